This is an optimization exercise on Yosys and OpenROAD, whose aim is small area, not a production implementation.
RTL that was checked went through simulation tests only; none was proved equivalent to the original.
Runs are listed by start time; runs that overlapped did not see each other's results, and the first one shown may already differ from the original design.
The series may have gaps, and a smaller design here may also do less where the tests do not look.
Only the layout flow was run in runs 4, 9, 11 and 12; the RTL was not checked for function there.
No activity file was given, so power comes from the tool's default toggle rates.

File: design.v
module APB_Master(
	input PCLK,                
	input PRESETn,             
	input TRANSFER,            
	input [31:0] PRDATA,       
	input PREADY,              
	input [31:0] address,      
	input [31:0] write_data,   
    input write_en,            
	output reg PSELx,          
	output reg PENABLE,        
	output reg PWRITE,		   
	output reg [31:0] PADDR,   
	output reg [31:0] PWDATA,  
	output reg [31:0] read_data
	);
	localparam IDLE = 0;
	localparam SETUP = 1;
	localparam ACCESS = 2;
	reg [1:0] state , next_state;
    always @(posedge PCLK or negedge PRESETn) begin
        if (!PRESETn) begin
            state <= IDLE;   
        end else begin
            state <= next_state;   
        end
    end
    always @(*) begin
        case (state)
            IDLE: begin
                if (TRANSFER) begin
                    next_state = SETUP;   
                end else begin
                    next_state = IDLE;    
                end
            end
            SETUP: begin
                next_state = ACCESS;   
            end
            ACCESS: begin
                if (PREADY) begin
                    next_state = IDLE;   
                end else begin
                    next_state = ACCESS;  
                end
            end
            default: next_state = IDLE;   
        endcase
    end
    always @(posedge PCLK or negedge PRESETn) begin
        if (!PRESETn) begin
            PADDR <= 32'b0;
            PSELx <= 1'b0;
            PENABLE <= 1'b0;
            PWRITE <= 1'b0;
            PWDATA <= 32'b0;
            read_data <= 32'b0;
        end else begin
            case (state)
                IDLE: begin
                    PSELx <= 1'b0;
                    PENABLE <= 1'b0;
                end
                SETUP: begin
                    PADDR <= address;      
                    PWRITE <= write_en;    
                    PSELx <= 1'b1;         
                    PWDATA <= write_data;  
                    PENABLE <= 1'b0;       
                end
                ACCESS: begin
                    PENABLE <= 1'b1;   
                    if (!PWRITE && PREADY) begin
                        read_data <= PRDATA;  
                    end
                end
            endcase
        end
    end
endmodule
module APB_Slave (
    input PCLK,
    input PRESETn,
    input PSELx,
    input PENABLE,
    input PWRITE,
    input [31:0] PADDR,
    input [31:0] PWDATA,
    output reg PREADY,
    output reg [31:0] PRDATA
);
    reg [31:0] memory [0:7];
    always @(posedge PCLK or negedge PRESETn) begin
        if (!PRESETn) begin
            PRDATA <= 32'b0;
            PREADY <= 1'b0;
        end
        else begin
            if (PSELx && PENABLE) begin
                if (PWRITE) begin
                    memory[PADDR[2:0]] <= PWDATA;
                    PREADY <= 1'b1;
                end
                else begin
                    PRDATA <= memory[PADDR[2:0]];
                    PREADY <= 1'b1;
                end
            end 
            else begin
                PREADY <= 1'b0;
            end
        end
    end
endmodule
module APB_WRAPPER(
    input PCLK,             
    input PRESETn,          
    input TRANSFER,         
    input [31:0] address,   
    input [31:0] write_data,  
    input write_en,         
    output [31:0] read_data  
);
    wire PSELx;
    wire PENABLE;
    wire PWRITE;
    wire [31:0] PADDR;
    wire [31:0] PWDATA;
    wire [31:0] PRDATA;
    wire PREADY;
    APB_Master MASTER (
        .PCLK(PCLK),
        .PRESETn(PRESETn),
        .PREADY(PREADY),      
        .PRDATA(PRDATA),     
        .TRANSFER(TRANSFER),
        .address(address),
        .write_data(write_data),
        .write_en(write_en),
        .PADDR(PADDR),
        .PSELx(PSELx),
        .PENABLE(PENABLE),
        .PWRITE(PWRITE),
        .PWDATA(PWDATA),
        .read_data(read_data)
    );
    APB_Slave SLAVE (
        .PCLK(PCLK),
        .PRESETn(PRESETn),
        .PSELx(PSELx),
        .PENABLE(PENABLE),
        .PREADY(PREADY),
        .PWRITE(PWRITE),
        .PADDR(PADDR),
        .PWDATA(PWDATA),
        .PRDATA(PRDATA)
    );
endmodule
File: run.sh
#!/bin/bash
# synth_recipe.tcl (not shown) runs the flow's synth.tcl, then flattens the netlist and writes it again
# the make line also repeats each setting of config.mk as NAME=value (left out here)
make -C /OpenROAD-flow-scripts/flow DESIGN_CONFIG=/design/flow/config.mk WORK_HOME=/design/flow/orfs CLKGATE_MAP_FILE= SYNTH_SCRIPT=/design/flow/synth_recipe.tcl finish
File: config.mk
export PLATFORM = sky130hd
export DESIGN_NAME = APB_WRAPPER
export DESIGN_NICKNAME = APB_WRAPPER
export VERILOG_FILES = /design/flow/design.v
export SDC_FILE = /design/flow/constraint.sdc
export NUM_CORES = 4
export LEC_CHECK = 0
export CAP_MARGIN = 20
export CORE_MARGIN = 2
export CORE_UTILIZATION = 40
export PLACE_DENSITY = 0.6
export SLEW_MARGIN = 20
File: constraint.sdc
create_clock -name core_clock -period 5.0 [get_ports {PCLK}]
set_input_delay 1.0000 -clock core_clock [delete_from_list [all_inputs] [get_ports {PCLK}]]
set_output_delay 1.0000 -clock core_clock [all_outputs]
set_load 0.01 [all_outputs]
==> run_results.csv, run 1 <==
group,metric,value,unit
sta,post-route-min-period,2.98,ns
sta,tightest_slew,0.963,ns
worst_setup_path,cp_slowest_stage_delay,0.92,ns
worst_setup_path,critical_path_required,5.17,ns
sta,maxSlewViolCount,0,
synthesis,synth_seq_cells,361,
floorplan,num_io_pins,100,
worst_setup_path,critical_path.max_fanout,45,
synthesis,synth.cell_area,0.0138,mm2
floorplan,die_w,189,um
synthesis,syn_inst,809,
final_layout,post-route-util,0.487,
sta,hold_ws,0.458,ns
synthesis,synth_top_area_frac,0.559,
sta,rsz0062_at_grt,"no",
placed_design,place_congestion,0.695,
flow_run,cap_violations,0,
worst_setup_path,end_kind,"register",
synthesis,syn-mean-instance-area,17.0,um2
clock_tree,root_buffer,"clkbuf_16",
final_layout,nets,964,
clock_tree,cts_tree,"yes",
power_and_ir_drop,power_density,597,mW/mm2
grt,antenna_found_initial,0,
placed_design,dpl.hpwl,15.7,mm
floorplan,rows,67,
worst_setup_path,worst-setup-path-type,"register to register",
final_layout,nFillCells,2863,
grt,grt_pass1_wl,42.7,mm
final_layout,multi_input_area,0.00308,mm2
synthesis,synth.most_common_cell,"edfxtp_1",
route,wire_per_inst,20.4,um
floorplan,initial_core_util,0.408,
grt,grt_max_degree,69,
floorplan,die-area,0.0359,mm2
synthesis,synthFlopType,"edfxtp_1",
route,totalWireLength,28.0,mm
route,drc,0,
power_and_ir_drop,peakVddDrop,0.277,mV
sta,setup_viol,0,
clock_tree,cts_resized,0,
sta,hold_viol_final,0,
worst_setup_path,cp.arrival,3.14,ns
clock_tree,hold_buffers,0,
sta,relSlewSlack,0.358,
synthesis,yosysTopAreaCell,"edfxtp_1",
final_layout,drive_above_1_share,0.208,
synthesis,yosysSeqAreaShare,0.750,
min_path,hold_path.class,"register to register",
sta,fin_skew,0.0151,ns
final_layout,area_delta_synth_final,19.2,%
placed_design,io_buffers,70,
route,via_per_inst,5.12,
clock_tree,post_cts_buffers,0,
outcome,status,"timing/DRC/antenna clean",
floorplan,die_h,189,um
clock_tree,clock-sinks,361,
synthesis,synth_edf_count,256,
grt,grt_pass1_vias,7090,
worst_setup_path,cpMaxStageDelayCell,"or3_2",
clock_tree,h-tree-depth,2,
clock_tree,insertion_delay,0.52,ns
sta,max_freq,336,MHz
worst_setup_path,start_kind,"register",
sta,fin_setup_tns,0,ns
route,ant_nets,0,
floorplan,core,0.0337,mm2
route,dr.pass1.iters,4,
grt,globalRouteOverflowTotal,0,
placed_design,pre_cts_ws,1.95,ns
synthesis,netlist_top_cells_count,"edfxtp_1, dfrtp_1, mux2i_1",
synthesis,netlist_top_cells_area,"edfxtp_1, dfrtp_1, mux2i_1",
synthesis,synth_fp_nets,877,
final_layout,diodes,0,
grt,track_usage,0.158,
synthesis,ys_types,37,
clock_tree,cts_buffers,38,
route,drt_iter0_markers,515,
sta,fin_ws,2.02,ns
sta,min_period_over_period,0.596,
clock_tree,clockBufferDepth,3,
power_and_ir_drop,p_leak,6.08,nW
synthesis,ys_warn_count,3,
final_layout,ff_latch_area,0.0103,mm2
route,dr_total_vias,7040,
clock_tree,clk_pin_slew,0.06,ns
synthesis,async_reset_ff_frac,0.291,
worst_setup_path,cp_cell_sequence,"or3_2 > nor2_4 > buf_4",
layout make-up:
class | instances | share of cell area
sequential | 361 | 0.629
multi-input combinational | 366 | 0.188
clock inverter | 17 | 0.0172
tap | 448 | 0.0342
clock buffer | 53 | 0.0690
timing repair buffer | 95 | 0.0548
inverter | 34 | 0.00778
layer usage:
layer	track usage	up-vias	share of wire
li1	-	3284	-
met1	0.218	3521	0.43
met2	0.257	192	0.48
met3	0.0289	43	0.071
met4	0.0495	0	0.021
met5	0	-	0
worst max-delay path: cells and delay by family, from the launching register on:
| kind | cells | cell delay, ns |
|---|---|---|
| AND/OR/NAND/NOR | 2 | 1.40 |
| flip-flops | 1 | 0.75 |
| buffers and inverters | 1 | 0.45 |
sequential cells by signal (all words and copies together), names as in the netlist:
register / cells
SLAVE.PREADY: 1
MASTER.PADDR: 3
MASTER.PWRITE: 1
MASTER.PWDATA: 32
MASTER.PSELx: 1
MASTER.read_data: 32
SLAVE.PRDATA: 32
SLAVE.memory: 256
MASTER.state: 2
MASTER.PENABLE: 1
logic make-up (layout without fill, tap and decap cells):
family / count (synthesis) / in the layout / synth area share
DFF: 361 / 361 / 0.750
muxes: 155 / 155 / 0.119
AOI/OAI and AO/OA: 141 / 141 / 0.0756
buffers and inverters: 82 / 199 / 0.0314
and+or+nand+nor: 70 / 70 / 0.0246
where the power goes:
group	switching, mW	total, mW	internal, mW
Combinational	1.18	2.21	1.03
Clock	1.14	3.09	1.95
Sequential	0.551	4.49	3.94
Total	2.87	9.79	6.92
worst paths after layout:
path | slack (ns) | to | depth (start not counted) | from
max | 2.02 | SLAVE.memory[0][5]$_DFFE_PP_ | 3 | MASTER.PADDR[2]$_DFFE_PN0P_
min | 0.46 | MASTER.state[1]$_DFF_PN0_ | 1 | SLAVE.PREADY$_DFF_PN0_
max reg2reg | 2.02 | SLAVE.memory[0][5]$_DFFE_PP_ | 3 | MASTER.PADDR[2]$_DFFE_PN0P_
min reg2reg | 0.46 | MASTER.state[1]$_DFF_PN0_ | 1 | SLAVE.PREADY$_DFF_PN0_
max in group asynchronous | 3.11 | MASTER.PADDR[2]$_DFFE_PN0P_ | 3 | PRESETn
min in group asynchronous | 0.77 | SLAVE.PRDATA[17]$_DFFE_PN0P_ | 2 | PRESETn
through the flow:
step / total power, mW / instances / cell area (um2)
final: 9.79 / 1374 / 16400
after global routing: 10.3 / 1374 / 16400
after CTS: 9.90 / 1374 / 16400
after detailed placement: 6.79 / 1304 / 15000
after global placement: 6.74 / 1304 / 15000
after floorplan: 5.95 / 809 / 13800
cells in the final DEF, fill, tap and decap left out, types with 4 or more instances in the layout:
cell type,n
edfxtp_1,256
dfrtp_1,102
mux2i_1,88
clkdlybuf4s50_1,69
mux2_2,67
o22ai_1,63
clkbuf_16,41
inv_1,34
nand2_1,31
o21ai_1,25
buf_4,25
a221oi_2,19
a221oi_1,9
bufinv_16,7
nand2b_1,6
o21ai_0,6
nor2b_1,6
a31oi_1,6
clkbuf_1,6
clkbuf_8,6
nand3_1,4
a21oi_1,4
nor2_1,4
a21o_1,4
==> inputs of run 2 (changes only) <==
==> design.v (replaced) <==
module APB_WRAPPER(
    input PCLK,
    input PRESETn,
    input TRANSFER,
    input [31:0] address,
    input [31:0] write_data,
    input write_en,
    output reg [31:0] read_data
);
    localparam IDLE  = 3'b000;
    localparam SETUP = 3'b001;
    localparam W1    = 3'b010;
    localparam W2    = 3'b011;
    localparam W3    = 3'b100;
    localparam R1    = 3'b101;
    localparam R2    = 3'b110;
    localparam R3    = 3'b111;
    reg [2:0] state;
    reg [2:0] next_state;
    reg [2:0] raddr;
    reg [31:0] memory [0:7];
    always @(*) begin
        case (state)
            IDLE:    next_state = TRANSFER ? SETUP : IDLE;
            SETUP:   next_state = write_en ? W1 : R1;
            W1:      next_state = W2;
            W2:      next_state = W3;
            R1:      next_state = R2;
            R2:      next_state = R3;
            default: next_state = IDLE;
        endcase
    end
    always @(posedge PCLK or negedge PRESETn) begin
        if (!PRESETn)
            state <= IDLE;
        else
            state <= next_state;
    end
    always @(posedge PCLK) begin
        if (state == SETUP)
            raddr <= address[2:0];
    end
    always @(posedge PCLK) begin
        if (state == SETUP && write_en)
            memory[address[2:0]] <= write_data;
    end
    wire load = (state == R3);
    reg [7:0] rsel;
    always @(posedge PCLK) begin
        rsel <= (state == R2) ? (8'b1 << raddr) : 8'b0;
    end
    wire [31:0] rd_next = ({32{rsel[0]}} & memory[0]) | ({32{rsel[1]}} & memory[1])
                        | ({32{rsel[2]}} & memory[2]) | ({32{rsel[3]}} & memory[3])
                        | ({32{rsel[4]}} & memory[4]) | ({32{rsel[5]}} & memory[5])
                        | ({32{rsel[6]}} & memory[6]) | ({32{rsel[7]}} & memory[7])
                        | ({32{~load}} & read_data);
    always @(posedge PCLK or negedge PRESETn) begin
        if (!PRESETn)
            read_data <= 32'b0;
        else
            read_data <= rd_next;
    end
endmodule
--- a/config.mk
+++ b/config.mk
@@ -7,6 +7,6 @@
 export LEC_CHECK = 0
 export CAP_MARGIN = 20
 export CORE_MARGIN = 2
-export CORE_UTILIZATION = 40
-export PLACE_DENSITY = 0.6
+export CORE_UTILIZATION = 60
+export PLACE_DENSITY = 0.7
 export SLEW_MARGIN = 20
==> run 2 against run 1 <==
Combinational power fell by 68%. Critical path depth rose by 2. Wire length fell by 20%. Clock-buffer cell count fell by 6. Area after synthesis fell by 22%. Register-to-register slack improved by 0.57 ns. Worst hold slack improved by 0.013 ns. Critical path type is now input port to register. Critical endpoint is now memory[4][18]$_DFFE_PP_. Highest routed layer unchanged.
==> run_results.csv, run 2 <==
group,metric,value,unit
outcome,status,"timing/DRC/antenna clean",
synthesis,synthFlopType,"edfxtp_1",
worst_setup_path,crit_cells,5,
power_and_ir_drop,p_seq_frac,0.533,
clock_tree,hold_buffers,0,
worst_setup_path,cp_slowest_stage_delay,0.70,ns
floorplan,die_h,138,um
synthesis,synth_seq_cells,302,
clock_tree,root_buffer,"clkbuf_16",
sta,max_freq,351,MHz
worst_setup_path,ff2ff_setup_slack,2.59,ns
placed_design,placed_area,0.0117,mm2
sta,hold_viol_final,0,
clock_tree,clockBufferDepth,3,
power_and_ir_drop,switching_power,1.33,mW
worst_setup_path,start_kind,"input port",
worst_setup_path,critPathBufInv,2,
floorplan,initial_core_util,0.617,
clock_tree,cts_tree,"yes",
synthesis,synth_fp_nets,631,
final_layout,fin_cells,895,
clock_tree,clock-sinks,302,
sta,fin_setup_tns,0,ns
min_path,min_from,"memory[4][5]$_DFFE_PP_",
synthesis,async_reset_ff_frac,0.116,
route,totalWireLength,22.3,mm
sta,maxSlewViolCount,0,
sta,setup_viol,0,
synthesis,synth.cell_area,0.0107,mm2
synthesis,yosysSeqAreaShare,0.823,
placed_design,dp.cells,840,
synthesis,syn-mean-instance-area,19.0,um2
final_layout,final_common_cell,"edfxtp_1",
clock_tree,h-tree-depth,1,
worst_setup_path,r2r-end,"memory[4][18]$_DFFE_PP_",
worst_setup_path,cp.arrival,3.07,ns
min_path,hold_path.class,"register to register",
floorplan,core,0.0174,mm2
final_layout,area_delta_synth_final,17.7,%
worst_setup_path,worst-setup-path-type,"input port to register",
synthesis,syn_inst,563,
route,drt_iter0_markers,391,
placed_design,io_buffers,70,
worst_setup_path,end_kind,"register",
synthesis,synth.most_common_cell,"edfxtp_1",
power_and_ir_drop,power_density,460,mW/mm2
sta,rsz0062_at_grt,"no",
power_and_ir_drop,power_frac_clock,0.346,
placed_design,dpl.hpwl,11.4,mm
power_and_ir_drop,power.share.switching,0.230,
final_layout,drive_above_1_share,0.148,
worst_setup_path,cp_cell_sequence,"clkdlybuf4s50_1 > and4bb_2 > nand2b_1 > nor2_4 > buf_4",
synthesis,yosysTopAreaCell,"edfxtp_1",
synthesis,netlist_top_cells_count,"edfxtp_1, a22oi_1, nand2_1",
final_layout,final_cell_mix,"edfxtp_1, clkdlybuf4s50_1, a22oi_1",
floorplan,num_io_pins,100,
route,ant_nets,0,
route,dr_total_vias,5677,
sta,min_period_over_period,0.570,
route,via_per_inst,6.34,
route,wire_per_inst,25.0,um
synthesis,synth_top_area_frac,0.726,
grt,track_usage,0.247,
min_path,min_delay_path_depth,2,
grt,globalRouteOverflowTotal,0,
synthesis,ys_warn_count,1,
clock_tree,cts_buffers,29,
power_and_ir_drop,peakVddDrop,0.361,mV
worst_setup_path,cpMaxStageDelayCell,"nor2_4",
placed_design,place_congestion,0.699,
sta,tightest_slew,1.14,ns
floorplan,rows,48,
power_and_ir_drop,combPwrFrac,0.120,
floorplan,die-area,0.0189,mm2
floorplan,die_w,138,um
worst_setup_path,rr_worst_depth,4,
flow_run,cap_violations,0,
sta,relSlewSlack,0.243,
clock_tree,post_cts_buffers,0,
final_layout,finalInstanceArea,0.0126,mm2
grt,grt_pass1_vias,5778,
clock_tree,clk_pin_slew,0.06,ns
synthesis,ys_types,23,
grt,antenna_found_initial,0,
final_layout,diodes,0,
route,dr.pass1.iters,5,
synthesis,netlist_top_cells_area,"edfxtp_1, dfrtp_1, a22oi_1",
worst_setup_path,path_delay_family,"simple AND/OR/NAND/NOR gates",
sta,post-route-min-period,2.85,ns
clock_tree,insertion_delay,0.54,ns
worst_setup_path,critical_path_required,5.22,ns
worst_setup_path,critical_path.max_fanout,21,
min_path,hold_path_end,"read_data[5]$_DFF_PN0_",
sta,fin_skew,0.0142,ns
clock_tree,cts_resized,0,
synthesis,synth_edf_count,259,
grt,grt_max_degree,36,
worst_setup_path,reg2reg_from,"state[1]$_DFF_PN0_",
final_layout,largest_reg_flops,256,
route,drc,0,
power_and_ir_drop,p_leak,4.14,nW
power_and_ir_drop,p_int,4.47,mW
grt,grt_pass1_wl,33.9,mm
final_layout,nets,715,
## run 2: worst min-delay path, cell delays in order (launching register included)
cell	delay (ns)
edfxtp_1	0.32
a22oi_1	0.06
nand4_1	0.06
## run 2: routing by layer
metal  routed length [um]  track usage  up-vias
met4                  236       0.0510        0
met3                 1540       0.0313       22
met5                    0            0        -
met2                11000        0.412      220
li1                     -            -     2505
met1                 9550        0.359     2930
## run 2: layout make-up
cell class,count,area (um2)
fill,1030,4760
tap,225,282
clock buffer,47,853
inverter,1,3.75
clock inverter,7,36.3
multi-input combinational,232,1810
sequential,302,8820
timing repair buffer,81,793
## run 2: how the worst max path moves through the flow
| stage | endpoint | start |
|---|---|---|
| floorplan | memory[0][0]$_DFFE_PP_ | write_en |
| global route | memory[4][18]$_DFFE_PP_ | write_en |
| detailed placement | memory[4][26]$_DFFE_PP_ | write_en |
| global placement | memory[4][28]$_DFFE_PP_ | write_en |
| CTS | memory[4][18]$_DFFE_PP_ | write_en |
| finish | memory[4][18]$_DFFE_PP_ | write_en |
## run 2: cell families (layout without fill, tap and decap cells)
family,after synthesis,after routing,share of synthesized area
simple gates,99,99,0.0472
compound gates,133,133,0.117
flops,302,302,0.823
buf+inv,29,136,0.0129
## run 2: power by group through the flow
stage	clock network [mW]	logic [mW]	registers, mW
5_1_grt	2.13	0.762	3.11
4_1_cts	2.03	0.697	3.09
2_1_floorplan	0	0.277	3.14
3_3_place_gp	0	0.675	3.13
6_report	2.01	0.698	3.09
3_5_place_dp	0	0.694	3.14
## run 2: metrics by stage
step	worst slack, ns	total power [mW]	utilization	hold WS [ns]
detailed placement	1.60	3.83	0.673	0.462
finish	2.15	5.80	0.726	0.472
CTS	2.15	5.82	0.725	0.472
global placement	1.63	3.81	0.673	0.452
global route	2.04	6.00	0.726	0.496
floorplan	1.01	3.42	-	0.447
==> inputs of run 3 (changes only) <==
==> flow/run.sh (new file) <==
#!/bin/bash
# Own layout flow: the standard flow with smaller port buffers and a
# clock tree without dummy loads. Logs go to ./flow_make.log and ORFS's logs.
set -euo pipefail
export BUFFER_PORTS_ARGS="-buffer_cell sky130_fd_sc_hd__buf_1"
export CTS_ARGS="-sink_clustering_enable -repair_clock_nets -dont_use_dummy_load -buf_list {sky130_fd_sc_hd__clkbuf_4 sky130_fd_sc_hd__clkbuf_8} -sink_clustering_size 20 -sink_clustering_max_diameter 50"
bash standard.sh finish > flow_make.log 2>&1
==> standard.sh (new file) <==
#!/bin/bash
# synth_recipe.tcl (not shown) runs the flow's synth.tcl, then flattens the netlist and writes it again
# the make line also repeats each setting of config.mk as NAME=value (left out here)
make -C /OpenROAD-flow-scripts/flow DESIGN_CONFIG=/design/flow/config.mk WORK_HOME=/design/flow/orfs CLKGATE_MAP_FILE= SYNTH_SCRIPT=/design/flow/synth_recipe.tcl "${@:-finish}"
removed: run.sh
==> run 3 against run 2 <==
Area after synthesis unchanged. Sequential power barely moved. Cell count decreased by 2.7%. Clock power shrank 43%. Synthesized cell count is the same. Register-to-register slack got worse by 0.15 ns. Maximum frequency rose by 9.5%. Via count fell by 1.6%. Wire length shrank 0.64%.
==> run_results.csv, run 3 <==
group,metric,value,unit
grt,antenna_found_initial,0,
clock_tree,clk_pin_slew,0.10,ns
floorplan,die_w,138,um
route,drc,0,
floorplan,initial_core_util,0.617,
synthesis,ys_warn_count,1,
synthesis,syn_inst,563,
power_and_ir_drop,total_power,4.77,mW
synthesis,synth_seq_cells,302,
power_and_ir_drop,p_leak,3.72,nW
outcome,status,"timing/DRC/antenna clean",
route,dr_total_vias,5585,
clock_tree,hold_buffers,0,
final_layout,nets,716,
synthesis,netlist_top_cells_count,"edfxtp_1, a22oi_1, nand2_1",
placed_design,io_buffers,70,
min_path,hold_path.class,"register to register",
sta,fin_setup_tns,0,ns
grt,grt_pass1_wl,33.0,mm
synthesis,synthSimpleGateAreaFrac,0.0472,
synthesis,synth.most_common_cell,"edfxtp_1",
synthesis,netlist_top_cells_area,"edfxtp_1, dfrtp_1, a22oi_1",
clock_tree,insertion_delay,0.55,ns
final_layout,largest_reg_flops,256,
sta,rsz0062_at_grt,"no",
worst_setup_path,endpoint,"memory[7][9]$_DFFE_PP_",
clock_tree,cts_buffers,26,
grt,grt_pass1_vias,5729,
sta,hold_viol_final,0,
synthesis,synth_top_family_by_area,"compound AO/OA/AOI/OAI gates",
sta,setup_viol,0,
clock_tree,root_buffer,"clkbuf_8",
sta,min_period_over_period,0.521,
floorplan,rows,48,
synthesis,syn-mean-instance-area,19.0,um2
worst_setup_path,critical_path_required,5.22,ns
route,via_per_inst,6.41,
worst_setup_path,r2r-end,"memory[7][9]$_DFFE_PP_",
synthesis,synth_top_area_frac,0.726,
power_and_ir_drop,peakVddDrop,0.304,mV
sta,post-route-min-period,2.60,ns
placed_design,place_congestion,0.702,
worst_setup_path,reg2reg_from,"state[1]$_DFF_PN0_",
final_layout,diodes,0,
clock_tree,cts_resized,0,
grt,track_usage,0.243,
sta,max_freq,384,MHz
synthesis,synth_mux_area_frac,0,
grt,grt_max_degree,36,
route,wire_per_inst,25.5,um
final_layout,drive_above_1_share,0.135,
sta,fin_ws,2.40,ns
worst_setup_path,worst-setup-path-type,"input port to register",
placed_design,placed_area,0.0113,mm2
flow_run,cap_violations,0,
worst_setup_path,start_kind,"input port",
placed_design,pre_cts_ws,1.84,ns
synthesis,async_reset_ff_frac,0.116,
worst_setup_path,rr_worst_depth,4,
route,totalWireLength,22.2,mm
worst_setup_path,end_kind,"register",
synthesis,synth_compound_area_frac,0.117,
power_and_ir_drop,power_density,409,mW/mm2
floorplan,die_h,138,um
final_layout,finalInstanceArea,0.0117,mm2
sta,fin_skew,0.0506,ns
route,dr.pass1.iters,5,
clock_tree,cts_tree,"yes",
sta,relSlewSlack,0.241,
worst_setup_path,cp.arrival,2.82,ns
clock_tree,post_cts_buffers,0,
clock_tree,h-tree-depth,1,
final_layout,area_delta_synth_final,9.03,%
synthesis,yosysTopAreaCell,"edfxtp_1",
floorplan,num_io_pins,100,
synthesis,ys_types,23,
sta,tightest_slew,1.14,ns
synthesis,synth_xor_area_frac,0,
synthesis,synth.cell_area,0.0107,mm2
worst_setup_path,crit_start,"write_en",
synthesis,yosysSeqAreaShare,0.823,
synthesis,synthFlopType,"edfxtp_1",
route,drt_iter0_markers,507,
synthesis,synth_edf_count,259,
final_layout,final_cell_mix,"edfxtp_1, buf_1, a22oi_1",
worst_setup_path,critical_path.max_fanout,23,
clock_tree,clock-sinks,302,
route,ant_nets,0,
grt,globalRouteOverflowTotal,0,
synthesis,synth_fp_nets,631,
synthesis,synth_fa_ha_area_frac,0,
sta,maxSlewViolCount,0,
floorplan,die-area,0.0189,mm2
clock_tree,clockBufferDepth,3,
floorplan,core,0.0174,mm2
final_layout,final_common_cell,"edfxtp_1",
worst_setup_path,ff2ff_setup_slack,2.44,ns
placed_design,dpl.hpwl,11.8,mm
-- run 3: worst min path at each step --
| stage | startpoint | endpoint | depth (start not counted) |
|---|---|---|---|
| 2_1_floorplan | memory[6][0]$_DFFE_PP_ | read_data[0]$_DFF_PN0_ | 2 |
| 3_3_place_gp | memory[6][14]$_DFFE_PP_ | read_data[14]$_DFF_PN0_ | 2 |
| 3_5_place_dp | memory[5][2]$_DFFE_PP_ | read_data[2]$_DFF_PN0_ | 2 |
| 4_1_cts | memory[4][15]$_DFFE_PP_ | read_data[15]$_DFF_PN0_ | 2 |
| 5_1_grt | memory[7][18]$_DFFE_PP_ | read_data[18]$_DFF_PN0_ | 2 |
| 6_report | memory[4][15]$_DFFE_PP_ | read_data[15]$_DFF_PN0_ | 2 |
-- run 3: cell type report --
class                   instances  area (um2)
multi-input cells             232        1810
fillers                      1162        5680
flip-flops and latches        302        8820
well taps                     225         282
repair buffers                 85         402
inverters                       1        3.75
clock buffers                  26         358
-- run 3: critical path, cell delays in order --
cell and delay [ns]:
buf_1 0.15, and4bb_2 0.27, nand2_1 0.21, nor2_4 0.81, buf_4 0.35
-- run 3: where the power goes --
group	total (mW)	internal (mW)	switching, mW
clock network	1.15	0.463	0.690
logic	0.541	0.202	0.338
registers	3.08	2.94	0.141
total	4.77	3.60	1.17
-- run 3: per-stage QoR --
step,cells,utilization,hold WS [ns]
5_1_grt,871,0.673,0.490
3_5_place_dp,843,0.650,0.462
2_1_floorplan,563,-,0.447
3_3_place_gp,843,0.650,0.449
6_report,871,0.673,0.455
4_1_cts,869,0.670,0.463
-- run 3: logic make-up after synthesis --
logic type | Yosys count
compound gates | 133
simple gates | 99
flops | 302
buf+inv | 29
-- run 3: layer usage --
layer | vias to the layer above | track usage | wire length [um]
met3 | 30 | 0.0430 | 1760
met4 | 0 | 0.0641 | 316
li1 | 2481 | - | -
met5 | - | 0 | 0
met2 | 222 | 0.375 | 10600
met1 | 2852 | 0.366 | 9520
==> inputs of run 4 (changes only) <==
--- a/design.v
+++ b/design.v
@@ -1,3 +1,22 @@
+module APB_aoi222 (
+    input  a1, a2, b1, b2, c1, c2,
+    output y
+);
+    assign y = ~((a1 & a2) | (b1 & b2) | (c1 & c2));
+endmodule
+module APB_rdbit (
+    input  [7:0] sel,
+    input  [7:0] word,
+    input        hold,
+    input        q,
+    output       d
+);
+    wire y0, y1, y2;
+    APB_aoi222 g0 (.a1(sel[0]), .a2(word[0]), .b1(sel[1]), .b2(word[1]), .c1(sel[2]), .c2(word[2]), .y(y0));
+    APB_aoi222 g1 (.a1(sel[3]), .a2(word[3]), .b1(sel[4]), .b2(word[4]), .c1(sel[5]), .c2(word[5]), .y(y1));
+    APB_aoi222 g2 (.a1(sel[6]), .a2(word[6]), .b1(sel[7]), .b2(word[7]), .c1(hold),   .c2(q),       .y(y2));
+    assign d = ~(y0 & y1 & y2);
+endmodule
 module APB_WRAPPER(
     input PCLK,
     input PRESETn,
@@ -45,15 +64,26 @@
             memory[address[2:0]] <= write_data;
     end
     wire load = (state == R3);
-    reg [7:0] rsel;
-    always @(posedge PCLK) begin
-        rsel <= (state == R2) ? (8'b1 << raddr) : 8'b0;
-    end
-    wire [31:0] rd_next = ({32{rsel[0]}} & memory[0]) | ({32{rsel[1]}} & memory[1])
-                        | ({32{rsel[2]}} & memory[2]) | ({32{rsel[3]}} & memory[3])
-                        | ({32{rsel[4]}} & memory[4]) | ({32{rsel[5]}} & memory[5])
-                        | ({32{rsel[6]}} & memory[6]) | ({32{rsel[7]}} & memory[7])
-                        | ({32{~load}} & read_data);
+    wire [7:0] rsel;
+    genvar g;
+    generate
+        for (g = 0; g < 8; g = g + 1) begin : dec
+            assign rsel[g] = load & (raddr == g);
+        end
+    endgenerate
+    wire [31:0] rd_next;
+    generate
+        for (g = 0; g < 32; g = g + 1) begin : rd
+            APB_rdbit bit_mux (
+                .sel(rsel),
+                .word({memory[7][g], memory[6][g], memory[5][g], memory[4][g],
+                       memory[3][g], memory[2][g], memory[1][g], memory[0][g]}),
+                .hold(~load),
+                .q(read_data[g]),
+                .d(rd_next[g])
+            );
+        end
+    endgenerate
     always @(posedge PCLK or negedge PRESETn) begin
         if (!PRESETn)
             read_data <= 32'b0;
--- a/config.mk
+++ b/config.mk
@@ -10,3 +10,5 @@
 export CORE_UTILIZATION = 60
 export PLACE_DENSITY = 0.7
 export SLEW_MARGIN = 20
+export SYNTH_HIERARCHICAL = 1
+export SYNTH_MINIMUM_KEEP_SIZE = 0
==> run 4 against run 3 <==
Worst hold slack improved by 0.021 ns. Clock power fell by 7%. Sequential power fell by 4%. Maximum frequency fell by 0.75%. Clock skew rose by 0.026 ns. Setup slack got worse by 0.020 ns. Flip-flop and latch count fell by 8. Combinational power rose by 1%. First-iteration DRC count rose by 82%. Register-to-register slack improved by 0.07 ns.
==> run_results.csv, run 4 <==
group,metric,value,unit
sta,post-route-min-period,2.62,ns
synthesis,synth_seq_cells,294,
synthesis,synth_fa_ha_area_frac,0,
route,drt_iter0_markers,924,
outcome,status,"timing/DRC/antenna clean",
route,totalWireLength,21.3,mm
final_layout,fin_cells,794,
synthesis,yosysTopAreaCell,"edfxtp_1",
sta,tightest_slew,1.07,ns
synthesis,synth_mux_area_frac,0.00100,
power_and_ir_drop,p_leak,3.50,nW
worst_setup_path,reg2reg_from,"state[1]$_DFF_PN0_",
power_and_ir_drop,power_density,414,mW/mm2
worst_setup_path,r2r-end,"memory[7][19]$_DFFE_PP_",
clock_tree,post_cts_buffers,0,
worst_setup_path,rr_worst_depth,4,
worst_setup_path,worst-setup-path-type,"input port to register",
clock_tree,h-tree-depth,1,
worst_setup_path,critical_path_required,5.24,ns
synthesis,synthFlopType,"edfxtp_1",
worst_setup_path,cp_slowest_stage_delay,0.91,ns
synthesis,synth.most_common_cell,"edfxtp_1",
placed_design,io_buffers,70,
final_layout,diodes,0,
min_path,hold_path.class,"register to register",
clock_tree,cts_tree,"yes",
power_and_ir_drop,peakVddDrop,0.287,mV
synthesis,synthSimpleGateAreaFrac,0.0358,
synthesis,netlist_top_cells_area,"edfxtp_1, a222oi_1, dfrtp_1",
route,dr_total_vias,5458,
route,via_per_inst,6.87,
route,dr.pass1.iters,6,
clock_tree,cts_resized,0,
min_path,hold_path_end,"read_data[16]$_DFF_PN0_",
synthesis,synth_top_family_by_area,"compound AO/OA/AOI/OAI gates",
clock_tree,root_buffer,"clkbuf_8",
min_path,min_from,"memory[1][16]$_DFFE_PP_",
grt,grt_pass1_wl,32.1,mm
clock_tree,clockBufferDepth,3,
grt,grt_pass1_vias,5596,
floorplan,core,0.0165,mm2
final_layout,nFillCells,1110,
sta,setup_viol,0,
synthesis,synth_edf_count,259,
worst_setup_path,cp.arrival,2.86,ns
clock_tree,clock-sinks,294,
floorplan,die_w,133,um
final_layout,drive_above_1_share,0.108,
worst_setup_path,start_kind,"input port",
route,drc,0,
floorplan,die-area,0.0177,mm2
sta,fin_setup_tns,0,ns
synthesis,ys_warn_count,7,
final_layout,nets,644,
grt,track_usage,0.246,
sta,maxSlewViolCount,0,
placed_design,dpl.hpwl,10.7,mm
synthesis,syn-mean-instance-area,21.6,um2
route,wire_per_inst,26.9,um
synthesis,syn_inst,463,
sta,rsz0062_at_grt,"no",
clock_tree,clk_pin_slew,0.08,ns
worst_setup_path,cp_cell_sequence,"buf_1 > and4bb_2 > nand2_1 > nor2_4 > buf_4",
sta,max_freq,381,MHz
placed_design,dp.cells,771,
min_path,min_delay_path_depth,2,
sta,hold_viol_final,0,
synthesis,synth_top_area_frac,0.777,
floorplan,num_io_pins,100,
final_layout,area_delta_synth_final,10.8,%
synthesis,synth_compound_area_frac,0.0980,
placed_design,place_congestion,0.702,
final_layout,finalInstanceArea,0.0111,mm2
clock_tree,hold_buffers,0,
grt,antenna_found_initial,0,
worst_setup_path,cpMaxStageDelayCell,"nor2_4",
placed_design,placed_area,0.0108,mm2
clock_tree,insertion_delay,0.55,ns
sta,relSlewSlack,0.282,
flow_run,cap_violations,0,
final_layout,largest_reg_flops,256,
grt,globalRouteOverflowTotal,0,
synthesis,synth_fp_nets,531,
sta,fin_skew,0.0767,ns
grt,grt_max_degree,36,
route,ant_nets,0,
worst_setup_path,ff2ff_setup_slack,2.51,ns
synthesis,synth_xor_area_frac,0,
floorplan,die_h,133,um
floorplan,initial_core_util,0.608,
floorplan,rows,47,
sta,min_period_over_period,0.525,
synthesis,yosysSeqAreaShare,0.865,
synthesis,synth.cell_area,0.0100,mm2
synthesis,ys_types,18,
synthesis,netlist_top_cells_count,"edfxtp_1, a222oi_1, dfrtp_1",
final_layout,final_common_cell,"edfxtp_1",
clock_tree,cts_buffers,23,
final_layout,final_cell_mix,"edfxtp_1, a222oi_1, buf_1",
worst_setup_path,critical_path.max_fanout,26,
final_layout,post-route-util,0.673,
worst_setup_path,end_kind,"register",
synthesis,async_reset_ff_frac,0.119,
## run 4: cell count changes after synthesis, sizes merged, moves of 32 or more
| cell | change |
|---|---|
| a22o | -32 |
| nand4 | -32 |
| nand3 | +32 |
| nand2 | -34 |
| a22oi | -64 |
| a221oi | -32 |
| a222oi | +96 |
## run 4: kinds of logic (layout without fill, tap and decap cells)
logic type	after synthesis	count (layout)
AOI/OAI and AO/OA	100	100
buffers and inverters	1	112
muxes	1	1
and+or+nand+nor	67	67
DFF	294	294
## run 4: area by class of cell
type	count	area [um2]	share of cell area
clock buffer	23	317	0.0286
multi-input combinational	168	1430	0.129
sequential	294	8650	0.781
tap	220	275	0.0248
timing repair buffer	89	407	0.0367
## run 4: metrics by stage
step | setup WS (ns) | hold slack [ns] | power (mW)
floorplan | 1.87 | 0.447 | 3.32
global placement | 1.87 | 0.455 | 3.54
detailed placement | 1.82 | 0.458 | 3.57
CTS | 2.38 | 0.473 | 4.62
global route | 2.28 | 0.489 | 4.77
finish | 2.38 | 0.476 | 4.59
## run 4: how the worst max path moves through the flow
stage	start	endpoint
floorplan	write_en	memory[7][0]$_DFFE_PP_
global placement	write_en	memory[7][16]$_DFFE_PP_
detailed placement	write_en	memory[7][16]$_DFFE_PP_
CTS	write_en	memory[7][19]$_DFFE_PP_
global route	write_en	memory[7][19]$_DFFE_PP_
finish	write_en	memory[7][19]$_DFFE_PP_
## run 4: modules after synthesis, one instance, submodules excluded
| module | cells | copies in the design |
|---|---|---|
| APB_rdbit | 1 | 32 |
| APB_WRAPPER | 335 | 1 |
| APB_aoi222 | 1 | 96 |
## run 4: layer usage
layer	track usage	wire, um	up-vias
met5	0	0	-
met4	0.0768	435	0
met3	0.0441	2130	40
met2	0.408	10600	301
met1	0.343	8190	2799
li1	-	-	2318
## run 4: critical path, delay by kind of cell
family        cells  cell delay (ns)
simple gates      3             1.41
buf+inv           2             0.44
## run 4: power breakdown
part / switching (mW) / internal, mW / total (mW)
sequential: 0.114 / 2.86 / 2.97
clock: 0.658 / 0.412 / 1.07
combinational: 0.333 / 0.215 / 0.548
==> inputs of run 5 (changes only) <==
--- a/design.v
+++ b/design.v
@@ -16,6 +16,12 @@
     APB_aoi222 g1 (.a1(sel[3]), .a2(word[3]), .b1(sel[4]), .b2(word[4]), .c1(sel[5]), .c2(word[5]), .y(y1));
     APB_aoi222 g2 (.a1(sel[6]), .a2(word[6]), .b1(sel[7]), .b2(word[7]), .c1(hold),   .c2(q),       .y(y2));
     assign d = ~(y0 & y1 & y2);
+endmodule
+module APB_mux2 (
+    input  s, a, b,
+    output y
+);
+    assign y = s ? a : b;
 endmodule
 module APB_WRAPPER(
     input PCLK,
@@ -36,8 +42,6 @@
     localparam R3    = 3'b111;
     reg [2:0] state;
     reg [2:0] next_state;
-    reg [2:0] raddr;
-    reg [31:0] memory [0:7];
     always @(*) begin
         case (state)
             IDLE:    next_state = TRANSFER ? SETUP : IDLE;
@@ -55,20 +59,48 @@
         else
             state <= next_state;
     end
+    reg [2:0]  taddr;
+    reg        pend;
+    reg [31:0] wdata;
     always @(posedge PCLK) begin
-        if (state == SETUP)
-            raddr <= address[2:0];
+        if (state == SETUP) begin
+            taddr <= address[2:0];
+            pend  <= write_en;
+            wdata <= write_data;
+        end
     end
+    reg [1:0] rot;
+    always @(posedge PCLK)
+        rot <= rot + 2'd1;
+    reg [31:0] ring0 [0:3];
+    reg [31:0] ring1 [0:3];
+    wire at_slot0 = pend & (taddr[1:0] == rot);
+    wire wr0 = at_slot0 & ~taddr[2];
+    wire wr1 = at_slot0 &  taddr[2];
+    wire [31:0] in0, in1;
+    genvar g;
+    generate
+        for (g = 0; g < 32; g = g + 1) begin : wr
+            APB_mux2 m0 (.s(wr0), .a(wdata[g]), .b(ring0[0][g]), .y(in0[g]));
+            APB_mux2 m1 (.s(wr1), .a(wdata[g]), .b(ring1[0][g]), .y(in1[g]));
+        end
+    endgenerate
     always @(posedge PCLK) begin
-        if (state == SETUP && write_en)
-            memory[address[2:0]] <= write_data;
+        ring0[0] <= ring0[1];
+        ring0[1] <= ring0[2];
+        ring0[2] <= ring0[3];
+        ring0[3] <= in0;
+        ring1[0] <= ring1[1];
+        ring1[1] <= ring1[2];
+        ring1[2] <= ring1[3];
+        ring1[3] <= in1;
     end
     wire load = (state == R3);
+    wire [1:0] rslot = taddr[1:0] - rot;
     wire [7:0] rsel;
-    genvar g;
     generate
         for (g = 0; g < 8; g = g + 1) begin : dec
-            assign rsel[g] = load & (raddr == g);
+            assign rsel[g] = load & ({taddr[2], rslot} == g);
         end
     endgenerate
     wire [31:0] rd_next;
@@ -76,8 +108,8 @@
         for (g = 0; g < 32; g = g + 1) begin : rd
             APB_rdbit bit_mux (
                 .sel(rsel),
-                .word({memory[7][g], memory[6][g], memory[5][g], memory[4][g],
-                       memory[3][g], memory[2][g], memory[1][g], memory[0][g]}),
+                .word({ring1[3][g], ring1[2][g], ring1[1][g], ring1[0][g],
+                       ring0[3][g], ring0[2][g], ring0[1][g], ring0[0][g]}),
                 .hold(~load),
                 .q(read_data[g]),
                 .d(rd_next[g])
==> flow/run.sh (replaced) <==
#!/bin/bash
# Own layout flow: the standard flow with every synthesised cell first
# set to its smallest size, smaller port buffers, and a clock tree without
# dummy loads. make's output goes to ./flow_make.log, each step's to ORFS's logs.
set -euo pipefail
here=$(pwd)
export PRE_FLOORPLAN_TCL="$here/flow/downsize.tcl"
export BUFFER_PORTS_ARGS="-buffer_cell sky130_fd_sc_hd__buf_1"
export CTS_ARGS="-sink_clustering_enable -repair_clock_nets -dont_use_dummy_load -buf_list {sky130_fd_sc_hd__clkbuf_4 sky130_fd_sc_hd__clkbuf_8} -sink_clustering_size 20 -sink_clustering_max_diameter 50"
bash standard.sh finish > flow_make.log 2>&1
==> flow/downsize.tcl (new file) <==
# Before floorplan: set every cell to the smallest-area drive strength of its
# own family (same function and pins). Later repair steps size cells up and
# buffer nets again wherever slew, capacitance or timing needs it.
set db [ord::get_db]
set block [[$db getChip] getBlock]
set best [dict create]
foreach lib [$db getLibs] {
  foreach m [$lib getMasters] {
    set name [$m getName]
    if {[string match "*lpflow*" $name] || [string match "*probe*" $name]} { continue }
    if {![regexp {^(sky130_fd_sc_hd__[a-z0-9]+)_([0-9]+)$} $name -> fam n]} { continue }
    set lc [get_lib_cells $name]
    if {$lc eq "" || [get_property $lc dont_use]} { continue }
    set area [expr {[$m getWidth] * [$m getHeight]}]
    if {![dict exists $best $fam] || $area < [lindex [dict get $best $fam] 1]} {
      dict set best $fam [list $m $area]
    }
  }
}
set n_swapped 0
foreach inst [$block getInsts] {
  set name [[$inst getMaster] getName]
  if {![regexp {^(sky130_fd_sc_hd__[a-z0-9]+)_([0-9]+)$} $name -> fam n]} { continue }
  if {![dict exists $best $fam]} { continue }
  set m [lindex [dict get $best $fam] 0]
  if {[$m getName] ne $name} {
    $inst swapMaster $m
    incr n_swapped
  }
}
puts "downsize.tcl: swapped $n_swapped cells to their smallest size"
==> run 5 against run 4 <==
Flip-flop and latch count rose by 35. Worst hold slack got worse by 0.21 ns. Clock skew rose by 0.0013 ns. Maximum frequency fell by 6.5%. Global-route usage fell by 0.30 points. Sequential power rose by 56%. Clock power rose by 13%. Utilization rose by 0.34 points. Clock-buffer cell count rose by 3. Largest cell class unchanged.
==> run_results.csv, run 5 <==
group,metric,value,unit
sta,rsz0062_at_grt,"no",
floorplan,die_h,128,um
sta,setup_viol,0,
floorplan,num_io_pins,100,
power_and_ir_drop,power_density,657,mW/mm2
final_layout,post-route-util,0.677,
outcome,status,"timing/DRC/antenna clean",
placed_design,io_buffers,70,
clock_tree,hold_buffers,0,
final_layout,drive_above_1_share,0.0752,
synthesis,syn_inst,557,
sta,tightest_slew,1.14,ns
final_layout,nets,736,
min_path,hold_path_end,"ring1[2][3]$_DFF_P_",
grt,globalRouteOverflowTotal,0,
worst_setup_path,critical_path_required,5.41,ns
min_path,min_delay_path_depth,0,
route,ant_nets,0,
sta,maxSlewViolCount,0,
sta,relSlewSlack,0.237,
clock_tree,insertion_delay,0.56,ns
sta,max_freq,357,MHz
clock_tree,root_buffer,"clkbuf_8",
floorplan,core,0.0150,mm2
route,dr_total_vias,5377,
worst_setup_path,cp.arrival,3.21,ns
floorplan,die_w,128,um
sta,min_period_over_period,0.561,
worst_setup_path,ff2ff_setup_slack,2.20,ns
power_and_ir_drop,peakVddDrop,0.345,mV
power_and_ir_drop,p_leak,4.00,nW
route,totalWireLength,19.5,mm
min_path,hold_path.class,"register to register",
min_path,min_from,"ring1[3][3]$_DFF_P_",
sta,hold_ws,0.268,ns
worst_setup_path,critical_path.max_fanout,17,
floorplan,die-area,0.0163,mm2
final_layout,nFillCells,1058,
sta,post-route-min-period,2.80,ns
floorplan,rows,45,
route,via_per_inst,6.30,
final_layout,final_common_cell,"dfxtp_1",
flow_run,cap_violations,0,
clock_tree,post_cts_buffers,0,
synthesis,synth_fp_nets,626,
grt,track_usage,0.243,
final_layout,ff_latch_area,0.00712,mm2
final_layout,final_cell_mix,"dfxtp_1, a222oi_1, buf_1",
sta,hold_viol_final,0,
worst_setup_path,end_kind,"register",
grt,grt_pass1_wl,30.8,mm
route,wire_per_inst,22.9,um
worst_setup_path,rr_worst_depth,7,
final_layout,diodes,0,
clock_tree,cts_resized,0,
worst_setup_path,reg2reg_from,"taddr[0]$_DFFE_PN_",
clock_tree,clockBufferDepth,3,
sta,fin_setup_tns,0,ns
route,dr.pass1.iters,6,
clock_tree,clk_pin_slew,0.11,ns
synthesis,ys_warn_count,11,
route,drt_iter0_markers,692,
worst_setup_path,start_kind,"register",
grt,antenna_found_initial,0,
route,drc,0,
placed_design,place_congestion,0.765,
floorplan,initial_core_util,0.609,
clock_tree,clock-sinks,329,
worst_setup_path,r2r-end,"read_data[31]$_DFF_PN0_",
clock_tree,cts_tree,"yes",
worst_setup_path,worst-setup-path-type,"register to register",
grt,grt_max_degree,36,
sta,fin_skew,0.0779,ns
clock_tree,h-tree-depth,1,
clock_tree,cts_buffers,26,
placed_design,dpl.hpwl,10.8,mm
grt,grt_pass1_vias,5777,
final_layout,multi_input_area,0.00208,mm2
-- run 5: power breakdown --
part           switching [mW]  total (mW)  internal, mW  leakage (nW)
Clock                   0.740        1.21         0.465         0.187
Sequential              0.646        4.63          3.98          2.95
Combinational           0.458       0.850         0.392         0.858
Total                    1.84        6.68          4.84          4.00
-- run 5: critical path, cell delays in order, from the launching register on --
cell and delay (ns):
edfxtp_1 0.32, inv_1 0.04, ha_1 0.37, or3_1 0.46, nor2_2 0.76, buf_4 0.45
a222oi_1 0.16, nand3_1 0.15
-- run 5: layout make-up --
cell class                 count  area share
clock buffer                  26      0.0352
inverter                       5     0.00185
tap                          188      0.0231
sequential                   329       0.700
timing repair buffer          82      0.0348
multi-input combinational    223       0.205
-- run 5: worst max path at each step --
stage | endpoint | from
finish | read_data[31]$_DFF_PN0_ | taddr[0]$_DFFE_PN_
global route | read_data[31]$_DFF_PN0_ | taddr[0]$_DFFE_PN_
CTS | read_data[31]$_DFF_PN0_ | taddr[0]$_DFFE_PN_
detailed placement | read_data[31]$_DFF_PN0_ | taddr[0]$_DFFE_PN_
global placement | read_data[0]$_DFF_PN0_ | taddr[0]$_DFFE_PN_
floorplan | read_data[0]$_DFF_PN0_ | state[2]$_DFF_PN0_
-- run 5: per-layer routing --
metal  wire, um  GRT usage  up-vias
li1           -          -     2440
met1       8540      0.346     2667
met2       9080      0.386      233
met3       1590     0.0377       37
met4        340     0.0847        0
met5          0          0        -
-- run 5: stage by stage --
step,setup WS (ns),power [mW],instance area (um2),instances
2_1_floorplan,1.19,5.01,9160,557
3_3_place_gp,2.33,5.40,9810,827
6_report,2.20,6.68,10200,853
5_1_grt,2.05,7.03,10200,853
4_1_cts,2.19,6.72,10200,853
3_5_place_dp,2.22,5.51,9810,827
==> inputs of run 6 (changes only) <==
==> flow/run.sh (replaced) <==
#!/bin/bash
# Own layout flow: the standard flow with every synthesised cell first
# set to its smallest size, smaller port buffers, and a clock tree without
# dummy loads. make's output goes to ./flow_make.log, each step's to ORFS's logs.
set -euo pipefail
here=$(pwd)
export PRE_FLOORPLAN_TCL="$here/flow/downsize.tcl"
export BUFFER_PORTS_ARGS="-buffer_cell sky130_fd_sc_hd__buf_1"
export CTS_ARGS="-sink_clustering_enable -repair_clock_nets -dont_use_dummy_load -buf_list {sky130_fd_sc_hd__clkbuf_8 sky130_fd_sc_hd__clkbuf_16} -sink_clustering_size 30 -sink_clustering_max_diameter 40"
bash standard.sh finish > flow_make.log 2>&1
==> run 6 against run 5 <==
Still clean. Clock skew down 0.040 ns. Die area unchanged. Sequential share of layout area shrank 3.4 points. Largest cell class unchanged.
==> run_results.csv, run 6 <==
group,metric,value,unit
sta,relSlewSlack,0.210,
grt,grt_pass1_vias,5812,
outcome,status,"timing/DRC/antenna clean",
synthesis,ys_warn_count,11,
synthesis,synth_fp_nets,626,
route,ant_nets,0,
min_path,min_delay_path_depth,0,
sta,post-route-min-period,2.85,ns
flow_run,cap_violations,0,
final_layout,diodes,0,
sta,max_freq,351,MHz
clock_tree,clock-sinks,329,
power_and_ir_drop,power_density,710,mW/mm2
power_and_ir_drop,p_leak,4.24,nW
synthesis,syn_inst,557,
route,totalWireLength,19.9,mm
worst_setup_path,start_kind,"register",
clock_tree,cts_tree,"yes",
floorplan,die_h,128,um
grt,use_met3,0.0419,
floorplan,initial_core_util,0.609,
min_path,hold_path.class,"register to register",
worst_setup_path,cp_slowest_stage_delay,0.82,ns
clock_tree,post_cts_buffers,0,
clock_tree,h-tree-depth,2,
sta,hold_ws,0.324,ns
sta,tightest_slew,1.18,ns
sta,fin_setup_tns,0,ns
placed_design,place_congestion,0.765,
power_and_ir_drop,peakVddDrop,0.341,mV
placed_design,dpl.hpwl,10.8,mm
grt,grt_max_degree,36,
worst_setup_path,rr_worst_depth,7,
route,drt_iter0_markers,744,
sta,rsz0062_at_grt,"no",
grt,grtUsageMet1,0.348,
min_path,hold_path_end,"ring0[1][15]$_DFF_P_",
worst_setup_path,critical_path.max_fanout,17,
clock_tree,hold_buffers,0,
worst_setup_path,cp.arrival,3.26,ns
clock_tree,root_buffer,"clkbuf_16",
floorplan,rows,45,
final_layout,nFillCells,987,
grt,grt_pass1_wl,31.1,mm
final_layout,ff_latch_area,0.00712,mm2
grt,grt.busiest_layer,"met2",
worst_setup_path,ff2ff_setup_slack,2.15,ns
grt,globalRouteMet2Util,0.391,
worst_setup_path,cp_cell_sequence,"inv_1 > ha_1 > or3_1 > nor2_2 > buf_4 > a222oi_1 > nand3_1",
floorplan,core,0.0150,mm2
clock_tree,cts_resized,0,
sta,fin_skew,0.0375,ns
sta,hold_viol_final,0,
route,drc,0,
grt,track_usage,0.249,
grt,antenna_found_initial,0,
final_layout,final_cell_mix,"dfxtp_1, a222oi_1, buf_1",
placed_design,io_buffers,70,
route,dr.pass1.iters,7,
sta,setup_viol,0,
worst_setup_path,end_kind,"register",
floorplan,num_io_pins,100,
sta,maxSlewViolCount,0,
final_layout,multi_input_area,0.00208,mm2
final_layout,drive_above_1_share,0.0875,
final_layout,final_common_cell,"dfxtp_1",
power_and_ir_drop,total_power,7.59,mW
worst_setup_path,cpMaxStageDelayCell,"nor2_2",
final_layout,nets,745,
sta,min_period_over_period,0.570,
floorplan,die-area,0.0163,mm2
clock_tree,clk_pin_slew,0.08,ns
route,wire_per_inst,23.1,um
route,via_per_inst,6.40,
route,dr_total_vias,5513,
worst_setup_path,reg2reg_from,"taddr[0]$_DFFE_PN_",
clock_tree,insertion_delay,0.51,ns
worst_setup_path,critical_path_required,5.40,ns
worst_setup_path,r2r-end,"read_data[31]$_DFF_PN0_",
grt,globalRouteOverflowTotal,0,
clock_tree,cts_buffers,35,
clock_tree,clockBufferDepth,3,
min_path,min_from,"ring0[2][15]$_DFF_P_",
floorplan,die_w,128,um
worst_setup_path,worst-setup-path-type,"register to register",
run 6: area by class of cell:
class	count	share of cell area
clock buffers	35	0.0819
inverters	5	0.00176
multi-input cells	223	0.195
flip-flops and latches	329	0.666
well taps	188	0.0220
repair buffers	82	0.0331
run 6: how the worst max path moves through the flow:
| stage | from | to | slack, ns | depth (start not counted) |
|---|---|---|---|---|
| floorplan | state[2]$_DFF_PN0_ | read_data[0]$_DFF_PN0_ | 1.19 | 5 |
| global placement | taddr[0]$_DFFE_PN_ | read_data[0]$_DFF_PN0_ | 2.33 | 7 |
| detailed placement | taddr[0]$_DFFE_PN_ | read_data[31]$_DFF_PN0_ | 2.22 | 7 |
| CTS | taddr[0]$_DFFE_PN_ | read_data[31]$_DFF_PN0_ | 2.20 | 7 |
| global route | taddr[0]$_DFFE_PN_ | read_data[31]$_DFF_PN0_ | 2.06 | 7 |
| finish | taddr[0]$_DFFE_PN_ | read_data[31]$_DFF_PN0_ | 2.15 | 7 |
run 6: where the power goes:
part / leakage (nW) / switching (mW) / internal [mW] / total (mW)
Sequential: 2.95 / 0.652 / 3.99 / 4.64
Clock: 0.431 / 0.871 / 1.23 / 2.10
Combinational: 0.858 / 0.459 / 0.392 / 0.851
Total: 4.24 / 1.98 / 5.61 / 7.59
run 6: worst max-delay path: cells and delay by family, from the launching register on:
kind            cells  cell delay (ns)
simple gates        3             1.44
buf+inv             2             0.48
fa+ha+maj           1             0.37
flops               1             0.31
compound gates      1             0.16
run 6: per-stage QoR:
stage,util,setup WS (ns),area (um2),instances
final,0.711,2.15,10700,862
after global routing,0.711,2.06,10700,862
after CTS,0.711,2.20,10700,862
after detailed placement,0.653,2.22,9810,827
after global placement,0.653,2.33,9810,827
after floorplan,-,1.19,9160,557
run 6: per-layer routing:
| metal | up-vias | wire length [um] |
|---|---|---|
| li1 | 2466 | - |
| met1 | 2776 | 8650 |
| met2 | 235 | 9380 |
| met3 | 36 | 1470 |
| met4 | 0 | 410 |
| met5 | - | 0 |
==> inputs of run 7 (changes only) <==
==> flow/run.sh (replaced) <==
#!/bin/bash
# Own layout flow: the standard flow with every synthesised cell first
# set to its smallest size, smaller port buffers, and a clock tree without
# dummy loads. make's output goes to ./flow_make.log, each step's to ORFS's logs.
set -euo pipefail
here=$(pwd)
export PRE_FLOORPLAN_TCL="$here/flow/downsize.tcl"
export BUFFER_PORTS_ARGS="-buffer_cell sky130_fd_sc_hd__buf_1"
export CTS_ARGS="-sink_clustering_enable -repair_clock_nets -dont_use_dummy_load -buf_list {sky130_fd_sc_hd__clkbuf_4 sky130_fd_sc_hd__clkbuf_8} -sink_clustering_size 20 -sink_clustering_max_diameter 50"
bash standard.sh finish > flow_make.log 2>&1
--- a/config.mk
+++ b/config.mk
@@ -7,8 +7,8 @@
 export LEC_CHECK = 0
 export CAP_MARGIN = 20
 export CORE_MARGIN = 2
-export CORE_UTILIZATION = 60
-export PLACE_DENSITY = 0.7
+export CORE_UTILIZATION = 70
+export PLACE_DENSITY = 0.85
 export SLEW_MARGIN = 20
 export SYNTH_HIERARCHICAL = 1
 export SYNTH_MINIMUM_KEEP_SIZE = 0
==> run 7 against run 6 <==
Still clean on timing, DRC and antenna. Sequential share of layout area increased by 3.9 points. Power decreased by 12%. Sequential power increased by 1%. Clock power decreased by 47%. Clock-buffer cell count decreased by 14. Wire length increased by 0.98%. First-iteration DRC count increased by 24%. Register-to-register slack got worse by 0.37 ns.
==> run_results.csv, run 7 <==
group,metric,value,unit
clock_tree,root_buffer,"clkbuf_8",
synthesis,syn_inst,557,
power_and_ir_drop,power.share.switching,0.287,
grt,grt_max_degree,37,
route,ant_nets,0,
route,drt_iter0_markers,923,
floorplan,rows,41,
sta,relSlewSlack,0.315,
power_and_ir_drop,power_frac_clock,0.167,
route,drc,0,
worst_setup_path,cp.arrival,3.68,ns
min_path,hold_path.class,"register to register",
clock_tree,hold_buffers,0,
sta,min_period_over_period,0.644,
sta,fin_setup_tns,0,ns
placed_design,dp.cells,813,
placed_design,io_buffers,70,
route,wire_per_inst,24.1,um
placed_design,dpl.hpwl,11.3,mm
grt,grt_pass1_vias,6024,
floorplan,num_io_pins,100,
sta,rsz0062_at_grt,"no",
worst_setup_path,end_kind,"register",
clock_tree,post_cts_buffers,0,
placed_design,placed_area,0.00980,mm2
final_layout,nets,733,
route,wl_met2,9.86,mm
synthesis,synth_fp_nets,626,
grt,track_usage,0.289,
worst_setup_path,start_kind,"register",
sta,hold_viol_final,0,
route,dr.pass1.iters,6,
final_layout,drive_above_1_share,0.0710,
placed_design,place_congestion,0.768,
floorplan,die_w,118,um
worst_setup_path,critical_path.max_fanout,25,
flow_run,cap_violations,0,
power_and_ir_drop,power_density,660,mW/mm2
sta,setup_viol,0,
clock_tree,clockBufferDepth,3,
worst_setup_path,critical_path_required,5.46,ns
power_and_ir_drop,switching_power,1.91,mW
grt,grt_pass1_wl,32.0,mm
route,met3WireLength,1.73,mm
final_layout,finalInstanceArea,0.0101,mm2
sta,max_freq,311,MHz
sta,maxSlewViolCount,0,
route,via_per_inst,6.68,
grt,globalRouteOverflowTotal,0,
floorplan,die_h,118,um
clock_tree,clock-sinks,329,
power_and_ir_drop,peakVddDrop,0.448,mV
worst_setup_path,worst-setup-path-type,"register to register",
route,routed.top_layer,"met4",
floorplan,die-area,0.0140,mm2
grt,antenna_found_initial,0,
synthesis,ys_warn_count,11,
outcome,status,"timing/DRC/antenna clean",
power_and_ir_drop,p_seq_frac,0.704,
route,routedLengthMet1,7.97,mm
clock_tree,clk_pin_slew,0.11,ns
clock_tree,cts_resized,0,
power_and_ir_drop,p_int,4.75,mW
floorplan,core,0.0127,mm2
clock_tree,cts_tree,"yes",
route,dr_total_vias,5573,
sta,tightest_slew,1.02,ns
sta,fin_skew,0.0337,ns
final_layout,final_common_cell,"dfxtp_1",
floorplan,initial_core_util,0.720,
final_layout,fin_cells,834,
clock_tree,insertion_delay,0.53,ns
power_and_ir_drop,combPwrFrac,0.129,
sta,post-route-min-period,3.22,ns
clock_tree,cts_buffers,21,
route,totalWireLength,20.1,mm
final_layout,nFillCells,778,
worst_setup_path,crit_start,"state[2]$_DFF_PN0_",
final_layout,diodes,0,
final_layout,final_cell_mix,"dfxtp_1, a222oi_1, buf_1",
worst_setup_path,reg2reg_from,"state[2]$_DFF_PN0_",
min_path,min_from,"ring0[3][18]$_DFF_P_",
clock_tree,h-tree-depth,1,
power_and_ir_drop,p_leak,3.98,nW
==> run 7: per-stage QoR <==
stage                     total power [mW]   util  hold WS [ns]  setup slack [ns]
after detailed placement              5.53  0.770         0.336              1.87
after floorplan                       5.01      -         0.330              1.19
final                                 6.67  0.794         0.323              1.78
after global placement                5.38  0.770         0.331              1.93
after global routing                  6.97  0.794         0.336              1.64
after CTS                             6.65  0.793         0.328              1.78
==> run 7: area by class of cell <==
class	instances	area [um2]	area share
clock buffer	21	289	0.0286
tap	172	215	0.0213
timing repair buffer	84	369	0.0366
inverter	5	18.8	0.00186
multi-input combinational	223	2080	0.206
sequential	329	7120	0.705
==> run 7: critical path, cell delays in order, from the launching register on <==
cell      delay, ns
dfrtp_1        0.45
and3_1         0.24
inv_1          0.38
buf_4          0.39
nor4_2         0.86
buf_4          0.50
a222oi_1       0.21
nand3_1        0.12
==> run 7: layer usage <==
layer / up-vias / track usage
met4: 0 / 0.108
met1: 2767 / 0.380
met2: 318 / 0.484
met5: - / 0
li1: 2428 / -
met3: 60 / 0.0487
==> run 7: power by group through the flow <==
stage,clock (mW),sequential [mW],combinational [mW]
6_report,1.11,4.69,0.860
5_1_grt,1.22,4.81,0.941
4_1_cts,1.12,4.67,0.863
3_5_place_dp,0,4.68,0.847
3_3_place_gp,0,4.57,0.810
2_1_floorplan,0,4.51,0.504
==> run 7: worst paths after layout <==
path,end,slack [ns],cells after the start
max,read_data[10]$_DFF_PN0_,1.78,7
min in group asynchronous,read_data[17]$_DFF_PN0_,0.55,2
min reg2reg,ring0[2][18]$_DFF_P_,0.32,0
max in group asynchronous,state[1]$_DFF_PN0_,4.02,2
max reg2reg,read_data[10]$_DFF_PN0_,1.78,7
min,ring0[2][18]$_DFF_P_,0.32,0
==> inputs of run 8 (changes only) <==
==> flow/run.sh (replaced) <==
#!/bin/bash
# Own layout flow: the standard flow with every synthesised cell first
# set to its smallest size, smaller port buffers, and a clock tree without
# dummy loads. make's output goes to ./flow_make.log, each step's to ORFS's logs.
set -euo pipefail
here=$(pwd)
export PRE_FLOORPLAN_TCL="$here/flow/downsize.tcl"
export BUFFER_PORTS_ARGS="-buffer_cell sky130_fd_sc_hd__buf_1"
export CTS_ARGS="-sink_clustering_enable -repair_clock_nets -dont_use_dummy_load -buf_list {sky130_fd_sc_hd__clkbuf_4 sky130_fd_sc_hd__clkbuf_8} -sink_clustering_size 24 -sink_clustering_max_diameter 35"
bash standard.sh finish > flow_make.log 2>&1
--- a/config.mk
+++ b/config.mk
@@ -7,8 +7,8 @@
 export LEC_CHECK = 0
 export CAP_MARGIN = 20
 export CORE_MARGIN = 2
-export CORE_UTILIZATION = 70
-export PLACE_DENSITY = 0.85
+export CORE_UTILIZATION = 60
+export PLACE_DENSITY = 0.7
 export SLEW_MARGIN = 20
 export SYNTH_HIERARCHICAL = 1
 export SYNTH_MINIMUM_KEEP_SIZE = 0
==> run 8 against run 7 <==
Still clean on timing, DRC and antenna. Global-route usage is 4.1 points lower. Worst hold slack worse by 0.013 ns. Maximum frequency up 13%. Highest routed layer unchanged. Combinational power is 1% lower. Clock-buffer cell count rose by 16. Synthesized cell count stayed put.
==> run_results.csv, run 8 <==
group,metric,value,unit
power_and_ir_drop,power_density,672,mW/mm2
placed_design,placed_area,0.00981,mm2
worst_setup_path,cp_slowest_stage_delay,0.81,ns
final_layout,fin_cells,864,
final_layout,finalInstanceArea,0.0103,mm2
floorplan,initial_core_util,0.609,
min_path,hold_path.class,"register to register",
clock_tree,post_cts_buffers,0,
grt,grt_pass1_wl,30.9,mm
sta,hold_ws,0.310,ns
sta,fin_ws,2.16,ns
sta,hold_viol_final,0,
route,ant_nets,0,
worst_setup_path,path_delay_family,"simple AND/OR/NAND/NOR gates",
final_layout,final_common_cell,"dfxtp_1",
synthesis,ys_warn_count,11,
route,dr.pass1.iters,6,
final_layout,post-route-util,0.687,
worst_setup_path,cp.arrival,3.27,ns
clock_tree,cts_tree,"yes",
final_layout,nets,747,
grt,antenna_found_initial,0,
power_and_ir_drop,peakVddDrop,0.348,mV
floorplan,num_io_pins,100,
sta,maxSlewViolCount,0,
placed_design,io_buffers,70,
grt,globalRouteOverflowTotal,0,
synthesis,synth_fp_nets,626,
route,dr_total_vias,5471,
floorplan,die-area,0.0163,mm2
worst_setup_path,reg2reg_from,"taddr[0]$_DFFE_PN_",
placed_design,place_congestion,0.765,
worst_setup_path,critical_path.max_fanout,17,
power_and_ir_drop,p_leak,4.08,nW
clock_tree,h-tree-depth,2,
floorplan,die_h,128,um
worst_setup_path,start_kind,"register",
clock_tree,clock-sinks,329,
route,totalWireLength,19.8,mm
sta,rsz0062_at_grt,"no",
final_layout,final_cell_mix,"dfxtp_1, a222oi_1, buf_1",
placed_design,pre_cts_ws,2.22,ns
sta,relSlewSlack,0.247,
min_path,min_from,"ring1[3][3]$_DFF_P_",
clock_tree,clk_pin_slew,0.08,ns
clock_tree,hold_buffers,0,
sta,tightest_slew,1.13,ns
worst_setup_path,cpMaxStageDelayCell,"nor2_2",
floorplan,core,0.0150,mm2
placed_design,dpl.hpwl,10.8,mm
sta,max_freq,352,MHz
grt,grt_max_degree,36,
min_path,min_delay_path_depth,0,
power_and_ir_drop,total_power,6.93,mW
clock_tree,cts_buffers,37,
sta,setup_viol,0,
grt,grt_pass1_vias,5824,
final_layout,nFillCells,1059,
clock_tree,cts_resized,0,
route,drc,0,
final_layout,drive_above_1_share,0.0902,
route,wire_per_inst,23.0,um
floorplan,rows,45,
worst_setup_path,end_kind,"register",
worst_setup_path,critPathBufInv,2,
min_path,hold_path_end,"ring1[2][3]$_DFF_P_",
clock_tree,root_buffer,"clkbuf_8",
route,drt_iter0_markers,715,
worst_setup_path,cp_cell_sequence,"inv_1 > ha_1 > or3_1 > nor2_2 > buf_4 > a222oi_1 > nand3_1",
worst_setup_path,critical_path_required,5.42,ns
final_layout,diodes,0,
worst_setup_path,crit_cells,7,
outcome,status,"timing/DRC/antenna clean",
synthesis,syn_inst,557,
worst_setup_path,ff2ff_setup_slack,2.16,ns
worst_setup_path,r2r-end,"read_data[31]$_DFF_PN0_",
flow_run,cap_violations,0,
grt,track_usage,0.248,
route,via_per_inst,6.33,
sta,post-route-min-period,2.84,ns
sta,min_period_over_period,0.569,
clock_tree,insertion_delay,0.53,ns
placed_design,dp.cells,827,
floorplan,die_w,128,um
sta,fin_setup_tns,0,ns
worst_setup_path,rr_worst_depth,7,
clock_tree,clockBufferDepth,3,
sta,fin_skew,0.0523,ns
worst_setup_path,worst-setup-path-type,"register to register",
[run 8: cell types whose count changed in the layout (fill, tap and decap cells not counted), sizes merged]
cell and delta:
clkbuf +16, buf -2
[run 8: power by group]
part / total [mW] / switching (mW) / leakage (nW) / internal, mW
Combinational: 0.848 / 0.456 / 0.858 / 0.392
Clock: 1.45 / 0.792 / 0.266 / 0.659
Sequential: 4.63 / 0.648 / 2.95 / 3.99
Total: 6.93 / 1.90 / 4.08 / 5.04
[run 8: final cells by class]
| cell class | count | area, um2 | share of cell area |
|---|---|---|---|
| timing repair buffer | 82 | 354 | 0.0343 |
| multi-input combinational | 223 | 2080 | 0.202 |
| tap | 188 | 235 | 0.0228 |
| inverter | 5 | 18.8 | 0.00182 |
| clock buffer | 37 | 509 | 0.0493 |
| sequential | 329 | 7120 | 0.690 |
[run 8: worst max path at each step]
| stage | slack (ns) | end | start |
|---|---|---|---|
| after floorplan | 1.19 | read_data[0]$_DFF_PN0_ | state[2]$_DFF_PN0_ |
| after detailed placement | 2.22 | read_data[31]$_DFF_PN0_ | taddr[0]$_DFFE_PN_ |
| after global routing | 2.05 | read_data[31]$_DFF_PN0_ | state[2]$_DFF_PN0_ |
| after global placement | 2.33 | read_data[0]$_DFF_PN0_ | taddr[0]$_DFFE_PN_ |
| final | 2.16 | read_data[31]$_DFF_PN0_ | taddr[0]$_DFFE_PN_ |
| after CTS | 2.20 | read_data[31]$_DFF_PN0_ | taddr[0]$_DFFE_PN_ |
[run 8: metal layers]
layer | global-route usage | vias to the layer above | wire, um
met3 | 0.0536 | 44 | 1630
li1 | - | 2459 | -
met4 | 0.0886 | 0 | 421
met2 | 0.387 | 250 | 9010
met1 | 0.346 | 2718 | 8770
met5 | 0 | - | 0
==> inputs of run 9 (changes only) <==
--- a/design.v
+++ b/design.v
@@ -17,11 +17,11 @@
     APB_aoi222 g2 (.a1(sel[6]), .a2(word[6]), .b1(sel[7]), .b2(word[7]), .c1(hold),   .c2(q),       .y(y2));
     assign d = ~(y0 & y1 & y2);
 endmodule
-module APB_mux2 (
-    input  s, a, b,
+module APB_ao22 (
+    input  a1, a2, b1, b2,
     output y
 );
-    assign y = s ? a : b;
+    assign y = (a1 & a2) | (b1 & b2);
 endmodule
 module APB_WRAPPER(
     input PCLK,
@@ -59,16 +59,22 @@
         else
             state <= next_state;
     end
-    reg [2:0]  taddr;
-    reg        pend;
-    reg [31:0] wdata;
-    always @(posedge PCLK) begin
-        if (state == SETUP) begin
-            taddr <= address[2:0];
-            pend  <= write_en;
-            wdata <= write_data;
+    wire cap  = (state == SETUP);
+    wire capn = ~cap;
+    reg  [2:0]  taddr;
+    reg         pend;
+    reg  [31:0] wdata;
+    wire [35:0] cap_d;
+    wire [35:0] cap_in  = {write_en, address[2:0], write_data};
+    wire [35:0] cap_old = {pend, taddr, wdata};
+    genvar g;
+    generate
+        for (g = 0; g < 36; g = g + 1) begin : capm
+            APB_ao22 m (.a1(cap), .a2(cap_in[g]), .b1(capn), .b2(cap_old[g]), .y(cap_d[g]));
         end
-    end
+    endgenerate
+    always @(posedge PCLK)
+        {pend, taddr, wdata} <= cap_d;
     reg [1:0] rot;
     always @(posedge PCLK)
         rot <= rot + 2'd1;
@@ -77,12 +83,13 @@
     wire at_slot0 = pend & (taddr[1:0] == rot);
     wire wr0 = at_slot0 & ~taddr[2];
     wire wr1 = at_slot0 &  taddr[2];
+    wire wr0n = ~wr0;
+    wire wr1n = ~wr1;
     wire [31:0] in0, in1;
-    genvar g;
     generate
         for (g = 0; g < 32; g = g + 1) begin : wr
-            APB_mux2 m0 (.s(wr0), .a(wdata[g]), .b(ring0[0][g]), .y(in0[g]));
-            APB_mux2 m1 (.s(wr1), .a(wdata[g]), .b(ring1[0][g]), .y(in1[g]));
+            APB_ao22 m0 (.a1(wr0), .a2(wdata[g]), .b1(wr0n), .b2(ring0[0][g]), .y(in0[g]));
+            APB_ao22 m1 (.a1(wr1), .a2(wdata[g]), .b1(wr1n), .b2(ring1[0][g]), .y(in1[g]));
         end
     endgenerate
     always @(posedge PCLK) begin
==> flow/run.sh (replaced) <==
#!/bin/bash
# Own layout flow: the standard flow with every synthesised cell first
# set to its smallest size, smaller port buffers, and a clock tree without
# dummy loads. make's output goes to ./flow_make.log, each step's to ORFS's logs.
set -euo pipefail
here=$(pwd)
export PRE_FLOORPLAN_TCL="$here/flow/downsize.tcl"
export BUFFER_PORTS_ARGS="-buffer_cell sky130_fd_sc_hd__buf_1"
export CTS_ARGS="-sink_clustering_enable -repair_clock_nets -dont_use_dummy_load -buf_list {sky130_fd_sc_hd__clkbuf_4 sky130_fd_sc_hd__clkbuf_8} -sink_clustering_size 20 -sink_clustering_max_diameter 50"
bash standard.sh finish > flow_make.log 2>&1
--- a/config.mk
+++ b/config.mk
@@ -7,8 +7,8 @@
 export LEC_CHECK = 0
 export CAP_MARGIN = 20
 export CORE_MARGIN = 2
-export CORE_UTILIZATION = 60
-export PLACE_DENSITY = 0.7
+export CORE_UTILIZATION = 70
+export PLACE_DENSITY = 0.85
 export SLEW_MARGIN = 20
 export SYNTH_HIERARCHICAL = 1
 export SYNTH_MINIMUM_KEEP_SIZE = 0
==> run 9 against run 8 <==
Still clean on timing, DRC and antenna. Setup slack better by 0.34 ns. Non-clock buffer count up 3. Power down 8.3%. Worst hold slack about the same. Die area down 16%. Critical path type unchanged. Largest cell class unchanged.
==> run_results.csv, run 9 <==
group,metric,value,unit
clock_tree,post_cts_buffers,0,
sta,tightest_slew,0.900,ns
synthesis,synth.cell_area,0.00898,mm2
worst_setup_path,worst-setup-path-type,"register to register",
route,drt_iter0_markers,1072,
grt,grt_pass1_vias,6389,
synthesis,synth_fp_nets,665,
synthesis,netlist_top_cells_area,"dfxtp_1, a222oi_1, a22o_1",
clock_tree,cts_buffers,21,
grt,globalRouteOverflowTotal,0,
route,routedLengthMet1,8.28,mm
worst_setup_path,start_kind,"register",
clock_tree,clock-sinks,329,
final_layout,multi_input_area,0.00224,mm2
synthesis,synth_top_area_frac,0.655,
clock_tree,clk_pin_slew,0.11,ns
min_path,min_delay_path_depth,0,
sta,relSlewSlack,0.398,
synthesis,synth_seq_cells,329,
worst_setup_path,rr_worst_depth,6,
final_layout,drive_above_1_share,0.0685,
clock_tree,root_buffer,"clkbuf_8",
route,met3WireLength,2.36,mm
outcome,status,"timing/DRC/antenna clean",
sta,maxSlewViolCount,0,
route,routed.top_layer,"met4",
clock_tree,cts_tree,"yes",
power_and_ir_drop,p_leak,4.03,nW
synthesis,syn_inst,596,
clock_tree,h-tree-depth,1,
route,ant_nets,0,
final_layout,final_cell_mix,"dfxtp_1, a22o_1, a222oi_1",
final_layout,area_delta_synth_final,10.3,%
clock_tree,hold_buffers,0,
final_layout,nets,772,
synthesis,ys_area,0.00899,mm2
placed_design,placed_area,0.00961,mm2
floorplan,core,0.0126,mm2
final_layout,finalInstanceArea,0.00990,mm2
synthesis,synth_top_family_by_area,"compound AO/OA/AOI/OAI gates",
clock_tree,clockBufferDepth,3,
route,dr_total_vias,6146,
worst_setup_path,end_kind,"register",
sta,rsz0062_at_grt,"no",
floorplan,die_h,117,um
grt,antenna_found_initial,0,
floorplan,initial_core_util,0.714,
synthesis,synth.most_common_cell,"dfxtp_1",
sta,fin_setup_tns,0,ns
route,wire_per_inst,24.7,um
synthesis,synth_edf_count,0,
floorplan,num_io_pins,100,
sta,setup_viol,0,
route,totalWireLength,21.6,mm
route,wl_met2,10.5,mm
clock_tree,insertion_delay,0.53,ns
synthesis,yosysSeqAreaShare,0.752,
floorplan,rows,41,
synthesis,yosysTopAreaCell,"dfxtp_1",
flow_run,cap_violations,0,
synthesis,synthSimpleGateAreaFrac,0.0317,
sta,max_freq,399,MHz
placed_design,dpl.hpwl,12.0,mm
worst_setup_path,critical_path_required,5.40,ns
synthesis,synthFlopType,"dfxtp_1",
sta,fin_skew,0.0366,ns
synthesis,synth_compound_area_frac,0.208,
sta,hold_ws,0.310,ns
synthesis,syn-mean-instance-area,15.1,um2
route,via_per_inst,7.04,
worst_setup_path,critical_path.max_fanout,21,
sta,post-route-min-period,2.50,ns
placed_design,io_buffers,70,
synthesis,async_reset_ff_frac,0.106,
sta,min_period_over_period,0.501,
placed_design,place_congestion,0.776,
sta,hold_viol_final,0,
power_and_ir_drop,power_density,642,mW/mm2
final_layout,nFillCells,758,
synthesis,synth_fa_ha_area_frac,0.00139,
min_path,hold_path.class,"register to register",
route,dr.pass1.iters,7,
worst_setup_path,cp.arrival,2.91,ns
synthesis,ys_warn_count,11,
grt,grt_pass1_wl,33.7,mm
route,drc,0,
floorplan,die-area,0.0137,mm2
synthesis,netlist_top_cells_count,"dfxtp_1, a22o_1, a222oi_1",
final_layout,ff_latch_area,0.00676,mm2
power_and_ir_drop,total_power,6.36,mW
synthesis,ys_types,25,
power_and_ir_drop,peakVddDrop,0.592,mV
final_layout,final_common_cell,"dfxtp_1",
final_layout,post-route-util,0.788,
grt,track_usage,0.322,
synthesis,synth_xor_area_frac,0.00473,
clock_tree,cts_resized,0,
floorplan,die_w,117,um
synthesis,synth_mux_area_frac,0,
grt,grt_max_degree,37,
final_layout,diodes,0,
## run 9: worst max-delay path, stage by stage, from the launching register on
cell and delay (ns):
dfxtp_1 0.35, xnor2_1 0.31, xor2_1 0.44, nor2_2 0.29
buf_4 0.32, a222oi_1 0.49, nand3_1 0.16
## run 9: power by group
part	leakage, nW	internal, mW	switching [mW]
Clock	0.151	0.381	0.730
Sequential	2.91	3.57	0.592
Combinational	0.969	0.500	0.588
## run 9: worst paths after layout
kind,from,endpoint,slack [ns]
min reg2reg,ring1[2][20]$_DFF_P_,ring1[1][20]$_DFF_P_,0.31
max reg2reg,rot[1]$_DFF_P_,read_data[16]$_DFF_PN0_,2.50
max,rot[1]$_DFF_P_,read_data[16]$_DFF_PN0_,2.50
max in group asynchronous,PRESETn,read_data[1]$_DFF_PN0_,4.02
min in group asynchronous,PRESETn,read_data[23]$_DFF_PN0_,0.54
min,ring1[2][20]$_DFF_P_,ring1[1][20]$_DFF_P_,0.31
## run 9: layout make-up
cell class | instances | area share
flip-flops and latches | 329 | 0.683
multi-input cells | 261 | 0.226
repair buffers | 85 | 0.0380
clock buffers | 21 | 0.0292
well taps | 172 | 0.0217
inverters | 5 | 0.00190
## run 9: cell families (layout without fill, tap and decap cells)
| group | count (synthesis) | count (layout) |
|---|---|---|
| adders and majority gates | 1 | 1 |
| xor gates and xnor gates | 4 | 4 |
| buffers and inverters | 6 | 111 |
| AOI/OAI and AO/OA | 201 | 201 |
| DFF | 329 | 329 |
| and+or+nand+nor | 55 | 55 |
## run 9: Yosys stat by module (local to each module, per instance)
module / flops+latches / copies in the design / cells inside / cell area [um2]
APB_ao22: 0 / 100 / 1 / 8.76
APB_aoi222: 0 / 96 / 1 / 10.0
APB_rdbit: 0 / 32 / 1 / 5.00
APB_WRAPPER: 329 / 1 / 368 / 6990
## run 9: per-stage QoR
| stage | setup WS [ns] | std cells |
|---|---|---|
| CTS | 2.52 | 873 |
| global route | 2.42 | 873 |
| finish | 2.50 | 873 |
| detailed placement | 2.61 | 852 |
| floorplan | 1.16 | 596 |
| global placement | 2.73 | 852 |
## run 9: metal layers
metal / vias to the layer above / GRT usage
li1: 2653 / -
met1: 3013 / 0.438
met2: 429 / 0.525
met3: 51 / 0.0597
met4: 0 / 0.116
met5: - / 0
==> inputs of run 10 (changes only) <==
--- a/design.v
+++ b/design.v
@@ -17,11 +17,11 @@
     APB_aoi222 g2 (.a1(sel[6]), .a2(word[6]), .b1(sel[7]), .b2(word[7]), .c1(hold),   .c2(q),       .y(y2));
     assign d = ~(y0 & y1 & y2);
 endmodule
-module APB_ao22 (
-    input  a1, a2, b1, b2,
+module APB_mux2 (
+    input  s, a, b,
     output y
 );
-    assign y = (a1 & a2) | (b1 & b2);
+    assign y = s ? a : b;
 endmodule
 module APB_WRAPPER(
     input PCLK,
@@ -59,22 +59,16 @@
         else
             state <= next_state;
     end
-    wire cap  = (state == SETUP);
-    wire capn = ~cap;
-    reg  [2:0]  taddr;
-    reg         pend;
-    reg  [31:0] wdata;
-    wire [35:0] cap_d;
-    wire [35:0] cap_in  = {write_en, address[2:0], write_data};
-    wire [35:0] cap_old = {pend, taddr, wdata};
-    genvar g;
-    generate
-        for (g = 0; g < 36; g = g + 1) begin : capm
-            APB_ao22 m (.a1(cap), .a2(cap_in[g]), .b1(capn), .b2(cap_old[g]), .y(cap_d[g]));
+    reg [2:0]  taddr;
+    reg        pend;
+    reg [31:0] wdata;
+    always @(posedge PCLK) begin
+        if (state == SETUP) begin
+            taddr <= address[2:0];
+            pend  <= write_en;
+            wdata <= write_data;
         end
-    endgenerate
-    always @(posedge PCLK)
-        {pend, taddr, wdata} <= cap_d;
+    end
     reg [1:0] rot;
     always @(posedge PCLK)
         rot <= rot + 2'd1;
@@ -83,13 +77,12 @@
     wire at_slot0 = pend & (taddr[1:0] == rot);
     wire wr0 = at_slot0 & ~taddr[2];
     wire wr1 = at_slot0 &  taddr[2];
-    wire wr0n = ~wr0;
-    wire wr1n = ~wr1;
     wire [31:0] in0, in1;
+    genvar g;
     generate
         for (g = 0; g < 32; g = g + 1) begin : wr
-            APB_ao22 m0 (.a1(wr0), .a2(wdata[g]), .b1(wr0n), .b2(ring0[0][g]), .y(in0[g]));
-            APB_ao22 m1 (.a1(wr1), .a2(wdata[g]), .b1(wr1n), .b2(ring1[0][g]), .y(in1[g]));
+            APB_mux2 m0 (.s(wr0), .a(wdata[g]), .b(ring0[0][g]), .y(in0[g]));
+            APB_mux2 m1 (.s(wr1), .a(wdata[g]), .b(ring1[0][g]), .y(in1[g]));
         end
     endgenerate
     always @(posedge PCLK) begin
==> flow/run.sh (replaced) <==
#!/bin/bash
# Own layout flow: the standard flow with every synthesised cell first
# set to its smallest size, smaller port buffers, and a clock tree without
# dummy loads. make's output goes to ./flow_make.log, each step's to ORFS's logs.
set -euo pipefail
here=$(pwd)
export PRE_FLOORPLAN_TCL="$here/flow/downsize.tcl"
export BUFFER_PORTS_ARGS="-buffer_cell sky130_fd_sc_hd__buf_1"
export CTS_ARGS="-sink_clustering_enable -repair_clock_nets -dont_use_dummy_load -buf_list {sky130_fd_sc_hd__clkbuf_4} -sink_clustering_size 10 -sink_clustering_max_diameter 30"
bash standard.sh finish > flow_make.log 2>&1
==> run 10 against run 9 <==
Cell count is 1.7% lower. Critical path type unchanged. Combinational power down 22%. Final area grew 2.5%. Flip-flop and latch count did not move. Global-route usage shrank 3.6 points. Power is 5.5% higher. Utilization increased by 1.0 points. First-iteration DRC count fell by 16%. Still clean on timing, DRC and antenna. Critical endpoint is now read_data[9]$_DFF_PN0_. Non-clock buffer count decreased by 1.
==> run_results.csv, run 10 <==
group,metric,value,unit
clock_tree,h-tree-depth,2,
sta,fin_skew,0.0542,ns
clock_tree,post_cts_buffers,0,
grt,antenna_found_initial,0,
route,totalWireLength,19.6,mm
floorplan,die-area,0.0140,mm2
worst_setup_path,start_kind,"register",
sta,hold_viol_final,0,
final_layout,diodes,0,
final_layout,nFillCells,769,
clock_tree,cts_tree,"yes",
placed_design,dp.cells,813,
clock_tree,root_buffer,"clkbuf_4",
sta,tightest_slew,1.04,ns
final_layout,nets,757,
sta,maxSlewViolCount,0,
grt,globalRouteOverflowTotal,0,
route,wire_per_inst,22.9,um
power_and_ir_drop,power_density,661,mW/mm2
placed_design,io_buffers,70,
route,drt_iter0_markers,898,
final_layout,drive_above_1_share,0.103,
worst_setup_path,end_kind,"register",
floorplan,core,0.0127,mm2
grt,grt_max_degree,37,
sta,max_freq,305,MHz
grt,track_usage,0.286,
sta,fin_setup_tns,0,ns
clock_tree,insertion_delay,0.64,ns
sta,post-route-min-period,3.28,ns
final_layout,final_cell_mix,"dfxtp_1, a222oi_1, buf_1",
clock_tree,cts_buffers,45,
placed_design,dpl.hpwl,11.3,mm
clock_tree,clk_pin_slew,0.10,ns
worst_setup_path,worst-setup-path-type,"register to register",
worst_setup_path,cp.arrival,3.85,ns
final_layout,fin_cells,858,
route,ant_nets,0,
sta,setup_viol,0,
floorplan,die_w,118,um
route,dr.pass1.iters,6,
clock_tree,clock-sinks,329,
synthesis,syn_inst,557,
sta,relSlewSlack,0.298,
synthesis,ys_warn_count,11,
floorplan,die_h,118,um
flow_run,cap_violations,0,
min_path,hold_path.class,"register to register",
floorplan,initial_core_util,0.720,
final_layout,post-route-util,0.798,
route,drc,0,
grt,grt_pass1_wl,31.5,mm
floorplan,num_io_pins,100,
synthesis,synth_fp_nets,626,
grt,grt_pass1_vias,6109,
worst_setup_path,critical_path.max_fanout,25,
sta,min_period_over_period,0.655,
route,dr_total_vias,5648,
final_layout,final_common_cell,"dfxtp_1",
power_and_ir_drop,p_leak,4.03,nW
placed_design,place_congestion,0.768,
outcome,status,"timing/DRC/antenna clean",
route,via_per_inst,6.58,
floorplan,rows,41,
sta,rsz0062_at_grt,"no",
power_and_ir_drop,peakVddDrop,0.559,mV
clock_tree,cts_resized,0,
worst_setup_path,critical_path_required,5.58,ns
clock_tree,clockBufferDepth,3,
clock_tree,hold_buffers,0,
==> run 10: path summary, 6_finish.rpt <==
path	from	to	slack, ns	cells after the start
worst max-delay path	state[2]$_DFF_PN0_	read_data[9]$_DFF_PN0_	1.72	7
worst min-delay path	ring1[2][31]$_DFF_P_	ring1[1][31]$_DFF_P_	0.30	0
worst max register to register	state[2]$_DFF_PN0_	read_data[9]$_DFF_PN0_	1.72	7
worst min register to register	ring1[2][31]$_DFF_P_	ring1[1][31]$_DFF_P_	0.30	0
max in group asynchronous	PRESETn	read_data[31]$_DFF_PN0_	4.10	2
min in group asynchronous	PRESETn	read_data[17]$_DFF_PN0_	0.44	2
==> run 10: stage by stage <==
stage | total power, mW | area (um2) | setup slack [ns] | hold WS [ns]
global placement | 5.38 | 9800 | 1.93 | 0.331
global route | 7.03 | 10100 | 1.62 | 0.299
CTS | 6.70 | 10100 | 1.80 | 0.289
floorplan | 5.01 | 9160 | 1.19 | 0.330
finish | 6.71 | 10100 | 1.72 | 0.299
detailed placement | 5.53 | 9800 | 1.87 | 0.336
==> run 10: where the power goes <==
group	leakage (nW)	switching [mW]	internal (mW)
clock	0.207	0.771	0.415
combinational	0.872	0.459	0.393
sequential	2.95	0.688	3.98
==> run 10: routing by layer <==
layer  share of wire  up-vias  GRT usage
li1                -     2491          -
met1            0.41     2807      0.384
met2            0.49      307      0.470
met3           0.080       43     0.0497
met4           0.019        0      0.112
met5               0        -          0
==> run 10: layout make-up <==
cell class | instances | area (um2) | area share
clock buffers | 45 | 338 | 0.0333
flip-flops and latches | 329 | 7120 | 0.702
well taps | 172 | 215 | 0.0212
inverters | 5 | 18.8 | 0.00185
repair buffers | 84 | 369 | 0.0364
multi-input cells | 223 | 2080 | 0.205
==> run 10: critical path, cell delays in order, from the launching register on <==
cell,delay [ns]
dfrtp_1,0.44
and3_1,0.24
inv_1,0.38
buf_4,0.39
nor4_2,0.87
buf_4,0.52
a222oi_1,0.22
nand3_1,0.14
==> inputs of run 11 (changes only) <==
==> design.v (replaced) <==
module APB_ao22 (
    input  a1, a2, b1, b2,
    output y
);
    assign y = (a1 & a2) | (b1 & b2);
endmodule
module APB_aoi222 (
    input  a1, a2, b1, b2, c1, c2,
    output y
);
    assign y = ~((a1 & a2) | (b1 & b2) | (c1 & c2));
endmodule
module APB_ao2222 (
    input  a1, a2, b1, b2, c1, c2, d1, d2,
    output y
);
    wire abc_n, d_n;
    APB_aoi222 g (.a1(a1), .a2(a2), .b1(b1), .b2(b2), .c1(c1), .c2(c2), .y(abc_n));
    APB_nand2  n (.a(d1), .b(d2), .y(d_n));
    assign y = ~(abc_n & d_n);
endmodule
module APB_nand2 (
    input  a, b,
    output y
);
    assign y = ~(a & b);
endmodule
module APB_WRAPPER(
    input PCLK,
    input PRESETn,
    input TRANSFER,
    input [31:0] address,
    input [31:0] write_data,
    input write_en,
    output reg [31:0] read_data
);
    localparam IDLE  = 3'b000;
    localparam SETUP = 3'b001;
    localparam W1    = 3'b010;
    localparam W2    = 3'b011;
    localparam W3    = 3'b100;
    localparam R1    = 3'b101;
    localparam R2    = 3'b110;
    localparam R3    = 3'b111;
    reg [2:0] state;
    reg [2:0] next_state;
    always @(*) begin
        case (state)
            IDLE:    next_state = TRANSFER ? SETUP : IDLE;
            SETUP:   next_state = write_en ? W1 : R1;
            W1:      next_state = W2;
            W2:      next_state = W3;
            R1:      next_state = R2;
            R2:      next_state = R3;
            default: next_state = IDLE;
        endcase
    end
    always @(posedge PCLK or negedge PRESETn) begin
        if (!PRESETn)
            state <= IDLE;
        else
            state <= next_state;
    end
    genvar g;
    reg [1:0] rot;
    always @(posedge PCLK)
        rot <= rot + 2'd1;
    wire cap  = (state == SETUP);
    wire capn = ~cap;
    reg  [2:0] taddr;
    reg        pend;
    wire [3:0] cap_d;
    wire [3:0] cap_in  = {write_en, address[2:0]};
    wire [3:0] cap_old = {pend, taddr};
    generate
        for (g = 0; g < 4; g = g + 1) begin : capm
            APB_ao22 m (.a1(cap), .a2(cap_in[g]), .b1(capn), .b2(cap_old[g]), .y(cap_d[g]));
        end
    endgenerate
    always @(posedge PCLK)
        {pend, taddr} <= cap_d;
    reg [31:0] ring0 [0:3];
    reg [31:0] ring1 [0:3];
    reg [31:0] hbuf;
    wire at_slot0 = pend & (taddr[1:0] == rot);
    wire wr0  = at_slot0 & ~taddr[2];
    wire wr1  = at_slot0 &  taddr[2];
    wire wr0n = ~wr0;
    wire wr1n = ~wr1;
    wire [31:0] in0, in1;
    generate
        for (g = 0; g < 32; g = g + 1) begin : wr
            APB_ao22 m0 (.a1(wr0), .a2(hbuf[g]), .b1(wr0n), .b2(ring0[0][g]), .y(in0[g]));
            APB_ao22 m1 (.a1(wr1), .a2(hbuf[g]), .b1(wr1n), .b2(ring1[0][g]), .y(in1[g]));
        end
    endgenerate
    always @(posedge PCLK) begin
        ring0[0] <= ring0[1];
        ring0[1] <= ring0[2];
        ring0[2] <= ring0[3];
        ring0[3] <= in0;
        ring1[0] <= ring1[1];
        ring1[1] <= ring1[2];
        ring1[2] <= ring1[3];
        ring1[3] <= in1;
    end
    wire rd_e1  = cap & ~write_en & (address[1:0] == rot);
    wire rd_e23 = ((state == R1) | (state == R2)) & (taddr[1:0] == rot);
    wire h_wr = cap & write_en;
    wire h_r0 = (rd_e1 & ~address[2]) | (rd_e23 & ~taddr[2]);
    wire h_r1 = (rd_e1 &  address[2]) | (rd_e23 &  taddr[2]);
    wire h_hold = ~(h_wr | h_r0 | h_r1);
    wire [31:0] h_d;
    generate
        for (g = 0; g < 32; g = g + 1) begin : hm
            APB_ao2222 m (.a1(h_wr), .a2(write_data[g]), .b1(h_r0), .b2(ring0[0][g]),
                          .c1(h_r1), .c2(ring1[0][g]), .d1(h_hold), .d2(hbuf[g]), .y(h_d[g]));
        end
    endgenerate
    always @(posedge PCLK)
        hbuf <= h_d;
    wire load = (state == R3);
    wire at4  = load & (taddr[1:0] == rot);
    wire r_s0 = at4 & ~taddr[2];
    wire r_s1 = at4 &  taddr[2];
    wire r_h  = load & ~(taddr[1:0] == rot);
    wire r_q  = ~load;
    wire [31:0] rd_next;
    generate
        for (g = 0; g < 32; g = g + 1) begin : rm
            APB_ao2222 m (.a1(r_s0), .a2(ring0[0][g]), .b1(r_s1), .b2(ring1[0][g]),
                          .c1(r_h), .c2(hbuf[g]), .d1(r_q), .d2(read_data[g]), .y(rd_next[g]));
        end
    endgenerate
    always @(posedge PCLK or negedge PRESETn) begin
        if (!PRESETn)
            read_data <= 32'b0;
        else
            read_data <= rd_next;
    end
endmodule
--- a/flow/run.sh
+++ b/flow/run.sh
@@ -6,5 +6,5 @@
 here=$(pwd)
 export PRE_FLOORPLAN_TCL="$here/flow/downsize.tcl"
 export BUFFER_PORTS_ARGS="-buffer_cell sky130_fd_sc_hd__buf_1"
-export CTS_ARGS="-sink_clustering_enable -repair_clock_nets -dont_use_dummy_load -buf_list {sky130_fd_sc_hd__clkbuf_4} -sink_clustering_size 10 -sink_clustering_max_diameter 30"
+export CTS_ARGS="-sink_clustering_enable -repair_clock_nets -dont_use_dummy_load -buf_list {sky130_fd_sc_hd__clkbuf_4 sky130_fd_sc_hd__clkbuf_8} -sink_clustering_size 20 -sink_clustering_max_diameter 50"
 bash standard.sh finish > flow_make.log 2>&1
==> run 11 against run 10 <==
Wire length down 6.2%. Clock skew is 0.026 ns lower. Critical path type unchanged. Clock power down about 10%. Non-clock buffer count is 5 lower. Sequential share of layout area up 0.33 points. Via count fell by 1.8%. Synthesized cell count is 13% higher. Critical path depth fell by 1. Combinational power grew 27%.
==> run_results.csv, run 11 <==
group,metric,value,unit
sta,hold_viol_final,0,
worst_setup_path,critical_path.max_fanout,24,
power_and_ir_drop,total_power,6.23,mW
worst_setup_path,endpoint,"read_data[27]$_DFF_PN0_",
synthesis,synth_fa_ha_area_frac,0,
worst_setup_path,r2r-end,"read_data[27]$_DFF_PN0_",
worst_setup_path,crit_start,"state[2]$_DFF_PN0_",
synthesis,yosysSeqAreaShare,0.774,
synthesis,synthSimpleGateAreaFrac,0.0675,
floorplan,die_w,116,um
power_and_ir_drop,power_density,650,mW/mm2
grt,grt_pass1_vias,5714,
route,wire_per_inst,20.6,um
floorplan,rows,40,
power_and_ir_drop,p_leak,4.06,nW
grt,antenna_found_initial,0,
synthesis,netlist_top_cells_area,"dfxtp_1, dfrtp_1, a222oi_1",
worst_setup_path,critical_path_required,5.44,ns
route,totalWireLength,18.4,mm
sta,fin_skew,0.0277,ns
clock_tree,cts_buffers,20,
sta,hold_ws,0.309,ns
worst_setup_path,cp_cell_sequence,"nand3_2 > buf_4 > nor3_2 > buf_4 > a222oi_1 > nand2_1",
synthesis,netlist_top_cells_count,"dfxtp_1, nand2_1, a22o_1",
flow_run,cap_violations,0,
grt,grt_max_degree,36,
floorplan,initial_core_util,0.722,
route,via_per_inst,6.20,
clock_tree,insertion_delay,0.53,ns
clock_tree,post_cts_buffers,0,
worst_setup_path,path_common_cell,"buf_4",
worst_setup_path,end_kind,"register",
synthesis,async_reset_ff_frac,0.106,
final_layout,diodes,0,
sta,min_period_over_period,0.572,
min_path,min_from,"ring1[1][7]$_DFF_P_",
synthesis,ys_warn_count,11,
sta,fin_setup_tns,0,ns
synthesis,synth_top_area_frac,0.674,
floorplan,core,0.0121,mm2
route,dr.pass1.iters,8,
clock_tree,hold_buffers,0,
synthesis,syn_inst,627,
synthesis,synth_edf_count,0,
synthesis,syn-mean-instance-area,13.9,um2
clock_tree,h-tree-depth,1,
outcome,status,"timing/DRC/antenna clean",
placed_design,io_buffers,70,
worst_setup_path,start_kind,"register",
final_layout,nets,796,
synthesis,synth_mux_area_frac,0,
synthesis,synth_seq_cells,329,
placed_design,dpl.hpwl,10.0,mm
synthesis,synth_top_family_by_area,"compound AO/OA/AOI/OAI gates",
power_and_ir_drop,peakVddDrop,0.386,mV
sta,rsz0062_at_grt,"no",
synthesis,synth.most_common_cell,"dfxtp_1",
synthesis,ys_types,28,
synthesis,synth_xor_area_frac,0.00588,
clock_tree,cts_tree,"yes",
synthesis,synthFlopType,"dfxtp_1",
route,dr_total_vias,5545,
worst_setup_path,cp.arrival,3.30,ns
floorplan,num_io_pins,100,
worst_setup_path,cp_slowest_stage_delay,0.64,ns
sta,relSlewSlack,0.202,
clock_tree,root_buffer,"clkbuf_8",
final_layout,nFillCells,705,
final_layout,final_common_cell,"dfxtp_1",
worst_setup_path,rr_worst_depth,6,
synthesis,ys_area,0.00873,mm2
worst_setup_path,ff2ff_setup_slack,2.14,ns
final_layout,area_delta_synth_final,10.1,%
sta,maxSlewViolCount,0,
worst_setup_path,reg2reg_from,"state[2]$_DFF_PN0_",
worst_setup_path,worst-setup-path-type,"register to register",
clock_tree,clockBufferDepth,3,
route,ant_nets,0,
min_path,hold_path.class,"register to register",
grt,track_usage,0.279,
sta,max_freq,349,MHz
grt,globalRouteOverflowTotal,0,
sta,fin_ws,2.14,ns
worst_setup_path,cpMaxStageDelayCell,"nor3_2",
grt,grt_pass1_wl,28.8,mm
final_layout,drive_above_1_share,0.0510,
route,drt_iter0_markers,915,
placed_design,place_congestion,0.815,
synthesis,yosysTopAreaCell,"dfxtp_1",
final_layout,post-route-util,0.795,
floorplan,die_h,116,um
synthesis,synth.cell_area,0.00871,mm2
clock_tree,cts_resized,0,
sta,post-route-min-period,2.86,ns
placed_design,pre_cts_ws,2.08,ns
route,drc,0,
clock_tree,clock-sinks,329,
sta,setup_viol,0,
sta,tightest_slew,1.20,ns
synthesis,synth_compound_area_frac,0.150,
clock_tree,clk_pin_slew,0.11,ns
floorplan,die-area,0.0134,mm2
final_layout,final_cell_mix,"dfxtp_1, nand2_1, buf_1",
synthesis,synth_fp_nets,695,
-- run 11: layer usage --
layer,vias to the layer above,share of wire,wire [um],GRT usage
li1,2508,-,-,-
met1,2668,0.41,7590,0.383
met2,318,0.47,8600,0.444
met3,51,0.093,1700,0.0497
met4,0,0.028,520,0.116
met5,-,0,0,0
-- run 11: through the flow --
stage               std cells  area, um2
global placement          874       9310
global route              894       9590
floorplan                 627       8710
detailed placement        874       9310
finish                    894       9590
CTS                       894       9590
-- run 11: area by class of cell --
| type | count | area (um2) | area share |
|---|---|---|---|
| flip-flops and latches | 329 | 6760 | 0.705 |
| well taps | 168 | 210 | 0.0219 |
| repair buffers | 79 | 332 | 0.0346 |
| multi-input cells | 294 | 2000 | 0.208 |
| clock buffers | 20 | 275 | 0.0287 |
| inverters | 4 | 15.0 | 0.00157 |
-- run 11: logic make-up (layout without fill, tap and decap cells) --
logic type             count (synthesis)  after routing
flip-flops                           329            329
buffers and inverters                  4            103
XOR/XNOR                               5              5
AO/OA/AOI/OAI                        142            142
AND/OR/NAND/NOR                      147            147
-- run 11: how the worst min path moves through the flow --
stage,slack [ns],end,depth (start not counted)
after detailed placement,0.31,ring1[1][23]$_DFF_P_,0
final,0.31,ring1[0][7]$_DFF_P_,0
after floorplan,0.31,ring0[0][0]$_DFF_P_,0
after CTS,0.31,ring1[0][7]$_DFF_P_,0
after global routing,0.32,ring1[2][28]$_DFF_P_,0
after global placement,0.31,ring0[0][0]$_DFF_P_,0
-- run 11: where the power goes --
part | switching (mW) | internal (mW) | total, mW
combinational | 0.670 | 0.412 | 1.08
sequential | 0.488 | 3.59 | 4.07
clock | 0.709 | 0.364 | 1.07
total | 1.87 | 4.36 | 6.23
-- run 11: modules after synthesis, one instance, submodules excluded --
module,flip-flops and latches,cell area [um2]
APB_WRAPPER,329,7010
APB_ao2222,0,3.75
APB_ao22,0,8.76
APB_aoi222,0,10.0
APB_nand2,0,3.75
-- run 11: worst max-delay path: cells and delay by family (launching register included) --
family / cells / cell delay (ns)
buffers and inverters: 2 / 0.89
and+or+nand+nor: 3 / 1.23
DFF: 1 / 0.46
AOI/OAI and AO/OA: 1 / 0.21
==> inputs of run 12 (changes only) <==
--- a/config.mk
+++ b/config.mk
@@ -7,8 +7,8 @@
 export LEC_CHECK = 0
 export CAP_MARGIN = 20
 export CORE_MARGIN = 2
-export CORE_UTILIZATION = 70
-export PLACE_DENSITY = 0.85
+export CORE_UTILIZATION = 80
+export PLACE_DENSITY = 0.92
 export SLEW_MARGIN = 20
 export SYNTH_HIERARCHICAL = 1
 export SYNTH_MINIMUM_KEEP_SIZE = 0
==> run 12 against run 11 <==
Register-to-register slack worse by 0.27 ns. Clock-buffer cell count stayed put. Setup slack got worse by 0.27 ns. Die area decreased by 12%. Power is 3.1% higher. Utilization rose by 9.5 points. Non-clock buffer count grew 3. First-iteration DRC count grew 0.44%. Final area decreased by 0.31%. Largest cell class unchanged. Largest power group unchanged.
==> run_results.csv, run 12 <==
group,metric,value,unit
outcome,status,"timing/DRC/antenna clean",
power_and_ir_drop,peakVddDrop,0.529,mV
floorplan,die-area,0.0117,mm2
synthesis,synth_edf_count,0,
worst_setup_path,r2r-end,"read_data[26]$_DFF_PN0_",
synthesis,synth_fp_nets,695,
worst_setup_path,end_kind,"register",
sta,maxSlewViolCount,0,
route,drc,0,
synthesis,ys_types,28,
placed_design,place_congestion,0.769,
min_path,hold_path.class,"register to register",
clock_tree,cts_tree,"yes",
floorplan,rows,38,
final_layout,final_common_cell,"dfxtp_1",
clock_tree,clock-sinks,329,
route,totalWireLength,21.9,mm
final_layout,diodes,0,
worst_setup_path,rr_worst_depth,5,
clock_tree,cts_resized,0,
power_and_ir_drop,total_power,6.42,mW
final_layout,nets,799,
synthesis,synth_xor_area_frac,0.00588,
min_path,min_from,"ring0[3][13]$_DFF_P_",
min_path,min_delay_path_depth,0,
power_and_ir_drop,power_density,672,mW/mm2
synthesis,ys_warn_count,11,
synthesis,synth_compound_area_frac,0.150,
synthesis,async_reset_ff_frac,0.106,
route,wire_per_inst,25.2,um
grt,grt_pass1_vias,6044,
final_layout,nFillCells,428,
worst_setup_path,ff2ff_setup_slack,1.87,ns
synthesis,synth.most_common_cell,"dfxtp_1",
floorplan,core,0.0107,mm2
clock_tree,cts_buffers,20,
clock_tree,clk_pin_slew,0.12,ns
synthesis,synth_fa_ha_area_frac,0,
grt,grt_pass1_wl,32.7,mm
floorplan,initial_core_util,0.811,
placed_design,dpl.hpwl,11.9,mm
clock_tree,insertion_delay,0.54,ns
synthesis,synth_seq_cells,329,
flow_run,cap_violations,0,
grt,antenna_found_initial,0,
sta,fin_skew,0.0196,ns
synthesis,netlist_top_cells_area,"dfxtp_1, dfrtp_1, a222oi_1",
worst_setup_path,worst-setup-path-type,"register to register",
synthesis,synthFlopType,"dfxtp_1",
sta,setup_viol,0,
grt,track_usage,0.372,
sta,tightest_slew,1.04,ns
clock_tree,clockBufferDepth,3,
synthesis,synth_top_family_by_area,"compound AO/OA/AOI/OAI gates",
power_and_ir_drop,p_leak,4.08,nW
sta,post-route-min-period,3.13,ns
synthesis,synth_mux_area_frac,0,
clock_tree,h-tree-depth,1,
worst_setup_path,start_kind,"register",
clock_tree,root_buffer,"clkbuf_8",
route,drt_iter0_markers,919,
synthesis,synthSimpleGateAreaFrac,0.0675,
sta,hold_viol_final,0,
min_path,hold_path_end,"ring0[2][13]$_DFF_P_",
route,dr_total_vias,6055,
sta,relSlewSlack,0.306,
clock_tree,post_cts_buffers,0,
synthesis,yosysTopAreaCell,"dfxtp_1",
final_layout,area_delta_synth_final,9.75,%
route,dr.pass1.iters,7,
route,ant_nets,0,
synthesis,ys_area,0.00873,mm2
synthesis,syn-mean-instance-area,13.9,um2
worst_setup_path,critical_path.max_fanout,36,
floorplan,die_w,108,um
worst_setup_path,critical_path_required,5.47,ns
synthesis,synth.cell_area,0.00871,mm2
final_layout,final_cell_mix,"dfxtp_1, nand2_1, buf_1",
worst_setup_path,cp.arrival,3.61,ns
synthesis,syn_inst,627,
floorplan,die_h,108,um
sta,min_period_over_period,0.627,
grt,grt_max_degree,37,
sta,rsz0062_at_grt,"no",
sta,max_freq,319,MHz
synthesis,netlist_top_cells_count,"dfxtp_1, nand2_1, a22o_1",
floorplan,num_io_pins,100,
synthesis,synth_top_area_frac,0.674,
final_layout,drive_above_1_share,0.0549,
grt,globalRouteOverflowTotal,0,
worst_setup_path,reg2reg_from,"state[2]$_DFF_PN0_",
synthesis,yosysSeqAreaShare,0.774,
sta,fin_setup_tns,0,ns
clock_tree,hold_buffers,0,
route,via_per_inst,6.97,
placed_design,io_buffers,70,
## run 12: cell counts after synthesis
Identical to the previous run, type by type.
## run 12: kinds of logic (layout without fill, tap and decap cells)
family,after synthesis,after routing
compound gates,142,142
xor+xnor,5,5
buf+inv,4,106
flops,329,329
simple gates,147,147
## run 12: per-stage QoR
step / hold slack, ns / setup slack, ns / instances / utilization / area [um2]
finish: 0.319 / 1.87 / 869 / 0.890 / 9560
global route: 0.330 / 1.89 / 869 / 0.890 / 9560
CTS: 0.326 / 2.01 / 869 / 0.890 / 9560
detailed placement: 0.312 / 1.93 / 849 / 0.864 / 9280
global placement: 0.310 / 2.11 / 849 / 0.864 / 9280
floorplan: 0.310 / 1.56 / 627 / - / 8710
## run 12: critical path, cell delays in order, from the launching register on
cell and delay, ns:
dfrtp_1 0.49, nand3_2 0.83, nor2_2 1.04, buf_4 0.44, a222oi_1 0.15, nand2_1 0.12
## run 12: worst max path at each step
stage	start	endpoint	cells past startpoint
final	state[2]$_DFF_PN0_	read_data[26]$_DFF_PN0_	5
after global routing	state[2]$_DFF_PN0_	read_data[9]$_DFF_PN0_	5
after CTS	state[2]$_DFF_PN0_	read_data[27]$_DFF_PN0_	5
after detailed placement	address[1]	hbuf[15]$_DFF_P_	7
after global placement	address[0]	hbuf[12]$_DFF_P_	7
after floorplan	state[2]$_DFF_PN0_	read_data[0]$_DFF_PN0_	4
## run 12: report_power, final
part,switching [mW],total (mW),internal (mW)
Combinational,0.755,1.17,0.414
Sequential,0.562,4.15,3.59
Clock,0.739,1.10,0.364
## run 12: Yosys stat by module, one instance, submodules excluded
module	cell area, um2	flops+latches
APB_ao22	8.76	0
APB_aoi222	10.0	0
APB_nand2	3.75	0
APB_ao2222	3.75	0
APB_WRAPPER	7010	329
## run 12: cell type report
| type | instances | area, um2 | share of cell area |
|---|---|---|---|
| repair buffers | 82 | 354 | 0.0370 |
| clock buffers | 20 | 275 | 0.0288 |
| well taps | 140 | 175 | 0.0183 |
| inverters | 4 | 15.0 | 0.00157 |
| flip-flops and latches | 329 | 6760 | 0.707 |
| multi-input cells | 294 | 1980 | 0.207 |
## run 12: layer usage
metal  up-vias  share of wire  track usage
met5         -              0            0
met4         0          0.049        0.207
met3       111           0.10       0.0735
li1       2513              -            -
met1      2928           0.37        0.483
met2       503           0.48        0.593
==> inputs of run 13 (changes only) <==
--- a/design.v
+++ b/design.v
@@ -107,8 +107,8 @@
     wire rd_e1  = cap & ~write_en & (address[1:0] == rot);
     wire rd_e23 = ((state == R1) | (state == R2)) & (taddr[1:0] == rot);
     wire h_wr = cap & write_en;
-    wire h_r0 = (rd_e1 & ~address[2]) | (rd_e23 & ~taddr[2]);
-    wire h_r1 = (rd_e1 &  address[2]) | (rd_e23 &  taddr[2]);
+    wire h_r0 = (rd_e1 & ~address[2] & ~wr0) | (rd_e23 & ~taddr[2]);
+    wire h_r1 = (rd_e1 &  address[2] & ~wr1) | (rd_e23 &  taddr[2]);
     wire h_hold = ~(h_wr | h_r0 | h_r1);
     wire [31:0] h_d;
     generate
--- a/config.mk
+++ b/config.mk
@@ -7,8 +7,8 @@
 export LEC_CHECK = 0
 export CAP_MARGIN = 20
 export CORE_MARGIN = 2
-export CORE_UTILIZATION = 80
-export PLACE_DENSITY = 0.92
+export CORE_UTILIZATION = 70
+export PLACE_DENSITY = 0.85
 export SLEW_MARGIN = 20
 export SYNTH_HIERARCHICAL = 1
 export SYNTH_MINIMUM_KEEP_SIZE = 0
==> run 13 against run 12 <==
Clock power hardly changed. Sequential power is 2% lower. Setup slack better by 0.37 ns. Flip-flop and latch count stayed put. Sequential share of layout area is 0.58 points lower. Global-route usage is 8.2 points lower. Worst hold slack worse by 0.032 ns. Final area is 0.82% higher. Via count is 6.6% lower. Critical path type unchanged. Largest power group unchanged.
==> run_results.csv, run 13 <==
group,metric,value,unit
worst_setup_path,start_kind,"register",
synthesis,async_reset_ff_frac,0.106,
sta,setup_viol,0,
final_layout,drive_above_1_share,0.0573,
sta,hold_ws,0.287,ns
final_layout,nFillCells,681,
sta,max_freq,362,MHz
placed_design,dpl.hpwl,10.8,mm
synthesis,yosysSeqAreaShare,0.773,
route,dr_total_vias,5655,
sta,hold_viol_final,0,
floorplan,die_w,116,um
sta,maxSlewViolCount,0,
floorplan,rows,40,
sta,rsz0062_at_grt,"no",
placed_design,placed_area,0.00935,mm2
floorplan,die-area,0.0134,mm2
worst_setup_path,cp.arrival,3.17,ns
grt,globalRouteOverflowTotal,0,
synthesis,syn_inst,630,
synthesis,ys_area,0.00875,mm2
clock_tree,clockBufferDepth,3,
synthesis,synth_top_area_frac,0.673,
route,ant_nets,0,
worst_setup_path,critical_path_required,5.40,ns
route,totalWireLength,19.1,mm
synthesis,ys_types,24,
synthesis,synthFlopType,"dfxtp_1",
synthesis,synth_edf_count,0,
clock_tree,clock-sinks,329,
grt,grt_pass1_wl,29.8,mm
grt,antenna_found_initial,0,
synthesis,netlist_top_cells_area,"dfxtp_1, dfrtp_1, a222oi_1",
grt,track_usage,0.290,
clock_tree,hold_buffers,0,
placed_design,pre_cts_ws,1.85,ns
worst_setup_path,end_kind,"register",
clock_tree,cts_resized,0,
route,via_per_inst,6.28,
final_layout,nets,803,
final_layout,final_cell_mix,"dfxtp_1, nand2_1, buf_1",
clock_tree,post_cts_buffers,0,
sta,relSlewSlack,0.314,
floorplan,initial_core_util,0.722,
floorplan,die_h,116,um
synthesis,synth_seq_cells,329,
clock_tree,cts_tree,"yes",
floorplan,core,0.0121,mm2
outcome,status,"timing/DRC/antenna clean",
synthesis,netlist_top_cells_count,"dfxtp_1, nand2_1, a22o_1",
clock_tree,h-tree-depth,1,
route,dr.pass1.iters,8,
final_layout,fin_cells,901,
sta,fin_setup_tns,0,ns
clock_tree,cts_buffers,21,
synthesis,synth_fp_nets,698,
clock_tree,clk_pin_slew,0.11,ns
route,drc,0,
grt,grt_max_degree,36,
worst_setup_path,worst-setup-path-type,"register to register",
clock_tree,insertion_delay,0.54,ns
route,drt_iter0_markers,876,
floorplan,num_io_pins,100,
power_and_ir_drop,peakVddDrop,0.389,mV
sta,fin_ws,2.24,ns
synthesis,ys_warn_count,11,
placed_design,place_congestion,0.832,
sta,min_period_over_period,0.553,
grt,grt_pass1_vias,5738,
power_and_ir_drop,power_density,651,mW/mm2
synthesis,yosysTopAreaCell,"dfxtp_1",
synthesis,synth.most_common_cell,"dfxtp_1",
clock_tree,root_buffer,"clkbuf_8",
route,wire_per_inst,21.2,um
final_layout,finalInstanceArea,0.00964,mm2
worst_setup_path,critical_path.max_fanout,25,
final_layout,diodes,0,
sta,fin_skew,0.0440,ns
placed_design,dp.cells,880,
flow_run,cap_violations,0,
min_path,hold_path.class,"register to register",
sta,tightest_slew,1.03,ns
final_layout,final_common_cell,"dfxtp_1",
placed_design,io_buffers,70,
power_and_ir_drop,p_leak,4.10,nW
sta,post-route-min-period,2.76,ns
## run 13: where the power goes
part | switching (mW) | internal [mW]
clock | 0.722 | 0.380
sequential | 0.493 | 3.57
combinational | 0.692 | 0.417
total | 1.91 | 4.37
## run 13: layout make-up
cell class / count / area [um2] / area share
Sequential cell: 329 / 6760 / 0.702
Multi-Input combinational cell: 295 / 2000 / 0.208
Timing Repair Buffer: 82 / 354 / 0.0367
Tap cell: 168 / 210 / 0.0218
Inverter: 6 / 22.5 / 0.00234
Clock buffer: 21 / 289 / 0.0300
## run 13: kinds of logic (layout without fill, tap and decap cells)
logic type	after synthesis	count (layout)	share of synthesized area
buffers and inverters	6	109	0.00257
xor gates and xnor gates	5	5	0.00587
DFF	329	329	0.773
and+or+nand+nor	151	151	0.0712
AOI/OAI and AO/OA	139	139	0.147
## run 13: critical path, stage by stage (launching register included)
cell and delay [ns]:
dfxtp_1 0.42, xor2_1 0.55, nor3_4 0.11, o32ai_4 0.57, buf_4 0.46, nor4_2 0.11, buf_4 0.27, nand2_1 0.12
nand2_1 0.06
## run 13: modules after synthesis (local to each module, per instance)
| module | flip-flops and latches | cells inside | area (um2) | times used |
|---|---|---|---|---|
| APB_nand2 | 0 | 1 | 3.75 | 64 |
| APB_ao22 | 0 | 1 | 8.76 | 68 |
| APB_ao2222 | 0 | 1 | 3.75 | 64 |
| APB_WRAPPER | 329 | 370 | 7030 | 1 |
| APB_aoi222 | 0 | 1 | 10.0 | 64 |
## run 13: path summary, 6_finish.rpt
path,start,end,slack (ns),cells past startpoint
hold reg to reg,ring1[1][11]$_DFF_P_,ring1[0][11]$_DFF_P_,0.29,0
hold / removal,ring1[1][11]$_DFF_P_,ring1[0][11]$_DFF_P_,0.29,0
max in group asynchronous,PRESETn,state[0]$_DFF_PN0_,3.74,1
min in group asynchronous,PRESETn,read_data[27]$_DFF_PN0_,0.62,1
setup reg to reg,rot[0]$_DFF_P_,hbuf[21]$_DFF_P_,2.24,8
setup / recovery,rot[0]$_DFF_P_,hbuf[21]$_DFF_P_,2.24,8
## run 13: routing by layer
metal  GRT usage  vias to the layer above  part of all wire
li1            -                     2512                 -
met1       0.385                     2758              0.40
met2       0.480                      331              0.48
met3      0.0528                       54             0.088
met4       0.113                        0             0.025
met5           0                        -                 0
## run 13: per-stage QoR
stage               total power, mW   util
global placement               5.05  0.775
CTS                            6.26  0.799
finish                         6.28  0.799
detailed placement             5.18  0.775
floorplan                      4.61      -
global route                   6.55  0.799
==> inputs of run 14 (changes only) <==
--- a/design.v
+++ b/design.v
@@ -10,20 +10,15 @@
 );
     assign y = ~((a1 & a2) | (b1 & b2) | (c1 & c2));
 endmodule
-module APB_ao2222 (
-    input  a1, a2, b1, b2, c1, c2, d1, d2,
+module APB_ao6x2 (
+    input  [5:0] s,
+    input  [5:0] d,
     output y
 );
-    wire abc_n, d_n;
-    APB_aoi222 g (.a1(a1), .a2(a2), .b1(b1), .b2(b2), .c1(c1), .c2(c2), .y(abc_n));
-    APB_nand2  n (.a(d1), .b(d2), .y(d_n));
-    assign y = ~(abc_n & d_n);
-endmodule
-module APB_nand2 (
-    input  a, b,
-    output y
-);
-    assign y = ~(a & b);
+    wire lo_n, hi_n;
+    APB_aoi222 g0 (.a1(s[0]), .a2(d[0]), .b1(s[1]), .b2(d[1]), .c1(s[2]), .c2(d[2]), .y(lo_n));
+    APB_aoi222 g1 (.a1(s[3]), .a2(d[3]), .b1(s[4]), .b2(d[4]), .c1(s[5]), .c2(d[5]), .y(hi_n));
+    assign y = ~(lo_n & hi_n);
 endmodule
 module APB_WRAPPER(
     input PCLK,
@@ -104,32 +99,31 @@
         ring1[2] <= ring1[3];
         ring1[3] <= in1;
     end
-    wire rd_e1  = cap & ~write_en & (address[1:0] == rot);
-    wire rd_e23 = ((state == R1) | (state == R2)) & (taddr[1:0] == rot);
-    wire h_wr = cap & write_en;
-    wire h_r0 = (rd_e1 & ~address[2] & ~wr0) | (rd_e23 & ~taddr[2]);
-    wire h_r1 = (rd_e1 &  address[2] & ~wr1) | (rd_e23 &  taddr[2]);
-    wire h_hold = ~(h_wr | h_r0 | h_r1);
-    wire [31:0] h_d;
+    wire [1:0] rslot = taddr[1:0] - rot;
+    wire rd_cap = ((state == R1) | (state == R2)) & ~rslot[0];
+    wire [5:0] h_s, h_d;
+    assign h_s[0] = cap & write_en;
+    assign h_s[1] = rd_cap & ~taddr[2] & ~rslot[1];
+    assign h_s[2] = rd_cap & ~taddr[2] &  rslot[1];
+    assign h_s[3] = rd_cap &  taddr[2] & ~rslot[1];
+    assign h_s[4] = rd_cap &  taddr[2] &  rslot[1];
+    assign h_s[5] = ~(h_s[0] | rd_cap);
+    wire [31:0] h_next;
     generate
         for (g = 0; g < 32; g = g + 1) begin : hm
-            APB_ao2222 m (.a1(h_wr), .a2(write_data[g]), .b1(h_r0), .b2(ring0[0][g]),
-                          .c1(h_r1), .c2(ring1[0][g]), .d1(h_hold), .d2(hbuf[g]), .y(h_d[g]));
+            APB_ao6x2 m (.s(h_s),
+                         .d({hbuf[g], ring1[2][g], ring1[0][g], ring0[2][g], ring0[0][g], write_data[g]}),
+                         .y(h_next[g]));
         end
     endgenerate
     always @(posedge PCLK)
-        hbuf <= h_d;
-    wire load = (state == R3);
-    wire at4  = load & (taddr[1:0] == rot);
-    wire r_s0 = at4 & ~taddr[2];
-    wire r_s1 = at4 &  taddr[2];
-    wire r_h  = load & ~(taddr[1:0] == rot);
-    wire r_q  = ~load;
+        hbuf <= h_next;
+    wire load  = (state == R3);
+    wire loadn = ~load;
     wire [31:0] rd_next;
     generate
         for (g = 0; g < 32; g = g + 1) begin : rm
-            APB_ao2222 m (.a1(r_s0), .a2(ring0[0][g]), .b1(r_s1), .b2(ring1[0][g]),
-                          .c1(r_h), .c2(hbuf[g]), .d1(r_q), .d2(read_data[g]), .y(rd_next[g]));
+            APB_ao22 m (.a1(load), .a2(hbuf[g]), .b1(loadn), .b2(read_data[g]), .y(rd_next[g]));
         end
     endgenerate
     always @(posedge PCLK or negedge PRESETn) begin
==> run 14 against run 13 <==
Via count down 5.8%. Worst hold slack better by 0.022 ns. Synthesized cell count down 11%. Maximum frequency up 15%. First-iteration DRC count down 12%. Final area down 2.1%. Setup slack better by 0.35 ns. Sequential power down 3%. Critical endpoint is now hbuf[7]$_DFF_P_. Largest cell class unchanged. Largest power group unchanged. Highest routed layer unchanged.
==> run_results.csv, run 14 <==
group,metric,value,unit
worst_setup_path,end_kind,"register",
placed_design,placed_area,0.00916,mm2
worst_setup_path,reg2reg_from,"taddr[0]$_DFF_P_",
floorplan,die_h,115,um
placed_design,io_buffers,70,
final_layout,finalInstanceArea,0.00944,mm2
outcome,status,"timing/DRC/antenna clean",
synthesis,synth_edf_count,0,
synthesis,yosysSeqAreaShare,0.785,
sta,maxSlewViolCount,0,
worst_setup_path,cp_slowest_stage_delay,0.77,ns
power_and_ir_drop,p_leak,3.93,nW
route,drt_iter0_markers,772,
power_and_ir_drop,peakVddDrop,0.410,mV
worst_setup_path,critPathBufInv,2,
sta,rsz0062_at_grt,"no",
clock_tree,hold_buffers,0,
synthesis,synth_seq_cells,329,
sta,fin_ws,2.59,ns
synthesis,synth_top_area_frac,0.683,
floorplan,num_io_pins,100,
clock_tree,post_cts_buffers,0,
floorplan,core,0.0120,mm2
worst_setup_path,crit_start,"taddr[0]$_DFF_P_",
sta,fin_setup_tns,0,ns
clock_tree,cts_resized,0,
route,dr.pass1.iters,6,
route,wire_per_inst,22.6,um
grt,antenna_found_initial,0,
final_layout,post-route-util,0.786,
power_and_ir_drop,switching_power,1.81,mW
synthesis,syn-mean-instance-area,15.3,um2
synthesis,synthFlopType,"dfxtp_1",
power_and_ir_drop,p_seq_frac,0.644,
placed_design,pre_cts_ws,2.51,ns
grt,globalRouteOverflowTotal,0,
sta,post-route-min-period,2.41,ns
synthesis,netlist_top_cells_count,"dfxtp_1, a22o_1, a222oi_1",
clock_tree,clk_pin_slew,0.11,ns
final_layout,final_cell_mix,"dfxtp_1, a22o_1, buf_1",
power_and_ir_drop,p_int,4.30,mW
synthesis,synth.cell_area,0.00861,mm2
route,drc,0,
floorplan,initial_core_util,0.717,
grt,grt_max_degree,36,
worst_setup_path,cpMaxStageDelayCell,"nor3_2",
worst_setup_path,critical_path_required,5.43,ns
placed_design,dpl.hpwl,10.2,mm
final_layout,drive_above_1_share,0.0530,
sta,max_freq,415,MHz
floorplan,rows,40,
route,via_per_inst,6.60,
grt,track_usage,0.281,
worst_setup_path,path_delay_family,"simple AND/OR/NAND/NOR gates",
route,dr_total_vias,5329,
sta,min_period_over_period,0.482,
clock_tree,cts_buffers,20,
worst_setup_path,cp_cell_sequence,"inv_1 > ha_1 > nand3_1 > nor3_2 > buf_4 > a222oi_1 > nand2_1",
placed_design,place_congestion,0.777,
grt,grt_pass1_vias,5464,
sta,hold_viol_final,0,
worst_setup_path,worst-setup-path-type,"register to register",
synthesis,yosysTopAreaCell,"dfxtp_1",
final_layout,final_common_cell,"dfxtp_1",
final_layout,nets,732,
worst_setup_path,cp.arrival,2.84,ns
floorplan,die-area,0.0132,mm2
sta,fin_skew,0.0251,ns
synthesis,netlist_top_cells_area,"dfxtp_1, a22o_1, dfrtp_1",
worst_setup_path,crit_cells,7,
min_path,min_from,"ring1[3][5]$_DFF_P_",
worst_setup_path,rr_worst_depth,7,
grt,grt_pass1_wl,28.8,mm
min_path,min_delay_path_depth,0,
clock_tree,insertion_delay,0.51,ns
synthesis,async_reset_ff_frac,0.106,
clock_tree,root_buffer,"clkbuf_8",
final_layout,area_delta_synth_final,9.56,%
route,totalWireLength,18.2,mm
floorplan,die_w,115,um
synthesis,ys_types,20,
synthesis,synth.most_common_cell,"dfxtp_1",
sta,relSlewSlack,0.277,
worst_setup_path,start_kind,"register",
power_and_ir_drop,power_frac_clock,0.176,
clock_tree,clock-sinks,329,
synthesis,synth_fp_nets,631,
clock_tree,h-tree-depth,1,
clock_tree,clockBufferDepth,3,
synthesis,syn_inst,562,
power_and_ir_drop,power_density,648,mW/mm2
flow_run,cap_violations,0,
sta,setup_viol,0,
power_and_ir_drop,combPwrFrac,0.180,
clock_tree,cts_tree,"yes",
min_path,hold_path.class,"register to register",
worst_setup_path,critical_path.max_fanout,23,
synthesis,ys_warn_count,11,
route,ant_nets,0,
power_and_ir_drop,power.share.switching,0.296,
final_layout,diodes,0,
sta,hold_ws,0.309,ns
sta,tightest_slew,1.08,ns
-- run 14: changes by cell type in the layout (fill, tap and decap cells not counted), sizes merged, moves of 2 or more --
cell	change
nor2	-4
a22o	+32
and3	+4
nor3	-2
or2	-2
nand2	-96
buf	-2
-- run 14: modules after synthesis, one instance, submodules excluded --
module | cells | cell area [um2] | times used
APB_WRAPPER | 366 | 6980 | 1
APB_ao6x2 | 1 | 3.75 | 32
APB_aoi222 | 1 | 10.0 | 64
APB_ao22 | 1 | 8.76 | 100
-- run 14: cell families (layout without fill, tap and decap cells) --
family                   Yosys count  in the layout  synth area share
buffers and inverters              6            105           0.00261
XOR/XNOR                           5              5           0.00508
AND/OR/NAND/NOR                   51             51            0.0260
flip-flops                       329            329             0.785
adder cells (fa/ha/maj)            1              1           0.00145
AO/OA/AOI/OAI                    170            170             0.180
-- run 14: final timing paths --
path / end / slack, ns
worst max-delay path: hbuf[7]$_DFF_P_ / 2.59
worst min-delay path: ring1[2][5]$_DFF_P_ / 0.31
worst max register to register: hbuf[7]$_DFF_P_ / 2.59
worst min register to register: ring1[2][5]$_DFF_P_ / 0.31
max in group asynchronous: read_data[30]$_DFF_PN0_ / 3.77
min in group asynchronous: read_data[28]$_DFF_PN0_ / 0.61
-- run 14: power by group through the flow --
stage	clock [mW]	combinational, mW	sequential, mW
final	1.08	1.10	3.94
after floorplan	0	0.656	3.87
after detailed placement	0	1.08	3.98
after global placement	0	1.04	3.91
after global routing	1.18	1.19	4.02
after CTS	1.09	1.09	3.93
-- run 14: stage by stage --
stage / cells / total power, mW
2_1_floorplan: 562 / 4.53
3_3_place_gp: 788 / 4.95
3_5_place_dp: 788 / 5.05
4_1_cts: 808 / 6.11
5_1_grt: 808 / 6.39
6_report: 808 / 6.11
-- run 14: area by class of cell --
class                      count  area, um2
clock buffer                  20        275
fill                         684       2570
inverter                       5       18.8
multi-input combinational    227       1860
sequential                   329       6760
tap                          147        184
timing repair buffer          80        339
-- run 14: per-layer routing --
layer | share of wire | wire length [um] | global-route usage
met1 | 0.42 | 7740 | 0.410
met3 | 0.093 | 1700 | 0.0480
met2 | 0.46 | 8420 | 0.442
met4 | 0.020 | 369 | 0.0787
met5 | 0 | 0 | 0
==> inputs of run 15 (changes only) <==
--- a/config.mk
+++ b/config.mk
@@ -5,10 +5,10 @@
 export SDC_FILE = /design/flow/constraint.sdc
 export NUM_CORES = 4
 export LEC_CHECK = 0
-export CAP_MARGIN = 20
+export CAP_MARGIN = 0
 export CORE_MARGIN = 2
 export CORE_UTILIZATION = 70
 export PLACE_DENSITY = 0.85
-export SLEW_MARGIN = 20
+export SLEW_MARGIN = 0
 export SYNTH_HIERARCHICAL = 1
 export SYNTH_MINIMUM_KEEP_SIZE = 0
==> run 15 against run 14 <==
Maximum frequency hardly changed. Sequential power hardly changed. Register-to-register slack hardly changed. Flip-flop and latch count stayed put. Die area stayed put. Still clean on timing, DRC and antenna. Clock skew is 0.00084 ns higher. Setup slack worse by 0.0011 ns. Area after synthesis stayed put.
==> run_results.csv, run 15 <==
group,metric,value,unit
outcome,status,"timing/DRC/antenna clean",
worst_setup_path,cp.arrival,2.85,ns
synthesis,synth_top_area_frac,0.683,
grt,antenna_found_initial,0,
synthesis,yosysTopAreaCell,"dfxtp_1",
final_layout,finalInstanceArea,0.00944,mm2
flow_run,cap_violations,0,
route,drc,0,
synthesis,netlist_top_cells_area,"dfxtp_1, a22o_1, dfrtp_1",
synthesis,synthFlopType,"dfxtp_1",
clock_tree,cts_resized,0,
synthesis,async_reset_ff_frac,0.106,
placed_design,dp.cells,788,
synthesis,netlist_top_cells_count,"dfxtp_1, a22o_1, a222oi_1",
worst_setup_path,cp_cell_sequence,"inv_1 > ha_1 > nand3_1 > nor3_2 > buf_4 > a222oi_1 > nand2_1",
floorplan,die-area,0.0132,mm2
grt,globalRouteMet2Util,0.442,
sta,fin_setup_tns,0,ns
grt,grt_pass1_vias,5464,
final_layout,multi_input_area,0.00186,mm2
route,totalWireLength,18.2,mm
synthesis,synth_edf_count,0,
final_layout,ff_latch_area,0.00676,mm2
power_and_ir_drop,p_int,4.30,mW
worst_setup_path,critical_path_required,5.43,ns
floorplan,num_io_pins,100,
power_and_ir_drop,p_seq_frac,0.644,
sta,post-route-min-period,2.41,ns
sta,relSlewSlack,0.278,
final_layout,area_delta_synth_final,9.56,%
synthesis,synth_fp_nets,631,
route,ant_nets,0,
power_and_ir_drop,p_leak,3.93,nW
grt,grt_pass1_wl,28.8,mm
clock_tree,root_buffer,"clkbuf_8",
final_layout,nets,732,
synthesis,syn_inst,562,
power_and_ir_drop,combPwrFrac,0.180,
floorplan,die_h,115,um
worst_setup_path,start_kind,"register",
placed_design,placed_area,0.00916,mm2
floorplan,initial_core_util,0.717,
power_and_ir_drop,power_frac_clock,0.176,
power_and_ir_drop,power.share.switching,0.296,
synthesis,synth.most_common_cell,"dfxtp_1",
sta,maxSlewViolCount,0,
synthesis,ys_types,20,
final_layout,diodes,0,
clock_tree,post_cts_buffers,0,
clock_tree,insertion_delay,0.51,ns
route,wire_per_inst,22.5,um
synthesis,syn-mean-instance-area,15.3,um2
worst_setup_path,cpMaxStageDelayCell,"nor3_2",
grt,grt_max_degree,36,
worst_setup_path,critical_path.max_fanout,23,
synthesis,synth.cell_area,0.00861,mm2
clock_tree,hold_buffers,0,
sta,hold_viol_final,0,
final_layout,final_common_cell,"dfxtp_1",
power_and_ir_drop,total_power,6.11,mW
final_layout,post-route-util,0.786,
clock_tree,cts_buffers,20,
route,dr.pass1.iters,6,
placed_design,io_buffers,70,
clock_tree,cts_tree,"yes",
power_and_ir_drop,peakVddDrop,0.410,mV
floorplan,die_w,115,um
sta,max_freq,415,MHz
floorplan,core,0.0120,mm2
final_layout,final_cell_mix,"dfxtp_1, a22o_1, buf_1",
grt,grt.busiest_layer,"met2",
clock_tree,clk_pin_slew,0.11,ns
synthesis,synth_seq_cells,329,
final_layout,drive_above_1_share,0.0530,
placed_design,place_congestion,0.777,
grt,grtUsageMet1,0.410,
worst_setup_path,end_kind,"register",
sta,rsz0062_at_grt,"no",
clock_tree,clock-sinks,329,
power_and_ir_drop,power_density,648,mW/mm2
sta,tightest_slew,1.08,ns
sta,hold_ws,0.308,ns
power_and_ir_drop,switching_power,1.81,mW
min_path,hold_path.class,"register to register",
grt,use_met3,0.0480,
sta,min_period_over_period,0.482,
synthesis,ys_warn_count,11,
placed_design,dpl.hpwl,10.2,mm
route,via_per_inst,6.59,
sta,fin_skew,0.0260,ns
worst_setup_path,cp_slowest_stage_delay,0.77,ns
clock_tree,h-tree-depth,1,
route,drt_iter0_markers,772,
final_layout,nFillCells,684,
grt,track_usage,0.281,
route,dr_total_vias,5326,
sta,setup_viol,0,
worst_setup_path,worst-setup-path-type,"register to register",
floorplan,rows,40,
grt,globalRouteOverflowTotal,0,
sta,fin_ws,2.59,ns
synthesis,yosysSeqAreaShare,0.785,
final_layout,fin_cells,808,
clock_tree,clockBufferDepth,3,
placed_design,pre_cts_ws,2.51,ns
[run 15: changes by cell type in the layout (fill, tap and decap cells not counted)]
cell / before / now
buf_2: 1 / 0
clkbuf_2: 0 / 1
[run 15: metal layers]
metal  wire (um)  up-vias
li1            -     2374
met1        7810     2640
met4         369        0
met2        8370      279
met5           0        -
met3        1680       33
[run 15: modules after synthesis, one instance, submodules excluded]
module | flip-flops and latches | cell area (um2)
APB_aoi222 | 0 | 10.0
APB_ao6x2 | 0 | 3.75
APB_ao22 | 0 | 8.76
APB_WRAPPER | 329 | 6980
[run 15: kinds of logic after synthesis]
family                   synth area share
AO/OA/AOI/OAI                       0.180
buffers and inverters             0.00261
AND/OR/NAND/NOR                    0.0260
adder cells (fa/ha/maj)           0.00145
XOR/XNOR                          0.00508
flip-flops                          0.785
[run 15: power by group through the flow]
stage               clock (mW)  combinational (mW)  sequential [mW]
floorplan                    0               0.656             3.87
global route              1.18                1.19             4.02
global placement             0                1.04             3.91
finish                    1.07                1.10             3.94
detailed placement           0                1.08             3.98
CTS                       1.09                1.09             3.93
[run 15: worst max-delay path: cells and delay by family, from the launching register on]
kind / cells / cell delay, ns
compound gates: 1 / 0.13
buf+inv: 2 / 0.54
simple gates: 3 / 1.01
flops: 1 / 0.35
fa+ha+maj: 1 / 0.30
[run 15: cell type report]
| type | instances | share of cell area |
|---|---|---|
| multi-input combinational | 227 | 0.197 |
| sequential | 329 | 0.716 |
| tap | 147 | 0.0195 |
| inverter | 5 | 0.00199 |
| clock buffer | 20 | 0.0292 |
| timing repair buffer | 80 | 0.0359 |
[run 15: worst paths after layout]
kind	from	end	slack (ns)	cells past startpoint
min reg2reg	ring1[3][5]$_DFF_P_	ring1[2][5]$_DFF_P_	0.31	0
max	taddr[0]$_DFF_P_	hbuf[7]$_DFF_P_	2.59	7
min	ring1[3][5]$_DFF_P_	ring1[2][5]$_DFF_P_	0.31	0
min in group asynchronous	PRESETn	read_data[28]$_DFF_PN0_	0.65	1
max reg2reg	taddr[0]$_DFF_P_	hbuf[7]$_DFF_P_	2.59	7
max in group asynchronous	PRESETn	read_data[30]$_DFF_PN0_	3.68	1
==> inputs of run 16 (changes only) <==
==> flow/run.sh (replaced) <==
#!/bin/bash
# Own layout flow: the standard flow with every synthesised cell first
# set to its smallest size, smaller port buffers, and a clock tree without
# dummy loads. make's output goes to ./flow_make.log, each step's to ORFS's logs.
set -euo pipefail
here=$(pwd)
export PRE_FLOORPLAN_TCL="$here/flow/downsize.tcl"
export BUFFER_PORTS_ARGS="-buffer_cell sky130_fd_sc_hd__buf_1"
export CTS_ARGS="-sink_clustering_enable -repair_clock_nets -dont_use_dummy_load -buf_list {sky130_fd_sc_hd__clkbuf_8} -root_buf sky130_fd_sc_hd__clkbuf_4 -tree_buf sky130_fd_sc_hd__clkbuf_4 -sink_clustering_size 20 -sink_clustering_max_diameter 50"
bash standard.sh finish > flow_make.log 2>&1
--- a/config.mk
+++ b/config.mk
@@ -5,10 +5,10 @@
 export SDC_FILE = /design/flow/constraint.sdc
 export NUM_CORES = 4
 export LEC_CHECK = 0
-export CAP_MARGIN = 0
+export CAP_MARGIN = 20
 export CORE_MARGIN = 2
 export CORE_UTILIZATION = 70
 export PLACE_DENSITY = 0.85
-export SLEW_MARGIN = 0
+export SLEW_MARGIN = 20
 export SYNTH_HIERARCHICAL = 1
 export SYNTH_MINIMUM_KEEP_SIZE = 0
==> run 16 against run 15 <==
Still clean on timing, DRC and antenna. Via count fell by 0.15%. Setup slack improved by 0.031 ns. Critical path depth fell by 1. Register-to-register slack improved by 0.03 ns. Worst hold slack got worse by 0.0036 ns. Cell count did not move. Critical path type unchanged. Largest cell class unchanged.
==> run_results.csv, run 16 <==
group,metric,value,unit
sta,hold_viol_final,0,
worst_setup_path,r2r-end,"hbuf[30]$_DFF_P_",
synthesis,synth_edf_count,0,
route,wire_per_inst,22.6,um
grt,grt_pass1_vias,5497,
route,dr_total_vias,5318,
route,totalWireLength,18.2,mm
sta,max_freq,420,MHz
clock_tree,hold_buffers,0,
clock_tree,cts_buffers,20,
synthesis,synthFlopType,"dfxtp_1",
route,drc,0,
sta,post-route-min-period,2.38,ns
synthesis,netlist_top_cells_area,"dfxtp_1, a22o_1, dfrtp_1",
floorplan,core,0.0120,mm2
power_and_ir_drop,power_density,646,mW/mm2
sta,rsz0062_at_grt,"no",
grt,grt.busiest_layer,"met2",
worst_setup_path,reg2reg_from,"state[0]$_DFF_PN0_",
flow_run,cap_violations,0,
grt,globalRouteOverflowTotal,0,
clock_tree,h-tree-depth,1,
synthesis,synth.cell_area,0.00861,mm2
worst_setup_path,start_kind,"register",
floorplan,rows,40,
synthesis,syn-mean-instance-area,15.3,um2
sta,relSlewSlack,0.265,
power_and_ir_drop,peakVddDrop,0.412,mV
route,dr.pass1.iters,6,
clock_tree,clockBufferDepth,3,
power_and_ir_drop,total_power,6.09,mW
final_layout,post-route-util,0.784,
sta,fin_setup_tns,0,ns
final_layout,final_common_cell,"dfxtp_1",
route,drt_iter0_markers,614,
clock_tree,cts_tree,"yes",
route,ant_nets,0,
final_layout,nFillCells,685,
worst_setup_path,critical_path.max_fanout,23,
final_layout,nets,732,
final_layout,area_delta_synth_final,9.34,%
min_path,hold_path.class,"register to register",
synthesis,syn_inst,562,
final_layout,drive_above_1_share,0.0530,
sta,maxSlewViolCount,0,
worst_setup_path,end_kind,"register",
sta,tightest_slew,1.10,ns
placed_design,dpl.hpwl,10.2,mm
worst_setup_path,cp.arrival,2.92,ns
grt,antenna_found_initial,0,
floorplan,die-area,0.0132,mm2
synthesis,netlist_top_cells_count,"dfxtp_1, a22o_1, a222oi_1",
power_and_ir_drop,p_leak,3.92,nW
final_layout,final_cell_mix,"dfxtp_1, a22o_1, buf_1",
worst_setup_path,rr_worst_depth,6,
worst_setup_path,critical_path_required,5.54,ns
grt,globalRouteMet2Util,0.434,
clock_tree,clk_pin_slew,0.12,ns
clock_tree,insertion_delay,0.62,ns
synthesis,yosysTopAreaCell,"dfxtp_1",
floorplan,die_w,115,um
grt,grt_max_degree,36,
floorplan,die_h,115,um
sta,min_period_over_period,0.476,
final_layout,diodes,0,
synthesis,ys_types,20,
min_path,min_from,"ring1[3][5]$_DFF_P_",
synthesis,synth_top_area_frac,0.683,
min_path,hold_path_end,"ring1[2][5]$_DFF_P_",
min_path,min_delay_path_depth,0,
worst_setup_path,worst-setup-path-type,"register to register",
synthesis,synth.most_common_cell,"dfxtp_1",
grt,use_met3,0.0538,
placed_design,place_congestion,0.777,
synthesis,yosysSeqAreaShare,0.785,
grt,grtUsageMet1,0.405,
clock_tree,cts_resized,0,
synthesis,synth_fp_nets,631,
clock_tree,post_cts_buffers,0,
synthesis,async_reset_ff_frac,0.106,
worst_setup_path,ff2ff_setup_slack,2.62,ns
synthesis,ys_warn_count,11,
sta,fin_skew,0.0291,ns
synthesis,synth_seq_cells,329,
grt,track_usage,0.280,
clock_tree,clock-sinks,329,
floorplan,num_io_pins,100,
clock_tree,root_buffer,"clkbuf_4",
grt,grt_pass1_wl,28.7,mm
route,via_per_inst,6.58,
outcome,status,"timing/DRC/antenna clean",
floorplan,initial_core_util,0.717,
final_layout,ff_latch_area,0.00676,mm2
placed_design,io_buffers,70,
sta,setup_viol,0,
final_layout,multi_input_area,0.00186,mm2
-- run 16: routing by layer --
layer	vias up	share of wire
li1	2378	-
met4	0	0.021
met2	269	0.46
met5	-	0
met1	2633	0.43
met3	38	0.086
-- run 16: worst max-delay path by stage --
| stage | startpoint | endpoint |
|---|---|---|
| CTS | rot[1]$_DFF_P_ | hbuf[17]$_DFF_P_ |
| floorplan | taddr[0]$_DFF_P_ | hbuf[0]$_DFF_P_ |
| global placement | write_en | hbuf[22]$_DFF_P_ |
| global route | state[0]$_DFF_PN0_ | hbuf[30]$_DFF_P_ |
| detailed placement | write_en | hbuf[23]$_DFF_P_ |
| finish | state[0]$_DFF_PN0_ | hbuf[30]$_DFF_P_ |
-- run 16: layout make-up --
class,instances,share of cell area
Multi-Input combinational cell,227,0.197
Clock buffer,20,0.0272
Tap cell,147,0.0195
Sequential cell,329,0.718
Inverter,5,0.00199
Timing Repair Buffer,80,0.0360
-- run 16: power breakdown --
| group | switching [mW] | internal (mW) |
|---|---|---|
| registers | 0.463 | 3.48 |
| clock network | 0.712 | 0.333 |
| logic | 0.638 | 0.464 |
| total | 1.81 | 4.27 |
-- run 16: per-stage QoR --
| step | area, um2 | setup WS, ns | hold slack [ns] | instances |
|---|---|---|---|---|
| final | 9420 | 2.62 | 0.305 | 808 |
| after CTS | 9420 | 2.64 | 0.321 | 808 |
| after floorplan | 8610 | 2.16 | 0.310 | 562 |
| after global routing | 9420 | 2.45 | 0.295 | 808 |
| after global placement | 9160 | 2.60 | 0.311 | 788 |
| after detailed placement | 9160 | 2.51 | 0.312 | 788 |
-- run 16: logic make-up (layout without fill, tap and decap cells) --
family,count (synthesis),after routing,share of synthesized area
fa+ha+maj,1,1,0.00145
flops,329,329,0.785
buf+inv,6,105,0.00261
simple gates,51,51,0.0260
xor+xnor,5,5,0.00508
compound gates,170,170,0.180
-- run 16: modules after synthesis (local to each module, per instance) --
module / cells / flops+latches / times used / area, um2
APB_aoi222: 1 / 0 / 64 / 10.0
APB_ao22: 1 / 0 / 100 / 8.76
APB_ao6x2: 1 / 0 / 32 / 3.75
APB_WRAPPER: 366 / 329 / 1 / 6980
-- run 16: critical path, stage by stage (launching register included) --
cell,delay [ns]
dfrtp_1,0.47
xor2_1,0.21
nand3_1,0.16
nor3_2,0.76
buf_4,0.47
a222oi_1,0.13
nand2_1,0.09
==> inputs of run 17 (changes only) <==
==> flow/run.sh (replaced) <==
#!/bin/bash
# Own layout flow: the standard flow with every synthesised cell first
# set to its smallest size, smaller port buffers, and a clock tree without
# dummy loads. make's output goes to ./flow_make.log, each step's to ORFS's logs.
set -euo pipefail
here=$(pwd)
export PRE_FLOORPLAN_TCL="$here/flow/downsize.tcl"
export BUFFER_PORTS_ARGS="-buffer_cell sky130_fd_sc_hd__buf_1"
export CTS_ARGS="-sink_clustering_enable -repair_clock_nets -dont_use_dummy_load -buf_list {sky130_fd_sc_hd__clkbuf_8} -root_buf sky130_fd_sc_hd__clkbuf_4 -tree_buf sky130_fd_sc_hd__clkbuf_4 -sink_clustering_size 22 -sink_clustering_max_diameter 45"
bash standard.sh finish > flow_make.log 2>&1
==> run 17 against run 16 <==
Still clean on timing, DRC and antenna. Sequential power about the same. Final area up 0.49%. Area after synthesis unchanged. Maximum frequency decreased by 1.9%. Utilization grew 0.39 points. Register-to-register slack worse by 0.05 ns. Clock power is 6% higher. Critical endpoint is now hbuf[28]$_DFF_P_. Largest power group unchanged.
==> run_results.csv, run 17 <==
group,metric,value,unit
final_layout,final_common_cell,"dfxtp_1",
floorplan,die-area,0.0132,mm2
sta,fin_setup_tns,0,ns
worst_setup_path,rr_worst_depth,6,
synthesis,synth_mux_area_frac,0,
power_and_ir_drop,p_int,4.32,mW
worst_setup_path,ff2ff_setup_slack,2.57,ns
clock_tree,clock-sinks,329,
floorplan,die_h,115,um
route,drc,0,
placed_design,placed_area,0.00916,mm2
outcome,status,"timing/DRC/antenna clean",
synthesis,synth_fa_ha_area_frac,0.00145,
sta,min_period_over_period,0.485,
clock_tree,hold_buffers,0,
clock_tree,cts_buffers,23,
final_layout,drive_above_1_share,0.0572,
grt,globalRouteOverflowTotal,0,
power_and_ir_drop,peakVddDrop,0.413,mV
sta,setup_viol,0,
power_and_ir_drop,combPwrFrac,0.179,
worst_setup_path,r2r-end,"hbuf[28]$_DFF_P_",
min_path,hold_path.class,"register to register",
power_and_ir_drop,power_density,648,mW/mm2
grt,antenna_found_initial,1,
grt,grt_max_degree,36,
placed_design,place_congestion,0.777,
clock_tree,clockBufferDepth,3,
synthesis,synthFlopType,"dfxtp_1",
worst_setup_path,end_kind,"register",
worst_setup_path,crit_start,"rot[1]$_DFF_P_",
synthesis,synth_fp_nets,631,
route,via_per_inst,6.52,
sta,relSlewSlack,0.271,
sta,rsz0062_at_grt,"no",
synthesis,synth.most_common_cell,"dfxtp_1",
grt,grt_pass1_vias,5483,
route,wire_per_inst,22.3,um
clock_tree,root_buffer,"clkbuf_4",
worst_setup_path,worst-setup-path-type,"register to register",
flow_run,cap_violations,0,
synthesis,syn-mean-instance-area,15.3,um2
synthesis,netlist_top_cells_area,"dfxtp_1, a22o_1, dfrtp_1",
sta,tightest_slew,1.09,ns
synthesis,synth_compound_area_frac,0.180,
final_layout,finalInstanceArea,0.00947,mm2
route,ant_nets,0,
power_and_ir_drop,switching_power,1.81,mW
route,dr_total_vias,5299,
worst_setup_path,critical_path_required,5.54,ns
power_and_ir_drop,p_seq_frac,0.643,
power_and_ir_drop,power_frac_clock,0.179,
clock_tree,cts_resized,0,
synthesis,synth.cell_area,0.00861,mm2
sta,maxSlewViolCount,0,
floorplan,initial_core_util,0.717,
route,drt_iter0_markers,733,
placed_design,dpl.hpwl,10.2,mm
synthesis,ys_types,20,
synthesis,netlist_top_cells_count,"dfxtp_1, a22o_1, a222oi_1",
synthesis,synth_xor_area_frac,0.00508,
floorplan,num_io_pins,100,
clock_tree,insertion_delay,0.64,ns
final_layout,area_delta_synth_final,9.88,%
clock_tree,clk_pin_slew,0.11,ns
route,totalWireLength,18.2,mm
clock_tree,post_cts_buffers,0,
sta,hold_viol_final,0,
synthesis,syn_inst,562,
clock_tree,h-tree-depth,1,
synthesis,synth_top_family_by_area,"compound AO/OA/AOI/OAI gates",
worst_setup_path,reg2reg_from,"rot[1]$_DFF_P_",
synthesis,synth_top_area_frac,0.683,
grt,grt_pass1_wl,28.6,mm
worst_setup_path,cp.arrival,2.97,ns
grt,track_usage,0.279,
synthesis,ys_warn_count,11,
synthesis,async_reset_ff_frac,0.106,
route,dr.pass1.iters,7,
power_and_ir_drop,p_leak,3.94,nW
final_layout,nets,735,
sta,max_freq,412,MHz
floorplan,core,0.0120,mm2
synthesis,synth_seq_cells,329,
floorplan,rows,40,
clock_tree,cts_tree,"yes",
worst_setup_path,endpoint,"hbuf[28]$_DFF_P_",
synthesis,yosysSeqAreaShare,0.785,
sta,fin_skew,0.0433,ns
synthesis,synth_edf_count,0,
final_layout,final_cell_mix,"dfxtp_1, a22o_1, buf_1",
worst_setup_path,critical_path.max_fanout,23,
power_and_ir_drop,power.share.switching,0.295,
worst_setup_path,start_kind,"register",
synthesis,synthSimpleGateAreaFrac,0.0260,
floorplan,die_w,115,um
synthesis,yosysTopAreaCell,"dfxtp_1",
min_path,min_delay_path_depth,0,
placed_design,io_buffers,70,
sta,post-route-min-period,2.43,ns
## run 17: cell counts after synthesis
No cell type changed its count.
## run 17: modules after synthesis (local to each module, per instance)
| module | flip-flops and latches | cell area [um2] | cells |
|---|---|---|---|
| APB_WRAPPER | 329 | 6980 | 366 |
| APB_aoi222 | 0 | 10.0 | 1 |
| APB_ao22 | 0 | 8.76 | 1 |
| APB_ao6x2 | 0 | 3.75 | 1 |
## run 17: how the worst min path moves through the flow
stage | start | end | slack [ns]
after detailed placement | ring0[3][19]$_DFF_P_ | ring0[2][19]$_DFF_P_ | 0.31
final | ring1[1][31]$_DFF_P_ | ring1[0][31]$_DFF_P_ | 0.28
after CTS | ring1[1][31]$_DFF_P_ | ring1[0][31]$_DFF_P_ | 0.28
after global routing | ring1[1][1]$_DFF_P_ | ring1[0][1]$_DFF_P_ | 0.29
after floorplan | ring0[1][0]$_DFF_P_ | ring0[0][0]$_DFF_P_ | 0.31
after global placement | ring0[3][1]$_DFF_P_ | ring0[2][1]$_DFF_P_ | 0.31
## run 17: power groups by stage
stage	registers [mW]	clock network (mW)	logic, mW
after floorplan	3.87	0	0.656
after global placement	3.91	0	1.04
after detailed placement	3.98	0	1.08
after CTS	3.93	1.11	1.09
after global routing	4.02	1.20	1.19
final	3.94	1.10	1.10
## run 17: stage by stage
stage	power [mW]	hold slack, ns	setup WS (ns)	util	cells
2_1_floorplan	4.53	0.310	2.16	-	562
3_3_place_gp	4.95	0.311	2.60	0.763	788
3_5_place_dp	5.05	0.312	2.51	0.763	788
4_1_cts	6.14	0.283	2.59	0.788	811
5_1_grt	6.41	0.291	2.43	0.788	813
6_report	6.14	0.284	2.57	0.788	813
## run 17: critical path, cell delays in order, from the launching register on
cell,delay [ns]
dfxtp_1,0.36
xnor2_1,0.31
xnor2_1,0.15
nor3_2,0.79
buf_4,0.49
a222oi_1,0.13
nand2_1,0.09
## run 17: cell families after synthesis
logic type	after synthesis
compound gates	170
fa+ha+maj	1
xor+xnor	5
flops	329
simple gates	51
buf+inv	6
## run 17: final cells by class
class	count	area, um2
timing repair buffer	80	339
inverter	5	18.8
multi-input combinational	227	1860
tap	147	184
fill	679	2550
antenna	2	5.00
clock buffer	23	298
sequential	329	6760
## run 17: per-layer routing
metal / vias to the layer above / part of all wire / track usage
li1: 2380 / - / -
met1: 2663 / 0.44 / 0.405
met2: 228 / 0.46 / 0.436
met3: 28 / 0.078 / 0.0490
met4: 0 / 0.017 / 0.0843
met5: - / 0 / 0
==> inputs of run 18 (changes only) <==
==> flow/run.sh (replaced) <==
#!/bin/bash
# Own layout flow: the standard flow with every synthesised cell first
# set to its smallest size, smaller port buffers, and a clock tree without
# dummy loads. make's output goes to ./flow_make.log, each step's to ORFS's logs.
set -euo pipefail
here=$(pwd)
export PRE_FLOORPLAN_TCL="$here/flow/downsize.tcl"
export BUFFER_PORTS_ARGS="-buffer_cell sky130_fd_sc_hd__buf_1"
export CTS_ARGS="-sink_clustering_enable -repair_clock_nets -dont_use_dummy_load -buf_list {sky130_fd_sc_hd__clkbuf_8} -root_buf sky130_fd_sc_hd__clkbuf_2 -tree_buf sky130_fd_sc_hd__clkbuf_2 -sink_clustering_size 20 -sink_clustering_max_diameter 50"
bash standard.sh finish > flow_make.log 2>&1
==> run 18 against run 17 <==
Still clean. Flip-flop and latch count unchanged. Final area shrank 0.57%. Setup slack improved by 0.039 ns. Non-clock buffer count unchanged. Sequential power is essentially flat. Clock skew shrank 0.017 ns. Synthesized cell count stayed put. Largest cell class unchanged. Largest power group unchanged.
==> run_results.csv, run 18 <==
group,metric,value,unit
outcome,status,"timing/DRC/antenna clean",
worst_setup_path,cp_slowest_stage_delay,0.76,ns
power_and_ir_drop,p_leak,3.92,nW
synthesis,synthFlopType,"dfxtp_1",
route,dr_total_vias,5351,
floorplan,num_io_pins,100,
final_layout,area_delta_synth_final,9.25,%
clock_tree,clk_pin_slew,0.12,ns
synthesis,netlist_top_cells_count,"dfxtp_1, a22o_1, a222oi_1",
clock_tree,cts_resized,0,
synthesis,netlist_top_cells_area,"dfxtp_1, a22o_1, dfrtp_1",
floorplan,rows,40,
worst_setup_path,cpMaxStageDelayCell,"nor3_2",
clock_tree,cts_tree,"yes",
synthesis,async_reset_ff_frac,0.106,
synthesis,yosysSeqAreaShare,0.785,
final_layout,post-route-util,0.784,
floorplan,die_w,115,um
route,drt_iter0_markers,693,
floorplan,die_h,115,um
grt,grt_max_degree,36,
min_path,hold_path.class,"register to register",
clock_tree,cts_buffers,20,
final_layout,drive_above_1_share,0.0530,
worst_setup_path,worst-setup-path-type,"register to register",
sta,fin_skew,0.0266,ns
placed_design,place_congestion,0.777,
route,drc,0,
clock_tree,h-tree-depth,1,
min_path,min_from,"ring1[3][5]$_DFF_P_",
final_layout,finalInstanceArea,0.00941,mm2
clock_tree,insertion_delay,0.75,ns
synthesis,synth_top_area_frac,0.683,
grt,antenna_found_initial,0,
sta,maxSlewViolCount,0,
final_layout,diodes,0,
sta,min_period_over_period,0.477,
sta,fin_setup_tns,0,ns
sta,relSlewSlack,0.272,
flow_run,cap_violations,0,
final_layout,final_common_cell,"dfxtp_1",
power_and_ir_drop,power_density,645,mW/mm2
synthesis,ys_warn_count,11,
floorplan,initial_core_util,0.717,
final_layout,final_cell_mix,"dfxtp_1, a22o_1, buf_1",
synthesis,yosysTopAreaCell,"dfxtp_1",
power_and_ir_drop,peakVddDrop,0.412,mV
worst_setup_path,start_kind,"register",
worst_setup_path,cp_cell_sequence,"xor2_1 > nand3_1 > nor3_2 > buf_4 > a222oi_1 > nand2_1",
synthesis,synth_fp_nets,631,
min_path,hold_path_end,"ring1[2][5]$_DFF_P_",
clock_tree,clockBufferDepth,3,
floorplan,core,0.0120,mm2
sta,setup_viol,0,
sta,rsz0062_at_grt,"no",
clock_tree,root_buffer,"clkbuf_2",
clock_tree,hold_buffers,0,
worst_setup_path,r2r-end,"hbuf[7]$_DFF_P_",
grt,grt_pass1_wl,28.8,mm
final_layout,nets,732,
grt,track_usage,0.280,
route,via_per_inst,6.62,
synthesis,synth_edf_count,0,
route,wire_per_inst,22.6,um
final_layout,nFillCells,690,
synthesis,synth.most_common_cell,"dfxtp_1",
min_path,min_delay_path_depth,0,
synthesis,syn_inst,562,
sta,post-route-min-period,2.39,ns
route,totalWireLength,18.2,mm
worst_setup_path,reg2reg_from,"state[0]$_DFF_PN0_",
synthesis,synth.cell_area,0.00861,mm2
worst_setup_path,critical_path.max_fanout,23,
placed_design,io_buffers,70,
synthesis,synth_seq_cells,329,
worst_setup_path,ff2ff_setup_slack,2.61,ns
sta,hold_viol_final,0,
grt,globalRouteOverflowTotal,0,
synthesis,ys_types,20,
sta,tightest_slew,1.09,ns
sta,max_freq,419,MHz
grt,grt_pass1_vias,5501,
route,dr.pass1.iters,6,
synthesis,syn-mean-instance-area,15.3,um2
worst_setup_path,critical_path_required,5.67,ns
placed_design,placed_area,0.00916,mm2
clock_tree,post_cts_buffers,0,
floorplan,die-area,0.0132,mm2
route,ant_nets,0,
worst_setup_path,cp.arrival,3.05,ns
worst_setup_path,rr_worst_depth,6,
placed_design,dpl.hpwl,10.2,mm
clock_tree,clock-sinks,329,
worst_setup_path,end_kind,"register",
==> run 18: cell count changes in the layout (fill, tap and decap cells not counted) <==
cell,change
clkbuf_8,-3
diode_2,-2
clkbuf_2,+3
clkbuf_4,-3
==> run 18: routing by layer <==
| metal | vias up | wire length, um | GRT usage |
|---|---|---|---|
| met5 | - | 0 | 0 |
| met4 | 0 | 374 | 0.0876 |
| met3 | 36 | 1620 | 0.0496 |
| met2 | 289 | 8570 | 0.442 |
| met1 | 2650 | 7680 | 0.404 |
| li1 | 2376 | - | - |
==> run 18: worst max path at each step <==
stage / start / end / slack (ns)
3_3_place_gp: write_en / hbuf[22]$_DFF_P_ / 2.60
4_1_cts: rot[1]$_DFF_P_ / hbuf[7]$_DFF_P_ / 2.64
5_1_grt: state[0]$_DFF_PN0_ / hbuf[7]$_DFF_P_ / 2.45
6_report: state[0]$_DFF_PN0_ / hbuf[7]$_DFF_P_ / 2.61
2_1_floorplan: taddr[0]$_DFF_P_ / hbuf[0]$_DFF_P_ / 2.16
3_5_place_dp: write_en / hbuf[23]$_DFF_P_ / 2.51
==> run 18: area by class of cell <==
cell class / count / area (um2) / share of cell area
sequential: 329 / 6760 / 0.718
multi-input combinational: 227 / 1860 / 0.198
timing repair buffer: 80 / 339 / 0.0360
tap: 147 / 184 / 0.0195
inverter: 5 / 18.8 / 0.00199
clock buffer: 20 / 249 / 0.0265
==> run 18: modules after synthesis (local to each module, per instance) <==
module | flops+latches | cell area [um2] | cells inside | copies in the design
APB_WRAPPER | 329 | 6980 | 366 | 1
APB_aoi222 | 0 | 10.0 | 1 | 64
APB_ao22 | 0 | 8.76 | 1 | 100
APB_ao6x2 | 0 | 3.75 | 1 | 32
==> run 18: logic make-up (layout without fill, tap and decap cells) <==
family / count (synthesis) / count (layout) / share of synthesized area
compound gates: 170 / 170 / 0.180
xor+xnor: 5 / 5 / 0.00508
fa+ha+maj: 1 / 1 / 0.00145
buf+inv: 6 / 105 / 0.00261
flops: 329 / 329 / 0.785
simple gates: 51 / 51 / 0.0260
==> run 18: worst max-delay path, delay by kind of cell, from the launching register on <==
| family | cells | cell delay, ns |
|---|---|---|
| xor gates and xnor gates | 1 | 0.21 |
| DFF | 1 | 0.48 |
| buffers and inverters | 1 | 0.47 |
| AOI/OAI and AO/OA | 1 | 0.12 |
| and+or+nand+nor | 3 | 1.02 |
==> run 18: report_power, final <==
part | internal, mW | switching, mW | total, mW
Clock | 0.317 | 0.712 | 1.03
Sequential | 3.48 | 0.466 | 3.94
Combinational | 0.464 | 0.638 | 1.10
Total | 4.26 | 1.82 | 6.07
==> run 18: metrics by stage <==
| stage | std cells | setup slack (ns) | hold WS (ns) | total power, mW |
|---|---|---|---|---|
| after floorplan | 562 | 2.16 | 0.310 | 4.53 |
| after global placement | 788 | 2.60 | 0.311 | 4.95 |
| after detailed placement | 788 | 2.51 | 0.312 | 5.05 |
| after CTS | 808 | 2.64 | 0.321 | 6.07 |
| after global routing | 808 | 2.45 | 0.279 | 6.34 |
| final | 808 | 2.61 | 0.313 | 6.07 |
==> inputs of run 19 (changes only) <==
--- a/config.mk
+++ b/config.mk
@@ -7,8 +7,8 @@
 export LEC_CHECK = 0
 export CAP_MARGIN = 20
 export CORE_MARGIN = 2
-export CORE_UTILIZATION = 70
-export PLACE_DENSITY = 0.85
+export CORE_UTILIZATION = 75
+export PLACE_DENSITY = 0.9
 export SLEW_MARGIN = 20
 export SYNTH_HIERARCHICAL = 1
 export SYNTH_MINIMUM_KEEP_SIZE = 0
==> run 19 against run 18 <==
Clock power about the same. Sequential share of layout area about the same. Clock skew up 0.030 ns. Cell count down 0.37%. Worst hold slack worse by 0.0095 ns. Global-route usage up 3.4 points. Register-to-register slack worse by 0.37 ns. Non-clock buffer count unchanged. Critical endpoint is now read_data[2]$_DFF_PN0_.
==> run_results.csv, run 19 <==
group,metric,value,unit
sta,tightest_slew,1.13,ns
synthesis,ys_types,20,
sta,relSlewSlack,0.245,
power_and_ir_drop,p_seq_frac,0.645,
synthesis,synth_seq_cells,329,
synthesis,synth_edf_count,0,
power_and_ir_drop,peakVddDrop,0.464,mV
clock_tree,post_cts_buffers,0,
sta,maxSlewViolCount,0,
min_path,min_delay_path_depth,0,
synthesis,synth.cell_area,0.00861,mm2
flow_run,cap_violations,0,
worst_setup_path,worst-setup-path-type,"register to register",
clock_tree,cts_resized,0,
synthesis,synth.most_common_cell,"dfxtp_1",
synthesis,syn_inst,562,
grt,grt_pass1_wl,30.7,mm
clock_tree,insertion_delay,0.76,ns
floorplan,die_h,111,um
clock_tree,hold_buffers,0,
worst_setup_path,ff2ff_setup_slack,2.24,ns
worst_setup_path,critical_path_required,5.71,ns
synthesis,netlist_top_cells_area,"dfxtp_1, a22o_1, dfrtp_1",
worst_setup_path,cp.arrival,3.46,ns
worst_setup_path,path_delay_family,"buffers and inverters",
route,ant_nets,0,
worst_setup_path,cp_cell_sequence,"nand3_2 > inv_1 > buf_4 > a22o_1",
route,wire_per_inst,24.5,um
worst_setup_path,r2r-end,"read_data[2]$_DFF_PN0_",
synthesis,synth_top_area_frac,0.683,
route,via_per_inst,6.82,
sta,rsz0062_at_grt,"no",
grt,globalRouteOverflowTotal,0,
min_path,min_from,"ring0[1][16]$_DFF_P_",
worst_setup_path,critical_path.max_fanout,34,
sta,post-route-min-period,2.76,ns
power_and_ir_drop,switching_power,1.88,mW
power_and_ir_drop,power_frac_clock,0.169,
grt,antenna_found_initial,1,
sta,fin_skew,0.0569,ns
floorplan,rows,39,
route,dr.pass1.iters,7,
placed_design,dpl.hpwl,10.8,mm
power_and_ir_drop,p_int,4.26,mW
sta,fin_setup_tns,0,ns
route,drc,0,
final_layout,final_common_cell,"dfxtp_1",
synthesis,syn-mean-instance-area,15.3,um2
synthesis,async_reset_ff_frac,0.106,
min_path,hold_path_end,"ring0[0][16]$_DFF_P_",
worst_setup_path,start_kind,"register",
synthesis,netlist_top_cells_count,"dfxtp_1, a22o_1, a222oi_1",
floorplan,core,0.0113,mm2
placed_design,io_buffers,70,
clock_tree,cts_buffers,20,
synthesis,synthFlopType,"dfxtp_1",
final_layout,area_delta_synth_final,9.22,%
grt,grt_max_degree,36,
worst_setup_path,end_kind,"register",
sta,min_period_over_period,0.551,
floorplan,initial_core_util,0.761,
synthesis,yosysTopAreaCell,"dfxtp_1",
worst_setup_path,cpMaxStageDelayCell,"inv_1",
route,drt_iter0_markers,671,
synthesis,synth_fp_nets,631,
worst_setup_path,critPathBufInv,2,
min_path,hold_path.class,"register to register",
floorplan,die-area,0.0124,mm2
floorplan,num_io_pins,100,
outcome,status,"timing/DRC/antenna clean",
sta,hold_viol_final,0,
power_and_ir_drop,p_leak,3.92,nW
clock_tree,root_buffer,"clkbuf_2",
placed_design,place_congestion,0.758,
grt,grt_pass1_vias,5808,
grt,track_usage,0.315,
route,totalWireLength,19.7,mm
synthesis,yosysSeqAreaShare,0.785,
floorplan,die_w,111,um
clock_tree,clock-sinks,329,
worst_setup_path,rr_worst_depth,4,
clock_tree,cts_tree,"yes",
final_layout,nets,732,
route,dr_total_vias,5493,
power_and_ir_drop,combPwrFrac,0.186,
clock_tree,h-tree-depth,1,
power_and_ir_drop,power.share.switching,0.307,
power_and_ir_drop,power_density,653,mW/mm2
sta,setup_viol,0,
synthesis,ys_warn_count,11,
final_layout,nFillCells,556,
sta,hold_ws,0.304,ns
worst_setup_path,cp_slowest_stage_delay,0.82,ns
final_layout,drive_above_1_share,0.0545,
clock_tree,clk_pin_slew,0.12,ns
sta,max_freq,363,MHz
clock_tree,clockBufferDepth,3,
worst_setup_path,reg2reg_from,"state[2]$_DFF_PN0_",
final_layout,final_cell_mix,"dfxtp_1, a22o_1, buf_1",
-- run 19: changes by cell type in the layout (fill, tap and decap cells not counted), sizes merged --
cell   before  now
diode       0    1
-- run 19: per-stage QoR --
stage	power (mW)	cell area, um2	setup slack [ns]	instances	util
detailed placement	5.09	9160	2.38	784	0.809
CTS	6.11	9410	2.27	804	0.831
finish	6.14	9410	2.24	805	0.831
global route	6.37	9410	2.21	805	0.831
global placement	4.94	9160	2.44	784	0.809
floorplan	4.53	8610	2.16	562	-
-- run 19: logic make-up after synthesis --
group           Yosys count  synth area share
flops                   329             0.785
compound gates          170             0.180
simple gates             51            0.0260
buf+inv                   6           0.00261
xor+xnor                  5           0.00508
fa+ha+maj                 1           0.00145
-- run 19: worst max-delay path by stage --
stage	start	to	slack [ns]	cells past startpoint
floorplan	taddr[0]$_DFF_P_	hbuf[0]$_DFF_P_	2.16	6
global placement	state[2]$_DFF_PN0_	read_data[0]$_DFF_PN0_	2.44	4
detailed placement	state[2]$_DFF_PN0_	read_data[2]$_DFF_PN0_	2.38	4
CTS	state[2]$_DFF_PN0_	read_data[30]$_DFF_PN0_	2.27	4
global route	state[2]$_DFF_PN0_	read_data[30]$_DFF_PN0_	2.21	4
finish	state[2]$_DFF_PN0_	read_data[2]$_DFF_PN0_	2.24	4
-- run 19: cell type report --
class | instances | area, um2 | share of cell area
flip-flops and latches | 329 | 6760 | 0.719
multi-input cells | 227 | 1860 | 0.198
repair buffers | 80 | 339 | 0.0360
clock buffers | 20 | 249 | 0.0265
well taps | 143 | 179 | 0.0190
inverters | 5 | 18.8 | 0.00199
diodes | 1 | 2.50 | 0.000266
-- run 19: worst register-to-register path, cell delays in order (launching register included) --
cell	delay, ns
dfrtp_1	0.52
nand3_2	0.74
inv_1	0.83
buf_4	0.40
a22o_1	0.23
-- run 19: modules after synthesis (local to each module, per instance) --
module	times used	cell area, um2	cells inside
APB_WRAPPER	1	6980	366
APB_ao6x2	32	3.75	1
APB_aoi222	64	10.0	1
APB_ao22	100	8.76	1
-- run 19: power by group through the flow --
stage / sequential, mW / combinational (mW) / clock (mW)
global placement: 3.90 / 1.03 / 0
global route: 4.03 / 1.21 / 1.12
detailed placement: 3.98 / 1.10 / 0
CTS: 3.95 / 1.13 / 1.04
finish: 3.96 / 1.14 / 1.04
floorplan: 3.87 / 0.656 / 0
-- run 19: metal layers --
layer	up-vias	wire, um	GRT usage
li1	2369	-	-
met1	2787	7940	0.422
met2	302	9710	0.514
met3	35	1650	0.0541
met4	0	386	0.133
met5	-	0	0
==> inputs of run 20 (changes only) <==
--- a/config.mk
+++ b/config.mk
@@ -7,8 +7,9 @@
 export LEC_CHECK = 0
 export CAP_MARGIN = 20
 export CORE_MARGIN = 2
-export CORE_UTILIZATION = 75
-export PLACE_DENSITY = 0.9
+export CORE_UTILIZATION = 70
+export GPL_TIMING_DRIVEN = 0
+export PLACE_DENSITY = 0.85
 export SLEW_MARGIN = 20
 export SYNTH_HIERARCHICAL = 1
 export SYNTH_MINIMUM_KEEP_SIZE = 0
==> run 20 against run 19 <==
Critical path type is now register to output port. Global-route usage decreased by 2.7 points. Clock skew increased by 0.0082 ns. Utilization decreased by 3.5 points. Wire length decreased by 4.4%. Final area increased by 1.6%. Maximum frequency increased by 18%. Worst hold slack got worse by 0.15 ns. First-iteration DRC count increased by 3.1%. Register-to-register slack improved by 0.45 ns. Via count decreased by 2.7%. Sequential share of layout area decreased by 1.1 points.
==> run_results.csv, run 20 <==
group,metric,value,unit
route,wire_per_inst,23.2,um
worst_setup_path,ff2ff_setup_slack,2.69,ns
placed_design,place_congestion,0.745,
synthesis,synthFlopType,"dfxtp_1",
placed_design,pre_cts_ws,2.66,ns
route,totalWireLength,18.8,mm
final_layout,fin_cells,812,
power_and_ir_drop,p_leak,3.97,nW
sta,min_period_over_period,0.466,
clock_tree,insertion_delay,0.75,ns
grt,globalRouteOverflowTotal,0,
sta,fin_setup_tns,0,ns
floorplan,initial_core_util,0.717,
min_path,hold_path.class,"input port to asynchronous set/reset pin",
grt,antenna_found_initial,1,
worst_setup_path,start_kind,"register",
synthesis,yosysTopAreaCell,"dfxtp_1",
worst_setup_path,critPathBufInv,1,
worst_setup_path,path_delay_family,"flip-flops",
worst_setup_path,crit_cells,1,
sta,maxSlewViolCount,0,
worst_setup_path,cp.arrival,1.33,ns
synthesis,synth.most_common_cell,"dfxtp_1",
floorplan,die-area,0.0132,mm2
worst_setup_path,worst-setup-path-type,"register to output port",
clock_tree,h-tree-depth,1,
clock_tree,root_buffer,"clkbuf_2",
route,dr_total_vias,5347,
synthesis,syn_inst,562,
final_layout,nets,735,
clock_tree,cts_tree,"yes",
power_and_ir_drop,peakVddDrop,0.438,mV
clock_tree,cts_buffers,20,
sta,relSlewSlack,0.462,
grt,track_usage,0.287,
synthesis,synth_fp_nets,631,
floorplan,rows,40,
route,drt_iter0_markers,692,
sta,tightest_slew,0.807,ns
clock_tree,cts_resized,0,
outcome,status,"timing/DRC/antenna clean",
worst_setup_path,r2r-end,"read_data[28]$_DFF_PN0_",
synthesis,netlist_top_cells_area,"dfxtp_1, a22o_1, dfrtp_1",
final_layout,drive_above_1_share,0.0678,
synthesis,ys_types,20,
sta,fin_ws,2.67,ns
clock_tree,post_cts_buffers,0,
grt,grt_pass1_vias,5478,
worst_setup_path,critical_path_required,4.00,ns
sta,rsz0062_at_grt,"no",
worst_setup_path,cp_slowest_stage_delay,0.40,ns
flow_run,cap_violations,0,
synthesis,synth.cell_area,0.00861,mm2
clock_tree,clk_pin_slew,0.12,ns
final_layout,final_cell_mix,"dfxtp_1, a22o_1, buf_1",
worst_setup_path,reg2reg_from,"state[2]$_DFF_PN0_",
sta,max_freq,429,MHz
sta,hold_viol_final,0,
floorplan,num_io_pins,100,
synthesis,synth_seq_cells,329,
worst_setup_path,end_kind,"output port",
clock_tree,hold_buffers,0,
floorplan,core,0.0120,mm2
worst_setup_path,cp_cell_sequence,"buf_1",
synthesis,ys_warn_count,11,
route,ant_nets,0,
worst_setup_path,crit_start,"read_data[7]$_DFF_PN0_",
synthesis,netlist_top_cells_count,"dfxtp_1, a22o_1, a222oi_1",
synthesis,yosysSeqAreaShare,0.785,
floorplan,die_w,115,um
clock_tree,clockBufferDepth,3,
placed_design,dp.cells,791,
clock_tree,clock-sinks,329,
placed_design,dpl.hpwl,11.4,mm
worst_setup_path,rr_worst_depth,5,
synthesis,syn-mean-instance-area,15.3,um2
final_layout,area_delta_synth_final,11.0,%
worst_setup_path,endpoint,"read_data[7]",
final_layout,post-route-util,0.796,
sta,post-route-min-period,2.33,ns
grt,grt_max_degree,33,
power_and_ir_drop,power_density,645,mW/mm2
sta,hold_ws,0.156,ns
synthesis,synth_edf_count,0,
sta,setup_viol,0,
route,drc,0,
grt,grt_pass1_wl,29.5,mm
route,dr.pass1.iters,7,
final_layout,nFillCells,671,
synthesis,synth_top_area_frac,0.683,
floorplan,die_h,115,um
sta,fin_skew,0.0651,ns
synthesis,async_reset_ff_frac,0.106,
route,via_per_inst,6.58,
worst_setup_path,cpMaxStageDelayCell,"dfrtp_1",
worst_setup_path,critical_path.max_fanout,2,
placed_design,io_buffers,70,
final_layout,final_common_cell,"dfxtp_1",
[run 20: cell counts after synthesis]
No cell type changed its count.
[run 20: modules after synthesis, one instance, submodules excluded]
module | cells | cell area [um2] | times used
APB_WRAPPER | 366 | 6980 | 1
APB_ao22 | 1 | 8.76 | 100
APB_aoi222 | 1 | 10.0 | 64
APB_ao6x2 | 1 | 3.75 | 32
[run 20: routing by layer]
layer	share of wire	global-route usage	vias up
li1	-	-	2378
met1	0.42	0.405	2669
met2	0.48	0.467	253
met3	0.073	0.0406	47
met4	0.027	0.0956	0
met5	0	0	-
[run 20: kinds of logic after synthesis]
group	share of synthesized area
XOR/XNOR	0.00508
AND/OR/NAND/NOR	0.0260
AO/OA/AOI/OAI	0.180
buffers and inverters	0.00261
adder cells (fa/ha/maj)	0.00145
flip-flops	0.785
[run 20: stage by stage]
stage | power [mW] | area, um2
5_1_grt | 6.44 | 9560
3_3_place_gp | 4.91 | 9060
3_5_place_dp | 5.16 | 9310
6_report | 6.17 | 9560
2_1_floorplan | 4.53 | 8610
4_1_cts | 6.16 | 9560
[run 20: how the worst min path moves through the flow]
stage,slack (ns),to,start,cells past startpoint
floorplan,0.31,ring0[0][0]$_DFF_P_,ring0[1][0]$_DFF_P_,0
global placement,0.31,ring0[2][28]$_DFF_P_,ring0[3][28]$_DFF_P_,0
detailed placement,0.31,ring0[2][10]$_DFF_P_,ring0[3][10]$_DFF_P_,0
CTS,0.13,read_data[11]$_DFF_PN0_,PRESETn,1
global route,0.16,read_data[11]$_DFF_PN0_,PRESETn,1
finish,0.16,read_data[11]$_DFF_PN0_,PRESETn,1
[run 20: layout make-up]
cell class / count / area (um2) / area share
antenna: 1 / 2.50 / 0.000262
buffer: 1 / 3.75 / 0.000393
clock buffer: 20 / 249 / 0.0260
inverter: 5 / 18.8 / 0.00196
multi-input combinational: 227 / 1870 / 0.196
sequential: 329 / 6760 / 0.707
tap: 147 / 184 / 0.0192
timing repair buffer: 82 / 467 / 0.0488
[run 20: where the power goes]
part	switching (mW)	internal (mW)
registers	0.464	3.48
clock network	0.707	0.317
logic	0.669	0.532
total	1.84	4.33

re-timing with driven ports:
In the flow no input, the clock included, has a driving cell. The finished layouts below were timed again as built, in two steps. Step 1, drivers: a clkbuf_16 drives PCLK and a buf_2 each remaining input, both assumed. Step 2 moves the port delays by t, midway between the first and last clock arrival at a register: inputs arrive t later, outputs are due t later. That takes back most of the time a late clock gives input paths. a / b / c = ideal / step 1 / step 2; a / b = the first two.
run	t (ns)	setup slack, ns	worst setup path at the end	latest minus earliest clock arrival (ns)
run 1	0.566	2.022 / 2.022 / 2.022	register to register	0.017 / 0.017
run 2	0.573	2.149 / 2.172 / 1.598	input to register	0.015 / 0.015
run 3	0.570	2.397 / 2.417 / 1.847	input to register	0.051 / 0.050
run 4	0.552	2.377 / 2.397 / 1.844	input to register	0.077 / 0.077
run 5	0.555	2.196 / 2.196 / 2.196	register to register	0.078 / 0.078
run 6	0.528	2.149 / 2.149 / 2.149	register to register	0.045 / 0.045
run 7	0.553	1.779 / 1.779 / 1.779	register to register	0.033 / 0.034
run 8	0.544	2.156 / 2.156 / 2.156	register to register	0.060 / 0.061
run 9	0.553	2.496 / 2.496 / 2.496	register to register	0.037 / 0.038
run 10	0.651	1.725 / 1.725 / 1.725	register to register	0.064 / 0.065
run 11	0.549	2.139 / 2.139 / 1.899	input to register	0.027 / 0.028
run 12	0.561	1.867 / 1.867 / 1.771	input to register	0.020 / 0.021
run 13	0.553	2.236 / 2.236 / 1.788	input to register	0.045 / 0.045
run 14	0.540	2.590 / 2.590 / 2.482	input to register	0.030 / 0.030
run 15	0.540	2.589 / 2.589 / 2.492	input to register	0.031 / 0.031
run 16	0.641	2.620 / 2.620 / 2.464	input to register	0.036 / 0.036
run 17	0.657	2.574 / 2.574 / 2.443	input to register	0.046 / 0.046
run 18	0.771	2.613 / 2.613 / 2.478	input to register	0.030 / 0.030
run 19	0.774	2.245 / 2.245 / 2.245	register to register	0.062 / 0.062
run 20	0.756	2.669 / 2.631 / 2.610	input to register	0.066 / 0.066
After both steps every run listed still meets setup and hold. For run 2, which loses most, drivers alone change the setup slack by +0.023 ns; drivers and shift together by -0.551 ns.
